What follows belongs to an exercise in optimizing a design on an open flow for small area, a short achievable clock period and few clock cycles; a production flow would make more cautious choices. The RTL was checked by simulation tests, not by an equivalence proof against the original design. Order is by start time. A run may have started before the one above it ended, and the first run may already hold edits. The series may have gaps, and a smaller design here may also do less where the tests do not look. Power figures rest on the tool's default switching activity, not on a simulated workload.

==> flow/design.v <==
`timescale 1ns/1ps
module reg_we #(parameter W=24)(
  input clk, input we, input [W-1:0] d, output reg [W-1:0] q
);
  always @(posedge clk) if (we) q <= d;
endmodule
module data_bank
#(parameter W=24, parameter DEPTH=40, parameter ADDRW=6, parameter FORWARD=1)
(
  input clk,
  input we, input [ADDRW-1:0] waddr, input [W-1:0] wdata,
  input [ADDRW-1:0] raddr_a, input [ADDRW-1:0] raddr_b,
  output reg [W-1:0] rdata_a, output reg [W-1:0] rdata_b
);
  reg [W-1:0] mem [0:DEPTH-1];
  always @(posedge clk) if (we) mem[waddr] <= wdata;
  always @* begin
    rdata_a = mem[raddr_a];
    if (FORWARD && we && (raddr_a == waddr)) rdata_a = wdata;
  end
  always @* begin
    rdata_b = mem[raddr_b];
    if (FORWARD && we && (raddr_b == waddr)) rdata_b = wdata;
  end
endmodule
module mem_reg
#(parameter W=24, parameter DEPTH=40, parameter ADDRW=6, parameter FORWARD=1)
(
  input clk,
  input db_we, input [ADDRW-1:0] db_waddr, input [W-1:0] db_wdata,
  input [ADDRW-1:0] db_raddr_a, input [ADDRW-1:0] db_raddr_b,
  output [W-1:0] db_rdata_a, output [W-1:0] db_rdata_b,
  input rq_we, input [W-1:0] rq_d, output [W-1:0] rq_q,
  input rd_we, input [W-1:0] rd_d, output [W-1:0] rd_q
);
  data_bank #(.W(W), .DEPTH(DEPTH), .ADDRW(ADDRW), .FORWARD(FORWARD)) Data_Bank (
    .clk(clk), .we(db_we), .waddr(db_waddr), .wdata(db_wdata),
    .raddr_a(db_raddr_a), .raddr_b(db_raddr_b),
    .rdata_a(db_rdata_a), .rdata_b(db_rdata_b)
  );
  reg_we #(.W(W)) RQ (.clk(clk), .we(rq_we), .d(rq_d), .q(rq_q));
  reg_we #(.W(W)) RD (.clk(clk), .we(rd_we), .d(rd_d), .q(rd_q));
endmodule
`timescale 1ns/1ps
module router_b
#(parameter W=24)
(
  input  [W-1:0] A_data,    
  input  [W-1:0] B_data,    
  input  [W-1:0] RQ,        
  input  [W-1:0] RD,        
  input  [1:0]   sel_R,     
  input  [1:0]   sel_S,     
  input          inv_R,     
  input          inv_S,     
  input  [1:0]   sel_I,     
  output [W-1:0] R,
  output [W-1:0] S,
  output [W-1:0] I,
  output         msb_R,
  output         msb_S
);
  reg [W-1:0] R_mux;
  always @* begin
    case (sel_R)
      2'b00: R_mux = A_data;
      2'b01: R_mux = RQ;
      2'b10: R_mux = {W{1'b0}};
      default: R_mux = {W{1'b1}};  
    endcase
  end
  reg [W-1:0] S_mux;
  always @* begin
    case (sel_S)
      2'b00: S_mux = B_data;
      2'b01: S_mux = RD;
      2'b10: S_mux = {W{1'b0}};
      default: S_mux = {W{1'b1}};  
    endcase
  end
  assign R = inv_R ? ~R_mux : R_mux;
  assign S = inv_S ? ~S_mux : S_mux;
  reg [W-1:0] I_r;
  always @* begin
    case (sel_I)
      2'b00: I_r = {W{1'b0}};                
      2'b01: I_r = {{(W-1){1'b0}}, 1'b1};    
      2'b10: I_r = {W{1'b1}};                
      default: I_r = {W{1'b0}};
    endcase
  end
  assign I = I_r;
  assign msb_R = R[W-1];
  assign msb_S = S[W-1];
endmodule
`timescale 1ns/1ps
module recip_unit
#(parameter W=24, parameter FRAC=14)
(
  input              clk,
  input              rst_n,       
  input              start,       
  input  [W-2:0]     den_mag,     
  output reg [W-2:0] q_mag,       
  output reg         rdy          
);
  localparam CNTW = 8;            
  reg [CNTW-1:0]    cnt;
  reg               run;
  reg [2*FRAC+W:0]  rem;          
  wire [2*FRAC+W:0] rem_sub = rem - {{(2*FRAC+1){1'b0}}, den_mag, {(W-1){1'b0}}};  
  always @(posedge clk) begin
    if (!rst_n) begin
      run   <= 1'b0;
      rdy   <= 1'b0;
    end else if (start && !run) begin
      rem   <= {{(W-2){1'b0}}, 1'b1, {(2*FRAC+1){1'b0}}};  
      q_mag <= {(W-1){1'b0}};
      cnt   <= (W-1);   
      run   <= 1'b1;
      rdy   <= 1'b0;
    end else if (run) begin
      rem <= {rem[2*FRAC+W-1:0], 1'b0};
      if (rem_sub[2*FRAC+W]) begin
        q_mag <= {q_mag[W-3:0], 1'b0};
      end else begin
        rem   <= {rem_sub[2*FRAC+W-1:0], 1'b0};
        q_mag <= {q_mag[W-3:0], 1'b1};
      end
      if (cnt == 1) begin
        run <= 1'b0;
        rdy <= 1'b1;
      end else begin
        cnt <= cnt - 1;
        rdy <= 1'b0;
      end
    end else begin
      rdy <= 1'b0;
    end
  end
endmodule
module au
#(parameter W=24, parameter FRAC=14)
(
  input               clk,
  input               rst_n,         
  input               start,         
  input  [W-1:0]      R_in,
  input  [W-1:0]      S_in,
  input  [W-1:0]      Iimm_in,       
  input  [1:0]        op_sel,        
  input  [1:0]        mul_y_sel,     
  output reg [W-1:0]  result,        
  output reg          done,          
  output              busy           
);
  localparam [W-2:0] MAG_MAX = {(W-1){1'b1}};
  function [W:0] sm_to_tc;  
    input [W-1:0] sm;
    reg   [W-2:0] mag;
    begin
      mag     = sm[W-2:0];
      sm_to_tc = sm[W-1] ? -{{1'b0}, mag} : {{1'b0}, mag};
    end
  endfunction
  function [W-1:0] tc_to_sm_sat;
    input signed [W:0] val;
    reg         sign;
    reg [W-2:0] mag;
    reg signed [W:0] absval;
    begin
      sign  = (val < 0);
      absval = sign ? -val : val;
      if (absval[W-1:0] > MAG_MAX) mag = MAG_MAX;
      else                         mag = absval[W-1:0];
      tc_to_sm_sat = {sign, mag};
    end
  endfunction
  wire signed [W:0] R_tc = sm_to_tc(R_in);
  wire signed [W:0] S_tc = sm_to_tc(S_in);
  wire signed [W:0] add_tc = R_tc + S_tc;
  wire signed [W:0] sub_tc = R_tc - S_tc;
  wire [W-1:0]      add_sm = tc_to_sm_sat(add_tc);
  wire [W-1:0]      sub_sm = tc_to_sm_sat(sub_tc);
  reg [W-1:0] R_lat, S_lat, Iimm_lat;
  reg [1:0]   op_lat, muly_lat;
  wire signed [W:0] R_lat_tc, S_lat_tc, add_lat_tc, sub_lat_tc;
  wire [W-1:0] add_lat_sm, sub_lat_sm;
  wire [W-2:0] R_mag   = R_lat[W-2:0];
  wire [W-2:0] S_mag   = S_lat[W-2:0];
  reg  [W-1:0] Y_sel;         
  wire [W-2:0] Y_mag   = Y_sel[W-2:0];
  wire         Y_sign  = Y_sel[W-1];
  wire         sign_mul_sel = R_lat[W-1] ^ Y_sign;
  wire [2*(W-1)-1:0] prod_full = R_mag * Y_mag;
  wire [W-2:0]       prod_scaled  = prod_full[2*(W-1)-1:FRAC];
  wire [W-2:0] mul_mag_sat = (prod_scaled > MAG_MAX) ? MAG_MAX : prod_scaled;
  wire [W-1:0] mul_sm      = {sign_mul_sel, mul_mag_sat};
  wire [W-2:0] recip_q_mag;
  wire         recip_rdy;
  reg          recip_start;
  reg          recip_start_reg;   
  recip_unit #(.W(W), .FRAC(FRAC)) Mult_Inv (
    .clk   (clk),
    .rst_n (rst_n),
    .start (recip_start_reg),
    .den_mag(S_mag == { (W-1){1'b0} } ? {{(W-2){1'b1}},1'b0} : S_mag),  
    .q_mag (recip_q_mag),
    .rdy   (recip_rdy)
  );
  localparam ST_IDLE   = 2'd0;
  localparam ST_SIMPLE = 2'd1;  
  localparam ST_WAITR  = 2'd2;  
  localparam ST_MULINV = 2'd3;  
  reg [1:0] state, next_state;
  assign R_lat_tc = sm_to_tc(R_lat);
  assign S_lat_tc = sm_to_tc(S_lat);
  assign add_lat_tc = R_lat_tc + S_lat_tc;
  assign sub_lat_tc = R_lat_tc - S_lat_tc;
  assign add_lat_sm = tc_to_sm_sat(add_lat_tc);
  assign sub_lat_sm = tc_to_sm_sat(sub_lat_tc);
  assign busy = (state == ST_WAITR);
  always @* begin
    next_state   = state;
    recip_start  = 1'b0;
    case (state)
      ST_IDLE: begin
        if (start) begin
          if (op_sel == 2'b11 || (op_sel==2'b10 && mul_y_sel==2'b10)) begin
            next_state  = ST_WAITR;
            recip_start = 1'b1;
          end else begin
            next_state  = ST_SIMPLE;
          end
        end
      end
      ST_SIMPLE: begin
        next_state = ST_IDLE;
      end
      ST_WAITR: begin
        if (recip_rdy) begin
          next_state = ST_MULINV;  
        end
      end
      ST_MULINV: begin
        next_state = ST_IDLE;
      end
    endcase
  end
  always @(posedge clk) begin
    if (state == ST_IDLE && start) begin
      R_lat    <= R_in;
      S_lat    <= S_in;
      Iimm_lat <= Iimm_in;
      op_lat   <= op_sel;
      muly_lat <= mul_y_sel;
    end
  end
  always @* begin
    case (state)
      ST_SIMPLE: begin
        case (op_lat==2'b10 ? muly_lat : 2'b00)  
          2'b01: Y_sel = Iimm_lat;
          2'b10: Y_sel = {S_lat[W-1], recip_q_mag};  
          default: Y_sel = S_lat;
        endcase
      end
      ST_MULINV: begin
        Y_sel = {S_lat[W-1], recip_q_mag};  
      end
      default: begin
        Y_sel = S_in;
      end
    endcase
  end
  always @(posedge clk) begin
    case (state)
      ST_SIMPLE: begin
        case (op_lat)
          2'b00: result <= add_lat_sm;     
          2'b01: result <= sub_lat_sm;     
          2'b10: result <= mul_sm;         
          default: result <= {1'b0, {(W-1){1'b0}}};
        endcase
      end
      ST_MULINV: begin
        result <= mul_sm;              
      end
    endcase
  end
  always @(posedge clk) begin
    if (!rst_n) begin
      state           <= ST_IDLE;
      done            <= 1'b0;
      recip_start_reg <= 1'b0;
    end else begin
      state <= next_state;
      done <= (state == ST_SIMPLE || state == ST_MULINV);
      recip_start_reg <= recip_start;
    end
  end
endmodule
`timescale 1ns/1ps
module rom_256x16 (
  input      [7:0]   addr,
  output reg [15:0]  dout
);
  always @* begin
    case (addr)
      8'd0: dout = 16'b00010_00000_00_00_01;  
      8'd1: dout = 16'b00011_00000_00_00_01;  
      8'd2: dout = 16'b00100_00000_00_00_01;  
      8'd3: dout = 16'b00000_00000_00_00_01;  
      8'd4: dout = 16'b00001_00000_00_00_01;  
      8'd5: dout = 16'b00101_00000_00_00_01;  
      8'd6: dout = 16'b00010_00000_00_00_11;  
      8'd7: dout = 16'b00000_01000_00_10_10;  
      8'd8: dout = 16'b00000_00000_01_00_00;  
      8'd9: dout = 16'b01000_00000_00_00_01;  
      8'd10: dout = 16'b00001_01000_00_10_10;  
      8'd11: dout = 16'b00000_00000_01_00_00;  
      8'd12: dout = 16'b01110_00000_00_00_01;  
      8'd13: dout = 16'b00110_01000_00_10_10;  
      8'd14: dout = 16'b00000_00000_01_00_00;  
      8'd15: dout = 16'b01110_00000_00_00_01;  
      8'd16: dout = 16'b00110_00000_00_00_11;  
      8'd17: dout = 16'b00011_01000_00_00_10;  
      8'd18: dout = 16'b00000_00000_01_00_00;  
      8'd19: dout = 16'b01110_00000_00_00_01;  
      8'd20: dout = 16'b00110_00000_00_00_11;  
      8'd21: dout = 16'b00100_01000_00_00_10;  
      8'd22: dout = 16'b00000_00000_01_00_00;  
      8'd23: dout = 16'b01111_00000_00_00_01;  
      8'd24: dout = 16'b00111_01000_00_11_10;  
      8'd25: dout = 16'b00000_00000_01_00_00;  
      8'd26: dout = 16'b01001_00000_00_00_01;  
      8'd27: dout = 16'b00101_00000_00_00_11;  
      8'd28: dout = 16'b00000_01000_00_01_10;  
      8'd29: dout = 16'b00000_00000_01_00_00;  
      8'd30: dout = 16'b01111_00000_00_00_01;  
      8'd31: dout = 16'b00001_00000_00_00_11;  
      8'd32: dout = 16'b00111_01000_00_10_10;  
      8'd33: dout = 16'b00000_00000_01_00_00;  
      8'd34: dout = 16'b01111_00000_00_00_01;  
      8'd35: dout = 16'b00000_00000_00_00_11;  
      8'd36: dout = 16'b00111_01000_00_00_10;  
      8'd37: dout = 16'b00000_00000_01_00_00;  
      8'd38: dout = 16'b01000_00000_00_00_01;  
      8'd39: dout = 16'b00000_00000_10_00_00;  
      default: dout = 16'b00000_00000_10_00_00;  
    endcase
  end
endmodule
module sequencer (
  input             clk,
  input             rst_n,       
  input             start,       
  input             continue_i,  
  output     [4:0]  ctl_a,
  output     [4:0]  ctl_b,
  output     [1:0]  ctl_c,
  output     [1:0]  ctl_d,
  output     [1:0]  ctl_e,
  output reg        ready,       
  output     [7:0]  pc_dbg       
);
  reg running;
  reg [7:0] pc;
  wire [15:0] instr;
  rom_256x16 ROM (
    .addr(pc),
    .dout(instr)
  );
  assign ctl_a = instr[15:11];
  assign ctl_b = instr[10:6];
  assign ctl_c = instr[5:4];
  assign ctl_d = instr[3:2];
  assign ctl_e = instr[1:0];
  assign pc_dbg = pc;
  always @(posedge clk) begin
    if (!rst_n) begin
      ready <= 1'b1;
      pc    <= 8'd0;
    end else if (ready) begin
      if (start) begin
        ready <= 1'b0;
        pc    <= 8'd0;
      end
    end else begin
      case (ctl_c)
        2'b00: begin
          pc <= pc + 8'd1;
        end
        2'b01: begin
          if (continue_i) begin
            pc <= pc + 8'd1;
          end
        end
        2'b10: begin
          ready <= 1'b1;
        end
        2'b11: begin
          pc <= pc + 8'd1;
        end
      endcase
    end
  end
endmodule
`timescale 1ns/1ps
module kf_top
#(parameter W=24, parameter FRAC=14, parameter NR=40, parameter ADDRW=6)
(
  input              clk,
  input              rst_n,
  input              start,            
  input  [W-1:0]     data_in,          
  output             ready,            
  output [W-1:0]     result_out,       
  output reg         au_done           
);
  wire [4:0]  ctl_a;       
  wire [4:0]  ctl_b;       
  wire [1:0]  ctl_c;       
  wire [1:0]  ctl_d;       
  wire [1:0]  ctl_e;       
  wire        continue_i;  
  sequencer Sequencer (
    .clk        (clk),
    .rst_n      (rst_n),
    .start      (start),
    .continue_i (continue_i),
    .ready      (ready),
    .ctl_a      (ctl_a),
    .ctl_b      (ctl_b),
    .ctl_c      (ctl_c),
    .ctl_d      (ctl_d),
    .ctl_e      (ctl_e),
    .pc_dbg     ()              
  );
  wire [1:0]  sel_data   = ctl_a[4:3];
  wire [ADDRW-1:0] addr_a = {{(ADDRW-3){1'b0}}, ctl_a[2:0]};
  wire [1:0]  sel_R      = ctl_b[4:3];
  wire [1:0]  sel_S      = ctl_b[2:1];
  wire        addr_mode  = ctl_b[0];
  wire [ADDRW-1:0] addr_b = addr_mode ? 
                            (addr_a + 1'b1) : 
                            addr_a;
  wire        inv_R      = 1'b0;   
  wire        inv_S      = 1'b0;
  wire [1:0]  sel_I      = 2'b00;  
  wire [1:0]  op_sel     = ctl_d[1:0];
  wire [1:0]  mul_y_sel  = 2'b00;  
  wire        rq_we      = (ctl_e == 2'b11);
  wire        rd_we      = (sel_data == 2'b10) && ctl_e[0] && !rq_we;
  wire        au_start   = ctl_e[1] && !rq_we && !rd_we;
  wire        write_en   = ctl_e[0] && !rq_we && !rd_we;
  wire [W-1:0]     ra_data;
  wire             ra_we;
  wire [W-1:0]     au_result;
  assign ra_data = (sel_data == 2'b00) ? data_in :
                   (sel_data == 2'b01) ? au_result :
                   {W{1'b0}};   
  assign ra_we = write_en;
  wire [W-1:0] db_rdata_a, db_rdata_b;
  wire [W-1:0] rq_q, rd_q;
  mem_reg #(.W(W), .DEPTH(NR), .ADDRW(ADDRW), .FORWARD(1)) Memory_Registers (
    .clk        (clk),
    .db_we      (ra_we && !rq_we && !rd_we),   
    .db_waddr   (addr_a),      
    .db_wdata   (ra_data),
    .db_raddr_a (addr_a),      
    .db_raddr_b (addr_b),      
    .db_rdata_a (db_rdata_a),
    .db_rdata_b (db_rdata_b),
    .rq_we      (rq_we),
    .rq_d       (db_rdata_a),   
    .rq_q       (rq_q),
    .rd_we      (rd_we),
    .rd_d       (db_rdata_a),   
    .rd_q       (rd_q)
  );
  wire [W-1:0] R_bus, S_bus, I_bus;
  router_b #(.W(W)) Router_B (
    .A_data (db_rdata_a),
    .B_data (db_rdata_b),
    .RQ     (rq_q),
    .RD     (rd_q),
    .sel_R  (sel_R),
    .sel_S  (sel_S),
    .inv_R  (inv_R),
    .inv_S  (inv_S),
    .sel_I  (sel_I),
    .R      (R_bus),
    .S      (S_bus),
    .I      (I_bus),
    .msb_R  (),   
    .msb_S  ()
  );
  wire au_busy;
  wire au_op_done;
  au #(.W(W), .FRAC(FRAC)) AU (
    .clk       (clk),
    .rst_n     (rst_n),
    .start     (au_start),
    .R_in      (R_bus),
    .S_in      (S_bus),
    .Iimm_in   (I_bus),
    .op_sel    (op_sel),
    .mul_y_sel (mul_y_sel),
    .result    (au_result),
    .done      (au_op_done),
    .busy      (au_busy)
  );
  assign continue_i = au_op_done;
  always @(posedge clk) begin
    if (!rst_n) au_done <= 1'b0;
    else        au_done <= !ready && (ctl_c == 2'b10);
  end
  assign result_out = au_result;
endmodule
==> flow/run.sh <==
#!/bin/bash
# synth_recipe.tcl (not shown) runs the flow's synth.tcl, then flattens the netlist and writes it again
# the make line also repeats each setting of config.mk as NAME=value (left out here)
make -C /OpenROAD-flow-scripts/flow DESIGN_CONFIG=/design/flow/config.mk WORK_HOME=/design/flow/orfs CLKGATE_MAP_FILE= SYNTH_SCRIPT=/design/flow/synth_recipe.tcl finish
==> flow/config.mk <==
export PLATFORM = sky130hd
export DESIGN_NAME = kf_top
export DESIGN_NICKNAME = kf_top
export VERILOG_FILES = /design/flow/design.v
export SDC_FILE = /design/flow/constraint.sdc
export NUM_CORES = 4
export LEC_CHECK = 0
export CAP_MARGIN = 20
export CORE_MARGIN = 2
export CORE_UTILIZATION = 40
export PLACE_DENSITY = 0.6
export SLEW_MARGIN = 20
==> flow/constraint.sdc <==
create_clock -name core_clock -period 10.0 [get_ports {clk}]
set_input_delay 2.0000 -clock core_clock [delete_from_list [all_inputs] [get_ports {clk}]]
set_output_delay 2.0000 -clock core_clock [all_outputs]
set_load 0.01 [all_outputs]
==> results.tsv, run 1 <==
metric	value	unit
firstDrtPassIters	7	
critical-path-max-stage-delay	0.53	ns
fin_area	0.0431	mm²
vias_per_cell	5.48	
antennaDiodeCount	0	
tightest_slew	1.14	ns
slowest_stage	a21oi_1	
syn_inst	3920	
die_h	313	µm
syn_area	0.0381	mm²
final-hold-violation-count	0	
track_usage	0.244	
netlist_top_cells_area	edfxtp_1 28%, fa_1 21%, ha_1 6.8%, inv_1 5.4%, nand2_1 4.1%	
synthArstFlopShare	0	
final_util	0.455	
avgSynthCellArea	9.71	µm²
cellPowerDensity	289	mW/mm²
synth_compound_gate_area_share	0.114	
grt_overflow	0	
numCtsBuffers	42	
die_area	0.0977	mm²
rsz0062_at_grt	false	
grt_max_degree	54	
synth_edf_count	350	
fp-row-count	113	
dpl.hpwl	92700	µm
synth.distinct_cells	85	
cts_tree	done	
fp.dieW	313	µm
synth_area_leader_cell	edfxtp_1	
cts_buffer_depth	3	
relSlewSlack	0.242	
synth_top_area_share	0.276	
grt_antenna_before_repair	0	
drt_iter0_markers	2423	
multi_input_area	0.0244	mm²
drc_errors	0	
io_buffers	52	
n_fill_cell	9060	
synth_warnings	8	
postCtsSetupBuffers	0	
place.gp.congestion	0.945	
ys_ff_latch	377	
postRouteAntennaNets	0	
cts-root-buf	clkbuf_16	
synth_top_family_by_area	adder cells	
period_share	0.963	
drive_gt1_frac	0.116	
ir_drop	0.530	mV
worst_path_most_repeated_cell	fa_1	
worstPathArrival	9.94	ns
vias	29400	
nNetsFinal	4707	
ys_seq_area_frac	0.290	
whs	0.477	ns
core	0.0947	mm²
yosys-mux-area-fraction	0.0402	
ioPinCount	53	
grt_first_pass_wirelength	182000	µm
area_growth_syn_to_layout	13.1	%
totalWireLength	119000	µm
grt_pass1_vias	29500	
largest_register_ffs	192	
synthSimpleGateAreaFrac	0.153	
clk_pin_slew	0.06	ns
synth-adder-area-share	0.281	
regArea	0.0111	mm²
period_minus_slack	9.63	ns
holdCritPathClass	reg -> reg	
post_drt_wl_per_cell	22.2	µm
drv_slew	0	
required	10.32	ns
crit_fanout	10	
critPathKind	in -> reg	
synth_xor_area_frac	0.0462	
initial_core_util	0.402	
setup.worst_path.start_class	primary input	
leakagePower	18.3	nW
fin_tns_setup	0	ns
synthFlopType	edfxtp_1	
status	timing/DRC/antenna clean	
htreeDepth	2	
setup_viol	0	
cap_viol_max_count	0	
clock_sinks	377	
skew	0.0251	ns
clk_latency	0.59	ns
dpl_cell_area	0.0416	mm²
end_kind	flop	
fmax	104	MHz
==> cell usage after synthesis, types with 27 or more instances <==
cell type  instances
inv_1            544
nand2_1          417
fa_1             406
edfxtp_1         350
nor2_1           232
ha_1             207
and2_1           191
clkbuf_1         177
a21oi_1          152
o21ai_0          140
xnor2_1          131
mux2i_1           73
nor2b_1           72
mux2_2            63
xor2_1            56
a21o_1            47
nand2b_1          43
nand3_1           43
nor3_1            42
o211ai_1          34
a31oi_1           31
o31ai_1           28
a211oi_1          27
dfxtp_1           27
==> path summary, 6_finish.rpt <==
check / end / start / slack [ns] / depth (start not counted)
worst max-delay path: AU.result[22]$_DFFE_PN_ / data_in[13] / 0.37 / 34
worst min register to register: AU.state[0]$_SDFFE_PN0P_ / AU.Mult_Inv.rdy$_SDFF_PP0_ / 0.48 / 2
worst min-delay path: AU.state[0]$_SDFFE_PN0P_ / AU.Mult_Inv.rdy$_SDFF_PP0_ / 0.48 / 2
worst max register to register: AU.result[22]$_DFFE_PN_ / flop / 0.63 / 32
==> routing by layer <==
| metal | routed length, µm | track usage | vias up |
|---|---|---|---|
| met5 | 0 | 0 | - |
| met2 | 56800 | 0.406 | 994 |
| li1 | - | - | 13400 |
| met3 | 7580 | 0.0311 | 174 |
| met4 | 3940 | 0.0718 | 0 |
| met1 | 50900 | 0.335 | 14800 |
==> placed cells by master, fill, tap and decap left out, types with 52 or more instances in the layout <==
master | Yosys | final
nand2_1 | 417 | 416
nor2b_1 | 72 | 71
mux2_2 | 63 | 63
and2_1 | 191 | 191
xor2_1 | 56 | 56
inv_1 | 544 | 544
fa_1 | 406 | 406
o21ai_0 | 140 | 139
edfxtp_1 | 350 | 350
buf_4 | 0 | 244
a21oi_1 | 152 | 130
clkdlybuf4s50_1 | 0 | 52
xnor2_1 | 131 | 130
nor2_1 | 232 | 225
ha_1 | 207 | 207
mux2i_1 | 73 | 73
==> final cells by class <==
cell class                      count  share of cell area
Clock inverter                     20             0.00436
Sequential cell                   377               0.257
Tap cell                         1265              0.0367
Multi-Input combinational cell   2787               0.566
Clock buffer                       56              0.0268
Timing Repair Buffer              312              0.0618
Inverter                          547              0.0477
==> power breakdown <==
group	switching (mW)	total [mW]	internal, mW
Combinational	5.07	9.16	4.09
Clock	0.665	1.51	0.849
Sequential	0.0102	1.76	1.75
==> what timing repair did <==
action,CTS,global route
resized for setup,3,17
endpoints found under the setup margin,4,7
hold buffers,0,0
pin swaps,0,1
==> worst max-delay path: cells and delay by family <==
kind	cells	cell delay, ns
AND/OR/NAND/NOR	3	0.22
XOR/XNOR	1	0.15
buffers and inverters	10	1.45
adder cells (fa/ha/maj)	8	3.66
AO/OA/AOI/OAI	11	2.28
multiplexers	1	0.17
==> cell families (layout without fill, tap and decap cells) <==
group                    count (synthesis)  count (layout)
flip-flops                             377             377
XOR/XNOR                               193             193
AND/OR/NAND/NOR                       1188            1188
AO/OA/AOI/OAI                          653             653
multiplexers                           140             140
buffers and inverters                  756             935
adder cells (fa/ha/maj)                613             613
==> per-stage QoR <==
stage | total power, mW | std cells | setup slack [ns]
after floorplan | 6.18 | 3920 | 0.242
final | 12.4 | 5364 | 0.373
after CTS | 12.4 | 5364 | 0.000128
after detailed placement | 10.8 | 5288 | -0.723
after global placement | 10.8 | 5288 | -0.607
after global routing | 13.2 | 5364 | 0.0107
Testbench counts, summed over its fixed seeds: cycles 24,000.
==> inputs of run 2 (changes only) <==
==> flow/design.v (replaced) <==
`timescale 1ns/1ps
module kf_top
#(parameter W=24, parameter FRAC=14, parameter NR=40, parameter ADDRW=6)
(
  input              clk,
  input              rst_n,
  input              start,
  input  [W-1:0]     data_in,
  output reg         ready,
  output [W-1:0]     result_out,
  output reg         au_done
);
  localparam S_IDLE = 4'd0, S_LOAD = 4'd1, S_M1 = 4'd2, S_M2 = 4'd3,
             S_OP1  = 4'd4, S_OP2  = 4'd5, S_DIV = 4'd6, S_M3F = 4'd7,
             S_M4   = 4'd8, S_OP4  = 4'd9;
  reg [3:0]  st;
  reg [2:0]  lc;           
  reg [2:0]  mcnt;         
  reg        mfirst;       
  reg        px;           
  reg        xmv;          
  reg        innd;         
  reg        dvalid;       
  reg        dhi;          
  reg        dfirst;       
  reg        dsmall;        
  reg [3:0]  dcnt;         
  reg        accs;         
  reg        m3first;      
  reg [23:0] PHI, Q, R, X, Y, AR;
  reg [36:0] ACC;
  reg [23:0] REM;
  reg [3:0]  DG;
  assign result_out = X;
  function [2:0] top_digit;   
    input [22:0] v;
    begin
      if      (|v[22:20]) top_digit = 3'd5;
      else if (|v[19:16]) top_digit = 3'd4;
      else if (|v[15:12]) top_digit = 3'd3;
      else if (|v[11:8])  top_digit = 3'd2;
      else if (|v[7:4])   top_digit = 3'd1;
      else                top_digit = 3'd0;
    end
  endfunction
  wire [23:0] phi_pad = {1'b0, PHI[22:0]};
  reg  [3:0]  bdig;
  always @* begin
    case (mcnt)
      3'd0: bdig = phi_pad[3:0];
      3'd1: bdig = phi_pad[7:4];
      3'd2: bdig = phi_pad[11:8];
      3'd3: bdig = phi_pad[15:12];
      3'd4: bdig = phi_pad[19:16];
      default: bdig = phi_pad[23:20];
    endcase
  end
  wire        m3_step = dvalid;                  
  wire [3:0]  dig     = m3_step ? DG : bdig;
  wire [26:0] pp      = AR[22:0] * dig;
  wire        mz      = m3_step ? m3first : mfirst;
  wire [36:0] acc_in  = mz ? 37'd0 : ACC;
  wire [36:0] msum    = {acc_in[32:0], 4'b0} + {10'd0, pp};
  wire [22:0] mprod   = msum[36:14];
  reg  [23:0] sa_in, sb_in;
  reg         sub_op;
  always @* begin
    sub_op = 1'b0;
    case (st)
      S_OP1:   begin sa_in = {accs, ACC[36:14]}; sb_in = Q; end
      S_OP2:   begin sa_in = R;                  sb_in = Q; end
      S_OP4:   begin sa_in = {accs, ACC[36:14]}; sb_in = X; end
      default: begin sa_in = Y;                  sb_in = X; sub_op = 1'b1; end
    endcase
  end
  wire        sa  = sa_in[23];
  wire        sb  = sb_in[23] ^ sub_op;
  wire [22:0] ma  = sa_in[22:0];
  wire [22:0] mb  = sb_in[22:0];
  wire        esub = sa ^ sb;
  wire [23:0] s_add = {1'b0, ma} + {1'b0, mb};
  wire [23:0] s_ab  = {1'b0, ma} - {1'b0, mb};
  wire [22:0] s_ba  = mb - ma;
  reg  [23:0] smres;
  always @* begin
    if (!esub)
      smres = {sa & (|ma | |mb), s_add[23] ? 23'h7FFFFF : s_add[22:0]};
    else if (!s_ab[23])
      smres = {sa & (ma != mb), s_ab[22:0]};
    else
      smres = {~sa, s_ba};
  end
  wire [22:0] dmag = R[22:0];
  wire [24:0] t1  = {1'b0, REM} - {2'b0, dmag};
  wire        b1  = ~t1[24];
  wire [23:0] r1  = b1 ? {t1[22:0], 1'b0} : {REM[22:0], 1'b0};
  wire [24:0] t2  = {1'b0, r1} - {2'b0, dmag};
  wire        b2  = ~t2[24];
  wire [23:0] r2  = b2 ? {t2[22:0], 1'b0} : {r1[22:0], 1'b0};
  wire        qb1 = dsmall ? ~dfirst : b1;
  wire        qb0 = dsmall | b2;
  wire [22:0] den_m  = (smres[22:0] == 23'd0) ? 23'h7FFFFE : smres[22:0];
  wire        den_sm = (den_m[22:6] == 17'd0) && (!den_m[5] || den_m[4:0] == 5'd0);
  reg  [3:0]  dm;
  always @* begin
    if      (|den_m[22:21]) dm = 4'd10;
    else if (|den_m[20:19]) dm = 4'd9;
    else if (|den_m[18:17]) dm = 4'd8;
    else if (|den_m[16:15]) dm = 4'd7;
    else if (|den_m[14:13]) dm = 4'd6;
    else if (|den_m[12:11]) dm = 4'd5;
    else if (|den_m[10:9])  dm = 4'd4;
    else if (|den_m[8:7])   dm = 4'd3;
    else                    dm = 4'd2;
  end
  reg [23:0] rinit;
  always @* begin
    rinit = 24'd0;
    rinit[{dm, 1'b1}] = 1'b1;
  end
  wire [24:0] d2   = {1'b0, R[22:0], 1'b0};
  wire [24:0] pm4  = {Q[22:0], 2'b0};
  wire [2:0]  kest = (pm4 < {2'b0, R[22:0]}) ? 3'd2 :
                     ({2'b0, Q[22:0]} < d2)  ? 3'd3 : 3'd5;
  wire mfree1 = ~px | (mcnt == 3'd0);
  wire mfree2 = ~px | (mcnt <= 3'd1);
  wire dgo    = dhi ? mfree2 : mfree1;
  wire mstep = (st == S_M1) | (st == S_M2) | (st == S_M4) | px;
  always @(posedge clk) begin
    if (!rst_n) begin
      st <= S_IDLE; ready <= 1'b1; au_done <= 1'b0;
      px <= 1'b0; dvalid <= 1'b0; lc <= 3'd0; mfirst <= 1'b0; m3first <= 1'b0;
      xmv <= 1'b0; innd <= 1'b0;
    end else begin
      au_done <= 1'b0;
      if (mstep && !m3_step) begin
        ACC    <= msum;
        mcnt   <= mcnt - 3'd1;
        mfirst <= 1'b0;
      end
      if (m3_step) begin
        ACC     <= msum;
        m3first <= 1'b0;
        dvalid  <= 1'b0;
      end
      if (px && mcnt == 3'd0) begin
        px  <= 1'b0;
        X   <= {X[23] ^ PHI[23], mprod};
        if (st != S_OP1) AR <= Q;      
        xmv <= 1'b1;
      end
      case (st)
        S_IDLE: if (start) begin
          st <= S_LOAD; lc <= 3'd1; ready <= 1'b0;
        end
        S_LOAD: begin
          lc <= lc + 3'd1;
          case (lc)
            3'd1: PHI <= data_in;
            3'd2: Q   <= data_in;
            3'd3: R   <= data_in;
            3'd4: X   <= data_in;
            default: begin
              AR <= data_in; st <= S_M1;
              mcnt <= top_digit(PHI[22:0]); mfirst <= 1'b1;
              xmv <= 1'b0; innd <= 1'b0;
            end
          endcase
        end
        S_M1: begin
          if (mfirst) Y <= data_in;
          if (mcnt == 3'd0) begin
            AR <= {AR[23] ^ PHI[23], mprod};
            st <= S_M2; mcnt <= top_digit(PHI[22:0]); mfirst <= 1'b1;
          end
        end
        S_M2: if (mcnt == 3'd0) begin
          accs <= AR[23] ^ PHI[23];
          AR   <= X;
          st   <= S_OP1; mcnt <= top_digit(PHI[22:0]); mfirst <= 1'b1; px <= 1'b1;
        end
        S_OP1: begin
          Q  <= smres;
          st <= S_OP2;
        end
        S_OP2: begin
          if (xmv) AR <= Q;            
          R      <= {smres[23], den_m};
          REM    <= rinit;
          dcnt   <= 4'd13 - dm;
          dhi    <= ~dm[0];
          DG     <= 4'd0;
          dfirst <= 1'b1;
          dsmall  <= den_sm;
          m3first <= 1'b1;
          st     <= S_DIV;
        end
        S_DIV: begin
          if (xmv && !innd) begin
            Y    <= smres;
            innd <= 1'b1;
          end
          if (dgo) begin
            REM    <= r2;
            dfirst <= 1'b0;
            dhi    <= ~dhi;
            if (dhi) DG[3:2] <= {qb1, qb0};
            else begin DG[1:0] <= {qb1, qb0}; dvalid <= 1'b1; end
            dcnt <= dcnt - 4'd1;
            if (dcnt == 4'd0) st <= S_M3F;
          end
        end
        S_M3F: begin
          PHI  <= {AR[23] ^ R[23], mprod};
          AR   <= Y;
          mcnt <= kest; mfirst <= 1'b1;
          st   <= S_M4;
        end
        S_M4: if (mcnt == 3'd0) begin
          accs <= AR[23] ^ PHI[23];
          st   <= S_OP4;
        end
        S_OP4: begin
          X <= smres;
          ready <= 1'b1; au_done <= 1'b1;
          st <= S_IDLE;
        end
        default: st <= S_IDLE;
      endcase
    end
  end
endmodule
==> results.tsv, run 2 <==
metric	value	unit	change
status	timing/DRC/antenna clean		unchanged
syn_inst	2949		was 3920
clk_pin_slew	0.06	ns	about the same
postRouteAntennaNets	0		unchanged
drive_gt1_frac	0.0741		was 0.116
grt_pass1_vias	23600		was 29.5k
slowest_stage	o21ai_0		was a21oi_1
period_share	0.966		was 0.963
rsz0062_at_grt	false		unchanged
synthMostInstantiatedCell	nand2_1		was inv_1
cts_resized	0		was 3
cts-root-buf	clkbuf_16		unchanged
critical-path-max-stage-delay	1.24	ns	was 0.53 ns
synth_commonest_cells	327 x nand2_1, 256 x o21ai_0, 227 x inv_1		was 544 x inv_1, 417 x nand2_1, 406 x fa_1
fin_tns_setup	0	ns	unchanged
synth.distinct_cells	107		was 85
required	10.37	ns	was 10.32 ns
firstDrtPassIters	7		unchanged
end_kind	flop		unchanged
synthFlopType	edfxtp_1		unchanged
ys_ff_latch	234		was 377
fp-row-count	91		was 113
worstPathArrival	10.04	ns	was 9.94 ns
drc_errors	0		unchanged
setup.worst_path.start_class	flop		was primary input
regArea	0.00688	mm²	was 0.0111 mm²
synth_top_area_share	0.264		was 0.276
io_buffers	52		unchanged
area_growth_syn_to_layout	10.0	%	was 13.1%
htreeDepth	1		was 2
nNetsFinal	3239		was 4707
die_area	0.0643	mm²	was 0.0977 mm²
place.gp.congestion	1.05		was 0.945
skew	0.0360	ns	was 0.0251 ns
numCtsBuffers	31		was 42
cts_buffer_depth	3		unchanged
multi_input_area	0.0167	mm²	was 0.0244 mm²
grt_first_pass_wirelength	160000	µm	was 182000 µm
postCtsSetupBuffers	0		unchanged
setup_viol	0		unchanged
die_h	254	µm	was 313 µm
clock_sinks	234		was 377
post_drt_wl_per_cell	28.6	µm	was 22.2 µm
vias	24700		was 29.4k
vias_per_cell	6.49		was 5.48
synthArstFlopShare	0		unchanged
dpl.hpwl	85000	µm	was 92700 µm
relSlewSlack	0.140		was 0.242
cap_viol_max_count	0		unchanged
synth_area_leader_cell	edfxtp_1		unchanged
drt_iter0_markers	3128		was 2423
netlist_top_cells_area	edfxtp_1 26%, ha_1 10%, fa_1 5.3%, o21ai_0 5.1%, nand2_1 4.9%		was edfxtp_1 28%, fa_1 21%, ha_1 6.8%, inv_1 5.4%, nand2_1 4.1%
holdBufCountCts	0		unchanged
initial_core_util	0.404		was 0.402
period_minus_slack	9.66	ns	was 9.63 ns
fp.dieW	254	µm	was 313 µm
worst_path_most_repeated_cell	a21oi_2		was fa_1
clk_latency	0.61	ns	was 0.59 ns
critPathKind	reg -> reg		was in -> reg
cts_tree	done		unchanged
final_common_cell	nand2_1		was inv_1
ys_seq_area_frac	0.276		was 0.290
tightest_slew	1.28	ns	was 1.14 ns
ioPinCount	53		unchanged
syn_area	0.0249	mm²	was 0.0381 mm²
synth_warnings	1		was 8
final_util	0.444		was 0.455
largest_register_ffs	37		was 192
holdCritPathClass	reg -> reg		unchanged
final-hold-violation-count	0		unchanged
avgSynthCellArea	8.45	µm²	was 9.71 µm²
whs	0.490	ns	was 0.477 ns
final_cell_mix	327 x nand2_1, 251 x o21ai_0, 226 x inv_1, 219 x edfxtp_1, 209 x a21oi_1		was 544 x inv_1, 416 x nand2_1, 406 x fa_1, 350 x edfxtp_1, 244 x buf_4
fmax	104	MHz	about the same
placed_cells	3748		was 5288
path_cells	nor2b_1, nand2_1, o21ai_0, inv_1, ha_1, nand2b_1, a31o_2, o211a_1, a21oi_2, o211ai_1, o22ai_2, nand2_1, o221ai_2, nand4b_1, or3b_1, nor4_4, a21oi_2, buf_4, a21oi_2		
max_flop_register	ACC		
n_fill_cell	6129		was 9060
synth_edf_count	219		was 350
stdcell_count	3815		was 5364
track_usage	0.335		was 0.244
grt_max_degree	60		was 54
grt_overflow	0		unchanged
totalWireLength	109000	µm	was 119000 µm
crit_fanout	26		was 10
core	0.0617	mm²	was 0.0947 mm²
drv_slew	0		unchanged
grt_antenna_before_repair	13		was 0
==> run 2: cell count changes after synthesis, sizes merged, moves of 39 or more <==
cell,previous run,this run
a22oi,6,45
inv,545,229
fa,406,66
edfxtp,350,219
and2,191,110
o21ai,144,261
a21oi,152,231
xnor2,131,57
clkbuf,177,123
nand2,417,327
mux2,63,19
==> run 2: critical path: cells and delay by family, from the launching register on <==
family,cells,cell delay [ns]
buffers and inverters,2,0.44
AO/OA/AOI/OAI,9,4.20
flip-flops,1,1.10
adder cells (fa/ha/maj),1,0.52
AND/OR/NAND/NOR,7,3.07
==> run 2: path summary, 6_finish.rpt <==
check	from	to	slack, ns	cells after the start
setup / recovery	st[0]$_SDFFE_PN0P_	R[8]$_DFFE_PP_	0.34	19
hold / removal	ready$_SDFFE_PN1P_	ready$_SDFFE_PN1P_	0.49	2
setup reg to reg	st[0]$_SDFFE_PN0P_	R[8]$_DFFE_PP_	0.34	19
hold reg to reg	ready$_SDFFE_PN1P_	ready$_SDFFE_PN1P_	0.49	2
==> run 2: area by class of cell <==
type	count	area share
repair buffers	113	0.0357
well taps	837	0.0382
multi-input cells	2336	0.608
inverters	229	0.0313
clock inverters	13	0.00415
clock buffers	45	0.0306
flip-flops and latches	234	0.251
diodes	8	0.000730
==> run 2: routing by layer <==
layer,vias up,track usage,wire length (µm)
li1,10800,-,-
met1,12100,0.452,44500
met2,1517,0.513,47100
met3,320,0.0690,11700
met4,4,0.157,5840
met5,-,0,22
==> run 2: per-stage QoR <==
stage,setup slack [ns],cell area [µm²]
finish,0.339,27400
global route,0.276,27400
CTS,0.829,27400
detailed placement,0.829,26400
global placement,0.298,26400
floorplan,3.31,24900
==> run 2: cell families after synthesis <==
| family | after synthesis | synth area share |
|---|---|---|
| buf+inv | 379 | 0.0597 |
| xor+xnor | 94 | 0.0330 |
| fa+ha+maj | 267 | 0.154 |
| mux | 97 | 0.0406 |
| simple gates | 934 | 0.187 |
| compound gates | 944 | 0.250 |
| flops | 234 | 0.276 |
Testbench counts for the RTL of run 2, summed over its fixed seeds: cycles 9,492.
Power of run 2 is not shown: the default activity estimate is doubtful for this run.
==> inputs of run 3 (changes only) <==
--- a/flow/config.mk
+++ b/flow/config.mk
@@ -10,3 +10,4 @@
 export CORE_UTILIZATION = 40
 export PLACE_DENSITY = 0.6
+export SETUP_SLACK_MARGIN = 5
 export SLEW_MARGIN = 20
==> results.tsv, run 3 <==
metric	value	unit	change
synth_area_leader_cell	edfxtp_1		unchanged
vias	26600		was 24.7k
synth_compound_gate_area_share	0.250		unchanged
period_share	0.671		was 0.966
drc_errors	0		unchanged
cap_viol_max_count	0		unchanged
cts_buffer_depth	3		unchanged
clk_pin_slew	0.06	ns	about the same
grt_pass1_vias	25100		was 23.6k
grt_overflow	0		unchanged
final_cell_mix	301 x nand2_1, 267 x buf_4, 219 x edfxtp_1, 207 x inv_1, 185 x o21ai_0		was 327 x nand2_1, 251 x o21ai_0, 226 x inv_1, 219 x edfxtp_1, 209 x a21oi_1
drt_iter0_markers	3369		was 3128
track_usage	0.351		was 0.335
clock_sinks	234		unchanged
syn_area	0.0249	mm²	unchanged
crit_fanout	6		was 26
synthArstFlopShare	0		unchanged
die_h	254	µm	unchanged
avgSynthCellArea	8.45	µm²	unchanged
worstPathArrival	7.15	ns	was 10.04 ns
synth_top_family_by_area	compound AO/OA/AOI/OAI gates		unchanged
rsz0062_at_grt	true		was false
postRouteAntennaNets	0		unchanged
largest_register_ffs	37		unchanged
grt_max_degree	55		was 60
max_flop_register	ACC		unchanged
skew	0.0420	ns	was 0.0360 ns
die_area	0.0643	mm²	unchanged
clk_latency	0.63	ns	was 0.61 ns
synthSimpleGateAreaFrac	0.187		unchanged
setup_viol	0		unchanged
synthMostInstantiatedCell	nand2_1		unchanged
synth_xor_area_frac	0.0330		unchanged
numCtsBuffers	31		unchanged
fin_tns_setup	0	ns	unchanged
setup.worst_path.start_class	flop		unchanged
ys_ff_latch	234		unchanged
ioPinCount	53		unchanged
yosys-mux-area-fraction	0.0406		unchanged
drv_slew	0		unchanged
totalWireLength	116000	µm	was 109000 µm
holdCritPathClass	reg -> reg		unchanged
nNetsFinal	3543		was 3239
drive_gt1_frac	0.279		was 0.0741
grt_first_pass_wirelength	167000	µm	was 160000 µm
htreeDepth	1		unchanged
dpl.hpwl	84500	µm	was 85000 µm
ys_seq_area_frac	0.276		unchanged
core	0.0617	mm²	unchanged
final_common_cell	nand2_1		unchanged
synth-adder-area-share	0.154		unchanged
cts-root-buf	clkbuf_16		unchanged
status	timing/DRC/antenna clean		unchanged
area_growth_syn_to_layout	32.8	%	was 10.0%
tightest_slew	1.03	ns	was 1.28 ns
synth_edf_count	219		unchanged
required	10.44	ns	was 10.37 ns
final-hold-violation-count	0		unchanged
syn_inst	2949		unchanged
synth.distinct_cells	107		unchanged
fp.dieW	254	µm	unchanged
io_buffers	52		unchanged
synth_top_area_share	0.264		unchanged
synth_warnings	1		unchanged
end_kind	flop		unchanged
holdBufCountCts	0		unchanged
period_minus_slack	6.71	ns	was 9.66 ns
fp-row-count	91		unchanged
initial_core_util	0.404		unchanged
netlist_top_cells_area	edfxtp_1 26%, ha_1 10%, fa_1 5.3%, o21ai_0 5.1%, nand2_1 4.9%		unchanged
cts_tree	done		unchanged
relSlewSlack	0.308		was 0.140
critPathKind	reg -> reg		unchanged
firstDrtPassIters	7		unchanged
fmax	149	MHz	was 104 MHz
grt_antenna_before_repair	4		was 13
post_drt_wl_per_cell	28.3	µm	was 28.6 µm
synth_commonest_cells	327 x nand2_1, 256 x o21ai_0, 227 x inv_1		unchanged
place.gp.congestion	1.03		was 1.05
vias_per_cell	6.46		was 6.49
synthFlopType	edfxtp_1		unchanged
==> run 3: cell count changes in the layout (fill, tap and decap cells not counted), sizes merged <==
cell / change
clkinv: +1
diode: -7
inv: -3
clkinvlp: +5
bufbuf: +1
bufinv: +2
clkbuf: -7
buf: +302
nand2: +2
==> run 3: cell families after synthesis <==
logic type / count (synthesis)
buffers and inverters: 379
muxes: 97
DFF: 234
adders and majority gates: 267
xor gates and xnor gates: 94
and+or+nand+nor: 934
AOI/OAI and AO/OA: 944
==> run 3: layer usage <==
metal	track usage	vias up	share of wire
met5	0	-	0.00054
met4	0.167	4	0.064
met3	0.0791	439	0.12
met2	0.534	1815	0.43
met1	0.472	12900	0.39
li1	-	11400	-
==> run 3: layout make-up <==
class / count / area (µm²)
inverter: 229 / 876
tap: 837 / 1050
multi-input combinational: 2338 / 19400
sequential: 234 / 6890
fill: 5565 / 28600
timing repair buffer: 415 / 3830
antenna: 1 / 2.50
clock buffer: 39 / 806
clock inverter: 18 / 206
==> run 3: path summary, 6_finish.rpt <==
kind	from	end	slack, ns	cells after the start
setup / recovery	mcnt[0]$_DFFE_PP_	AR[14]$_DFFE_PP_	3.29	27
hold / removal	ready$_SDFFE_PN1P_	ready$_SDFFE_PN1P_	0.48	2
setup reg to reg	mcnt[0]$_DFFE_PP_	AR[14]$_DFFE_PP_	3.29	27
hold reg to reg	ready$_SDFFE_PN1P_	ready$_SDFFE_PN1P_	0.48	2
==> run 3: critical path, stage by stage, from the launching register on <==
cell	delay [ns]
edfxtp_1	0.46
buf_6	0.16
ha_4	0.18
a22oi_2	0.20
a21oi_2	0.08
a31o_2	0.25
a21oi_4	0.15
o21ai_4	0.07
buf_6	0.15
and2_4	0.15
fa_1	0.51
fa_1	0.43
fa_1	0.48
ha_1	0.30
a21o_1	0.19
a21oi_4	0.19
o21ai_4	0.08
a2111oi_4	0.37
o31ai_2	0.11
a2111o_1	0.43
a211o_4	0.38
nand4_1	0.26
buf_4	0.19
buf_4	0.11
nand3_2	0.11
xnor2_4	0.28
o21ai_1	0.10
a22oi_1	0.16
==> run 3: metrics by stage <==
stage	setup WS, ns	cells	instance area [µm²]	util	hold slack, ns
6_report	3.29	4111	33100	0.536	0.476
5_1_grt	3.10	4110	33100	0.536	0.513
4_1_cts	3.23	4027	31400	0.509	0.481
3_5_place_dp	2.43	3749	26800	0.434	0.472
3_3_place_gp	2.60	3749	26800	0.434	0.467
2_1_floorplan	3.88	2949	25400	-	0.453
==> run 3: what timing repair did <==
action | in CTS | in global routing
gates cloned | 9 | 0
pin swaps | 140 | 120
setup endpoints to repair | 200 | 174
setup buffers | 212 | 83
resized for setup | 383 | 202
Power of run 3 is left out: the tool's default activity adds up to more than one toggle a clock period on the data nets, which glitch-free logic cannot reach.
==> inputs of run 4 (changes only) <==
--- a/flow/config.mk
+++ b/flow/config.mk
@@ -6,4 +6,5 @@
 export NUM_CORES = 4
 export LEC_CHECK = 0
+export ABC_CLOCK_PERIOD_IN_PS = 4000
 export CAP_MARGIN = 20
 export CORE_MARGIN = 2
==> results.tsv, run 4 <==
metric	value	unit	change
whs	0.476	ns	unchanged
multi_input_area	0.0194	mm²	unchanged
area_growth_syn_to_layout	32.8	%	unchanged
worst_path_most_repeated_cell	fa_1		unchanged
crit_fanout	6		unchanged
die_area	0.0643	mm²	unchanged
synthArstFlopShare	0		unchanged
synth_top_area_share	0.264		unchanged
skew	0.0420	ns	unchanged
final_common_cell	nand2_1		unchanged
n_fill_cell	5565		unchanged
clk_pin_slew	0.06	ns	about the same
totalWireLength	116000	µm	unchanged
numCtsBuffers	31		unchanged
setup.worst_path.start_class	flop		unchanged
grt_antenna_before_repair	4		unchanged
io_buffers	52		unchanged
place.gp.congestion	1.03		unchanged
period_share	0.671		unchanged
synth_commonest_cells	327 x nand2_1, 256 x o21ai_0, 227 x inv_1		unchanged
rr_startpoint	mcnt[0]$_DFFE_PP_		unchanged
dpl.hpwl	84500	µm	unchanged
final-hold-violation-count	0		unchanged
drc_errors	0		unchanged
cts-root-buf	clkbuf_16		unchanged
fin_tns_setup	0	ns	unchanged
syn_inst	2949		unchanged
end_kind	flop		unchanged
netlist_top_cells_area	edfxtp_1 26%, ha_1 10%, fa_1 5.3%, o21ai_0 5.1%, nand2_1 4.9%		unchanged
critical-path-max-stage-delay	0.51	ns	about the same
drv_slew	0		unchanged
synthMostInstantiatedCell	nand2_1		unchanged
vias_per_cell	6.46		unchanged
fin_ws	3.29	ns	unchanged
fmax	149	MHz	unchanged
critPathKind	reg -> reg		unchanged
vias	26600		unchanged
nNetsFinal	3543		unchanged
initial_core_util	0.404		unchanged
grt_max_degree	55		unchanged
setup_viol	0		unchanged
tightest_slew	1.03	ns	unchanged
rsz0062_at_grt	true		unchanged
grt_pass1_vias	25100		unchanged
ioPinCount	53		unchanged
relSlewSlack	0.308		unchanged
cts_buffer_depth	3		unchanged
clk_latency	0.63	ns	about the same
cpLargestDelayFamily	compound AO/OA/AOI/OAI gates		unchanged
drive_gt1_frac	0.279		unchanged
path_buf_inv	4		unchanged
clock_sinks	234		unchanged
holdCritPathClass	reg -> reg		unchanged
required	10.44	ns	about the same
synth_warnings	1		unchanged
regArea	0.00689	mm²	unchanged
htreeDepth	1		unchanged
syn_area	0.0249	mm²	unchanged
worstHoldStart	ready$_SDFFE_PN1P_		unchanged
post_drt_wl_per_cell	28.3	µm	unchanged
period_minus_slack	6.71	ns	unchanged
postRouteAntennaNets	0		unchanged
status	timing/DRC/antenna clean		unchanged
fp-row-count	91		unchanged
max_flop_register	ACC		unchanged
largest_register_ffs	37		unchanged
ys_seq_area_frac	0.276		unchanged
track_usage	0.351		unchanged
grt_overflow	0		unchanged
fp.dieW	254	µm	unchanged
firstDrtPassIters	7		unchanged
die_h	254	µm	unchanged
grt_first_pass_wirelength	167000	µm	unchanged
final_cell_mix	301 x nand2_1, 267 x buf_4, 219 x edfxtp_1, 207 x inv_1, 185 x o21ai_0		unchanged
cap_viol_max_count	0		unchanged
slowest_stage	fa_1		unchanged
cts_tree	done		unchanged
drt_iter0_markers	3369		unchanged
worstPathArrival	7.15	ns	about the same
avgSynthCellArea	8.45	µm²	unchanged
synth_edf_count	219		unchanged
synth.distinct_cells	107		unchanged
synth_area_leader_cell	edfxtp_1		unchanged
critical_path.startpoint	mcnt[0]$_DFFE_PP_		unchanged
core	0.0617	mm²	unchanged
synthFlopType	edfxtp_1		unchanged
ys_ff_latch	234		unchanged
place_ws	2.43	ns	unchanged
==> run 4: cell counts after synthesis <==
No cell type changed its count.
==> run 4: metal layers <==
metal	vias to the layer above	GRT usage	wire length [µm]
met5	-	0	63
met3	439	0.0791	13500
met2	1815	0.534	49800
met4	4	0.167	7410
li1	11400	-	-
met1	12900	0.472	45500
==> run 4: through the flow <==
step / util / std cells / cell area [µm²]
after detailed placement: 0.434 / 3749 / 26800
after global placement: 0.434 / 3749 / 26800
after floorplan: - / 2949 / 25400
after global routing: 0.536 / 4110 / 33100
after CTS: 0.509 / 4027 / 31400
final: 0.536 / 4111 / 33100
==> run 4: worst paths after layout <==
| check | endpoint | slack [ns] | cells past startpoint |
|---|---|---|---|
| min | ready$_SDFFE_PN1P_ | 0.48 | 2 |
| min reg2reg | ready$_SDFFE_PN1P_ | 0.48 | 2 |
| max reg2reg | AR[14]$_DFFE_PP_ | 3.29 | 27 |
| max | AR[14]$_DFFE_PP_ | 3.29 | 27 |
==> run 4: tightest hold or removal path: stages, from the launching register on <==
cell and delay (ns):
dfxtp_1 0.31, nand2_1 0.05, nand3_1 0.06
==> run 4: layout make-up <==
| class | count | share of cell area |
|---|---|---|
| Antenna cell | 1 | 0.0000756 |
| Clock buffer | 39 | 0.0243 |
| Clock inverter | 18 | 0.00624 |
| Inverter | 229 | 0.0265 |
| Multi-Input combinational cell | 2338 | 0.587 |
| Sequential cell | 234 | 0.208 |
| Tap cell | 837 | 0.0316 |
| Timing Repair Buffer | 415 | 0.116 |
==> run 4: logic make-up after synthesis <==
family,after synthesis,share of synthesized area
AOI/OAI and AO/OA,944,0.250
and+or+nand+nor,934,0.187
buffers and inverters,379,0.0597
adders and majority gates,267,0.154
DFF,234,0.276
muxes,97,0.0406
xor gates and xnor gates,94,0.0330
==> run 4: what timing repair did <==
action                                  4_1_cts  5_1_grt
pin swaps                                   140      120
endpoints found under the setup margin      200      174
setup buffers                               212       83
hold buffers                                  0        0
gates cloned                                  9        0
resized for setup                           383      202
Power of run 4 is left out for the same reason.
==> inputs of run 5 (changes only) <==
==> flow/design.v (replaced) <==
`timescale 1ns/1ps
module kf_top
#(parameter W=24, parameter FRAC=14, parameter NR=40, parameter ADDRW=6)
(
  input              clk,
  input              rst_n,
  input              start,
  input  [W-1:0]     data_in,
  output reg         ready,
  output [W-1:0]     result_out,
  output reg         au_done
);
  reg sLOAD, sM1, sM2, sOP1, sOP2, sDI, sDIV, sM3F, sM4, sOP4;
  reg [2:0]  lc;           
  reg [2:0]  mcnt;         
  reg        mfirst;       
  reg        px;           
  reg        xmv;          
  reg        innd;         
  reg        dvalid;       
  reg        dhi;          
  reg        dfirst;       
  reg        dsm;          
  reg [3:0]  dcnt;         
  reg        accs;         
  reg [23:0] PHI, Q, R, X, Y, AR;
  reg [36:0] ACC;
  reg [23:0] REM;
  reg [3:0]  DG;
  reg [1:0]  DGH;
  assign result_out = X;
  function [2:0] top_digit;   
    input [22:0] v;
    begin
      if      (|v[22:20]) top_digit = 3'd5;
      else if (|v[19:16]) top_digit = 3'd4;
      else if (|v[15:12]) top_digit = 3'd3;
      else if (|v[11:8])  top_digit = 3'd2;
      else if (|v[7:4])   top_digit = 3'd1;
      else                top_digit = 3'd0;
    end
  endfunction
  function [3:0] digit;
    input [22:0] v;
    input [2:0]  i;
    begin
      case (i)
        3'd0: digit = v[3:0];
        3'd1: digit = v[7:4];
        3'd2: digit = v[11:8];
        3'd3: digit = v[15:12];
        3'd4: digit = v[19:16];
        default: digit = {1'b0, v[22:20]};
      endcase
    end
  endfunction
  wire [26:0] pp     = AR[22:0] * DG;
  wire [36:0] acc_in = mfirst ? 37'd0 : ACC;
  wire [36:0] msum   = {acc_in[32:0], 4'b0} + {10'd0, pp};
  wire [22:0] mprod  = msum[36:14];
  wire        mB     = sM1 | sM2 | sM4 | px;        
  wire        mstep  = mB | dvalid | sM3F;
  wire        mlastB = mB & (mcnt == 3'd0);
  wire [2:0]  ptop   = top_digit(PHI[22:0]);
  wire        a_prod = sOP1 | sOP4;
  wire        b_q    = sOP1 | sOP2;
  wire        sub_op = sDIV;
  wire [23:0] sa_in  = a_prod ? {accs, ACC[36:14]} : (sOP2 ? R : Y);
  wire [23:0] sb_in  = b_q ? Q : X;
  wire [23:0] smres;
  smadd SMA (.a(sa_in), .b({sb_in[23] ^ sub_op, sb_in[22:0]}), .y(smres));
  wire [22:0] smag = smres[22:0];
  wire [22:0] dmag = R[22:0];
  wire [25:0] u2  = {1'b0, REM, 1'b0};
  wire [25:0] dd  = {3'b0, dmag};
  wire [25:0] t1  = {2'b0, REM} - dd;                  
  wire [25:0] ta  = u2 - dd;                           
  wire [25:0] tb  = u2 + ~dd + ~{dd[24:0], 1'b0} + 26'd2;    
  wire        b1  = ~t1[25];
  wire        b2  = b1 ? ~tb[25] : ~ta[25];
  reg  [22:0] rv;
  always @* begin
    case ({b1, b2})
      2'b00: rv = u2[22:0];
      2'b01: rv = ta[22:0];
      2'b10: rv = {t1[21:0], 1'b0};
      default: rv = tb[22:0];
    endcase
  end
  wire [23:0] r2  = {rv, 1'b0};
  wire        qb1 = dsm ? ~dfirst : b1;
  wire        qb0 = dsm | b2;
  wire        den_z  = ~|R[22:0];
  wire [22:0] den_m  = den_z ? 23'h7FFFFE : R[22:0];
  wire        den_sm = ~den_z && (R[22:6] == 17'd0) && (!R[5] || R[4:0] == 5'd0);
  reg  [3:0]  dm;
  always @* begin
    if      (|R[22:21]) dm = 4'd10;
    else if (|R[20:19]) dm = 4'd9;
    else if (|R[18:17]) dm = 4'd8;
    else if (|R[16:15]) dm = 4'd7;
    else if (|R[14:13]) dm = 4'd6;
    else if (|R[12:11]) dm = 4'd5;
    else if (|R[10:9])  dm = 4'd4;
    else if (|R[8:7])   dm = 4'd3;
    else if (den_z)     dm = 4'd10;
    else                dm = 4'd2;
  end
  reg [23:0] rinit;
  always @* begin
    rinit = 24'd0;
    rinit[{dm, 1'b1}] = 1'b1;
  end
  wire        klow = {1'b0, Q[22:0]} < {R[22:0], 1'b0};
  wire mfree1 = ~px | (mcnt == 3'd0);
  wire mfree2 = ~px | (mcnt <= 3'd1);
  wire dgo    = sDIV & (dhi ? mfree2 : mfree1);
  always @(posedge clk) begin
    if (!rst_n) begin
      ready <= 1'b1; au_done <= 1'b0;
      sLOAD <= 1'b0; sM1 <= 1'b0; sM2 <= 1'b0; sOP1 <= 1'b0; sOP2 <= 1'b0; sDI <= 1'b0;
      sDIV <= 1'b0; sM3F <= 1'b0; sM4 <= 1'b0; sOP4 <= 1'b0;
      px <= 1'b0; dvalid <= 1'b0; lc <= 3'd0; mfirst <= 1'b0;
      xmv <= 1'b0; innd <= 1'b0; mcnt <= 3'd0;
    end else begin
      au_done <= 1'b0;
      if (mstep) begin
        ACC    <= msum;
        mfirst <= mlastB | sM3F;
      end
      if (mB && mcnt != 3'd0) begin
        mcnt <= mcnt - 3'd1;
        DG   <= digit(PHI[22:0], mcnt - 3'd1);
      end
      if (dvalid) dvalid <= 1'b0;
      if (px && mcnt == 3'd0) begin
        px  <= 1'b0;
        X   <= {X[23] ^ PHI[23], mprod};
        if (!sOP1) AR <= Q;            
        xmv <= 1'b1;
      end
      if (ready) begin
        if (start) begin
          ready <= 1'b0; sLOAD <= 1'b1; lc <= 3'd1;
        end
      end
      if (sLOAD) begin
        lc <= lc + 3'd1;
        case (lc)
          3'd1: PHI <= data_in;
          3'd2: Q   <= data_in;
          3'd3: R   <= data_in;
          3'd4: X   <= data_in;
          default: begin
            AR <= data_in;
            sLOAD <= 1'b0; sM1 <= 1'b1;
            mcnt <= ptop; DG <= digit(PHI[22:0], ptop); mfirst <= 1'b1;
            xmv <= 1'b0; innd <= 1'b0;
          end
        endcase
      end
      if (sM1) begin
        if (mfirst) Y <= data_in;
        if (mcnt == 3'd0) begin
          AR <= {AR[23] ^ PHI[23], mprod};
          sM1 <= 1'b0; sM2 <= 1'b1;
          mcnt <= ptop; DG <= digit(PHI[22:0], ptop);
        end
      end
      if (sM2 && mcnt == 3'd0) begin
        accs <= AR[23] ^ PHI[23];
        AR   <= X;
        sM2 <= 1'b0; sOP1 <= 1'b1;
        mcnt <= ptop; DG <= digit(PHI[22:0], ptop); px <= 1'b1;
      end
      if (sOP1) begin
        Q <= smres;
        sOP1 <= 1'b0; sOP2 <= 1'b1;
      end
      if (sOP2) begin
        if (xmv) AR <= Q;              
        R    <= smres;
        sOP2 <= 1'b0; sDI <= 1'b1;
      end
      if (sDI) begin
        R[22:0] <= den_m;
        REM    <= rinit;
        dcnt   <= 4'd13 - dm;
        dhi    <= ~dm[0];
        DGH    <= 2'd0;
        dfirst <= 1'b1;
        dsm    <= den_sm;
        sDI <= 1'b0; sDIV <= 1'b1;
      end
      if (sDIV) begin
        if (xmv && !innd) begin
          Y    <= smres;
          innd <= 1'b1;
        end
        if (dgo) begin
          REM    <= r2;
          dfirst <= 1'b0;
          dhi    <= ~dhi;
          if (dhi) DGH <= {qb1, qb0};
          else begin DG <= {DGH, qb1, qb0}; dvalid <= 1'b1; end
          dcnt <= dcnt - 4'd1;
          if (dcnt == 4'd0) begin sDIV <= 1'b0; sM3F <= 1'b1; end
        end
      end
      if (sM3F) begin
        PHI  <= {AR[23] ^ R[23], mprod};
        AR   <= Y;
        mcnt <= klow ? 3'd3 : 3'd5;
        DG   <= klow ? msum[29:26] : {1'b0, msum[36:34]};
        sM3F <= 1'b0; sM4 <= 1'b1;
      end
      if (sM4 && mcnt == 3'd0) begin
        accs <= AR[23] ^ PHI[23];
        sM4 <= 1'b0; sOP4 <= 1'b1;
      end
      if (sOP4) begin
        X <= smres;
        ready <= 1'b1; au_done <= 1'b1;
        sOP4 <= 1'b0;
      end
    end
  end
endmodule
module smadd(input [23:0] a, input [23:0] b, output [23:0] y);
  wire        sa   = a[23];
  wire        esub = a[23] ^ b[23];
  wire [22:0] ma   = a[22:0];
  wire [22:0] yb   = b[22:0] ^ {23{esub}};
  wire [22:0] g0   = ma & yb;
  wire [22:0] p0   = ma ^ yb;
  wire [22:0] g [0:5];
  wire [22:0] p [0:5];
  assign g[0] = g0; assign p[0] = p0;
  genvar l, i;
  generate
    for (l = 0; l < 5; l = l + 1) begin : lv
      for (i = 0; i < 23; i = i + 1) begin : bt
        if ((i >> l) & 1) begin : cmb
          localparam integer j = ((i >> l) << l) - 1;
          assign g[l+1][i] = g[l][i] | (p[l][i] & g[l][j]);
          assign p[l+1][i] = p[l][i] & p[l][j];
        end else begin : pas
          assign g[l+1][i] = g[l][i];
          assign p[l+1][i] = p[l][i];
        end
      end
    end
  endgenerate
  wire [22:0] G = g[5];
  wire [22:0] P = p[5];
  wire [22:0] c0 = {G[21:0], 1'b0};
  wire [22:0] c1 = {G[21:0] | P[21:0], 1'b1};
  wire [22:0] s0 = p0 ^ c0;
  wire [22:0] s1 = p0 ^ c1;
  wire        gt = G[22];              
  wire        eq = P[22];              
  reg  [23:0] r;
  always @* begin
    if (!esub)
      r = {sa & (|ma | |b[22:0]), gt ? 23'h7FFFFF : s0};
    else if (gt | eq)
      r = {sa & gt, s1};
    else
      r = {~sa, ~s0};
  end
  assign y = r;
endmodule
--- a/flow/config.mk
+++ b/flow/config.mk
@@ -6,5 +6,4 @@
 export NUM_CORES = 4
 export LEC_CHECK = 0
-export ABC_CLOCK_PERIOD_IN_PS = 4000
 export CAP_MARGIN = 20
 export CORE_MARGIN = 2
==> results.tsv, run 5 <==
metric	value	unit	change
status	timing/DRC/antenna clean		unchanged
fp-row-count	91		unchanged
combPwrFrac	0.675		
placed_cells	3677		was 3749
sw_frac_of_total	0.470		
die_area	0.0644	mm²	was 0.0643 mm²
clk_latency	0.62	ns	was 0.63 ns
drive_gt1_frac	0.124		was 0.279
ioPinCount	53		unchanged
ys_ff_latch	242		was 234
nNetsFinal	3238		was 3543
grt_first_pass_wirelength	142000	µm	was 167000 µm
antennaDiodeCount	0		was 1
netSwitchingPower	4.07	mW	
worstHoldStart	innd$_SDFF_PN0_		was ready$_SDFFE_PN1P_
initial_core_util	0.404		about the same
synthMostInstantiatedCell	a21oi_1		was nand2_1
final_common_cell	nand2_1		unchanged
syn_area	0.0250	mm²	was 0.0249 mm²
leakagePower	11.6	nW	
synth_warnings	2		was 1
grt_max_degree	64		was 55
grt_overflow	0		unchanged
grt_pass1_vias	22200		was 25.1k
core	0.0617	mm²	unchanged
setup.worst_path.start_class	flop		unchanged
required	10.37	ns	was 10.44 ns
min_to	innd$_SDFF_PN0_		was ready$_SDFFE_PN1P_
min_path_cells	2		unchanged
synth_area_leader_cell	edfxtp_1		unchanged
drv_slew	0		unchanged
period_minus_slack	5.15	ns	was 6.71 ns
synthArstFlopShare	0		unchanged
post_drt_wl_per_cell	25.3	µm	was 28.3 µm
synth_top_area_share	0.263		was 0.264
syn_inst	2893		was 2949
rsz0062_at_grt	true		unchanged
n_fill_cell	5881		was 5565
holdBufCountCts	0		unchanged
stdcell_count	3795		was 4111
rr_startpoint	DG[2]$_DFFE_PP_		was mcnt[0]$_DFFE_PP_
grt_antenna_before_repair	0		was 4
skew	0.0484	ns	was 0.0420 ns
regArea	0.00705	mm²	was 0.00689 mm²
htreeDepth	1		unchanged
rrSetupSlack	4.85	ns	was 3.29 ns
area_growth_syn_to_layout	16.0	%	was 32.8%
fmax	194	MHz	was 149 MHz
firstDrtPassIters	9		was 7
avgSynthCellArea	8.63	µm²	was 8.45 µm²
final_cell_mix	281 x nand2_1, 271 x a21oi_1, 233 x nor2_1, 219 x edfxtp_1, 180 x inv_1		was 301 x nand2_1, 267 x buf_4, 219 x edfxtp_1, 207 x inv_1, 185 x o21ai_0
cts-root-buf	clkbuf_16		unchanged
worst-r2r-cell-count	20		was 27
period_share	0.515		was 0.671
worst-path-stages	20		was 27
critPathKind	reg -> reg		unchanged
die_h	254	µm	about the same
fp.dieW	254	µm	about the same
final-hold-violation-count	0		unchanged
cellPowerDensity	299	mW/mm²	
multi_input_area	0.0176	mm²	was 0.0194 mm²
cap_viol_max_count	0		unchanged
vias	23400		was 26.6k
clock_sinks	242		was 234
clock_power_share	0.147		
path_cells	buf_6, buf_6, and2_4, fa_2, fa_1, fa_1, buf_6, ha_4, a211oi_4, nor4_4, nor2_1, buf_4, a21oi_4, o21ai_2, a211o_4, a21boi_4, xnor2_4, buf_12, nor4_4, a211o_1		
synth.distinct_cells	92		was 107
netlist_top_cells_area	edfxtp_1 26%, ha_1 9.3%, fa_1 7.4%, a21oi_1 5.8%, mux2i_1 4.5%		was edfxtp_1 26%, ha_1 10%, fa_1 5.3%, o21ai_0 5.1%, nand2_1 4.9%
largest_register_ffs	37		unchanged
worst_path_most_repeated_cell	buf_6		was fa_1
numCtsBuffers	31		unchanged
totalWireLength	96100	µm	was 116000 µm
vias_per_cell	6.17		was 6.46
path_buf_inv	5		was 4
track_usage	0.291		was 0.351
cts_buffer_depth	3		unchanged
ir_drop	0.317	mV	
io_buffers	52		unchanged
worstPathArrival	5.53	ns	was 7.15 ns
drt_iter0_markers	3038		was 3369
r2r_end	X[20]$_DFFE_PP_		was AR[14]$_DFFE_PP_
end_kind	flop		unchanged
dpl.hpwl	68800	µm	was 84500 µm
relSlewSlack	0.307		was 0.308
critical-path-max-stage-delay	0.53	ns	was 0.51 ns
drc_errors	0		unchanged
synthFlopType	edfxtp_1		unchanged
seq_power_share	0.179		
max_flop_register	ACC		unchanged
tightest_slew	1.04	ns	was 1.03 ns
cpLargestDelayFamily	adder cells		was compound AO/OA/AOI/OAI gates
postRouteAntennaNets	0		unchanged
synth_edf_count	219		unchanged
slowest_stage	fa_2		was fa_1
synth_commonest_cells	289 x a21oi_1, 282 x nand2_1, 239 x nor2_1		was 327 x nand2_1, 256 x o21ai_0, 227 x inv_1
intPower	4.59	mW	
clk_pin_slew	0.06	ns	about the same
setup_viol	0		unchanged
holdCritPathClass	reg -> reg		unchanged
crit_fanout	5		was 6
place.gp.congestion	0.976		was 1.03
cts_tree	done		unchanged
ys_seq_area_frac	0.282		was 0.276
fin_tns_setup	0	ns	unchanged
==> run 5: metrics by stage <==
stage	utilization	setup WS [ns]	hold slack (ns)	total power, mW	instance area (µm²)
finish	0.469	4.85	0.451	8.66	29000
global route	0.469	4.75	0.480	9.16	29000
CTS	0.457	4.97	0.452	7.69	28200
detailed placement	0.426	3.62	0.444	5.96	26300
global placement	0.426	3.73	0.441	5.90	26300
floorplan	-	5.02	0.431	4.65	25000
==> run 5: how the worst max path moves through the flow <==
| stage | endpoint | slack (ns) | startpoint |
|---|---|---|---|
| 2_1_floorplan | Q[17]$_DFFE_PP_ | 5.02 | sOP2$_SDFF_PP0_ |
| 3_3_place_gp | R[17]$_SDFFCE_PP1P_ | 3.73 | sOP2$_SDFF_PP0_ |
| 3_5_place_dp | R[17]$_SDFFCE_PP1P_ | 3.62 | sOP2$_SDFF_PP0_ |
| 4_1_cts | DG[2]$_DFFE_PP_ | 4.97 | DG[2]$_DFFE_PP_ |
| 5_1_grt | X[20]$_DFFE_PP_ | 4.75 | DG[2]$_DFFE_PP_ |
| 6_report | X[20]$_DFFE_PP_ | 4.85 | DG[2]$_DFFE_PP_ |
==> run 5: power by group through the flow <==
stage	Clock [mW]	Combinational, mW	Sequential [mW]
after global routing	1.32	6.29	1.55
after CTS	1.27	4.88	1.54
after global placement	0	4.34	1.56
after floorplan	0	3.19	1.46
final	1.27	5.84	1.55
after detailed placement	0	4.39	1.57
==> run 5: tightest hold or removal path, delay by kind of cell (launching register included) <==
family           cells  cell delay [ns]
flip-flops           1             0.30
AO/OA/AOI/OAI        1             0.05
AND/OR/NAND/NOR      1             0.05
==> run 5: routing by layer <==
metal | share of wire | track usage | up-vias
met3 | 0.11 | 0.0530 | 247
li1 | - | - | 10500
met5 | 0 | 0 | -
met4 | 0.050 | 0.119 | 0
met1 | 0.41 | 0.410 | 11200
met2 | 0.43 | 0.439 | 1424
==> run 5: what timing repair did <==
item	in CTS	in global routing
cloned	5	0
pin swaps	16	51
resized for setup	86	109
buffers inserted	20	35
setup endpoints to repair	153	107
==> run 5: cells by family after synthesis <==
logic type | count (synthesis) | synth area share
AO/OA/AOI/OAI | 828 | 0.210
XOR/XNOR | 142 | 0.0504
adder cells (fa/ha/maj) | 278 | 0.167
buffers and inverters | 331 | 0.0520
flip-flops | 242 | 0.282
multiplexers | 161 | 0.0671
AND/OR/NAND/NOR | 911 | 0.172
==> run 5: final cells by class <==
cell class	count	share of cell area
Timing Repair Buffer	149	0.0497
Multi-Input combinational cell	2321	0.607
Sequential cell	242	0.243
Clock inverter	23	0.0111
Clock buffer	35	0.0273
Tap cell	837	0.0362
Inverter	188	0.0249
Testbench counts for the RTL of run 5, summed over its fixed seeds: cycles 9,625.
==> inputs of run 6 (changes only) <==
==> flow/design.v (replaced) <==
`timescale 1ns/1ps
module kf_top
#(parameter W=24, parameter FRAC=14, parameter NR=40, parameter ADDRW=6)
(
  input              clk,
  input              rst_n,
  input              start,
  input  [W-1:0]     data_in,
  output reg         ready,
  output [W-1:0]     result_out,
  output reg         au_done
);
  reg sLOAD, sM1, sM2, sOP1, sOP2, sDI, sDIV, sM3, sM4, sOP4;
  reg [2:0]  lc;           
  reg [1:0]  mcnt;         
  reg        mfirst;       
  reg        px;           
  reg        dfirst;       
  reg        dsm;          
  reg [3:0]  dcnt;         
  reg        accs;         
  reg [23:0] PHI, Q, R, X, Y, AR;
  reg [36:0] ACC;
  reg [23:0] REM;
  reg [11:0] BSEL;         
  assign result_out = X;
  function [1:0] top_chunk;
    input [22:0] v;
    begin
      if      (|v[22:15]) top_chunk = 2'd2;
      else if (|v[14:7])  top_chunk = 2'd1;
      else                top_chunk = 2'd0;
    end
  endfunction
  function [11:0] booth;
    input [8:0] c;
    integer k;
    begin
      for (k = 0; k < 4; k = k + 1) begin
        booth[3*k]   = c[2*k+1] ^ c[2*k];                                   
        booth[3*k+1] = (c[2*k+2] & ~c[2*k+1] & ~c[2*k]) |
                       (~c[2*k+2] & c[2*k+1] & c[2*k]);                     
        booth[3*k+2] = c[2*k+2] & ~(c[2*k+1] & c[2*k]);                     
      end
    end
  endfunction
  function [8:0] chunk;
    input [22:0] v;
    input [1:0]  i;
    begin
      case (i)
        2'd0:    chunk = {v[7:0], 1'b0};
        2'd1:    chunk = v[15:7];
        default: chunk = {1'b0, v[22:15]};
      endcase
    end
  endfunction
  wire [23:0] am  = {1'b0, AR[22:0]};
  wire [23:0] am2 = {AR[22:0], 1'b0};
  wire [23:0] row [0:3];
  wire [3:0]  ng;
  genvar gk;
  generate
    for (gk = 0; gk < 4; gk = gk + 1) begin : brow
      assign ng[gk]  = BSEL[3*gk+2];
      assign row[gk] = (({24{BSEL[3*gk]}} & am) | ({24{BSEL[3*gk+1]}} & am2)) ^ {24{ng[gk]}};
    end
  endgenerate
  wire [36:0] acc_sh = mfirst ? 37'd0 : {ACC[28:0], 8'd0};
  wire [36:0] op0 = {12'd0, ~ng[0], row[0]};
  wire [36:0] op1 = {10'd0, ~ng[1], row[1], 2'd0};
  wire [36:0] op2 = {8'd0,  ~ng[2], row[2], 4'd0};
  wire [36:0] op3 = {6'd0,  ~ng[3], row[3], 6'd0};
  wire [36:0] opn = {30'd0, ng[3], 1'b0, ng[2], 1'b0, ng[1], 1'b0, ng[0]};
  localparam [36:0] SEXT = 37'h1FAB000000;    
  wire [36:0] msum  = acc_sh + op0 + op1 + op2 + op3 + opn + SEXT;
  wire [22:0] mprod = msum[36:14];
  wire        mB     = sM1 | sM2 | sM3 | sM4 | px;
  wire        mlast  = mB & (mcnt == 2'd0);
  wire [1:0]  ptop   = top_chunk(PHI[22:0]);
  wire [1:0]  qtop   = top_chunk(Q[22:0]);
  wire        klow = {1'b0, Q[22:0]} < {R[22:0], 1'b0};
  wire        bsel_q  = sDIV | (sM3 & (mcnt != 2'd0));       
  wire        mstart  = (sLOAD & (lc == 3'd5)) | ((sM1 | sM2) & (mcnt == 2'd0));
  wire [1:0]  cidx    = sDIV ? qtop : mstart ? ptop : mcnt - 2'd1;
  wire [8:0]  bchunk  = chunk(bsel_q ? Q[22:0] : PHI[22:0], cidx);
  wire [8:0]  kchunk  = klow ? mprod[15:7] : {1'b0, mprod[22:15]};
  wire [11:0] bnext   = booth(sM3 & (mcnt == 2'd0) ? kchunk : bchunk);
  wire        a_prod = sOP1 | sOP4;
  wire        b_q    = sOP1 | sOP2;
  wire        sub_op = sDIV;
  wire [23:0] sa_in  = a_prod ? {accs, ACC[36:14]} : (sOP2 ? R : Y);
  wire [23:0] sb_in  = b_q ? Q : X;
  wire [23:0] smres;
  smadd SMA (.a(sa_in), .b({sb_in[23] ^ sub_op, sb_in[22:0]}), .y(smres));
  wire [22:0] dmag = R[22:0];
  wire [25:0] u2  = {1'b0, REM, 1'b0};
  wire [25:0] dd  = {3'b0, dmag};
  wire [25:0] t1  = {2'b0, REM} - dd;                        
  wire [25:0] ta  = u2 - dd;                                 
  wire [25:0] tb  = u2 + ~dd + ~{dd[24:0], 1'b0} + 26'd2;    
  wire        b1  = ~t1[25];
  wire        b2  = b1 ? ~tb[25] : ~ta[25];
  reg  [22:0] rv;
  always @* begin
    case ({b1, b2})
      2'b00: rv = u2[22:0];
      2'b01: rv = ta[22:0];
      2'b10: rv = {t1[21:0], 1'b0};
      default: rv = tb[22:0];
    endcase
  end
  wire        qb1 = dsm ? ~dfirst : b1;
  wire        qb0 = dsm | b2;
  wire        den_z  = ~|R[22:0];
  wire [22:0] den_m  = den_z ? 23'h7FFFFE : R[22:0];
  wire        den_sm = ~den_z && (R[22:6] == 17'd0) && (!R[5] || R[4:0] == 5'd0);
  reg  [3:0]  dm;
  always @* begin
    if      (|R[22:21]) dm = 4'd10;
    else if (|R[20:19]) dm = 4'd9;
    else if (|R[18:17]) dm = 4'd8;
    else if (|R[16:15]) dm = 4'd7;
    else if (|R[14:13]) dm = 4'd6;
    else if (|R[12:11]) dm = 4'd5;
    else if (|R[10:9])  dm = 4'd4;
    else if (|R[8:7])   dm = 4'd3;
    else if (den_z)     dm = 4'd10;
    else                dm = 4'd2;
  end
  reg [23:0] rinit;
  always @* begin
    rinit = 24'd0;
    rinit[{dm, 1'b1}] = 1'b1;
  end
  always @(posedge clk) begin
    if (!rst_n) begin
      ready <= 1'b1; au_done <= 1'b0;
      sLOAD <= 1'b0; sM1 <= 1'b0; sM2 <= 1'b0; sOP1 <= 1'b0; sOP2 <= 1'b0;
      sDI <= 1'b0; sDIV <= 1'b0; sM3 <= 1'b0; sM4 <= 1'b0; sOP4 <= 1'b0;
      px <= 1'b0; lc <= 3'd0; mfirst <= 1'b0; mcnt <= 2'd0;
    end else begin
      au_done <= 1'b0;
      if (mB) begin
        ACC    <= msum;
        mfirst <= mlast;
        if (mcnt != 2'd0) begin
          mcnt <= mcnt - 2'd1;
          BSEL <= bnext;
        end
      end
      if (px && mcnt == 2'd0) begin
        px <= 1'b0;
        X  <= {X[23] ^ PHI[23], mprod};
      end
      if (ready && start) begin
        ready <= 1'b0; sLOAD <= 1'b1; lc <= 3'd1;
      end
      if (sLOAD) begin
        lc <= lc + 3'd1;
        case (lc)
          3'd1: PHI <= data_in;
          3'd2: Q   <= data_in;
          3'd3: R   <= data_in;
          3'd4: X   <= data_in;
          default: begin
            AR <= data_in;
            sLOAD <= 1'b0; sM1 <= 1'b1;
            mcnt <= ptop; BSEL <= bnext; mfirst <= 1'b1;
          end
        endcase
      end
      if (sM1) begin
        if (mfirst) Y <= data_in;
        if (mcnt == 2'd0) begin
          AR <= {AR[23] ^ PHI[23], mprod};
          sM1 <= 1'b0; sM2 <= 1'b1;
          mcnt <= ptop; BSEL <= bnext;
        end
      end
      if (sM2 && mcnt == 2'd0) begin
        accs <= AR[23] ^ PHI[23];
        AR   <= X;
        sM2 <= 1'b0; sOP1 <= 1'b1;
        mcnt <= ptop; BSEL <= bnext; px <= 1'b1;
      end
      if (sOP1) begin
        Q <= smres;
        sOP1 <= 1'b0; sOP2 <= 1'b1;
      end
      if (sOP2) begin
        R    <= smres;
        sOP2 <= 1'b0; sDI <= 1'b1;
      end
      if (sDI) begin
        R[22:0] <= den_m;
        REM    <= rinit;
        AR     <= 24'd0;
        dcnt   <= 4'd13 - dm;
        dfirst <= 1'b1;
        dsm    <= den_sm;
        sDI <= 1'b0; sDIV <= 1'b1;
      end
      if (sDIV) begin
        if (dfirst) Y <= smres;        
        REM    <= {rv, 1'b0};
        AR     <= {AR[21:0], qb1, qb0};
        dfirst <= 1'b0;
        dcnt   <= dcnt - 4'd1;
        if (dcnt == 4'd0) begin
          sDIV <= 1'b0; sM3 <= 1'b1;
          mcnt <= qtop; BSEL <= bnext; mfirst <= 1'b1;
        end
      end
      if (sM3 && mcnt == 2'd0) begin
        PHI  <= {Q[23] ^ R[23], mprod};
        AR   <= Y;
        mcnt <= klow ? 2'd1 : 2'd2;
        BSEL <= bnext;
        sM3 <= 1'b0; sM4 <= 1'b1;
      end
      if (sM4 && mcnt == 2'd0) begin
        accs <= AR[23] ^ PHI[23];
        sM4 <= 1'b0; sOP4 <= 1'b1;
      end
      if (sOP4) begin
        X <= smres;
        ready <= 1'b1; au_done <= 1'b1;
        sOP4 <= 1'b0;
      end
    end
  end
endmodule
module smadd(input [23:0] a, input [23:0] b, output [23:0] y);
  wire        sa   = a[23];
  wire        esub = a[23] ^ b[23];
  wire [22:0] ma   = a[22:0];
  wire [22:0] yb   = b[22:0] ^ {23{esub}};
  wire [22:0] g0   = ma & yb;
  wire [22:0] p0   = ma ^ yb;
  wire [22:0] g [0:5];
  wire [22:0] p [0:5];
  assign g[0] = g0; assign p[0] = p0;
  genvar l, i;
  generate
    for (l = 0; l < 5; l = l + 1) begin : lv
      for (i = 0; i < 23; i = i + 1) begin : bt
        if ((i >> l) & 1) begin : cmb
          localparam integer j = ((i >> l) << l) - 1;
          assign g[l+1][i] = g[l][i] | (p[l][i] & g[l][j]);
          assign p[l+1][i] = p[l][i] & p[l][j];
        end else begin : pas
          assign g[l+1][i] = g[l][i];
          assign p[l+1][i] = p[l][i];
        end
      end
    end
  endgenerate
  wire [22:0] G = g[5];
  wire [22:0] P = p[5];
  wire [22:0] c0 = {G[21:0], 1'b0};
  wire [22:0] c1 = {G[21:0] | P[21:0], 1'b1};
  wire [22:0] s0 = p0 ^ c0;
  wire [22:0] s1 = p0 ^ c1;
  wire        gt = G[22];              
  wire        eq = P[22];              
  reg  [23:0] r;
  always @* begin
    if (!esub)
      r = {sa & (|ma | |b[22:0]), gt ? 23'h7FFFFF : s0};
    else if (gt | eq)
      r = {sa & gt, s1};
    else
      r = {~sa, ~s0};
  end
  assign y = r;
endmodule
==> results.tsv, run 6 <==
metric	value	unit	change
status	timing/DRC/antenna clean		unchanged
core	0.0655	mm²	was 0.0617 mm²
max_flop_register	ACC		unchanged
grt_pass1_vias	25000		was 22.2k
area_growth_syn_to_layout	23.0	%	was 16.0%
io_buffers	52		unchanged
relSlewSlack	0.195		was 0.307
synth_warnings	2		unchanged
vias	25800		was 23.4k
firstDrtPassIters	7		was 9
cts-root-buf	clkbuf_16		unchanged
cts_tree	done		unchanged
grt_first_pass_wirelength	163000	µm	was 142000 µm
synthArstFlopShare	0		unchanged
fmax	180	MHz	was 194 MHz
fin_tns_setup	0	ns	unchanged
synthMostInstantiatedCell	nand2_1		was a21oi_1
die_h	261	µm	was 254 µm
drt_iter0_markers	3160		was 3038
path_cells	buf_6, buf_12, a22oi_2, xnor2_2, fa_1, fa_1, inv_1, fa_1, inv_2, ha_4, a21o_1, a31o_2, a221oi_2, buf_4, buf_6, a21oi_4, or3_4, nand2_4, inv_2, a221o_1, or4b_1, nand3_1		was buf_6, buf_6, and2_4, fa_2, fa_1, fa_1, buf_6, ha_4, a211oi_4, nor4_4, nor2_1, buf_4, a21oi_4, o21ai_2, a211o_4, a21boi_4, xnor2_4, buf_12, nor4_4, a211o_1
clk_latency	0.64	ns	was 0.62 ns
setup_viol	0		unchanged
critPathKind	reg -> reg		unchanged
grt_overflow	0		unchanged
period_share	0.554		was 0.515
initial_core_util	0.403		was 0.404
synth_area_leader_cell	edfxtp_1		unchanged
vias_per_cell	6.35		was 6.17
worst_path_most_repeated_cell	fa_1		was buf_6
place.gp.congestion	0.967		was 0.976
die_area	0.0681	mm²	was 0.0644 mm²
stdcell_count	4059		was 3795
synth_edf_count	223		was 219
nNetsFinal	3511		was 3238
cts_buffer_depth	3		unchanged
holdCritPathClass	reg -> reg		unchanged
synthFlopType	edfxtp_1		unchanged
dpl.hpwl	78200	µm	was 68800 µm
period_minus_slack	5.54	ns	was 5.15 ns
cap_viol_max_count	0		unchanged
clk_pin_slew	0.07	ns	was 0.06 ns
post_drt_wl_per_cell	27.8	µm	was 25.3 µm
numCtsBuffers	31		unchanged
htreeDepth	1		unchanged
whs	0.490	ns	was 0.451 ns
synth.distinct_cells	93		was 92
grt_antenna_before_repair	4		was 0
critical-path-max-stage-delay	0.51	ns	was 0.53 ns
crit_end	BSEL[10]$_DFFE_PP_		was X[20]$_DFFE_PP_
fin_area	0.0325	mm²	was 0.0290 mm²
syn_inst	3013		was 2893
use_met1	0.416		was 0.410
grt.busiest_layer	met2		unchanged
skew	0.0478	ns	was 0.0484 ns
worstPathArrival	6.04	ns	was 5.53 ns
critical_path.startpoint	BSEL[0]$_DFFE_PP_		was DG[2]$_DFFE_PP_
min_path_cells	1		was 2
worst-path-stages	22		was 20
end_kind	flop		unchanged
totalWireLength	113000	µm	was 96100 µm
rsz0062_at_grt	true		unchanged
r2r_end	BSEL[10]$_DFFE_PP_		was X[20]$_DFFE_PP_
netlist_top_cells_area	edfxtp_1 25%, ha_1 11%, fa_1 7.1%, xnor2_1 6.2%, nand2_1 4.7%		was edfxtp_1 26%, ha_1 9.3%, fa_1 7.4%, a21oi_1 5.8%, mux2i_1 4.5%
slowest_stage	fa_1		was fa_2
drc_errors	0		unchanged
grt_max_degree	89		was 64
crit_fanout	8		was 5
drv_slew	0		unchanged
synth_commonest_cells	329 x nand2_1, 225 x ha_1, 223 x edfxtp_1		was 289 x a21oi_1, 282 x nand2_1, 239 x nor2_1
ioPinCount	53		unchanged
rr_startpoint	BSEL[0]$_DFFE_PP_		was DG[2]$_DFFE_PP_
fp-row-count	94		was 91
final_common_cell	nand2_1		unchanged
ys_ff_latch	242		unchanged
placed_cells	3791		was 3677
setup.worst_path.start_class	flop		unchanged
avgSynthCellArea	8.76	µm²	was 8.63 µm²
synth_top_area_share	0.254		was 0.263
syn_area	0.0264	mm²	was 0.0250 mm²
path_buf_inv	7		was 5
drive_gt1_frac	0.196		was 0.124
cpLargestDelayFamily	adder cells		unchanged
final_cell_mix	314 x nand2_1, 223 x edfxtp_1, 194 x ha_1, 182 x inv_1, 182 x a21oi_1		was 281 x nand2_1, 271 x a21oi_1, 233 x nor2_1, 219 x edfxtp_1, 180 x inv_1
tightest_slew	1.21	ns	was 1.04 ns
worst-r2r-cell-count	22		was 20
grt.met3_usage	0.0794		was 0.0530
track_usage	0.322		was 0.291
rrSetupSlack	4.46	ns	was 4.85 ns
fp.dieW	261	µm	was 254 µm
dpl_cell_area	0.0278	mm²	was 0.0263 mm²
largest_register_ffs	37		unchanged
required	10.50	ns	was 10.37 ns
postRouteAntennaNets	0		unchanged
met2_usage	0.495		was 0.439
final-hold-violation-count	0		unchanged
ys_seq_area_frac	0.268		was 0.282
clock_sinks	242		unchanged
run 6: layout make-up:
| class | count | area, µm² |
|---|---|---|
| repair buffers | 294 | 2900 |
| well taps | 864 | 1080 |
| multi-input cells | 2401 | 19600 |
| diodes | 4 | 10.0 |
| fillers | 5991 | 33000 |
| clock buffers | 41 | 843 |
| inverters | 196 | 741 |
| clock inverters | 17 | 193 |
| flip-flops and latches | 242 | 7090 |
run 6: per-layer routing:
metal	wire length (µm)	up-vias
met5	74	-
met4	7030	4
met3	12700	350
met2	49600	1630
met1	43500	12600
li1	-	11200
run 6: kinds of logic after synthesis:
logic type                 Yosys count  share of synthesized area
AOI/OAI and AO/OA                  865                      0.219
xor gates and xnor gates           237                     0.0786
adders and majority gates          318                      0.177
buffers and inverters              373                     0.0538
DFF                                242                      0.268
muxes                              132                     0.0513
and+or+nand+nor                    846                      0.152
run 6: repair_timing:
| action | 4_1_cts | 5_1_grt |
|---|---|---|
| hold buffers | 0 | 0 |
| cloned | 6 | 2 |
| pin swaps | 99 | 66 |
| buffers inserted | 165 | 32 |
| endpoints found under the setup margin | 177 | 152 |
| gates resized for setup | 278 | 125 |
run 6: stage by stage:
stage	util	worst slack [ns]
after floorplan	-	4.96
after global placement	0.424	3.25
after detailed placement	0.424	3.10
after CTS	0.483	4.56
after global routing	0.496	4.33
final	0.496	4.46
run 6: worst min path at each step:
stage | startpoint | slack, ns | to
finish | sOP1$_SDFF_PP0_ | 0.49 | sOP1$_SDFF_PP0_
global route | sOP1$_SDFF_PP0_ | 0.49 | sOP1$_SDFF_PP0_
CTS | sM4$_SDFFE_PP0P_ | 0.50 | sOP4$_SDFF_PP0_
detailed placement | sM4$_SDFFE_PP0P_ | 0.49 | sOP4$_SDFF_PP0_
global placement | sM4$_SDFFE_PP0P_ | 0.49 | sOP4$_SDFF_PP0_
floorplan | px$_SDFFE_PN0P_ | 0.48 | px$_SDFFE_PN0P_
Testbench counts for the RTL of run 6, summed over its fixed seeds: cycles 8,176.
Power of run 6 is left out: the tool's default activity adds up to more than one toggle a clock period on the data nets, which glitch-free logic cannot reach.
==> inputs of run 7 (changes only) <==
==> flow/flow/run.sh (new file) <==
#!/bin/bash
set -euo pipefail
bash standard.sh SETUP_SLACK_MARGIN=6.5 finish > standard.log 2>&1
==> flow/standard.sh (new file) <==
#!/bin/bash
# synth_recipe.tcl (not shown) runs the flow's synth.tcl, then flattens the netlist and writes it again
# the make line also repeats each setting of config.mk as NAME=value (left out here)
make -C /OpenROAD-flow-scripts/flow DESIGN_CONFIG=/design/flow/config.mk WORK_HOME=/design/flow/orfs CLKGATE_MAP_FILE= SYNTH_SCRIPT=/design/flow/synth_recipe.tcl "${@:-finish}"
removed: flow/run.sh
==> results.tsv, run 7 <==
metric	value	unit	change
synth_warnings	2		unchanged
synth_area_leader_cell	edfxtp_1		unchanged
grt_pass1_vias	25800		was 25.0k
clock_sinks	242		unchanged
area_growth_syn_to_layout	36.5	%	was 23.0%
postRouteAntennaNets	0		unchanged
worstPathArrival	6.00	ns	was 6.04 ns
relSlewSlack	0.178		was 0.195
fmax	181	MHz	was 180 MHz
synthMostInstantiatedCell	nand2_1		unchanged
skew	0.0318	ns	was 0.0478 ns
cap_viol_max_count	0		unchanged
fin_ws	4.48	ns	was 4.46 ns
tightest_slew	1.23	ns	was 1.21 ns
numCtsBuffers	31		unchanged
critPathKind	reg -> reg		unchanged
synthArstFlopShare	0		unchanged
drive_gt1_frac	0.300		was 0.196
grt_first_pass_wirelength	167000	µm	was 163000 µm
dpl.hpwl	76600	µm	was 78200 µm
die_area	0.0681	mm²	unchanged
final_cell_mix	304 x nand2_1, 273 x buf_4, 223 x edfxtp_1, 177 x ha_1, 167 x inv_1		was 314 x nand2_1, 223 x edfxtp_1, 194 x ha_1, 182 x inv_1, 182 x a21oi_1
synth.distinct_cells	93		unchanged
grt_max_degree	72		was 89
crit_fanout	6		was 8
cts-root-buf	clkbuf_16		unchanged
avgSynthCellArea	8.76	µm²	unchanged
post_drt_wl_per_cell	27.5	µm	was 27.8 µm
r2r_end	BSEL[10]$_DFFE_PP_		unchanged
clk_pin_slew	0.07	ns	about the same
worst-r2r-cell-count	21		was 22
vias_per_cell	6.38		was 6.35
die_h	261	µm	unchanged
holdCritPathClass	reg -> reg		unchanged
grt_antenna_before_repair	2		was 4
largest_register_ffs	37		unchanged
netlist_top_cells_area	edfxtp_1 25%, ha_1 11%, fa_1 7.1%, xnor2_1 6.2%, nand2_1 4.7%		unchanged
drt_iter0_markers	3494		was 3160
synth_top_area_share	0.254		unchanged
ys_ff_latch	242		unchanged
fp-row-count	94		unchanged
place.gp.congestion	0.981		was 0.967
crit_end	BSEL[10]$_DFFE_PP_		unchanged
status	timing/DRC/antenna clean		unchanged
cts_tree	done		unchanged
rsz0062_at_grt	true		unchanged
grt_overflow	0		unchanged
ioPinCount	53		unchanged
antennaDiodeCount	0		was 4
max_flop_register	ACC		unchanged
nNetsFinal	3720		was 3511
drc_errors	0		unchanged
synth_edf_count	223		unchanged
fin_tns_setup	0	ns	unchanged
grt.met3_usage	0.0757		was 0.0794
clk_latency	0.63	ns	was 0.64 ns
totalWireLength	117000	µm	was 113000 µm
end_kind	flop		unchanged
initial_core_util	0.403		unchanged
core	0.0655	mm²	unchanged
syn_inst	3013		unchanged
drv_slew	0		unchanged
setup.worst_path.start_class	flop		unchanged
firstDrtPassIters	6		was 7
io_buffers	52		unchanged
place_ws	3.41	ns	was 3.10 ns
fp.dieW	261	µm	unchanged
use_met1	0.431		was 0.416
synthFlopType	edfxtp_1		unchanged
track_usage	0.330		was 0.322
period_share	0.552		was 0.554
ys_seq_area_frac	0.268		unchanged
vias	27200		was 25.8k
period_minus_slack	5.52	ns	was 5.54 ns
met2_usage	0.512		was 0.495
final-hold-violation-count	0		unchanged
critical_path.startpoint	BSEL[0]$_DFFE_PP_		unchanged
rrSetupSlack	4.48	ns	was 4.46 ns
htreeDepth	1		unchanged
setup_viol	0		unchanged
required	10.47	ns	was 10.50 ns
cts_buffer_depth	3		unchanged
grt.busiest_layer	met2		unchanged
synth_commonest_cells	329 x nand2_1, 225 x ha_1, 223 x edfxtp_1		unchanged
rr_startpoint	BSEL[0]$_DFFE_PP_		unchanged
syn_area	0.0264	mm²	unchanged
final_common_cell	nand2_1		unchanged
## run 7: cell counts after synthesis
No cell type changed its count.
## run 7: final cells by class
cell class | instances | area, µm²
multi-input cells | 2404 | 21100
clock inverters | 18 | 244
flip-flops and latches | 242 | 7090
clock buffers | 38 | 812
inverters | 196 | 783
well taps | 864 | 1080
fillers | 5541 | 29500
repair buffers | 500 | 4930
## run 7: what timing repair did
| action | 4_1_cts | 5_1_grt |
|---|---|---|
| hold buffers | 0 | 0 |
| setup buffers | 300 | 96 |
| cloned | 17 | 1 |
| gates resized for setup | 494 | 251 |
| pin swaps | 150 | 153 |
| setup endpoints to repair | 269 | 298 |
## run 7: per-layer routing
metal  part of all wire  vias to the layer above
met5                  0                        -
met4              0.067                        0
met3               0.12                      458
met2               0.44                     1867
met1               0.38                    13200
li1                   -                    11700
## run 7: logic make-up after synthesis
group / after synthesis / share of synthesized area
simple gates: 846 / 0.152
compound gates: 865 / 0.219
fa+ha+maj: 318 / 0.177
xor+xnor: 237 / 0.0786
flops: 242 / 0.268
mux: 132 / 0.0513
buf+inv: 373 / 0.0538
## run 7: worst min path at each step
stage               slack (ns)  depth (start not counted)        startpoint              end
floorplan                 0.48                          2   px$_SDFFE_PN0P_  px$_SDFFE_PN0P_
global placement          0.49                          1  sM4$_SDFFE_PP0P_  sOP4$_SDFF_PP0_
detailed placement        0.49                          1  sM4$_SDFFE_PP0P_  sOP4$_SDFF_PP0_
global route              0.51                          1  sM4$_SDFFE_PP0P_  sOP4$_SDFF_PP0_
finish                    0.50                          1  sM4$_SDFFE_PP0P_  sOP4$_SDFF_PP0_
CTS                       0.50                          1  sM4$_SDFFE_PP0P_  sOP4$_SDFF_PP0_
## run 7: critical path, cell delays in order (launching register included)
cell,delay [ns]
edfxtp_1,0.47
buf_6,0.18
buf_16,0.14
a22oi_2,0.23
xnor2_2,0.16
fa_1,0.47
fa_1,0.49
inv_1,0.05
fa_1,0.47
inv_1,0.07
ha_4,0.35
nand2_1,0.12
o21ai_4,0.24
a211oi_4,0.05
buf_6,0.14
o31ai_4,0.24
a21oi_2,0.14
o211a_1,0.29
xnor2_4,0.31
o221ai_4,0.16
or4b_1,0.51
nand3_1,0.10
## run 7: per-stage QoR
step           cells  hold WS [ns]  area (µm²)   util
2_1_floorplan   3013         0.479       27300      -
3_3_place_gp    3792         0.487       28300  0.433
3_5_place_dp    3792         0.494       28300  0.433
4_1_cts         4165         0.502       34300  0.523
5_1_grt         4262         0.515       36000  0.550
6_report        4262         0.497       36000  0.550
Power of run 7 is left out for the same reason.
==> inputs of run 8 (changes only) <==
--- a/flow/design.v
+++ b/flow/design.v
@@ -17,5 +17,4 @@
   reg        px;           
   reg        dfirst;       
-  reg        dsm;          
   reg [3:0]  dcnt;         
   reg        accs;         
@@ -80,11 +79,9 @@
   wire [1:0]  ptop   = top_chunk(PHI[22:0]);
   wire [1:0]  qtop   = top_chunk(Q[22:0]);
-  wire        klow = {1'b0, Q[22:0]} < {R[22:0], 1'b0};
   wire        bsel_q  = sDIV | (sM3 & (mcnt != 2'd0));       
-  wire        mstart  = (sLOAD & (lc == 3'd5)) | ((sM1 | sM2) & (mcnt == 2'd0));
+  wire        mstart  = (sLOAD & (lc == 3'd5)) | ((sM1 | sM2 | sM3) & (mcnt == 2'd0));
   wire [1:0]  cidx    = sDIV ? qtop : mstart ? ptop : mcnt - 2'd1;
   wire [8:0]  bchunk  = chunk(bsel_q ? Q[22:0] : PHI[22:0], cidx);
-  wire [8:0]  kchunk  = klow ? mprod[15:7] : {1'b0, mprod[22:15]};
-  wire [11:0] bnext   = booth(sM3 & (mcnt == 2'd0) ? kchunk : bchunk);
+  wire [11:0] bnext   = booth(bchunk);
   wire        a_prod = sOP1 | sOP4;
   wire        b_q    = sOP1 | sOP2;
@@ -94,5 +91,5 @@
   wire [23:0] smres;
   smadd SMA (.a(sa_in), .b({sb_in[23] ^ sub_op, sb_in[22:0]}), .y(smres));
-  wire [22:0] dmag = R[22:0];
+  wire [22:0] dmag = dz ? 23'h7FFFFE : R[22:0];
   wire [25:0] u2  = {1'b0, REM, 1'b0};
   wire [25:0] dd  = {3'b0, dmag};
@@ -111,26 +108,38 @@
     endcase
   end
+  wire        dz  = ~|R[22:0];
+  wire        dsm = ~dz && (R[22:6] == 17'd0) && (!R[5] || R[4:0] == 5'd0);
   wire        qb1 = dsm ? ~dfirst : b1;
   wire        qb0 = dsm | b2;
-  wire        den_z  = ~|R[22:0];
-  wire [22:0] den_m  = den_z ? 23'h7FFFFE : R[22:0];
-  wire        den_sm = ~den_z && (R[22:6] == 17'd0) && (!R[5] || R[4:0] == 5'd0);
-  reg  [3:0]  dm;
-  always @* begin
-    if      (|R[22:21]) dm = 4'd10;
-    else if (|R[20:19]) dm = 4'd9;
-    else if (|R[18:17]) dm = 4'd8;
-    else if (|R[16:15]) dm = 4'd7;
-    else if (|R[14:13]) dm = 4'd6;
-    else if (|R[12:11]) dm = 4'd5;
-    else if (|R[10:9])  dm = 4'd4;
-    else if (|R[8:7])   dm = 4'd3;
-    else if (den_z)     dm = 4'd10;
-    else                dm = 4'd2;
-  end
-  reg [23:0] rinit;
-  always @* begin
-    rinit = 24'd0;
-    rinit[{dm, 1'b1}] = 1'b1;
+  wire [22:0] qr     = Q[22:0] | R[22:0];
+  wire        dfast  = (Q[23] == R[23]) && (|qr[22:6]);
+  wire        pxdone = !px || mcnt == 2'd0;
+  reg  [3:0]  fm;
+  always @* begin
+    if      (|qr[22:21]) fm = 4'd10;
+    else if (|qr[20:19]) fm = 4'd9;
+    else if (|qr[18:17]) fm = 4'd8;
+    else if (|qr[16:15]) fm = 4'd7;
+    else if (|qr[14:13]) fm = 4'd6;
+    else if (|qr[12:11]) fm = 4'd5;
+    else if (|qr[10:9])  fm = 4'd4;
+    else if (|qr[8:7])   fm = 4'd3;
+    else                 fm = 4'd2;
+  end
+  reg [23:0] finit;
+  always @* begin
+    finit = 24'd0;
+    finit[{fm, 1'b1}] = 1'b1;
+  end
+  always @(posedge clk) begin
+    ACC  <= msum;
+    BSEL <= bnext;
+    if (sOP2 | sDI) begin
+      REM  <= (sOP2 & dfast) ? finit : 24'd32;
+      dcnt <= (sOP2 & dfast) ? 4'd13 - fm : 4'd11;
+    end else begin
+      REM  <= {rv, 1'b0};
+      dcnt <= dcnt - 4'd1;
+    end
   end
   always @(posedge clk) begin
@@ -143,10 +152,6 @@
       au_done <= 1'b0;
       if (mB) begin
-        ACC    <= msum;
         mfirst <= mlast;
-        if (mcnt != 2'd0) begin
-          mcnt <= mcnt - 2'd1;
-          BSEL <= bnext;
-        end
+        if (mcnt != 2'd0) mcnt <= mcnt - 2'd1;
       end
       if (px && mcnt == 2'd0) begin
@@ -167,5 +172,5 @@
             AR <= data_in;
             sLOAD <= 1'b0; sM1 <= 1'b1;
-            mcnt <= ptop; BSEL <= bnext; mfirst <= 1'b1;
+            mcnt <= ptop; mfirst <= 1'b1;
           end
         endcase
@@ -176,5 +181,5 @@
           AR <= {AR[23] ^ PHI[23], mprod};
           sM1 <= 1'b0; sM2 <= 1'b1;
-          mcnt <= ptop; BSEL <= bnext;
+          mcnt <= ptop;
         end
       end
@@ -183,5 +188,5 @@
         AR   <= X;
         sM2 <= 1'b0; sOP1 <= 1'b1;
-        mcnt <= ptop; BSEL <= bnext; px <= 1'b1;
+        mcnt <= ptop; px <= 1'b1;
       end
       if (sOP1) begin
@@ -191,31 +196,28 @@
       if (sOP2) begin
         R    <= smres;
-        sOP2 <= 1'b0; sDI <= 1'b1;
+        sOP2 <= 1'b0;
+        dfirst <= 1'b1;
+        if (pxdone) begin
+          AR   <= 24'd0;
+          sDIV <= 1'b1;
+        end else
+          sDI <= 1'b1;                 
       end
       if (sDI) begin
-        R[22:0] <= den_m;
-        REM    <= rinit;
         AR     <= 24'd0;
-        dcnt   <= 4'd13 - dm;
-        dfirst <= 1'b1;
-        dsm    <= den_sm;
         sDI <= 1'b0; sDIV <= 1'b1;
       end
       if (sDIV) begin
-        if (dfirst) Y <= smres;        
-        REM    <= {rv, 1'b0};
+        if (dfirst) PHI <= smres;      
         AR     <= {AR[21:0], qb1, qb0};
         dfirst <= 1'b0;
-        dcnt   <= dcnt - 4'd1;
         if (dcnt == 4'd0) begin
           sDIV <= 1'b0; sM3 <= 1'b1;
-          mcnt <= qtop; BSEL <= bnext; mfirst <= 1'b1;
+          mcnt <= qtop; mfirst <= 1'b1;
         end
       end
       if (sM3 && mcnt == 2'd0) begin
-        PHI  <= {Q[23] ^ R[23], mprod};
-        AR   <= Y;
-        mcnt <= klow ? 2'd1 : 2'd2;
-        BSEL <= bnext;
+        AR   <= {Q[23] ^ R[23], mprod};    
+        mcnt <= ptop;       
         sM3 <= 1'b0; sM4 <= 1'b1;
       end
==> flow/run.sh (new file) <==
#!/bin/bash
# synth_recipe.tcl (not shown) runs the flow's synth.tcl, then flattens the netlist and writes it again
# the make line also repeats each setting of config.mk as NAME=value (left out here)
make -C /OpenROAD-flow-scripts/flow DESIGN_CONFIG=/design/flow/config.mk WORK_HOME=/design/flow/orfs CLKGATE_MAP_FILE= SYNTH_SCRIPT=/design/flow/synth_recipe.tcl finish
removed: flow/flow/run.sh
removed: flow/standard.sh
==> results.tsv, run 8 <==
metric	value	unit	change
worst-r2r-cell-count	19		was 21
nNetsFinal	3194		was 3720
drt_iter0_markers	2252		was 3494
critPathKind	reg -> reg		unchanged
final-hold-violation-count	0		unchanged
synthArstFlopShare	0		unchanged
fin_area	0.0302	mm²	was 0.0360 mm²
syn_inst	2710		was 3013
tightest_slew	1.09	ns	was 1.23 ns
totalWireLength	93000	µm	was 117000 µm
vias_per_cell	6.18		was 6.38
final_util	0.511		was 0.550
synthFlopType	edfxtp_1		unchanged
grt_max_degree	49		was 72
antennaDiodeCount	0		unchanged
crit_fanout	6		unchanged
drv_slew	0		unchanged
cts_buffer_depth	3		unchanged
critical_path.startpoint	AR[18]$_DFFE_PP_		was BSEL[0]$_DFFE_PP_
synth_commonest_cells	230 x a21oi_1, 221 x nand2_1, 202 x nor2_1		was 329 x nand2_1, 225 x ha_1, 223 x edfxtp_1
rsz0062_at_grt	true		unchanged
clk_pin_slew	0.06	ns	was 0.07 ns
syn_area	0.0240	mm²	was 0.0264 mm²
synth.distinct_cells	89		was 93
grt_first_pass_wirelength	136000	µm	was 167000 µm
fin_tns_setup	0	ns	unchanged
end_kind	flop		unchanged
max_flop_register	ACC		unchanged
period_share	0.520		was 0.552
firstDrtPassIters	5		was 6
synth_top_area_share	0.183		was 0.254
synth_warnings	2		unchanged
rr_startpoint	AR[18]$_DFFE_PP_		was BSEL[0]$_DFFE_PP_
die_h	249	µm	was 261 µm
track_usage	0.283		was 0.330
synthMostInstantiatedCell	a21oi_1		was nand2_1
avgSynthCellArea	8.84	µm²	was 8.76 µm²
crit_end	X[21]$_DFFE_PP_		was BSEL[10]$_DFFE_PP_
fmax	192	MHz	was 181 MHz
htreeDepth	1		unchanged
io_buffers	52		unchanged
r2r_end	X[21]$_DFFE_PP_		was BSEL[10]$_DFFE_PP_
final_common_cell	nand2_1		unchanged
skew	0.0224	ns	was 0.0318 ns
clk_latency	0.61	ns	was 0.63 ns
dpl_cell_area	0.0252	mm²	was 0.0283 mm²
relSlewSlack	0.273		was 0.178
cap_viol_max_count	0		unchanged
post_drt_wl_per_cell	25.3	µm	was 27.5 µm
status	timing/DRC/antenna clean		unchanged
synth_area_leader_cell	edfxtp_1		unchanged
grt_antenna_before_repair	0		was 2
rrSetupSlack	4.80	ns	was 4.48 ns
grt_overflow	0		unchanged
whs	0.462	ns	was 0.497 ns
initial_core_util	0.405		was 0.403
holdCritPathClass	reg -> reg		unchanged
netlist_top_cells_area	edfxtp_1 18%, ha_1 10%, dfxtp_1 7.9%, fa_1 7.6%, xnor2_1 7.2%		was edfxtp_1 25%, ha_1 11%, fa_1 7.1%, xnor2_1 6.2%, nand2_1 4.7%
final_cell_mix	214 x nand2_1, 202 x a21oi_1, 182 x buf_4, 178 x nor2_1, 169 x xnor2_1		was 304 x nand2_1, 273 x buf_4, 223 x edfxtp_1, 177 x ha_1, 167 x inv_1
drive_gt1_frac	0.232		was 0.300
dpl.hpwl	63700	µm	was 76600 µm
die_area	0.0619	mm²	was 0.0681 mm²
fp-row-count	89		was 94
area_growth_syn_to_layout	26.1	%	was 36.5%
ys_seq_area_frac	0.262		was 0.268
largest_register_ffs	37		unchanged
ys_ff_latch	241		was 242
core	0.0591	mm²	was 0.0655 mm²
clock_sinks	241		was 242
numCtsBuffers	29		was 31
postRouteAntennaNets	0		unchanged
cts-root-buf	clkbuf_16		unchanged
fp.dieW	249	µm	was 261 µm
setup_viol	0		unchanged
drc_errors	0		unchanged
worstPathArrival	5.52	ns	was 6.00 ns
ioPinCount	53		unchanged
period_minus_slack	5.20	ns	was 5.52 ns
vias	22700		was 27.2k
setup.worst_path.start_class	flop		unchanged
required	10.33	ns	was 10.47 ns
cts_tree	done		unchanged
grt_pass1_vias	21800		was 25.8k
synth_edf_count	146		was 223
place.gp.congestion	0.977		was 0.981
[run 8: cell count changes after synthesis, sizes merged, moves of 26 or more]
cell    change
clkbuf     -26
dfxtp      +76
edfxtp     -77
ha         -30
inv        -30
mux2       +33
mux2i      +28
nand2     -108
nand3      -48
o21ai      -63
[run 8: area by class of cell]
| cell class | count | area, µm² |
|---|---|---|
| fillers | 5356 | 28900 |
| multi-input cells | 2145 | 18300 |
| flip-flops and latches | 241 | 6320 |
| repair buffers | 300 | 2990 |
| well taps | 773 | 967 |
| clock buffers | 41 | 832 |
| inverters | 164 | 623 |
| clock inverters | 13 | 139 |
[run 8: logic make-up (layout without fill, tap and decap cells)]
family	after synthesis	after routing	share of synthesized area
DFF	241	241	0.262
and+or+nand+nor	653	653	0.125
xor gates and xnor gates	244	244	0.0892
buffers and inverters	324	518	0.0524
muxes	193	193	0.0838
AOI/OAI and AO/OA	769	769	0.210
adders and majority gates	286	286	0.178
[run 8: what timing repair did]
item / in CTS / in global routing
gates resized for setup: 223 / 228
gates cloned: 6 / 5
setup buffers: 133 / 68
hold buffers: 0 / 0
pin swaps: 87 / 125
endpoints found under the setup margin: 160 / 139
[run 8: worst min-delay path by stage]
stage	start	to	cells after the start
CTS	dcnt[0]$_DFF_P_	dcnt[0]$_DFF_P_	1
finish	dcnt[0]$_DFF_P_	dcnt[0]$_DFF_P_	1
global placement	dcnt[0]$_DFF_P_	dcnt[0]$_DFF_P_	1
detailed placement	dcnt[0]$_DFF_P_	dcnt[0]$_DFF_P_	1
floorplan	dcnt[0]$_DFF_P_	dcnt[0]$_DFF_P_	1
global route	dcnt[0]$_DFF_P_	dcnt[0]$_DFF_P_	1
[run 8: per-layer routing]
layer	track usage	vias up	routed length (µm)
met3	0.0481	239	8120
met5	0	-	0
met2	0.453	1195	42500
li1	-	10200	-
met1	0.377	11100	38000
met4	0.124	0	4430
[run 8: per-stage QoR]
stage | setup WS, ns | instances
final | 4.80 | 3677
after global routing | 4.63 | 3677
after CTS | 4.79 | 3604
after detailed placement | 3.32 | 3411
after global placement | 3.39 | 3411
after floorplan | 5.02 | 2710
[run 8: critical path, stage by stage, from the launching register on]
cell	delay (ns)
edfxtp_1	0.41
buf_6	0.16
a22oi_2	0.18
xnor2_1	0.17
fa_1	0.52
fa_1	0.53
inv_1	0.05
fa_1	0.50
inv_2	0.05
ha_4	0.27
nand4_1	0.11
or3_4	0.36
o311a_4	0.39
o21bai_1	0.17
a21oi_2	0.10
o41ai_2	0.34
xor2_1	0.13
buf_4	0.18
a211oi_2	0.22
a21oi_1	0.07
Testbench counts for the RTL of run 8, summed over its fixed seeds: cycles 8,234.
Power of run 8 is left out for the same reason.
==> inputs of run 9 (changes only) <==
--- a/flow/config.mk
+++ b/flow/config.mk
@@ -6,4 +6,5 @@
 export NUM_CORES = 4
 export LEC_CHECK = 0
+export ABC_AREA = 1
 export CAP_MARGIN = 20
 export CORE_MARGIN = 2
==> results.tsv, run 9 <==
metric	value	unit	change
status	timing/DRC/antenna clean		unchanged
path_cells	clkinvlp_4, buf_4, o22ai_2, xor2_2, fa_1, fa_1, inv_1, fa_1, inv_1, ha_2, nand2_1, o21ai_0, inv_1, nand2_2, xor2_1, nand2_1, nand3_1, nand3_1, o21ai_1		was buf_6, a22oi_2, xnor2_1, fa_1, fa_1, inv_1, fa_1, inv_2, ha_4, nand4_1, or3_4, o311a_4, o21bai_1, a21oi_2, o41ai_2, xor2_1, buf_4, a211oi_2, a21oi_1
synth_compound_gate_area_share	0.147		was 0.210
post_drt_wl_per_cell	22.2	µm	was 25.3 µm
postRouteAntennaNets	0		unchanged
final_common_cell	nand2_1		unchanged
firstDrtPassIters	6		was 5
critPathKind	reg -> reg		unchanged
final-hold-violation-count	0		unchanged
final_cell_mix	945 x nand2_1, 508 x inv_1, 274 x nor2_1, 251 x nand3_1, 206 x o21ai_0		was 214 x nand2_1, 202 x a21oi_1, 182 x buf_4, 178 x nor2_1, 169 x xnor2_1
htreeDepth	1		unchanged
end_kind	flop		unchanged
synth.distinct_cells	57		was 89
vias	27100		was 22.7k
grt_pass1_vias	24700		was 21.8k
syn_area	0.0262	mm²	was 0.0240 mm²
totalWireLength	106000	µm	was 93000 µm
clk_pin_slew	0.06	ns	about the same
ys_ff_latch	241		unchanged
holdBufCountCts	0		unchanged
n_fill_cell	6644		was 5356
period_share	0.491		was 0.520
synth_top_area_share	0.167		was 0.183
holdCritPathClass	reg -> reg		unchanged
nNetsFinal	4199		was 3194
ioPinCount	53		unchanged
max_flop_register	ACC		unchanged
cts_buffer_depth	3		unchanged
synth_top_family_by_area	simple AND/OR/NAND/NOR gates		was compound AO/OA/AOI/OAI gates
synth-adder-area-share	0.163		was 0.178
yosys-mux-area-fraction	0.00339		was 0.0838
period_minus_slack	4.91	ns	was 5.20 ns
die_area	0.0675	mm²	was 0.0619 mm²
initial_core_util	0.405		about the same
fp.dieW	260	µm	was 249 µm
slowest_stage	fa_1		unchanged
grt_overflow	0		unchanged
netlist_top_cells_area	edfxtp_1 17%, nand2_1 14%, ha_1 9.3%, inv_1 7.6%, dfxtp_1 7.3%		was edfxtp_1 18%, ha_1 10%, dfxtp_1 7.9%, fa_1 7.6%, xnor2_1 7.2%
fp-row-count	93		was 89
rsz0062_at_grt	true		unchanged
clk_latency	0.61	ns	about the same
cts-root-buf	clkbuf_16		unchanged
critical-path-max-stage-delay	0.52	ns	was 0.53 ns
drt_iter0_markers	3043		was 2252
track_usage	0.303		was 0.283
worstPathArrival	5.36	ns	was 5.52 ns
drive_gt1_frac	0.0918		was 0.232
fmax	204	MHz	was 192 MHz
cts_tree	done		unchanged
synth_edf_count	146		unchanged
grt_antenna_before_repair	1		was 0
drc_errors	0		unchanged
antennaDiodeCount	0		unchanged
numCtsBuffers	30		was 29
fin_tns_setup	0	ns	unchanged
required	10.45	ns	was 10.33 ns
setup.worst_path.start_class	flop		unchanged
synthMostInstantiatedCell	nand2_1		was a21oi_1
largest_register_ffs	37		unchanged
synthSimpleGateAreaFrac	0.277		was 0.125
synth_warnings	2		unchanged
avgSynthCellArea	6.84	µm²	was 8.84 µm²
grt_max_degree	68		was 49
relSlewSlack	0.219		was 0.273
io_buffers	52		unchanged
setup_viol	0		unchanged
crit_fanout	6		unchanged
grt_first_pass_wirelength	155000	µm	was 136000 µm
dpl.hpwl	79900	µm	was 63700 µm
skew	0.0202	ns	was 0.0224 ns
clock_sinks	241		unchanged
cap_viol_max_count	0		unchanged
syn_inst	3829		was 2710
ys_seq_area_frac	0.240		was 0.262
rrSetupSlack	5.09	ns	was 4.80 ns
area_growth_syn_to_layout	13.7	%	was 26.1%
core	0.0646	mm²	was 0.0591 mm²
synth_commonest_cells	967 x nand2_1, 528 x inv_1, 306 x nor2_1		was 230 x a21oi_1, 221 x nand2_1, 202 x nor2_1
tightest_slew	1.17	ns	was 1.09 ns
vias_per_cell	5.70		was 6.18
synth_xor_area_frac	0.0692		was 0.0892
place.gp.congestion	1.04		was 0.977
synthFlopType	edfxtp_1		unchanged
drv_slew	0		unchanged
synthArstFlopShare	0		unchanged
synth_area_leader_cell	edfxtp_1		unchanged
die_h	260	µm	was 249 µm
run 9: changes by cell type after synthesis, moves of 40 or more:
cell and delta:
inv_1 +369, a21o_1 -56, xor2_1 +121, mux2i_1 -132
nor2_1 +104, o21ai_0 +111, a22oi_1 -103, nand2_1 +746
clkbuf_1 -40, o22ai_1 +65, nand4_1 +52, mux2_2 -56
xnor2_1 -158, nand3_1 +223
run 9: path summary, 6_finish.rpt:
path,to,depth (start not counted),start
max,X[1]$_DFFE_PP_,19,BSEL[3]$_DFF_P_
min reg2reg,sOP1$_SDFF_PP0_,1,sOP1$_SDFF_PP0_
min,sOP1$_SDFF_PP0_,1,sOP1$_SDFF_PP0_
max reg2reg,X[1]$_DFFE_PP_,19,BSEL[3]$_DFF_P_
run 9: area by class of cell:
class	count	area [µm²]	share of cell area
Timing Repair Buffer	143	1280	0.0430
Clock buffer	40	850	0.0285
Clock inverter	16	115	0.00386
Inverter	548	2130	0.0715
Timing Repair inverter	14	105	0.00353
Multi-Input combinational cell	2908	17900	0.602
Sequential cell	241	6310	0.212
Tap cell	855	1070	0.0359
run 9: per-stage QoR:
step                worst slack (ns)  cell area [µm²]   util  cells  hold WS (ns)
floorplan                       5.48            26200      -   3829         0.417
global placement                4.18            27500  0.425   4633         0.411
detailed placement              4.12            27500  0.425   4633         0.421
CTS                             4.99            28900  0.447   4723         0.453
global route                    4.91            29800  0.461   4765         0.486
finish                          5.09            29800  0.461   4765         0.456
run 9: kinds of logic after synthesis:
| group | after synthesis |
|---|---|
| adders and majority gates | 286 |
| buffers and inverters | 682 |
| DFF | 241 |
| xor gates and xnor gates | 207 |
| AOI/OAI and AO/OA | 688 |
| muxes | 8 |
| and+or+nand+nor | 1717 |
run 9: layer usage:
metal,wire (µm),up-vias,track usage
li1,-,12700,-
met1,43600,12600,0.412
met2,44700,1499,0.453
met3,10400,271,0.0500
met4,7060,0,0.174
met5,0,-,0
run 9: timing repair:
| action | CTS | global route |
|---|---|---|
| setup endpoints to repair | 137 | 128 |
| setup buffers | 20 | 40 |
| gates cloned | 14 | 2 |
| resized for setup | 87 | 136 |
| endpoints found under the hold margin | 0 | 0 |
| pin swaps | 3 | 11 |
run 9: critical path, delay by kind of cell (launching register included):
family	cells	cell delay [ns]
compound gates	3	0.61
fa+ha+maj	4	1.86
flops	1	0.43
xor+xnor	2	0.62
buf+inv	5	0.62
simple gates	5	0.62
Power of run 9 is left out for the same reason.
==> inputs of run 10 (changes only) <==
--- a/flow/design.v
+++ b/flow/design.v
@@ -19,4 +19,5 @@
   reg [3:0]  dcnt;         
   reg        accs;         
+  reg        qtop2;        
   reg [23:0] PHI, Q, R, X, Y, AR;
   reg [36:0] ACC;
@@ -55,32 +56,26 @@
     end
   endfunction
-  wire [23:0] am  = {1'b0, AR[22:0]};
-  wire [23:0] am2 = {AR[22:0], 1'b0};
-  wire [23:0] row [0:3];
-  wire [3:0]  ng;
-  genvar gk;
-  generate
-    for (gk = 0; gk < 4; gk = gk + 1) begin : brow
-      assign ng[gk]  = BSEL[3*gk+2];
-      assign row[gk] = (({24{BSEL[3*gk]}} & am) | ({24{BSEL[3*gk+1]}} & am2)) ^ {24{ng[gk]}};
-    end
-  endgenerate
   wire [36:0] acc_sh = mfirst ? 37'd0 : {ACC[28:0], 8'd0};
-  wire [36:0] op0 = {12'd0, ~ng[0], row[0]};
-  wire [36:0] op1 = {10'd0, ~ng[1], row[1], 2'd0};
-  wire [36:0] op2 = {8'd0,  ~ng[2], row[2], 4'd0};
-  wire [36:0] op3 = {6'd0,  ~ng[3], row[3], 6'd0};
-  wire [36:0] opn = {30'd0, ng[3], 1'b0, ng[2], 1'b0, ng[1], 1'b0, ng[0]};
-  localparam [36:0] SEXT = 37'h1FAB000000;    
-  wire [36:0] msum  = acc_sh + op0 + op1 + op2 + op3 + opn + SEXT;
+  wire [36:0] msum;
+  mulstep MUL (.acc(acc_sh), .a(AR[22:0]), .bsel(BSEL), .sum(msum));
   wire [22:0] mprod = msum[36:14];
-  wire        mB     = sM1 | sM2 | sM3 | sM4 | px;
-  wire        mlast  = mB & (mcnt == 2'd0);
+  wire        m3div  = sDIV & ((dcnt == 4'd5 & qtop2) | dcnt == 4'd1);
+  wire        mP     = sM1 | sM2 | sM4 | px;           
+  wire        mB     = mP | m3div | sM3;
+  wire        mlast  = (mP & (mcnt == 2'd0)) | sM3;
   wire [1:0]  ptop   = top_chunk(PHI[22:0]);
-  wire [1:0]  qtop   = top_chunk(Q[22:0]);
-  wire        bsel_q  = sDIV | (sM3 & (mcnt != 2'd0));       
   wire        mstart  = (sLOAD & (lc == 3'd5)) | ((sM1 | sM2 | sM3) & (mcnt == 2'd0));
-  wire [1:0]  cidx    = sDIV ? qtop : mstart ? ptop : mcnt - 2'd1;
-  wire [8:0]  bchunk  = chunk(bsel_q ? Q[22:0] : PHI[22:0], cidx);
+  wire [1:0]  cidx    = mstart ? ptop : mcnt - 2'd1;
+  reg  [8:0]  bchunk;
+  always @* begin
+    if (sDIV)
+      case (dcnt)
+        4'd6:    bchunk = {1'b0, Y[22:15]};
+        4'd2:    bchunk = Y[15:7];
+        default: bchunk = {Y[7:2], qb1, qb0, 1'b0};
+      endcase
+    else
+      bchunk = chunk(PHI[22:0], cidx);
+  end
   wire [11:0] bnext   = booth(bchunk);
   wire        a_prod = sOP1 | sOP4;
@@ -91,22 +86,9 @@
   wire [23:0] smres;
   smadd SMA (.a(sa_in), .b({sb_in[23] ^ sub_op, sb_in[22:0]}), .y(smres));
+  wire        dz   = ~|R[22:0];    
   wire [22:0] dmag = dz ? 23'h7FFFFE : R[22:0];
-  wire [25:0] u2  = {1'b0, REM, 1'b0};
-  wire [25:0] dd  = {3'b0, dmag};
-  wire [25:0] t1  = {2'b0, REM} - dd;                        
-  wire [25:0] ta  = u2 - dd;                                 
-  wire [25:0] tb  = u2 + ~dd + ~{dd[24:0], 1'b0} + 26'd2;    
-  wire        b1  = ~t1[25];
-  wire        b2  = b1 ? ~tb[25] : ~ta[25];
-  reg  [22:0] rv;
-  always @* begin
-    case ({b1, b2})
-      2'b00: rv = u2[22:0];
-      2'b01: rv = ta[22:0];
-      2'b10: rv = {t1[21:0], 1'b0};
-      default: rv = tb[22:0];
-    endcase
-  end
-  wire        dz  = ~|R[22:0];
+  wire        b1, b2;
+  wire [22:0] rv;
+  divstep DIVS (.r(REM), .d(dmag), .b1(b1), .b2(b2), .rv(rv));
   wire        dsm = ~dz && (R[22:6] == 17'd0) && (!R[5] || R[4:0] == 5'd0);
   wire        qb1 = dsm ? ~dfirst : b1;
@@ -133,5 +115,5 @@
   end
   always @(posedge clk) begin
-    ACC  <= msum;
+    if (mB) ACC <= msum;
     BSEL <= bnext;
     if (sOP2 | sDI) begin
@@ -153,5 +135,5 @@
       if (mB) begin
         mfirst <= mlast;
-        if (mcnt != 2'd0) mcnt <= mcnt - 2'd1;
+        if (mP && mcnt != 2'd0) mcnt <= mcnt - 2'd1;
       end
       if (px && mcnt == 2'd0) begin
@@ -198,6 +180,7 @@
         sOP2 <= 1'b0;
         dfirst <= 1'b1;
+        qtop2 <= ~dfast | (fm <= 4'd6);
         if (pxdone) begin
-          AR   <= 24'd0;
+          AR   <= Q;                   
           sDIV <= 1'b1;
         end else
@@ -205,19 +188,23 @@
       end
       if (sDI) begin
-        AR     <= 24'd0;
+        AR     <= Q;
+        qtop2  <= 1'b1;
         sDI <= 1'b0; sDIV <= 1'b1;
       end
       if (sDIV) begin
-        if (dfirst) PHI <= smres;      
-        AR     <= {AR[21:0], qb1, qb0};
+        if (dfirst) begin
+          PHI <= smres;                
+          Y   <= 24'd0;
+        end
+        Y[{dcnt, 1'b1}] <= qb1;
+        Y[{dcnt, 1'b0}] <= qb0;
         dfirst <= 1'b0;
         if (dcnt == 4'd0) begin
           sDIV <= 1'b0; sM3 <= 1'b1;
-          mcnt <= qtop; mfirst <= 1'b1;
-        end
-      end
-      if (sM3 && mcnt == 2'd0) begin
+        end
+      end
+      if (sM3) begin
         AR   <= {Q[23] ^ R[23], mprod};    
-        mcnt <= ptop;       
+        mcnt <= ptop;                      
         sM3 <= 1'b0; sM4 <= 1'b1;
       end
@@ -278,2 +265,30 @@
   assign y = r;
 endmodule
+module mulstep(input [36:0] acc, input [22:0] a, input [11:0] bsel, output [36:0] sum);
+  wire [23:0] am  = {1'b0, a};
+  wire [23:0] am2 = {a, 1'b0};
+  wire [23:0] row [0:3];
+  wire [3:0]  ng;
+  genvar gk;
+  generate
+    for (gk = 0; gk < 4; gk = gk + 1) begin : brow
+      assign ng[gk]  = bsel[3*gk+2];
+      assign row[gk] = (({24{bsel[3*gk]}} & am) | ({24{bsel[3*gk+1]}} & am2)) ^ {24{ng[gk]}};
+    end
+  endgenerate
+  wire [36:0] op0 = {12'd0, ~ng[0], row[0]};
+  wire [36:0] op1 = {10'd0, ~ng[1], row[1], 2'd0};
+  wire [36:0] op2 = {8'd0,  ~ng[2], row[2], 4'd0};
+  wire [36:0] op3 = {6'd0,  ~ng[3], row[3], 6'd0};
+  wire [36:0] opn = {30'd0, ng[3], 1'b0, ng[2], 1'b0, ng[1], 1'b0, ng[0]};
+  localparam [36:0] SEXT = 37'h1FAB000000;    
+  assign sum = acc + op0 + op1 + op2 + op3 + opn + SEXT;
+endmodule
+module divstep(input [23:0] r, input [22:0] d, output b1, output b2, output [22:0] rv);
+  wire [24:0] t1  = {1'b0, r} - {2'b0, d};
+  assign      b1  = ~t1[24];
+  wire [23:0] r1  = b1 ? {t1[22:0], 1'b0} : {r[22:0], 1'b0};
+  wire [24:0] t2  = {1'b0, r1} - {2'b0, d};
+  assign      b2  = ~t2[24];
+  assign      rv  = b2 ? t2[22:0] : r1[22:0];
+endmodule
--- a/flow/config.mk
+++ b/flow/config.mk
@@ -13,2 +13,3 @@
 export SETUP_SLACK_MARGIN = 5
 export SLEW_MARGIN = 20
+export SYNTH_HIERARCHICAL = 1
==> results.tsv, run 10 <==
metric	value	unit	change
status	timing/DRC/antenna clean		unchanged
ys_ff_latch	242		was 241
crit_end	X[0]$_DFFE_PP_		was X[1]$_DFFE_PP_
initial_core_util	0.405		about the same
ys_seq_area_frac	0.251		was 0.240
slowest_stage	fa_1		unchanged
skew	0.0384	ns	was 0.0202 ns
track_usage	0.307		was 0.303
tightest_slew	1.08	ns	was 1.17 ns
synthMostInstantiatedCell	nand2_1		unchanged
fin_ws	5.09	ns	about the same
syn_inst	3857		was 3829
worst-r2r-cell-count	21		was 19
place.gp.congestion	1.02		was 1.04
final_util	0.476		was 0.461
postRouteAntennaNets	0		unchanged
numCtsBuffers	30		unchanged
htreeDepth	1		unchanged
cpLargestDelayFamily	adder cells		unchanged
clk_pin_slew	0.07	ns	was 0.06 ns
synth_commonest_cells	963 x nand2_1, 650 x inv_1, 272 x o21ai_0		was 967 x nand2_1, 528 x inv_1, 306 x nor2_1
post_drt_wl_per_cell	22.7	µm	was 22.2 µm
rrSetupSlack	5.09	ns	about the same
area_growth_syn_to_layout	17.6	%	was 13.7%
die_h	262	µm	was 260 µm
path_cells	clkinvlp_4, buf_4, o22ai_2, xor2_2, fa_1, fa_1, inv_1, fa_1, inv_1, ha_4, nand2_2, nor2_1, nand2_1, nand2_2, nand2_1, nand2_2, xor2_1, inv_1, o21ai_0, a21oi_1, a21oi_1		was clkinvlp_4, buf_4, o22ai_2, xor2_2, fa_1, fa_1, inv_1, fa_1, inv_1, ha_2, nand2_1, o21ai_0, inv_1, nand2_2, xor2_1, nand2_1, nand3_1, nand3_1, o21ai_1
drt_iter0_markers	3945		was 3043
clock_sinks	242		was 241
dpl.hpwl	82200	µm	was 79900 µm
synth_warnings	9		was 2
nNetsFinal	4243		was 4199
grt_antenna_before_repair	2		was 1
ioPinCount	53		unchanged
setup.worst_path.start_class	flop		unchanged
r2r_end	X[0]$_DFFE_PP_		was X[1]$_DFFE_PP_
core	0.0659	mm²	was 0.0646 mm²
max_flop_register	ACC		unchanged
relSlewSlack	0.277		was 0.219
cts-root-buf	clkbuf_16		unchanged
holdCritPathClass	reg -> reg		unchanged
drv_slew	0		unchanged
setup_viol	0		unchanged
vias	27600		was 27.1k
synthArstFlopShare	0		unchanged
synth_edf_count	184		was 146
fin_tns_setup	0	ns	unchanged
critical_path.startpoint	BSEL[3]$_DFF_P_		unchanged
place_ws	3.32	ns	was 4.12 ns
end_kind	flop		unchanged
die_area	0.0688	mm²	was 0.0675 mm²
fmax	204	MHz	about the same
final_cell_mix	926 x nand2_1, 613 x inv_1, 259 x o21ai_0, 241 x nor2_1, 184 x edfxtp_1		was 945 x nand2_1, 508 x inv_1, 274 x nor2_1, 251 x nand3_1, 206 x o21ai_0
avgSynthCellArea	6.92	µm²	was 6.84 µm²
critical-path-max-stage-delay	0.54	ns	was 0.52 ns
cts_buffer_depth	3		unchanged
cap_viol_max_count	0		unchanged
rsz0062_at_grt	true		unchanged
synth.distinct_cells	66		was 57
whs	0.491	ns	was 0.456 ns
netlist_top_cells_area	edfxtp_1 21%, nand2_1 14%, inv_1 9.1%, ha_1 7.9%, fa_1 6.0%		was edfxtp_1 17%, nand2_1 14%, ha_1 9.3%, inv_1 7.6%, dfxtp_1 7.3%
grt_first_pass_wirelength	162000	µm	was 155000 µm
critPathKind	reg -> reg		unchanged
syn_area	0.0267	mm²	was 0.0262 mm²
required	10.48	ns	was 10.45 ns
period_share	0.491		about the same
synth_area_leader_cell	edfxtp_1		unchanged
synth_top_area_share	0.207		was 0.167
largest_register_ffs	37		unchanged
vias_per_cell	5.68		was 5.70
period_minus_slack	4.91	ns	about the same
totalWireLength	110000	µm	was 106000 µm
io_buffers	52		unchanged
grt_pass1_vias	25200		was 24.7k
fp.dieW	262	µm	was 260 µm
final_common_cell	nand2_1		unchanged
drc_errors	0		unchanged
cts_tree	done		unchanged
rr_startpoint	BSEL[3]$_DFF_P_		unchanged
grt_max_degree	63		was 68
firstDrtPassIters	7		was 6
crit_fanout	5		was 6
clk_latency	0.64	ns	was 0.61 ns
synthFlopType	edfxtp_1		unchanged
worstPathArrival	5.40	ns	was 5.36 ns
fp-row-count	94		was 93
worst-path-stages	21		was 19
path_buf_inv	5		unchanged
min_path_cells	1		unchanged
final-hold-violation-count	0		unchanged
grt_overflow	0		unchanged
drive_gt1_frac	0.157		was 0.0918
run 10: worst min path at each step:
stage                          to               start  slack, ns
6_report         sM4$_SDFFE_PP0P_    sM4$_SDFFE_PP0P_       0.49
4_1_cts          sM4$_SDFFE_PP0P_    sM4$_SDFFE_PP0P_       0.48
5_1_grt          sM4$_SDFFE_PP0P_    sM4$_SDFFE_PP0P_       0.52
3_5_place_dp   ready$_SDFFE_PP1P_  ready$_SDFFE_PP1P_       0.47
3_3_place_gp     sM4$_SDFFE_PP0P_    sM4$_SDFFE_PP0P_       0.46
2_1_floorplan    sM4$_SDFFE_PP0P_    sM4$_SDFFE_PP0P_       0.44
run 10: layer usage:
| layer | up-vias | global-route usage | share of wire |
|---|---|---|---|
| met5 | - | 0 | 0.000082 |
| met4 | 2 | 0.151 | 0.060 |
| met3 | 304 | 0.0664 | 0.12 |
| met2 | 1726 | 0.453 | 0.42 |
| met1 | 12800 | 0.425 | 0.40 |
| li1 | 12700 | - | - |
run 10: worst reg2reg max path, stage by stage (launching register included):
cell	delay (ns)
dfxtp_4	0.39
clkinvlp_4	0.16
buf_4	0.19
o22ai_2	0.21
xor2_2	0.11
fa_1	0.54
fa_1	0.50
inv_1	0.05
fa_1	0.48
inv_1	0.07
ha_4	0.31
nand2_2	0.09
nor2_1	0.12
nand2_1	0.08
nand2_2	0.15
nand2_1	0.09
nand2_2	0.10
xor2_1	0.53
inv_1	0.18
o21ai_0	0.21
a21oi_1	0.09
a21oi_1	0.15
run 10: layout make-up:
class | instances | area, µm²
clock buffer | 38 | 842
fill | 6684 | 34500
clock inverter | 18 | 171
multi-input combinational | 2813 | 18000
sequential | 242 | 6720
timing repair buffer | 187 | 1800
inverter | 681 | 2610
timing repair inverter | 13 | 96.3
antenna | 1 | 2.50
tap | 864 | 1080
run 10: what timing repair did:
| action | 4_1_cts | 5_1_grt |
|---|---|---|
| setup buffers | 44 | 59 |
| hold endpoints to repair | 0 | 0 |
| pin swaps | 13 | 54 |
| endpoints found under the setup margin | 147 | 137 |
| gates resized for setup | 118 | 203 |
| hold buffers | 0 | 0 |
| cloned | 20 | 5 |
run 10: logic make-up (layout without fill, tap and decap cells):
family	Yosys count	in the layout	synth area share
AOI/OAI and AO/OA	706	706	0.151
xor gates and xnor gates	191	191	0.0627
adders and majority gates	248	248	0.139
buffers and inverters	818	937	0.122
DFF	242	242	0.251
muxes	5	5	0.00206
other	1	11	0.000141
and+or+nand+nor	1646	1653	0.273
run 10: through the flow:
step | instances | cell area (µm²)
final | 4857 | 31400
after global routing | 4856 | 31400
after CTS | 4792 | 30000
after detailed placement | 4672 | 27900
after global placement | 4672 | 27900
after floorplan | 3866 | 26700
run 10: Yosys stat by module, one instance, submodules excluded:
module / copies in the design / flip-flops and latches / cell area [µm²]
kf_top: 1 / 242 / 13800
mulstep: 1 / 0 / 6460
divstep: 1 / 0 / 3790
smadd: 1 / 0 / 2600
Testbench counts for the RTL of run 10, summed over its fixed seeds: cycles 7,763.
Power of run 10 is left out for the same reason.
==> inputs of run 11 (changes only) <==
==> flow/flow/run.sh (new file) <==
#!/bin/bash
set -euo pipefail
bash standard.sh SETUP_SLACK_MARGIN=6.5 finish > standard.log 2>&1
==> flow/standard.sh (new file) <==
#!/bin/bash
# synth_recipe.tcl (not shown) runs the flow's synth.tcl, then flattens the netlist and writes it again
# the make line also repeats each setting of config.mk as NAME=value (left out here)
make -C /OpenROAD-flow-scripts/flow DESIGN_CONFIG=/design/flow/config.mk WORK_HOME=/design/flow/orfs CLKGATE_MAP_FILE= SYNTH_SCRIPT=/design/flow/synth_recipe.tcl "${@:-finish}"
removed: flow/run.sh
==> results.tsv, run 11 <==
metric	value	unit	change
io_buffers	52		unchanged
core	0.0659	mm²	unchanged
clock_sinks	242		unchanged
ys_ff_latch	242		unchanged
max_flop_register	ACC		unchanged
fin_tns_setup	0	ns	unchanged
end_kind	flop		unchanged
drc_errors	0		unchanged
firstDrtPassIters	9		was 7
nNetsFinal	4491		was 4243
drt_iter0_markers	3800		was 3945
syn_area	0.0267	mm²	unchanged
rrSetupSlack	5.23	ns	was 5.09 ns
grt_first_pass_wirelength	173000	µm	was 162000 µm
track_usage	0.328		was 0.307
period_share	0.477		was 0.491
synthFlopType	edfxtp_1		unchanged
clk_latency	0.58	ns	was 0.64 ns
fp.dieW	262	µm	unchanged
tightest_slew	1.30	ns	was 1.08 ns
grt_overflow	0		unchanged
period_minus_slack	4.77	ns	was 4.91 ns
postRouteAntennaNets	0		unchanged
cap_viol_max_count	0		unchanged
post_drt_wl_per_cell	23.9	µm	was 22.7 µm
cts_buffer_depth	3		unchanged
ys_seq_area_frac	0.251		unchanged
rsz0062_at_grt	true		unchanged
min_path_cells	1		unchanged
regArea	0.00672	mm²	about the same
grt_antenna_before_repair	3		was 2
n_fill_cell	5776		was 6684
netlist_top_cells_area	edfxtp_1 21%, nand2_1 14%, inv_1 9.1%, ha_1 7.9%, fa_1 6.0%		unchanged
grt_max_degree	74		was 63
synth_area_leader_cell	edfxtp_1		unchanged
fp-row-count	94		unchanged
holdBufCountCts	0		unchanged
synth_edf_count	184		unchanged
crit_fanout	6		was 5
ioPinCount	53		unchanged
avgSynthCellArea	6.92	µm²	unchanged
clk_pin_slew	0.06	ns	was 0.07 ns
totalWireLength	122000	µm	was 110000 µm
worst_path_most_repeated_cell	nand2_4		
dpl.hpwl	82800	µm	was 82200 µm
critPathKind	reg -> reg		unchanged
final_common_cell	nand2_1		unchanged
dpl_cell_area	0.0291	mm²	was 0.0279 mm²
vias_per_cell	5.82		was 5.68
syn_inst	3857		unchanged
synth_commonest_cells	963 x nand2_1, 650 x inv_1, 272 x o21ai_0		unchanged
final_cell_mix	696 x nand2_1, 491 x inv_1, 251 x buf_4, 213 x nor2_1, 191 x nand2_2		was 926 x nand2_1, 613 x inv_1, 259 x o21ai_0, 241 x nor2_1, 184 x edfxtp_1
synth.distinct_cells	66		unchanged
multi_input_area	0.0222	mm²	was 0.0180 mm²
htreeDepth	2		was 1
largest_register_ffs	37		unchanged
skew	0.0329	ns	was 0.0384 ns
final_util	0.580		was 0.476
critical-path-max-stage-delay	0.40	ns	was 0.54 ns
r2r_end	Y[4]$_DFFE_PP_		was X[0]$_DFFE_PP_
drv_slew	0		unchanged
die_area	0.0688	mm²	unchanged
fmax	210	MHz	was 204 MHz
worstHoldStart	sM4$_SDFFE_PP0P_		unchanged
synthArstFlopShare	0		unchanged
vias	29700		was 27.6k
min_to	sM4$_SDFFE_PP0P_		unchanged
initial_core_util	0.405		unchanged
slowest_stage	edfxtp_1		was fa_1
setup.worst_path.start_class	flop		unchanged
rr_startpoint	R[6]$_DFFE_PP_		was BSEL[3]$_DFF_P_
final-hold-violation-count	0		unchanged
status	timing/DRC/antenna clean		unchanged
place.gp.congestion	1.01		was 1.02
drive_gt1_frac	0.361		was 0.157
cts_tree	done		unchanged
synthMostInstantiatedCell	nand2_1		unchanged
numCtsBuffers	34		was 30
holdCritPathClass	reg -> reg		unchanged
area_growth_syn_to_layout	43.2	%	was 17.6%
relSlewSlack	0.131		was 0.277
die_h	262	µm	unchanged
cts-root-buf	clkbuf_16		unchanged
worst-r2r-cell-count	33		was 21
worstPathArrival	5.18	ns	was 5.40 ns
fin_ws	5.23	ns	was 5.09 ns
place_ws	3.89	ns	was 3.32 ns
synth_top_area_share	0.207		unchanged
required	10.41	ns	was 10.48 ns
fin_area	0.0382	mm²	was 0.0314 mm²
synth_warnings	9		unchanged
setup_viol	0		unchanged
grt_pass1_vias	27500		was 25.2k
## run 11: critical path: cells and delay by family (launching register included)
kind | cells | cell delay (ns)
AND/OR/NAND/NOR | 22 | 2.78
adder cells (fa/ha/maj) | 2 | 0.54
flip-flops | 1 | 0.40
AO/OA/AOI/OAI | 2 | 0.31
buffers and inverters | 7 | 0.56
## run 11: final cells by class
type	count	share of cell area
Multi-Input combinational cell	2814	0.580
Sequential cell	242	0.176
Timing Repair Buffer	437	0.114
Inverter	681	0.0729
Tap cell	864	0.0283
Clock buffer	43	0.0234
Clock inverter	19	0.00370
Timing Repair inverter	6	0.00160
Antenna cell	1	0.0000655
## run 11: what timing repair did
action                                  4_1_cts  5_1_grt
setup buffers                               255       97
pin swaps                                   320      296
cloned                                       20        2
resized for setup                           765      481
endpoints found under the setup margin      276      206
## run 11: stage by stage
step,instances,hold WS [ns]
floorplan,3866,0.444
global placement,4669,0.465
detailed placement,4670,0.471
CTS,5007,0.492
global route,5106,0.530
finish,5107,0.494
## run 11: metal layers
| layer | vias to the layer above | share of wire | GRT usage | wire length (µm) |
|---|---|---|---|---|
| met3 | 498 | 0.11 | 0.0691 | 13600 |
| met5 | - | 0.00022 | 0 | 27 |
| met2 | 1932 | 0.43 | 0.497 | 51900 |
| li1 | 13300 | - | - | - |
| met1 | 14000 | 0.38 | 0.435 | 46800 |
| met4 | 4 | 0.078 | 0.185 | 9560 |
## run 11: per-module statistics from Yosys (local to each module, per instance)
module / area, µm² / cells / copies in the design / flops+latches
mulstep: 6460 / 930 / 1 / 0
smadd: 2600 / 437 / 1 / 0
divstep: 3790 / 749 / 1 / 0
kf_top: 13800 / 1741 / 1 / 242
## run 11: logic make-up after synthesis
group / after synthesis / share of synthesized area
AO/OA/AOI/OAI: 706 / 0.151
adder cells (fa/ha/maj): 248 / 0.139
buffers and inverters: 818 / 0.122
AND/OR/NAND/NOR: 1646 / 0.273
XOR/XNOR: 191 / 0.0627
multiplexers: 5 / 0.00206
other: 1 / 0.000141
flip-flops: 242 / 0.251
## run 11: how the worst max path moves through the flow
stage / from / to / slack, ns
global placement: R[0]$_DFFE_PP_ / BSEL[0]$_DFF_P_ / 3.99
finish: R[6]$_DFFE_PP_ / Y[4]$_DFFE_PP_ / 5.23
floorplan: R[6]$_DFFE_PP_ / BSEL[0]$_DFF_P_ / 5.69
global route: R[6]$_DFFE_PP_ / BSEL[1]$_DFF_P_ / 5.04
CTS: R[13]$_DFFE_PP_ / BSEL[0]$_DFF_P_ / 5.43
detailed placement: R[0]$_DFFE_PP_ / BSEL[0]$_DFF_P_ / 3.89
Power of run 11 is left out for the same reason.
==> inputs of run 12 (changes only) <==
--- a/flow/design.v
+++ b/flow/design.v
@@ -56,7 +56,23 @@
     end
   endfunction
+  wire [23:0] am  = {1'b0, AR[22:0]};
+  wire [23:0] am2 = {AR[22:0], 1'b0};
+  wire [23:0] row [0:3];
+  wire [3:0]  ng;
+  genvar gk;
+  generate
+    for (gk = 0; gk < 4; gk = gk + 1) begin : brow
+      assign ng[gk]  = BSEL[3*gk+2];
+      assign row[gk] = (({24{BSEL[3*gk]}} & am) | ({24{BSEL[3*gk+1]}} & am2)) ^ {24{ng[gk]}};
+    end
+  endgenerate
   wire [36:0] acc_sh = mfirst ? 37'd0 : {ACC[28:0], 8'd0};
-  wire [36:0] msum;
-  mulstep MUL (.acc(acc_sh), .a(AR[22:0]), .bsel(BSEL), .sum(msum));
+  wire [36:0] op0 = {12'd0, ~ng[0], row[0]};
+  wire [36:0] op1 = {10'd0, ~ng[1], row[1], 2'd0};
+  wire [36:0] op2 = {8'd0,  ~ng[2], row[2], 4'd0};
+  wire [36:0] op3 = {6'd0,  ~ng[3], row[3], 6'd0};
+  wire [36:0] opn = {30'd0, ng[3], 1'b0, ng[2], 1'b0, ng[1], 1'b0, ng[0]};
+  localparam [36:0] SEXT = 37'h1FAB000000;    
+  wire [36:0] msum  = acc_sh + op0 + op1 + op2 + op3 + opn + SEXT;
   wire [22:0] mprod = msum[36:14];
   wire        m3div  = sDIV & ((dcnt == 4'd5 & qtop2) | dcnt == 4'd1);
@@ -88,7 +104,10 @@
   wire        dz   = ~|R[22:0];    
   wire [22:0] dmag = dz ? 23'h7FFFFE : R[22:0];
-  wire        b1, b2;
-  wire [22:0] rv;
-  divstep DIVS (.r(REM), .d(dmag), .b1(b1), .b2(b2), .rv(rv));
+  wire [24:0] t1  = {1'b0, REM} - {2'b0, dmag};
+  wire        b1  = ~t1[24];
+  wire [23:0] r1  = b1 ? {t1[22:0], 1'b0} : {REM[22:0], 1'b0};
+  wire [24:0] t2  = {1'b0, r1} - {2'b0, dmag};
+  wire        b2  = ~t2[24];
+  wire [22:0] rv  = b2 ? t2[22:0] : r1[22:0];
   wire        dsm = ~dz && (R[22:6] == 17'd0) && (!R[5] || R[4:0] == 5'd0);
   wire        qb1 = dsm ? ~dfirst : b1;
@@ -265,30 +284,2 @@
   assign y = r;
 endmodule
-module mulstep(input [36:0] acc, input [22:0] a, input [11:0] bsel, output [36:0] sum);
-  wire [23:0] am  = {1'b0, a};
-  wire [23:0] am2 = {a, 1'b0};
-  wire [23:0] row [0:3];
-  wire [3:0]  ng;
-  genvar gk;
-  generate
-    for (gk = 0; gk < 4; gk = gk + 1) begin : brow
-      assign ng[gk]  = bsel[3*gk+2];
-      assign row[gk] = (({24{bsel[3*gk]}} & am) | ({24{bsel[3*gk+1]}} & am2)) ^ {24{ng[gk]}};
-    end
-  endgenerate
-  wire [36:0] op0 = {12'd0, ~ng[0], row[0]};
-  wire [36:0] op1 = {10'd0, ~ng[1], row[1], 2'd0};
-  wire [36:0] op2 = {8'd0,  ~ng[2], row[2], 4'd0};
-  wire [36:0] op3 = {6'd0,  ~ng[3], row[3], 6'd0};
-  wire [36:0] opn = {30'd0, ng[3], 1'b0, ng[2], 1'b0, ng[1], 1'b0, ng[0]};
-  localparam [36:0] SEXT = 37'h1FAB000000;    
-  assign sum = acc + op0 + op1 + op2 + op3 + opn + SEXT;
-endmodule
-module divstep(input [23:0] r, input [22:0] d, output b1, output b2, output [22:0] rv);
-  wire [24:0] t1  = {1'b0, r} - {2'b0, d};
-  assign      b1  = ~t1[24];
-  wire [23:0] r1  = b1 ? {t1[22:0], 1'b0} : {r[22:0], 1'b0};
-  wire [24:0] t2  = {1'b0, r1} - {2'b0, d};
-  assign      b2  = ~t2[24];
-  assign      rv  = b2 ? t2[22:0] : r1[22:0];
-endmodule
==> flow/run.sh (new file) <==
#!/bin/bash
# synth_recipe.tcl (not shown) runs the flow's synth.tcl, then flattens the netlist and writes it again
# the make line also repeats each setting of config.mk as NAME=value (left out here)
make -C /OpenROAD-flow-scripts/flow DESIGN_CONFIG=/design/flow/config.mk WORK_HOME=/design/flow/orfs CLKGATE_MAP_FILE= SYNTH_SCRIPT=/design/flow/synth_recipe.tcl finish
--- a/flow/config.mk
+++ b/flow/config.mk
@@ -13,3 +13,2 @@
 export SETUP_SLACK_MARGIN = 5
 export SLEW_MARGIN = 20
-export SYNTH_HIERARCHICAL = 1
removed: flow/flow/run.sh
removed: flow/standard.sh
==> results.tsv, run 12 <==
metric	value	unit	change
ys_ff_latch	242		unchanged
clk_pin_slew	0.07	ns	was 0.06 ns
max_flop_register	ACC		unchanged
grt_antenna_before_repair	2		was 3
synth_commonest_cells	644 x nand2_1, 518 x inv_1, 280 x o21ai_0		was 963 x nand2_1, 650 x inv_1, 272 x o21ai_0
io_buffers	52		unchanged
n_fill_cell	5671		was 5776
synth_area_leader_cell	edfxtp_1		unchanged
slowest_stage	fa_2		was edfxtp_1
synth.distinct_cells	63		was 66
drive_gt1_frac	0.249		was 0.361
drv_slew	0		unchanged
fp.dieW	250	µm	was 262 µm
vias	26400		was 29.7k
grt_pass1_vias	24000		was 27.5k
ys_seq_area_frac	0.275		was 0.251
fin_tns_setup	0	ns	unchanged
nNetsFinal	3874		was 4491
antennaDiodeCount	0		was 1
fp-row-count	90		was 94
netlist_top_cells_area	edfxtp_1 23%, nand2_1 10%, ha_1 8.3%, inv_1 8.0%, xor2_1 5.9%		was edfxtp_1 21%, nand2_1 14%, inv_1 9.1%, ha_1 7.9%, fa_1 6.0%
postRouteAntennaNets	0		unchanged
htreeDepth	1		was 2
cts-root-buf	clkbuf_16		unchanged
clock_sinks	242		unchanged
worstPathArrival	5.73	ns	was 5.18 ns
synthFlopType	edfxtp_1		unchanged
ioPinCount	53		unchanged
area_growth_syn_to_layout	30.9	%	was 43.2%
cap_viol_max_count	0		unchanged
period_minus_slack	5.39	ns	was 4.77 ns
place.gp.congestion	1.04		was 1.01
synthArstFlopShare	0		unchanged
cts_tree	done		unchanged
initial_core_util	0.404		was 0.405
synth_top_area_share	0.228		was 0.207
skew	0.0224	ns	was 0.0329 ns
die_h	250	µm	was 262 µm
critPathKind	reg -> reg		unchanged
die_area	0.0627	mm²	was 0.0688 mm²
placed_cells	4094		was 4670
final-hold-violation-count	0		unchanged
holdCritPathClass	reg -> reg		unchanged
rsz0062_at_grt	true		unchanged
required	10.35	ns	was 10.41 ns
firstDrtPassIters	8		was 9
dpl.hpwl	75200	µm	was 82800 µm
fmax	186	MHz	was 210 MHz
end_kind	flop		unchanged
regArea	0.00671	mm²	was 0.00672 mm²
drc_errors	0		unchanged
whs	0.477	ns	was 0.494 ns
vias_per_cell	5.97		was 5.82
status	timing/DRC/antenna clean		unchanged
synth_warnings	2		was 9
largest_register_ffs	37		unchanged
grt_max_degree	62		was 74
setup_viol	0		unchanged
avgSynthCellArea	7.22	µm²	was 6.92 µm²
crit_fanout	11		was 6
stdcell_count	4422		was 5107
core	0.0601	mm²	was 0.0659 mm²
relSlewSlack	0.160		was 0.131
grt_first_pass_wirelength	154000	µm	was 173000 µm
path_buf_inv	7		unchanged
cts_buffer_depth	3		unchanged
grt_overflow	0		unchanged
drt_iter0_markers	3370		was 3800
syn_inst	3360		was 3857
period_share	0.539		was 0.477
final_cell_mix	544 x nand2_1, 452 x inv_1, 234 x nor2_1, 230 x buf_4, 184 x edfxtp_1		was 696 x nand2_1, 491 x inv_1, 251 x buf_4, 213 x nor2_1, 191 x nand2_2
track_usage	0.324		was 0.328
syn_area	0.0243	mm²	was 0.0267 mm²
tightest_slew	1.25	ns	was 1.30 ns
final_common_cell	nand2_1		unchanged
synth_edf_count	184		unchanged
setup.worst_path.start_class	flop		unchanged
multi_input_area	0.0178	mm²	was 0.0222 mm²
cpLargestDelayFamily	adder cells		was simple AND/OR/NAND/NOR gates
numCtsBuffers	31		was 34
critical-path-max-stage-delay	0.56	ns	was 0.40 ns
synthMostInstantiatedCell	nand2_1		unchanged
totalWireLength	109000	µm	was 122000 µm
post_drt_wl_per_cell	24.6	µm	was 23.9 µm
clk_latency	0.62	ns	was 0.58 ns
-- run 12: final cells by class --
class / count / share of cell area
timing repair inverter: 13 / 0.00311
inverter: 533 / 0.0664
sequential: 242 / 0.211
tap: 782 / 0.0308
multi-input combinational: 2462 / 0.561
timing repair buffer: 333 / 0.0946
clock inverter: 18 / 0.00697
clock buffer: 39 / 0.0254
-- run 12: what timing repair did --
action	CTS	global route
endpoints found under the setup margin	180	164
pin swaps	78	178
hold buffers	0	0
setup buffers	127	116
resized for setup	298	483
cloned	21	7
-- run 12: per-stage QoR --
stage               utilization  setup WS (ns)  cell area [µm²]
finish                    0.528           4.61            31800
global placement          0.425           2.74            25500
detailed placement        0.425           2.74            25500
floorplan                     -           5.01            24300
global route              0.528           4.39            31800
CTS                       0.479           4.66            28800
-- run 12: worst paths after layout --
kind	start	end	slack, ns	cells after the start
max	BSEL[1]$_DFF_P_	X[20]$_DFFE_PP_	4.61	29
min	ready$_SDFFE_PP1P_	ready$_SDFFE_PP1P_	0.48	2
max reg2reg	BSEL[1]$_DFF_P_	X[20]$_DFFE_PP_	4.61	29
min reg2reg	ready$_SDFFE_PP1P_	ready$_SDFFE_PP1P_	0.48	2
-- run 12: cells by family after synthesis --
group / Yosys count / synth area share
AO/OA/AOI/OAI: 824 / 0.196
XOR/XNOR: 200 / 0.0722
adder cells (fa/ha/maj): 231 / 0.141
buffers and inverters: 666 / 0.105
flip-flops: 242 / 0.275
multiplexers: 5 / 0.00211
AND/OR/NAND/NOR: 1192 / 0.208
-- run 12: routing by layer --
layer  part of all wire  global-route usage  wire [µm]
met3               0.10              0.0453      11300
met5           0.000074                   0          8
met1               0.38               0.429      41200
met4              0.081               0.189       8780
met2               0.44               0.506      47400
-- run 12: tightest hold or removal path, cell delays in order, from the launching register on --
cell and delay (ns):
dfxtp_1 0.32, nand2_1 0.06, nand3_1 0.05
Testbench counts for the RTL of run 12, summed over its fixed seeds: cycles 7,763.
Power of run 12 is left out for the same reason.
==> inputs of run 13 (changes only) <==
==> flow/design.v: back to that of run 10 <==
--- a/flow/config.mk
+++ b/flow/config.mk
@@ -9,6 +9,7 @@
 export CAP_MARGIN = 20
 export CORE_MARGIN = 2
-export CORE_UTILIZATION = 40
-export PLACE_DENSITY = 0.6
+export CORE_UTILIZATION = 60
+export PLACE_DENSITY = 0.75
 export SETUP_SLACK_MARGIN = 5
 export SLEW_MARGIN = 20
+export SYNTH_HIERARCHICAL = 1
==> results.tsv, run 13 <==
metric	value	unit	change
ys_ff_latch	242		unchanged
setup.worst_path.start_class	flop		unchanged
synthArstFlopShare	0		unchanged
worstPathArrival	5.33	ns	was 5.73 ns
whs	0.487	ns	was 0.477 ns
avgSynthCellArea	6.92	µm²	was 7.22 µm²
cts-root-buf	clkbuf_16		unchanged
clock_sinks	242		unchanged
synthMostInstantiatedCell	nand2_1		unchanged
cts_tree	done		unchanged
syn_area	0.0267	mm²	was 0.0243 mm²
nNetsFinal	4237		was 3874
grt_antenna_before_repair	5		was 2
firstDrtPassIters	8		unchanged
tightest_slew	0.920	ns	was 1.25 ns
top_layer	met5		unchanged
drt_iter0_markers	4452		was 3370
rr_startpoint	BSEL[0]$_DFF_P_		was BSEL[1]$_DFF_P_
synth_commonest_cells	963 x nand2_1, 650 x inv_1, 272 x o21ai_0		was 644 x nand2_1, 518 x inv_1, 280 x o21ai_0
max_flop_register	ACC		unchanged
initial_core_util	0.606		was 0.404
rrSetupSlack	5.02	ns	was 4.61 ns
setup_viol	0		unchanged
die_area	0.0462	mm²	was 0.0627 mm²
critPathKind	reg -> reg		unchanged
relSlewSlack	0.380		was 0.160
largest_register_ffs	37		unchanged
fp.dieW	215	µm	was 250 µm
totalWireLength	110000	µm	was 109000 µm
post_drt_wl_per_cell	23.9	µm	was 24.6 µm
synth_top_area_share	0.207		was 0.228
drv_slew	0		unchanged
final_common_cell	nand2_1		unchanged
numCtsBuffers	30		was 31
cts_buffer_depth	3		unchanged
r2r_end	AR[17]$_DFFE_PP_		was X[20]$_DFFE_PP_
grt_pass1_vias	25200		was 24.0k
synth_area_leader_cell	edfxtp_1		unchanged
worst-r2r-cell-count	25		was 29
crit_fanout	8		was 11
clk_pin_slew	0.06	ns	was 0.07 ns
netlist_top_cells_area	edfxtp_1 21%, nand2_1 14%, inv_1 9.1%, ha_1 7.9%, fa_1 6.0%		was edfxtp_1 23%, nand2_1 10%, ha_1 8.3%, inv_1 8.0%, xor2_1 5.9%
grt_first_pass_wirelength	156000	µm	was 154000 µm
required	10.35	ns	about the same
rsz0062_at_grt	true		unchanged
io_buffers	52		unchanged
drt-met1-wl	41100	µm	was 41200 µm
end_kind	flop		unchanged
drc_errors	0		unchanged
synth.distinct_cells	66		was 63
syn_inst	3857		was 3360
track_usage	0.448		was 0.324
wl_met2	43700	µm	was 47400 µm
die_h	215	µm	was 250 µm
holdCritPathClass	reg -> reg		unchanged
synth_warnings	9		was 2
grt_max_degree	79		was 62
htreeDepth	1		unchanged
area_growth_syn_to_layout	16.8	%	was 30.9%
cap_viol_max_count	0		unchanged
core	0.0440	mm²	was 0.0601 mm²
wl_met3	17500	µm	was 11300 µm
ioPinCount	53		unchanged
postRouteAntennaNets	0		unchanged
fin_area	0.0312	mm²	was 0.0318 mm²
place.gp.congestion	1.08		was 1.04
synth_edf_count	184		unchanged
skew	0.0419	ns	was 0.0224 ns
dpl.hpwl	80100	µm	was 75200 µm
dpl_cell_area	0.0275	mm²	was 0.0255 mm²
ys_seq_area_frac	0.251		was 0.275
grt_overflow	0		unchanged
vias_per_cell	6.19		was 5.97
period_minus_slack	4.98	ns	was 5.39 ns
status	timing/DRC/antenna clean		unchanged
worstHoldStart	ready$_SDFFE_PP1P_		unchanged
final_cell_mix	917 x nand2_1, 619 x inv_1, 256 x o21ai_0, 242 x nor2_1, 185 x nand3_1		was 544 x nand2_1, 452 x inv_1, 234 x nor2_1, 230 x buf_4, 184 x edfxtp_1
drive_gt1_frac	0.157		was 0.249
clk_latency	0.63	ns	was 0.62 ns
fp-row-count	77		was 90
synthFlopType	edfxtp_1		unchanged
vias	28400		was 26.4k
fmax	201	MHz	was 186 MHz
min_path_cells	2		unchanged
period_share	0.498		was 0.539
min_to	ready$_SDFFE_PP1P_		unchanged
fin_tns_setup	0	ns	unchanged
final-hold-violation-count	0		unchanged
## run 13: timing repair
action | CTS | global route
hold buffers | 0 | 0
pin swaps | 18 | 50
buffers inserted | 37 | 64
endpoints found under the setup margin | 147 | 151
cloned | 17 | 6
resized for setup | 99 | 257
## run 13: cells by family after synthesis
| kind of cell | count (synthesis) | synth area share |
|---|---|---|
| buffers and inverters | 818 | 0.122 |
| adders and majority gates | 248 | 0.139 |
| and+or+nand+nor | 1646 | 0.273 |
| DFF | 242 | 0.251 |
| xor gates and xnor gates | 191 | 0.0627 |
| AOI/OAI and AO/OA | 706 | 0.151 |
| muxes | 5 | 0.00206 |
| other | 1 | 0.000141 |
## run 13: area by class of cell
class	count	area [µm²]
repair inverters	13	101
diodes	4	10.0
clock buffers	45	858
clock inverters	10	100
flip-flops and latches	242	6710
fillers	3817	12900
multi-input cells	2813	18300
repair buffers	181	1720
inverters	681	2620
well taps	592	741
## run 13: routing by layer
| metal | global-route usage | vias up |
|---|---|---|
| li1 | - | 12700 |
| met1 | 0.618 | 13000 |
| met2 | 0.632 | 2168 |
| met3 | 0.135 | 477 |
| met4 | 0.226 | 4 |
| met5 | 0 | - |
## run 13: worst max-delay path by stage
| stage | start | endpoint | slack, ns | depth (start not counted) |
|---|---|---|---|---|
| 6_report | BSEL[0]$_DFF_P_ | AR[17]$_DFFE_PP_ | 5.02 | 25 |
| 5_1_grt | BSEL[9]$_DFF_P_ | AR[22]$_DFFE_PP_ | 4.84 | 25 |
| 4_1_cts | BSEL[1]$_DFF_P_ | X[5]$_DFFE_PP_ | 4.96 | 19 |
| 3_5_place_dp | R[8]$_DFFE_PP_ | BSEL[0]$_DFF_P_ | 3.39 | 32 |
| 3_3_place_gp | R[8]$_DFFE_PP_ | BSEL[0]$_DFF_P_ | 3.50 | 34 |
| 2_1_floorplan | rst_n | R[0]$_DFFE_PP_ | 5.36 | 3 |
## run 13: stage by stage
step,util,setup slack (ns),instances
after CTS,0.667,4.96,4507
final,0.708,5.02,4581
after global placement,0.625,3.50,4398
after floorplan,-,5.36,3866
after detailed placement,0.625,3.39,4398
after global routing,0.708,4.84,4578
## run 13: worst max-delay path, cell delays in order, from the launching register on
cell and delay [ns]:
dfxtp_4 0.42, clkinvlp_4 0.11, buf_4 0.18, buf_4 0.16, o22ai_1 0.16, xor2_1 0.22
fa_1 0.47, fa_1 0.51, inv_1 0.05, fa_1 0.47, inv_1 0.04, ha_2 0.30
a21oi_2 0.20, nor2_1 0.07, nor2_2 0.18, nand2_2 0.12, nand2_1 0.12, nand2_4 0.09
nand2_4 0.09, nand2_1 0.05, nand2_1 0.11, nand2_4 0.11, o221ai_2 0.17, nand2_1 0.12
nand3_1 0.09, o21ai_1 0.10
## run 13: modules after synthesis (local to each module, per instance)
module	cell area (µm²)	cells inside	copies in the design	flops+latches
mulstep	6460	930	1	0
divstep	3790	749	1	0
kf_top	13800	1741	1	242
smadd	2600	437	1	0
Testbench counts for the RTL of run 13, summed over its fixed seeds: cycles 7,763.
Power of run 13 is left out for the same reason.
==> inputs of run 14 (changes only) <==
--- a/flow/design.v
+++ b/flow/design.v
@@ -24,5 +24,5 @@
   reg [23:0] REM;
   reg [11:0] BSEL;         
-  assign result_out = X;
+  assign result_out = Q;           
   function [1:0] top_chunk;
     input [22:0] v;
@@ -214,5 +214,5 @@
       end
       if (sOP4) begin
-        X <= smres;
+        Q <= smres;
         ready <= 1'b1; au_done <= 1'b1;
         sOP4 <= 1'b0;
--- a/flow/config.mk
+++ b/flow/config.mk
@@ -9,6 +9,6 @@
 export CAP_MARGIN = 20
 export CORE_MARGIN = 2
-export CORE_UTILIZATION = 60
-export PLACE_DENSITY = 0.75
+export CORE_UTILIZATION = 40
+export PLACE_DENSITY = 0.6
 export SETUP_SLACK_MARGIN = 5
 export SLEW_MARGIN = 20
==> results.tsv, run 14 <==
metric	value	unit	change
status	timing/DRC/antenna clean		unchanged
grt_overflow	0		unchanged
relSlewSlack	0.158		was 0.380
numCtsBuffers	29		was 30
use_met1	0.409		was 0.618
critical-path-max-stage-delay	0.51	ns	about the same
cts_buffer_depth	3		unchanged
initial_core_util	0.403		was 0.606
synth-adder-area-share	0.140		was 0.139
clock_sinks	242		unchanged
cts_tree	done		unchanged
clk_latency	0.61	ns	was 0.63 ns
synthFlopType	edfxtp_1		unchanged
synth_commonest_cells	924 x nand2_1, 655 x inv_1, 327 x nor2_1		was 963 x nand2_1, 650 x inv_1, 272 x o21ai_0
min_to	sM4$_SDFFE_PP0P_		was ready$_SDFFE_PP1P_
setup_viol	0		unchanged
grt.busiest_layer	met2		unchanged
area_growth_syn_to_layout	15.6	%	was 16.8%
grt_pass1_vias	24600		was 25.2k
yosys-mux-area-fraction	0.000853		was 0.00206
critPathKind	reg -> reg		unchanged
syn_inst	3844		was 3857
clk_pin_slew	0.06	ns	about the same
firstDrtPassIters	9		was 8
totalWireLength	104000	µm	was 110000 µm
rsz0062_at_grt	true		unchanged
setup.worst_path.start_class	flop		unchanged
core	0.0655	mm²	was 0.0440 mm²
largest_register_ffs	37		unchanged
die_h	261	µm	was 215 µm
path_cells	clkinvlp_4, buf_4, o22ai_2, xor2_1, fa_1, fa_1, inv_1, fa_1, inv_1, ha_1, nand2_2, inv_2, a21oi_2, nand3_2, nand2_1, nand2_2, nand2_1, nand2_1, nand2_1, nand2_4, o211ai_1, nand2_1, o211ai_1, nand2_1		
crit_fanout	11		was 8
synth_area_leader_cell	edfxtp_1		unchanged
critical_path.startpoint	BSEL[1]$_DFF_P_		was BSEL[0]$_DFF_P_
track_usage	0.298		was 0.448
place.gp.congestion	0.994		was 1.08
io_buffers	52		unchanged
grt_max_degree	74		was 79
min_path_cells	1		was 2
met2_usage	0.463		was 0.632
fp-row-count	94		was 77
cts-root-buf	clkbuf_16		unchanged
synth_top_family_by_area	simple AND/OR/NAND/NOR gates		unchanged
tightest_slew	1.25	ns	was 0.920 ns
drc_errors	0		unchanged
rr_startpoint	BSEL[1]$_DFF_P_		was BSEL[0]$_DFF_P_
synthMostInstantiatedCell	nand2_1		unchanged
final-hold-violation-count	0		unchanged
r2r_end	AR[22]$_DFFE_PP_		was AR[17]$_DFFE_PP_
die_area	0.0681	mm²	was 0.0462 mm²
synth_edf_count	184		unchanged
syn_area	0.0264	mm²	was 0.0267 mm²
synth_xor_area_frac	0.0640		was 0.0627
worstHoldStart	sM4$_SDFFE_PP0P_		was ready$_SDFFE_PP1P_
fp.dieW	261	µm	was 215 µm
synth_warnings	9		unchanged
synthArstFlopShare	0		unchanged
drv_slew	0		unchanged
vias	26700		was 28.4k
grt_first_pass_wirelength	154000	µm	was 156000 µm
grt_antenna_before_repair	3		was 5
required	10.35	ns	about the same
path_buf_inv	5		unchanged
ys_ff_latch	242		unchanged
n_fill_cell	6618		was 3817
period_share	0.481		was 0.498
synthSimpleGateAreaFrac	0.269		was 0.273
skew	0.0187	ns	was 0.0419 ns
ys_seq_area_frac	0.253		was 0.251
end_kind	flop		unchanged
worstPathArrival	5.15	ns	was 5.33 ns
slowest_stage	fa_1		unchanged
worst-path-stages	24		was 25
holdBufCountCts	0		unchanged
cap_viol_max_count	0		unchanged
ioPinCount	53		unchanged
postRouteAntennaNets	0		unchanged
worst-r2r-cell-count	24		was 25
netlist_top_cells_area	edfxtp_1 21%, nand2_1 13%, inv_1 9.3%, ha_1 8.0%, fa_1 6.1%		was edfxtp_1 21%, nand2_1 14%, inv_1 9.1%, ha_1 7.9%, fa_1 6.0%
dpl.hpwl	78300	µm	was 80100 µm
synth_compound_gate_area_share	0.151		about the same
cpLargestDelayFamily	adder cells		unchanged
worst_path_most_repeated_cell	nand2_1		unchanged
post_drt_wl_per_cell	21.6	µm	was 23.9 µm
period_minus_slack	4.81	ns	was 4.98 ns
max_flop_register	ACC		unchanged
nNetsFinal	4192		was 4237
rrSetupSlack	5.19	ns	was 5.02 ns
drt_iter0_markers	2989		was 4452
vias_per_cell	5.56		was 6.19
grt.met3_usage	0.0394		was 0.135
synth_top_area_share	0.209		was 0.207
avgSynthCellArea	6.87	µm²	was 6.92 µm²
holdCritPathClass	reg -> reg		unchanged
fmax	208	MHz	was 201 MHz
fin_tns_setup	0	ns	unchanged
final_cell_mix	893 x nand2_1, 634 x inv_1, 307 x nor2_1, 282 x o21ai_0, 184 x edfxtp_1		was 917 x nand2_1, 619 x inv_1, 256 x o21ai_0, 242 x nor2_1, 185 x nand3_1
synth.distinct_cells	67		was 66
drive_gt1_frac	0.122		was 0.157
htreeDepth	1		unchanged
final_common_cell	nand2_1		unchanged
-- run 14: area by class of cell --
| cell class | instances | area, µm² | area share |
|---|---|---|---|
| inverter | 679 | 2610 | 0.0853 |
| timing repair inverter | 11 | 85.1 | 0.00279 |
| sequential | 242 | 6710 | 0.220 |
| clock buffer | 43 | 862 | 0.0282 |
| clock inverter | 11 | 123 | 0.00402 |
| tap | 864 | 1080 | 0.0354 |
| timing repair buffer | 151 | 1490 | 0.0487 |
| multi-input combinational | 2803 | 17600 | 0.576 |
| antenna | 1 | 2.50 | 0.0000820 |
-- run 14: per-module statistics from Yosys (local to each module, per instance) --
module / cell area [µm²] / cells inside / copies in the design / flip-flops and latches
divstep: 3790 / 749 / 1 / 0
kf_top: 13600 / 1728 / 1 / 242
mulstep: 6460 / 930 / 1 / 0
smadd: 2600 / 437 / 1 / 0
-- run 14: kinds of logic (layout without fill, tap and decap cells) --
group	Yosys count	in the layout
simple gates	1636	1643
buf+inv	815	895
compound gates	707	707
fa+ha+maj	248	248
flops	242	242
xor+xnor	193	193
mux	2	2
other cells	1	11
-- run 14: worst max-delay path by stage --
stage | endpoint | slack, ns
after global placement | BSEL[0]$_DFF_P_ | 3.80
after global routing | BSEL[0]$_DFF_P_ | 4.95
after CTS | Y[2]$_DFFE_PP_ | 5.00
after floorplan | BSEL[0]$_DFF_P_ | 5.43
after detailed placement | BSEL[0]$_DFF_P_ | 3.63
final | AR[22]$_DFFE_PP_ | 5.19
-- run 14: layer usage --
| metal | up-vias | wire length (µm) |
|---|---|---|
| met4 | 2 | 5870 |
| met1 | 12600 | 43000 |
| li1 | 12600 | - |
| met2 | 1287 | 45600 |
| met5 | - | 13 |
| met3 | 257 | 9110 |
-- run 14: per-stage QoR --
stage               std cells  setup WS (ns)  utilization  instance area (µm²)  hold WS (ns)
finish                   4805           5.19        0.466                30500         0.483
global placement         4660           3.80        0.422                27600         0.465
detailed placement       4661           3.63        0.422                27600         0.478
CTS                      4765           5.00        0.452                29600         0.486
global route             4804           4.95        0.466                30500         0.503
floorplan                3853           5.43            -                26400         0.434
-- run 14: timing repair --
action	4_1_cts	5_1_grt
pin swaps	11	38
setup buffers	34	37
gates cloned	16	2
gates resized for setup	85	142
setup endpoints to repair	129	126
Testbench counts for the RTL of run 14, summed over its fixed seeds: cycles 7,763.
Power of run 14 is left out for the same reason.
==> inputs of run 15 (changes only) <==
==> flow/flow/run.sh (new file) <==
#!/bin/bash
set -euo pipefail
bash standard.sh SETUP_SLACK_MARGIN=5.6 finish > standard.log 2>&1
==> flow/standard.sh (new file) <==
#!/bin/bash
# synth_recipe.tcl (not shown) runs the flow's synth.tcl, then flattens the netlist and writes it again
# the make line also repeats each setting of config.mk as NAME=value (left out here)
make -C /OpenROAD-flow-scripts/flow DESIGN_CONFIG=/design/flow/config.mk WORK_HOME=/design/flow/orfs CLKGATE_MAP_FILE= SYNTH_SCRIPT=/design/flow/synth_recipe.tcl "${@:-finish}"
removed: flow/run.sh
==> results.tsv, run 15 <==
metric	value	unit	change
status	timing/DRC/antenna clean		unchanged
die_h	261	µm	unchanged
vias	28000		was 26.7k
syn_inst	3844		unchanged
fmax	211	MHz	was 208 MHz
numCtsBuffers	29		unchanged
synth_top_area_share	0.209		unchanged
final-hold-violation-count	0		unchanged
cap_viol_max_count	0		unchanged
synth.distinct_cells	67		unchanged
fin_tns_setup	0	ns	unchanged
end_kind	flop		unchanged
syn_area	0.0264	mm²	unchanged
required	10.45	ns	was 10.35 ns
path_cells	clkinvlp_4, o22ai_2, xor2_1, fa_1, fa_1, inv_2, fa_1, inv_2, ha_4, nand2_4, nor2_4, nand3_2, nand3_4, nand2_4, nand2_8, buf_6, nand2_4, nand2_2, nand2_2, nand2_4, inv_2, o211ai_1, a21oi_1, a21oi_1		was clkinvlp_4, buf_4, o22ai_2, xor2_1, fa_1, fa_1, inv_1, fa_1, inv_1, ha_1, nand2_2, inv_2, a21oi_2, nand3_2, nand2_1, nand2_2, nand2_1, nand2_1, nand2_1, nand2_4, o211ai_1, nand2_1, o211ai_1, nand2_1
dpl.hpwl	79400	µm	was 78300 µm
critical-path-max-stage-delay	0.57	ns	was 0.51 ns
period_minus_slack	4.75	ns	was 4.81 ns
crit_fanout	5		was 11
ys_seq_area_frac	0.253		unchanged
synth_warnings	9		unchanged
critPathKind	reg -> reg		unchanged
max_flop_register	ACC		unchanged
clk_pin_slew	0.06	ns	about the same
vias_per_cell	5.63		was 5.56
drive_gt1_frac	0.256		was 0.122
die_area	0.0681	mm²	unchanged
final_util	0.526		was 0.466
synthMostInstantiatedCell	nand2_1		unchanged
ys_ff_latch	242		unchanged
final_cell_mix	763 x nand2_1, 581 x inv_1, 262 x nor2_1, 252 x o21ai_0, 214 x buf_4		was 893 x nand2_1, 634 x inv_1, 307 x nor2_1, 282 x o21ai_0, 184 x edfxtp_1
core	0.0655	mm²	unchanged
synth_commonest_cells	924 x nand2_1, 655 x inv_1, 327 x nor2_1		unchanged
n_fill_cell	6198		was 6618
synthArstFlopShare	0		unchanged
drc_errors	0		unchanged
slowest_stage	fa_1		unchanged
holdCritPathClass	reg -> reg		unchanged
nNetsFinal	4366		was 4192
initial_core_util	0.403		unchanged
drt_iter0_markers	2949		was 2989
fp.dieW	261	µm	unchanged
grt_first_pass_wirelength	161000	µm	was 154000 µm
area_growth_syn_to_layout	30.4	%	was 15.6%
clk_latency	0.62	ns	was 0.61 ns
grt_overflow	0		unchanged
relSlewSlack	0.218		was 0.158
rsz0062_at_grt	true		unchanged
cts-root-buf	clkbuf_16		unchanged
synth_area_leader_cell	edfxtp_1		unchanged
cts_tree	done		unchanged
synth_edf_count	184		unchanged
cts_buffer_depth	3		unchanged
track_usage	0.313		was 0.298
postRouteAntennaNets	0		unchanged
largest_register_ffs	37		unchanged
htreeDepth	1		unchanged
skew	0.0403	ns	was 0.0187 ns
drv_slew	0		unchanged
place_ws	4.10	ns	was 3.63 ns
grt_pass1_vias	25900		was 24.6k
place.gp.congestion	1.02		was 0.994
worst_path_most_repeated_cell	nand2_4		was nand2_1
setup.worst_path.start_class	flop		unchanged
fin_ws	5.25	ns	was 5.19 ns
grt_antenna_before_repair	2		was 3
period_share	0.475		was 0.481
tightest_slew	1.16	ns	was 1.25 ns
worstPathArrival	5.19	ns	was 5.15 ns
fp-row-count	94		unchanged
post_drt_wl_per_cell	22.4	µm	was 21.6 µm
ioPinCount	53		unchanged
io_buffers	52		unchanged
setup_viol	0		unchanged
clock_sinks	242		unchanged
avgSynthCellArea	6.87	µm²	unchanged
final_common_cell	nand2_1		unchanged
netlist_top_cells_area	edfxtp_1 21%, nand2_1 13%, inv_1 9.3%, ha_1 8.0%, fa_1 6.1%		unchanged
firstDrtPassIters	6		was 9
grt_max_degree	52		was 74
synthFlopType	edfxtp_1		unchanged
totalWireLength	112000	µm	was 104000 µm
holdBufCountCts	0		unchanged
[run 15: layout make-up]
cell class,instances,area [µm²],share of cell area
multi-input cells,2803,19800,0.575
flip-flops and latches,242,6720,0.195
repair buffers,325,3080,0.0895
inverters,679,2650,0.0770
well taps,864,1080,0.0314
clock buffers,44,873,0.0254
clock inverters,10,111,0.00323
repair inverters,11,104,0.00301
diodes,2,5.00,0.000145
[run 15: what timing repair did]
action                                  4_1_cts  5_1_grt
setup buffers                               139       99
endpoints found under the setup margin      179      170
gates cloned                                 21        3
resized for setup                           400      428
pin swaps                                   139      258
[run 15: worst paths after layout]
kind / from / endpoint / slack (ns) / cells after the start
setup reg to reg: AR[6]$_DFFE_PP_ / AR[14]$_DFFE_PP_ / 5.25 / 24
hold / removal: sOP2$_SDFF_PP0_ / sOP2$_SDFF_PP0_ / 0.47 / 1
setup / recovery: AR[6]$_DFFE_PP_ / AR[14]$_DFFE_PP_ / 5.25 / 24
hold reg to reg: sOP2$_SDFF_PP0_ / sOP2$_SDFF_PP0_ / 0.47 / 1
[run 15: per-module statistics from Yosys (local to each module, per instance)]
module | cells | times used | cell area, µm²
kf_top | 1728 | 1 | 13600
mulstep | 930 | 1 | 6460
divstep | 749 | 1 | 3790
smadd | 437 | 1 | 2600
[run 15: critical path: cells and delay by family, from the launching register on]
| family | cells | cell delay, ns |
|---|---|---|
| adders and majority gates | 4 | 1.91 |
| buffers and inverters | 5 | 0.48 |
| and+or+nand+nor | 10 | 0.96 |
| AOI/OAI and AO/OA | 4 | 0.58 |
| xor gates and xnor gates | 1 | 0.19 |
| DFF | 1 | 0.47 |
[run 15: kinds of logic (layout without fill, tap and decap cells)]
family | after synthesis | after routing | synth area share
flip-flops | 242 | 242 | 0.253
XOR/XNOR | 193 | 193 | 0.0640
adder cells (fa/ha/maj) | 248 | 248 | 0.140
multiplexers | 2 | 2 | 0.000853
buffers and inverters | 815 | 1069 | 0.121
AND/OR/NAND/NOR | 1636 | 1643 | 0.269
AO/OA/AOI/OAI | 707 | 707 | 0.151
other | 1 | 12 | 0.000142
[run 15: layer usage]
metal  share of wire  GRT usage
met5         0.00019          0
met4           0.068      0.171
met3           0.089     0.0479
met2            0.44      0.487
met1            0.40      0.418
[run 15: stage by stage]
stage	std cells	hold slack, ns	area, µm²
finish	4980	0.470	34400
global route	4978	0.478	34400
CTS	4876	0.467	32000
detailed placement	4662	0.424	28000
global placement	4662	0.424	28000
floorplan	3853	0.434	26800
Power of run 15 is left out for the same reason.
==> inputs of run 16 (changes only) <==
==> flow/flow/run.sh (replaced) <==
#!/bin/bash
# The standard layout (standard.sh), with Yosys's full-adder cell mapping
# turned off so that ABC maps the adder trees; clock and constraints unchanged.
set -euo pipefail
bash standard.sh ADDER_MAP_FILE= finish > standard.log 2>&1
==> results.tsv, run 16 <==
metric	value	unit	change
drc_errors	0		unchanged
final_util	0.445		was 0.526
required	10.35	ns	was 10.45 ns
cap_viol_max_count	0		unchanged
rrSetupSlack	5.08	ns	was 5.25 ns
synthArstFlopShare	0		unchanged
tightest_slew	1.09	ns	was 1.16 ns
max_flop_register	ACC		unchanged
min_path_cells	2		was 1
postRouteAntennaNets	0		unchanged
skew	0.0196	ns	was 0.0403 ns
crit_fanout	55		was 5
cts_buffer_depth	3		unchanged
fin_area	0.0326	mm²	was 0.0344 mm²
numCtsBuffers	31		was 29
ioPinCount	53		unchanged
cts_tree	done		unchanged
synth_top_area_share	0.258		was 0.209
fmax	203	MHz	was 211 MHz
firstDrtPassIters	8		was 6
netlist_top_cells_area	nand2_1 26%, edfxtp_1 19%, inv_1 8.3%, nand3_1 7.8%, nor2_1 5.0%		was edfxtp_1 21%, nand2_1 13%, inv_1 9.3%, ha_1 8.0%, fa_1 6.1%
fp.dieW	276	µm	was 261 µm
ys_ff_latch	242		unchanged
die_h	276	µm	was 261 µm
rsz0062_at_grt	true		unchanged
worstPathArrival	5.27	ns	was 5.19 ns
period_minus_slack	4.92	ns	was 4.75 ns
holdCritPathClass	reg -> reg		unchanged
status	timing/DRC/antenna clean		unchanged
setup.worst_path.start_class	flop		unchanged
ys_seq_area_frac	0.225		was 0.253
syn_area	0.0297	mm²	was 0.0264 mm²
min_to	sM1$_SDFF_PN0_		was sOP2$_SDFF_PP0_
io_buffers	52		unchanged
whs	0.509	ns	was 0.470 ns
vias	33800		was 28.0k
clk_latency	0.62	ns	about the same
nNetsFinal	5248		was 4366
grt_overflow	0		unchanged
drive_gt1_frac	0.0940		was 0.256
vias_per_cell	5.45		was 5.63
track_usage	0.301		was 0.313
grt_first_pass_wirelength	179000	µm	was 161000 µm
cts-root-buf	clkbuf_16		unchanged
synth.distinct_cells	69		was 67
die_area	0.0764	mm²	was 0.0681 mm²
synthMostInstantiatedCell	nand2_1		unchanged
worstHoldStart	sM1$_SDFF_PN0_		was sOP2$_SDFF_PP0_
final_common_cell	nand2_1		unchanged
drt_iter0_markers	3584		was 2949
largest_register_ffs	37		unchanged
drv_slew	0		unchanged
dpl.hpwl	91900	µm	was 79400 µm
grt_pass1_vias	30300		was 25.9k
relSlewSlack	0.266		was 0.218
synthFlopType	edfxtp_1		unchanged
synth_edf_count	184		unchanged
dpl_cell_area	0.0307	mm²	was 0.0280 mm²
initial_core_util	0.405		was 0.403
holdBufCountCts	0		unchanged
post_drt_wl_per_cell	19.3	µm	was 22.4 µm
setup_viol	0		unchanged
fin_tns_setup	0	ns	unchanged
syn_inst	5223		was 3844
grt_antenna_before_repair	2		unchanged
worst-r2r-cell-count	20		was 24
critPathKind	reg -> reg		unchanged
rr_startpoint	sOP4$_SDFF_PP0_		was AR[6]$_DFFE_PP_
fp-row-count	99		was 94
end_kind	flop		unchanged
synth_commonest_cells	2041 x nand2_1, 655 x inv_1, 462 x nand3_1		was 924 x nand2_1, 655 x inv_1, 327 x nor2_1
avgSynthCellArea	5.68	µm²	was 6.87 µm²
clk_pin_slew	0.06	ns	about the same
grt_max_degree	69		was 52
r2r_end	R[7]$_DFFE_PP_		was AR[14]$_DFFE_PP_
synth_area_leader_cell	nand2_1		was edfxtp_1
synth_warnings	9		unchanged
htreeDepth	1		unchanged
period_share	0.492		was 0.475
clock_sinks	242		unchanged
final_cell_mix	2025 x nand2_1, 653 x inv_1, 459 x nand3_1, 385 x nor2_1, 273 x o21ai_0		was 763 x nand2_1, 581 x inv_1, 262 x nor2_1, 252 x o21ai_0, 214 x buf_4
final-hold-violation-count	0		unchanged
area_growth_syn_to_layout	9.67	%	was 30.4%
place.gp.congestion	1.01		was 1.02
totalWireLength	120000	µm	was 112000 µm
core	0.0732	mm²	was 0.0655 mm²
-- run 16: repair_timing --
item / CTS / global route
setup buffers: 10 / 17
endpoints found under the hold margin: 0 / 0
cloned: 12 / 3
resized for setup: 29 / 56
endpoints found under the setup margin: 110 / 132
pin swaps: 10 / 13
-- run 16: worst max-delay path, cell delays in order (launching register included) --
cell and delay, ns:
dfxtp_1 0.53, nor2_4 0.28, buf_6 0.40, o21ai_0 0.16, o22ai_1 0.62, nor2_1 0.15, inv_1 0.08, nand2_1 0.13
nor2_2 0.19, nand2_2 0.14, nor2_4 0.31, inv_2 0.06, nor2_1 0.15, nand2_1 0.19, nand3_4 0.26, inv_1 0.13
o21ai_0 0.17, nand2_1 0.06, nand2_1 0.29, nand2_1 0.12, o21ai_0 0.22
-- run 16: kinds of logic (layout without fill, tap and decap cells) --
logic type / after synthesis / in the layout / share of synthesized area
buffers and inverters: 913 / 905 / 0.127
other: 1 / 20 / 0.000126
DFF: 242 / 242 / 0.225
muxes: 10 / 10 / 0.00337
and+or+nand+nor: 3256 / 3269 / 0.475
xor gates and xnor gates: 124 / 124 / 0.0371
AOI/OAI and AO/OA: 677 / 677 / 0.132
-- run 16: worst max-delay path by stage --
stage               startpoint               to  slack (ns)
2_1_floorplan            rst_n   Q[0]$_DFFE_PP_        5.80
3_3_place_gp    R[0]$_DFFE_PP_   Y[2]$_DFFE_PP_        3.46
3_5_place_dp    R[0]$_DFFE_PP_  Y[20]$_DFFE_PP_        3.47
4_1_cts         R[6]$_DFFE_PP_  Y[20]$_DFFE_PP_        5.01
5_1_grt        sOP2$_SDFF_PP0_   R[7]$_DFFE_PP_        4.94
6_report       sOP4$_SDFF_PP0_   R[7]$_DFFE_PP_        5.08
-- run 16: cell type report --
cell class              instances  area (µm²)
clock buffers                  39         847
inverters                     737        2790
repair inverters                1        5.00
fillers                      7957       40700
multi-input cells            4099       19700
diodes                          1        2.50
flip-flops and latches        242        6700
clock inverters                19         249
repair buffers                109        1070
well taps                     959        1200
-- run 16: stage by stage --
stage,instances,setup WS [ns]
after detailed placement,6105,3.47
after global routing,6205,4.94
after global placement,6104,3.46
final,6206,5.08
after floorplan,5241,5.80
after CTS,6185,5.01
-- run 16: routing by layer --
layer  vias up  track usage  wire (µm)
met5         -            0          0
met4         0        0.130       6000
met3       276       0.0483      11200
met2      1525        0.461      50400
met1     15400        0.419      52500
li1      16700            -          -
-- run 16: Yosys stat by module, one instance, submodules excluded --
| module | cells | copies in the design |
|---|---|---|
| smadd | 564 | 1 |
| divstep | 927 | 1 |
| kf_top | 1679 | 1 |
| mulstep | 2053 | 1 |
Power of run 16 is left out for the same reason.
==> inputs of run 17 (changes only) <==
==> flow/run.sh (new file) <==
#!/bin/bash
# synth_recipe.tcl (not shown) runs the flow's synth.tcl, then flattens the netlist and writes it again
# the make line also repeats each setting of config.mk as NAME=value (left out here)
make -C /OpenROAD-flow-scripts/flow DESIGN_CONFIG=/design/flow/config.mk WORK_HOME=/design/flow/orfs CLKGATE_MAP_FILE= SYNTH_SCRIPT=/design/flow/synth_recipe.tcl finish
--- a/flow/config.mk
+++ b/flow/config.mk
@@ -14,2 +14,3 @@
 export SLEW_MARGIN = 20
 export SYNTH_HIERARCHICAL = 1
+export TNS_END_PERCENT = 20
removed: flow/flow/run.sh
removed: flow/standard.sh
==> results.tsv, run 17 <==
metric	value	unit	change
ioPinCount	53		unchanged
period_minus_slack	4.85	ns	was 4.92 ns
cts-root-buf	clkbuf_16		unchanged
netlist_top_cells_area	edfxtp_1 21%, nand2_1 13%, inv_1 9.3%, ha_1 8.0%, fa_1 6.1%		was nand2_1 26%, edfxtp_1 19%, inv_1 8.3%, nand3_1 7.8%, nor2_1 5.0%
relSlewSlack	0.157		was 0.266
top_layer	met5		was met4
area_growth_syn_to_layout	15.2	%	was 9.67%
synth_area_leader_cell	edfxtp_1		was nand2_1
synthSimpleGateAreaFrac	0.269		was 0.475
worstHoldStart	sM4$_SDFFE_PP0P_		was sM1$_SDFF_PN0_
end_kind	flop		unchanged
io_buffers	52		unchanged
vias	26500		was 33.8k
synth_commonest_cells	924 x nand2_1, 655 x inv_1, 327 x nor2_1		was 2041 x nand2_1, 655 x inv_1, 462 x nand3_1
worst-r2r-cell-count	21		was 20
period_share	0.485		was 0.492
largest_register_ffs	37		unchanged
fp-row-count	94		was 99
clk_pin_slew	0.06	ns	about the same
htreeDepth	1		unchanged
setup.worst_path.start_class	flop		unchanged
fp.dieW	261	µm	was 276 µm
ys_ff_latch	242		unchanged
fin_tns_setup	0	ns	unchanged
wl_met3	9080	µm	was 11200 µm
vias_per_cell	5.53		was 5.45
yosys-mux-area-fraction	0.000853		was 0.00337
ys_seq_area_frac	0.253		was 0.225
die_h	261	µm	was 276 µm
critPathKind	reg -> reg		unchanged
synthFlopType	edfxtp_1		unchanged
wl_met2	45700	µm	was 50400 µm
dpl.hpwl	78300	µm	was 91900 µm
post_drt_wl_per_cell	21.5	µm	was 19.3 µm
syn_inst	3844		was 5223
drc_errors	0		unchanged
synth_top_area_share	0.209		was 0.258
rsz0062_at_grt	true		unchanged
cts_tree	done		unchanged
nNetsFinal	4190		was 5248
holdCritPathClass	reg -> reg		unchanged
clk_latency	0.61	ns	was 0.62 ns
multi_input_area	0.0175	mm²	was 0.0197 mm²
syn_area	0.0264	mm²	was 0.0297 mm²
drt-met1-wl	42900	µm	was 52500 µm
final_common_cell	nand2_1		unchanged
worstPathArrival	5.30	ns	was 5.27 ns
postRouteAntennaNets	0		unchanged
grt_overflow	0		unchanged
grt_pass1_vias	24600		was 30.3k
critical_path.startpoint	BSEL[1]$_DFF_P_		was sOP4$_SDFF_PP0_
initial_core_util	0.403		was 0.405
grt_antenna_before_repair	3		was 2
drt_iter0_markers	2999		was 3584
status	timing/DRC/antenna clean		unchanged
max_flop_register	ACC		unchanged
regArea	0.00671	mm²	was 0.00670 mm²
cts_buffer_depth	3		unchanged
numCtsBuffers	29		was 31
r2r_end	AR[1]$_DFFE_PP_		was R[7]$_DFFE_PP_
fin_ws	5.15	ns	was 5.08 ns
grt_first_pass_wirelength	154000	µm	was 179000 µm
drv_slew	0		unchanged
final_cell_mix	895 x nand2_1, 635 x inv_1, 307 x nor2_1, 283 x o21ai_0, 184 x edfxtp_1		was 2025 x nand2_1, 653 x inv_1, 459 x nand3_1, 385 x nor2_1, 273 x o21ai_0
clock_sinks	242		unchanged
setup_viol	0		unchanged
die_area	0.0681	mm²	was 0.0764 mm²
tightest_slew	1.25	ns	was 1.09 ns
synth.distinct_cells	67		was 69
synth_top_family_by_area	simple AND/OR/NAND/NOR gates		unchanged
drive_gt1_frac	0.119		was 0.0940
firstDrtPassIters	5		was 8
synth_warnings	9		unchanged
whs	0.484	ns	was 0.509 ns
crit_fanout	11		was 55
final-hold-violation-count	0		unchanged
synth_xor_area_frac	0.0640		was 0.0371
totalWireLength	103000	µm	was 120000 µm
min_path_cells	1		was 2
track_usage	0.298		was 0.301
rrSetupSlack	5.15	ns	was 5.08 ns
n_fill_cell	6630		was 7957
required	10.45	ns	was 10.35 ns
synthArstFlopShare	0		unchanged
place.gp.congestion	0.994		was 1.01
skew	0.0116	ns	was 0.0196 ns
avgSynthCellArea	6.87	µm²	was 5.68 µm²
antennaDiodeCount	0		was 1
place_ws	3.63	ns	was 3.47 ns
fmax	206	MHz	was 203 MHz
grt_max_degree	74		was 69
holdBufCountCts	0		unchanged
synth_edf_count	184		unchanged
synth-adder-area-share	0.140		was 0
cap_viol_max_count	0		unchanged
rr_startpoint	BSEL[1]$_DFF_P_		was sOP4$_SDFF_PP0_
min_to	sM4$_SDFFE_PP0P_		was sM1$_SDFF_PN0_
core	0.0655	mm²	was 0.0732 mm²
synth_compound_gate_area_share	0.151		was 0.132
synthMostInstantiatedCell	nand2_1		unchanged
run 17: worst max-delay path by stage:
| stage | end | cells after the start |
|---|---|---|
| 2_1_floorplan | BSEL[0]$_DFF_P_ | 36 |
| 3_3_place_gp | BSEL[0]$_DFF_P_ | 32 |
| 3_5_place_dp | BSEL[0]$_DFF_P_ | 32 |
| 4_1_cts | Q[1]$_DFFE_PP_ | 24 |
| 5_1_grt | AR[0]$_DFFE_PP_ | 21 |
| 6_report | AR[1]$_DFFE_PP_ | 21 |
run 17: per-layer routing:
| layer | GRT usage | vias up |
|---|---|---|
| li1 | - | 12600 |
| met1 | 0.408 | 12500 |
| met2 | 0.462 | 1244 |
| met3 | 0.0391 | 237 |
| met4 | 0.145 | 2 |
| met5 | 0 | - |
run 17: cell type report:
class                           instances  share of cell area
Clock buffer                           43              0.0283
Inverter                              679              0.0857
Tap cell                              864              0.0355
Sequential cell                       242               0.220
Timing Repair inverter                 11             0.00280
Timing Repair Buffer                  149              0.0479
Clock inverter                         11             0.00403
Multi-Input combinational cell       2803               0.575
run 17: cells by family (layout without fill, tap and decap cells):
| group | after synthesis | count (layout) |
|---|---|---|
| simple gates | 1636 | 1643 |
| buf+inv | 815 | 893 |
| compound gates | 707 | 707 |
| fa+ha+maj | 248 | 248 |
| flops | 242 | 242 |
| xor+xnor | 193 | 193 |
| mux | 2 | 2 |
| other cells | 1 | 10 |
run 17: per-stage QoR:
stage	cells	cell area (µm²)	util
finish	4802	30400	0.464
global route	4802	30400	0.464
CTS	4764	29600	0.451
detailed placement	4661	27600	0.422
global placement	4660	27600	0.422
floorplan	3853	26400	-
run 17: modules after synthesis (local to each module, per instance):
module   copies in the design  flops+latches  cell area [µm²]
smadd                       1              0             2600
mulstep                     1              0             6460
divstep                     1              0             3790
kf_top                      1            242            13600
run 17: critical path, cell delays in order (launching register included):
cell	delay [ns]
dfxtp_4	0.43
clkinvlp_4	0.10
buf_4	0.18
o22ai_1	0.20
xor2_1	0.20
fa_1	0.47
fa_1	0.50
inv_1	0.05
fa_1	0.52
inv_1	0.05
ha_1	0.34
a21oi_2	0.22
nor2_1	0.07
nor2_2	0.15
nand2_2	0.10
nand2_1	0.08
nand2_2	0.09
xor2_2	0.44
nand2_1	0.10
nand3_1	0.10
o211ai_1	0.11
a21oi_1	0.16
run 17: timing repair:
item                       in CTS  in global routing
gates cloned                   15                  3
resized for setup              85                127
pin swaps                      11                 35
setup endpoints to repair     129                136
setup buffers                  34                 35
Power of run 17 is left out for the same reason.
==> inputs of run 18 (changes only) <==
--- a/flow/config.mk
+++ b/flow/config.mk
@@ -14,3 +14,3 @@
 export SLEW_MARGIN = 20
 export SYNTH_HIERARCHICAL = 1
-export TNS_END_PERCENT = 20
+export TNS_END_PERCENT = 0
==> results.tsv, run 18 <==
metric	value	unit	change
place.gp.congestion	0.994		unchanged
initial_core_util	0.403		unchanged
holdCritPathClass	reg -> reg		unchanged
fmax	203	MHz	was 206 MHz
grt_max_degree	74		unchanged
nNetsFinal	4163		was 4190
core	0.0655	mm²	unchanged
fin_ws	5.07	ns	was 5.15 ns
drt_iter0_markers	2874		was 2999
post_drt_wl_per_cell	21.6	µm	was 21.5 µm
ys_ff_latch	242		unchanged
max_flop_register	ACC		unchanged
period_share	0.493		was 0.485
numCtsBuffers	29		unchanged
rr_startpoint	BSEL[1]$_DFF_P_		unchanged
period_minus_slack	4.93	ns	was 4.85 ns
place_ws	3.63	ns	unchanged
setup_viol	0		unchanged
drc_errors	0		unchanged
cts-root-buf	clkbuf_16		unchanged
avgSynthCellArea	6.87	µm²	unchanged
worstHoldStart	sM4$_SDFFE_PP0P_		unchanged
syn_area	0.0264	mm²	unchanged
relSlewSlack	0.193		was 0.157
synth-adder-area-share	0.140		unchanged
postRouteAntennaNets	0		unchanged
tightest_slew	1.20	ns	was 1.25 ns
grt_pass1_vias	24600		about the same
netlist_top_cells_area	edfxtp_1 21%, nand2_1 13%, inv_1 9.3%, ha_1 8.0%, fa_1 6.1%		unchanged
yosys-mux-area-fraction	0.000853		unchanged
skew	0.0133	ns	was 0.0116 ns
worstPathArrival	5.38	ns	was 5.30 ns
cap_viol_max_count	0		unchanged
status	timing/DRC/antenna clean		unchanged
vias_per_cell	5.55		was 5.53
grt_overflow	0		unchanged
drv_slew	0		unchanged
ioPinCount	53		unchanged
holdBufCountCts	0		unchanged
io_buffers	52		unchanged
firstDrtPassIters	6		was 5
grt_antenna_before_repair	3		unchanged
rrSetupSlack	5.07	ns	was 5.15 ns
final_util	0.458		was 0.464
clock_sinks	242		unchanged
totalWireLength	103000	µm	about the same
crit_fanout	11		unchanged
critPathKind	reg -> reg		unchanged
clk_latency	0.61	ns	about the same
drive_gt1_frac	0.106		was 0.119
fin_tns_setup	0	ns	unchanged
syn_inst	3844		unchanged
required	10.46	ns	was 10.45 ns
synthFlopType	edfxtp_1		unchanged
area_growth_syn_to_layout	13.6	%	was 15.2%
synth_commonest_cells	924 x nand2_1, 655 x inv_1, 327 x nor2_1		unchanged
fp-row-count	94		unchanged
synth_top_area_share	0.209		unchanged
vias	26500		about the same
htreeDepth	1		unchanged
final-hold-violation-count	0		unchanged
synth_warnings	9		unchanged
cts_tree	done		unchanged
end_kind	flop		unchanged
dpl.hpwl	78300	µm	unchanged
grt_first_pass_wirelength	154000	µm	about the same
setup.worst_path.start_class	flop		unchanged
largest_register_ffs	37		unchanged
synth_compound_gate_area_share	0.151		unchanged
die_h	261	µm	unchanged
synth.distinct_cells	67		unchanged
clk_pin_slew	0.06	ns	about the same
cts_buffer_depth	3		unchanged
track_usage	0.297		was 0.298
worst-r2r-cell-count	19		was 21
rsz0062_at_grt	true		unchanged
final_cell_mix	899 x nand2_1, 641 x inv_1, 308 x nor2_1, 286 x o21ai_0, 184 x edfxtp_1		was 895 x nand2_1, 635 x inv_1, 307 x nor2_1, 283 x o21ai_0, 184 x edfxtp_1
synth_top_family_by_area	simple AND/OR/NAND/NOR gates		unchanged
fp.dieW	261	µm	unchanged
r2r_end	AR[4]$_DFFE_PP_		was AR[1]$_DFFE_PP_
synth_area_leader_cell	edfxtp_1		unchanged
synth_xor_area_frac	0.0640		unchanged
die_area	0.0681	mm²	unchanged
ys_seq_area_frac	0.253		unchanged
final_common_cell	nand2_1		unchanged
min_path_cells	1		unchanged
min_to	sM4$_SDFFE_PP0P_		unchanged
synthMostInstantiatedCell	nand2_1		unchanged
synthSimpleGateAreaFrac	0.269		unchanged
synth_edf_count	184		unchanged
synthArstFlopShare	0		unchanged
## run 18: changes by cell type in the layout (fill, tap and decap cells not counted), moves of 5 or more
cell     before  now
inv_1       635  641
a21oi_1     137  145
a21oi_2      28   20
ha_1        130  137
ha_4         33   28
inv_2        28   23
buf_4        77   58
## run 18: critical path: stages, from the launching register on
cell and delay, ns:
dfxtp_2 0.44, clkinvlp_4 0.11, buf_4 0.19, o22ai_1 0.21
xor2_1 0.21, fa_1 0.46, fa_1 0.49, inv_1 0.05
fa_1 0.47, inv_1 0.04, ha_1 0.45, nand2_2 0.13
o21ai_0 0.39, a21oi_1 0.10, nand2_2 0.17, xor2_2 0.40
nand2_1 0.10, nand3_1 0.09, o211ai_1 0.12, a21oi_1 0.16
## run 18: final cells by class
cell class,count,area [µm²]
multi-input cells,2803,17400
fillers,6689,35500
repair buffers,123,1210
well taps,864,1080
inverters,679,2600
clock inverters,11,123
diodes,1,2.50
clock buffers,43,862
flip-flops and latches,242,6700
repair inverters,10,75.1
## run 18: worst max path at each step
stage	to	startpoint	cells after the start	slack, ns
2_1_floorplan	BSEL[0]$_DFF_P_	R[7]$_DFFE_PP_	36	5.43
3_3_place_gp	BSEL[0]$_DFF_P_	R[7]$_DFFE_PP_	32	3.80
3_5_place_dp	BSEL[0]$_DFF_P_	R[7]$_DFFE_PP_	32	3.63
4_1_cts	Y[2]$_DFFE_PP_	R[7]$_DFFE_PP_	35	4.99
5_1_grt	BSEL[0]$_DFF_P_	R[6]$_DFFE_PP_	37	4.86
6_report	AR[4]$_DFFE_PP_	BSEL[1]$_DFF_P_	19	5.07
## run 18: logic make-up after synthesis
family | after synthesis
buffers and inverters | 815
AOI/OAI and AO/OA | 707
and+or+nand+nor | 1636
adders and majority gates | 248
xor gates and xnor gates | 193
DFF | 242
muxes | 2
other | 1
## run 18: timing repair
item | CTS | global route
endpoints found under the hold margin | 0 | 0
pin swaps | 10 | 22
endpoints found under the setup margin | 129 | 136
gates cloned | 15 | 2
resized for setup | 81 | 85
buffers inserted | 31 | 12
## run 18: stage by stage
step	hold slack (ns)	area (µm²)	std cells
6_report	0.484	30000	4776
5_1_grt	0.503	30000	4775
4_1_cts	0.486	29500	4761
3_5_place_dp	0.478	27600	4661
3_3_place_gp	0.465	27600	4660
2_1_floorplan	0.434	26400	3853
## run 18: routing by layer
layer  share of wire  wire length (µm)  GRT usage
met5         0.00013                13          0
met3           0.087              8930     0.0391
met1            0.42             42900      0.408
met2            0.44             45100      0.461
met4           0.058              6010      0.147
## run 18: modules after synthesis, one instance, submodules excluded
module	cells	copies in the design
kf_top	1728	1
mulstep	930	1
divstep	749	1
smadd	437	1
Power of run 18 is left out for the same reason.
==> inputs of run 19 (changes only) <==
==> flow/flow/run.sh (new file) <==
#!/bin/bash
# The standard layout (standard.sh, unchanged synthesis); the timing repair
# may also resize cells to other footprints. Clock and constraints unchanged.
set -euo pipefail
bash standard.sh MATCH_CELL_FOOTPRINT=0 finish > standard.log 2>&1
==> flow/standard.sh (new file) <==
#!/bin/bash
# synth_recipe.tcl (not shown) runs the flow's synth.tcl, then flattens the netlist and writes it again
# the make line also repeats each setting of config.mk as NAME=value (left out here)
make -C /OpenROAD-flow-scripts/flow DESIGN_CONFIG=/design/flow/config.mk WORK_HOME=/design/flow/orfs CLKGATE_MAP_FILE= SYNTH_SCRIPT=/design/flow/synth_recipe.tcl "${@:-finish}"
--- a/flow/config.mk
+++ b/flow/config.mk
@@ -14,3 +14,2 @@
 export SLEW_MARGIN = 20
 export SYNTH_HIERARCHICAL = 1
-export TNS_END_PERCENT = 0
removed: flow/run.sh
==> results.tsv, run 19 <==
metric	value	unit	change
netlist_top_cells_area	edfxtp_1 21%, nand2_1 13%, inv_1 9.3%, ha_1 8.0%, fa_1 6.1%		unchanged
syn_inst	3844		unchanged
clock_sinks	242		unchanged
fmax	207	MHz	was 203 MHz
rsz0062_at_grt	true		unchanged
nNetsFinal	4182		was 4163
grt_overflow	0		unchanged
track_usage	0.298		was 0.297
cts-root-buf	clkbuf_16		unchanged
relSlewSlack	0.172		was 0.193
firstDrtPassIters	6		unchanged
syn_area	0.0264	mm²	unchanged
io_buffers	52		unchanged
end_kind	flop		unchanged
synth_warnings	9		unchanged
period_share	0.484		was 0.493
die_area	0.0681	mm²	unchanged
area_growth_syn_to_layout	15.5	%	was 13.6%
cts_tree	done		unchanged
max_flop_register	ACC		unchanged
synth-adder-area-share	0.140		unchanged
place.gp.congestion	0.994		unchanged
grt_antenna_before_repair	2		was 3
synth_top_family_by_area	simple AND/OR/NAND/NOR gates		unchanged
synth_xor_area_frac	0.0640		unchanged
status	timing/DRC/antenna clean		unchanged
drt_iter0_markers	2742		was 2874
numCtsBuffers	29		unchanged
final_cell_mix	896 x nand2_1, 626 x inv_1, 307 x nor2_1, 282 x o21ai_0, 184 x edfxtp_1		was 899 x nand2_1, 641 x inv_1, 308 x nor2_1, 286 x o21ai_0, 184 x edfxtp_1
postRouteAntennaNets	0		unchanged
synth_top_area_share	0.209		unchanged
skew	0.0148	ns	was 0.0133 ns
synth_commonest_cells	924 x nand2_1, 655 x inv_1, 327 x nor2_1		unchanged
holdCritPathClass	reg -> reg		unchanged
avgSynthCellArea	6.87	µm²	unchanged
tightest_slew	1.23	ns	was 1.20 ns
yosys-mux-area-fraction	0.000853		unchanged
synthFlopType	edfxtp_1		unchanged
clk_pin_slew	0.06	ns	about the same
drv_slew	0		unchanged
dpl.hpwl	78300	µm	unchanged
grt_first_pass_wirelength	154000	µm	about the same
grt_max_degree	74		unchanged
period_minus_slack	4.84	ns	was 4.93 ns
drive_gt1_frac	0.124		was 0.106
fp.dieW	261	µm	unchanged
n_fill_cell	6615		was 6689
antennaDiodeCount	0		was 1
vias_per_cell	5.53		was 5.55
critPathKind	reg -> reg		unchanged
required	10.35	ns	was 10.46 ns
vias	26500		about the same
final_common_cell	nand2_1		unchanged
fp-row-count	94		unchanged
cts_buffer_depth	3		unchanged
core	0.0655	mm²	unchanged
initial_core_util	0.403		unchanged
synth_area_leader_cell	edfxtp_1		unchanged
fin_tns_setup	0	ns	unchanged
synth.distinct_cells	67		unchanged
drc_errors	0		unchanged
grt_pass1_vias	24700		was 24.6k
post_drt_wl_per_cell	21.6	µm	about the same
synthMostInstantiatedCell	nand2_1		unchanged
synth_edf_count	184		unchanged
synth_compound_gate_area_share	0.151		unchanged
largest_register_ffs	37		unchanged
die_h	261	µm	unchanged
crit_fanout	8		was 11
synthArstFlopShare	0		unchanged
clk_latency	0.61	ns	about the same
totalWireLength	103000	µm	about the same
ys_ff_latch	242		unchanged
cap_viol_max_count	0		unchanged
worstPathArrival	5.19	ns	was 5.38 ns
ioPinCount	53		unchanged
final-hold-violation-count	0		unchanged
ys_seq_area_frac	0.253		unchanged
setup.worst_path.start_class	flop		unchanged
htreeDepth	1		unchanged
setup_viol	0		unchanged
synthSimpleGateAreaFrac	0.269		unchanged
## run 19: layout make-up
class	count	area, µm²	area share
multi-input combinational	2803	17700	0.579
sequential	242	6710	0.220
inverter	679	2610	0.0855
timing repair buffer	141	1360	0.0446
tap	864	1080	0.0355
clock buffer	43	862	0.0283
clock inverter	11	123	0.00402
timing repair inverter	11	85.1	0.00279
## run 19: path summary, 6_finish.rpt
path / startpoint / to / slack [ns] / cells past startpoint
worst max-delay path: AR[7]$_DFFE_PP_ / AR[22]$_DFFE_PP_ / 5.16 / 23
worst min-delay path: sM4$_SDFFE_PP0P_ / sM4$_SDFFE_PP0P_ / 0.49 / 1
worst max register to register: AR[7]$_DFFE_PP_ / AR[22]$_DFFE_PP_ / 5.16 / 23
worst min register to register: sM4$_SDFFE_PP0P_ / sM4$_SDFFE_PP0P_ / 0.49 / 1
## run 19: cell families (layout without fill, tap and decap cells)
kind of cell | Yosys count | count (layout)
DFF | 242 | 242
AOI/OAI and AO/OA | 707 | 707
xor gates and xnor gates | 193 | 193
other | 1 | 10
muxes | 2 | 2
buffers and inverters | 815 | 885
and+or+nand+nor | 1636 | 1643
adders and majority gates | 248 | 248
## run 19: timing repair
action	CTS	global route
gates resized for setup	92	148
buffers inserted	32	29
hold endpoints to repair	0	0
pin swaps	12	36
endpoints found under the setup margin	129	125
cloned	16	2
hold buffers	0	0
## run 19: per-layer routing
| metal | routed length (µm) | vias up | global-route usage |
|---|---|---|---|
| li1 | - | 12500 | - |
| met1 | 43000 | 12500 | 0.409 |
| met2 | 45200 | 1225 | 0.461 |
| met3 | 9000 | 262 | 0.0385 |
| met4 | 6240 | 0 | 0.152 |
| met5 | 0 | - | 0 |
## run 19: per-stage QoR
| step | cells | cell area [µm²] | util | hold slack (ns) | worst slack [ns] |
|---|---|---|---|---|---|
| after global routing | 4794 | 30500 | 0.465 | 0.503 | 4.96 |
| after detailed placement | 4661 | 27600 | 0.422 | 0.478 | 3.63 |
| after CTS | 4763 | 29600 | 0.452 | 0.486 | 5.00 |
| final | 4794 | 30500 | 0.465 | 0.491 | 5.16 |
| after global placement | 4660 | 27600 | 0.422 | 0.465 | 3.80 |
| after floorplan | 3853 | 26400 | - | 0.434 | 5.43 |
## run 19: worst max-delay path, stage by stage, from the launching register on
cell and delay, ns:
edfxtp_1 0.47, inv_1 0.31, o22ai_1 0.13, xor2_1 0.18
fa_1 0.49, fa_1 0.49, inv_1 0.06, fa_1 0.51
inv_1 0.06, ha_1 0.34, nand2_2 0.12, inv_2 0.05
a21oi_2 0.18, nand3_2 0.15, nand2_1 0.10, nand2_2 0.10
nand2_1 0.11, nand2_1 0.06, nand2_1 0.07, nand2_2 0.14
o211ai_1 0.21, nand2_1 0.08, o211ai_1 0.10, nand2_1 0.07
## run 19: modules after synthesis, one instance, submodules excluded
module	copies in the design	area [µm²]	flip-flops and latches
kf_top	1	13600	242
smadd	1	2600	0
divstep	1	3790	0
mulstep	1	6460	0
Power of run 19 is left out for the same reason.
==> inputs of run 20 (changes only) <==
==> flow/flow/run.sh (replaced) <==
#!/bin/bash
# The standard layout (standard.sh, unchanged synthesis); the timing repair
# may also resize cells to other footprints. Clock and constraints unchanged.
set -euo pipefail
bash standard.sh MATCH_CELL_FOOTPRINT=0 SETUP_SLACK_MARGIN=5.5 finish > standard.log 2>&1
==> results.tsv, run 20 <==
metric	value	unit	change
holdBufCountCts	0		unchanged
synthArstFlopShare	0		unchanged
period_minus_slack	4.86	ns	was 4.84 ns
drv_slew	0		unchanged
drive_gt1_frac	0.271		was 0.124
post_drt_wl_per_cell	22.3	µm	was 21.6 µm
grt_pass1_vias	25900		was 24.7k
holdCritPathClass	reg -> reg		unchanged
vias_per_cell	5.61		was 5.53
totalWireLength	112000	µm	was 103000 µm
synth_edf_count	184		unchanged
fmax	206	MHz	was 207 MHz
final_util	0.535		was 0.465
track_usage	0.313		was 0.298
worst_path_most_repeated_cell	nand2_1		unchanged
ys_seq_area_frac	0.253		unchanged
synth_commonest_cells	924 x nand2_1, 655 x inv_1, 327 x nor2_1		unchanged
slowest_stage	edfxtp_1		was fa_1
cts_tree	done		unchanged
cts_buffer_depth	3		unchanged
grt_antenna_before_repair	2		unchanged
final_common_cell	nand2_1		unchanged
crit_fanout	7		was 8
required	10.46	ns	was 10.35 ns
tightest_slew	1.12	ns	was 1.23 ns
fp-row-count	94		unchanged
synth.distinct_cells	67		unchanged
cts-root-buf	clkbuf_16		unchanged
clock_sinks	242		unchanged
core	0.0655	mm²	unchanged
clk_pin_slew	0.06	ns	about the same
status	timing/DRC/antenna clean		unchanged
io_buffers	52		unchanged
skew	0.0272	ns	was 0.0148 ns
worstPathArrival	5.32	ns	was 5.19 ns
final_cell_mix	739 x nand2_1, 578 x inv_1, 259 x o21ai_0, 251 x nor2_1, 217 x buf_4		was 896 x nand2_1, 626 x inv_1, 307 x nor2_1, 282 x o21ai_0, 184 x edfxtp_1
relSlewSlack	0.247		was 0.172
drt_iter0_markers	3267		was 2742
grt_max_degree	54		was 74
ys_ff_latch	242		unchanged
clk_latency	0.57	ns	was 0.61 ns
synthMostInstantiatedCell	nand2_1		unchanged
numCtsBuffers	34		was 29
multi_input_area	0.0202	mm²	was 0.0177 mm²
setup_viol	0		unchanged
critical-path-max-stage-delay	0.45	ns	was 0.51 ns
synth_top_area_share	0.209		unchanged
initial_core_util	0.403		unchanged
vias	28100		was 26.5k
regArea	0.00671	mm²	about the same
fin_tns_setup	0	ns	unchanged
final-hold-violation-count	0		unchanged
place.gp.congestion	1.01		was 0.994
avgSynthCellArea	6.87	µm²	unchanged
period_share	0.486		was 0.484
rsz0062_at_grt	true		unchanged
dpl.hpwl	79100	µm	was 78300 µm
grt_overflow	0		unchanged
area_growth_syn_to_layout	32.6	%	was 15.5%
nNetsFinal	4387		was 4182
htreeDepth	2		was 1
ioPinCount	53		unchanged
syn_inst	3844		unchanged
end_kind	flop		unchanged
syn_area	0.0264	mm²	unchanged
synth_area_leader_cell	edfxtp_1		unchanged
netlist_top_cells_area	edfxtp_1 21%, nand2_1 13%, inv_1 9.3%, ha_1 8.0%, fa_1 6.1%		unchanged
fp.dieW	261	µm	unchanged
die_h	261	µm	unchanged
n_fill_cell	6123		was 6615
setup.worst_path.start_class	flop		unchanged
drc_errors	0		unchanged
firstDrtPassIters	6		unchanged
synth_warnings	9		unchanged
die_area	0.0681	mm²	unchanged
max_flop_register	ACC		unchanged
synthFlopType	edfxtp_1		unchanged
largest_register_ffs	37		unchanged
critPathKind	reg -> reg		unchanged
grt_first_pass_wirelength	161000	µm	was 154000 µm
cap_viol_max_count	0		unchanged
postRouteAntennaNets	0		unchanged
==> run 20: changes by cell type in the layout (fill, tap and decap cells not counted), moves of 38 or more <==
cell / previous run / this run
nand2_1: 896 / 739
buf_4: 74 / 217
nand2_2: 71 / 151
nand2_4: 17 / 91
nor2_1: 307 / 251
inv_1: 626 / 578
nand3_1: 175 / 134
inv_2: 36 / 74
==> run 20: cell type report <==
type                    instances  share of cell area
multi-input cells            2804               0.576
flip-flops and latches        242               0.192
repair buffers                336              0.0910
inverters                     679              0.0755
well taps                     864              0.0309
clock buffers                  48              0.0267
repair inverters               15             0.00421
clock inverters                13             0.00354
diodes                          2            0.000143
==> run 20: per-module statistics from Yosys (local to each module, per instance) <==
module	cells inside	area [µm²]
divstep	749	3790
kf_top	1728	13600
mulstep	930	6460
smadd	437	2600
==> run 20: through the flow <==
step                instances  setup slack (ns)  hold slack (ns)  cell area (µm²)
CTS                      4893              5.41            0.422            32100
detailed placement       4661              3.88            0.414            27600
finish                   5003              5.14            0.426            35000
global route             5001              5.01            0.436            35000
global placement         4661              3.98            0.411            27600
floorplan                3853              5.50            0.434            26500
==> run 20: cells by family after synthesis <==
family	share of synthesized area
flops	0.253
buf+inv	0.121
other cells	0.000142
compound gates	0.151
xor+xnor	0.0640
simple gates	0.269
mux	0.000853
fa+ha+maj	0.140
==> run 20: per-layer routing <==
layer	track usage	vias up	wire, µm
li1	-	13000	-
met1	0.411	13300	44100
met2	0.486	1466	49800
met3	0.0584	343	10300
met4	0.173	4	7540
met5	0	-	34
==> run 20: path summary, 6_finish.rpt <==
kind	from	slack [ns]	cells past startpoint	endpoint
setup / recovery	R[9]$_DFFE_PP_	5.14	36	REM[16]$_SDFF_PN0_
hold / removal	sM3$_SDFF_PP0_	0.43	1	sM3$_SDFF_PP0_
setup reg to reg	R[9]$_DFFE_PP_	5.14	36	REM[16]$_SDFF_PN0_
hold reg to reg	sM3$_SDFF_PP0_	0.43	1	sM3$_SDFF_PP0_
==> run 20: critical path: cells and delay by family, from the launching register on <==
kind                     cells  cell delay, ns
flip-flops                   1            0.45
buffers and inverters        9            0.80
AO/OA/AOI/OAI                2            0.30
adder cells (fa/ha/maj)      2            0.58
AND/OR/NAND/NOR             23            2.60
==> run 20: timing repair <==
| item | 4_1_cts | 5_1_grt |
|---|---|---|
| setup endpoints to repair | 179 | 160 |
| gates cloned | 21 | 7 |
| resized for setup | 442 | 500 |
| hold endpoints to repair | 0 | 0 |
| pin swaps | 123 | 239 |
| setup buffers | 150 | 101 |
Power of run 20 is left out for the same reason.
==> inputs of run 21 (changes only) <==
--- a/flow/design.v
+++ b/flow/design.v
@@ -56,7 +56,23 @@
     end
   endfunction
+  wire [23:0] am  = {1'b0, AR[22:0]};
+  wire [23:0] am2 = {AR[22:0], 1'b0};
+  wire [23:0] row [0:3];
+  wire [3:0]  ng;
+  genvar gk;
+  generate
+    for (gk = 0; gk < 4; gk = gk + 1) begin : brow
+      assign ng[gk]  = BSEL[3*gk+2];
+      assign row[gk] = (({24{BSEL[3*gk]}} & am) | ({24{BSEL[3*gk+1]}} & am2)) ^ {24{ng[gk]}};
+    end
+  endgenerate
   wire [36:0] acc_sh = mfirst ? 37'd0 : {ACC[28:0], 8'd0};
-  wire [36:0] msum;
-  mulstep MUL (.acc(acc_sh), .a(AR[22:0]), .bsel(BSEL), .sum(msum));
+  wire [36:0] op0 = {12'd0, ~ng[0], row[0]};
+  wire [36:0] op1 = {10'd0, ~ng[1], row[1], 2'd0};
+  wire [36:0] op2 = {8'd0,  ~ng[2], row[2], 4'd0};
+  wire [36:0] op3 = {6'd0,  ~ng[3], row[3], 6'd0};
+  wire [36:0] opn = {30'd0, ng[3], 1'b0, ng[2], 1'b0, ng[1], 1'b0, ng[0]};
+  localparam [36:0] SEXT = 37'h1FAB000000;    
+  wire [36:0] msum  = acc_sh + op0 + op1 + op2 + op3 + opn + SEXT;
   wire [22:0] mprod = msum[36:14];
   wire        m3div  = sDIV & ((dcnt == 4'd5 & qtop2) | dcnt == 4'd1);
@@ -88,7 +104,10 @@
   wire        dz   = ~|R[22:0];    
   wire [22:0] dmag = dz ? 23'h7FFFFE : R[22:0];
-  wire        b1, b2;
-  wire [22:0] rv;
-  divstep DIVS (.r(REM), .d(dmag), .b1(b1), .b2(b2), .rv(rv));
+  wire [24:0] t1  = {1'b0, REM} - {2'b0, dmag};
+  wire        b1  = ~t1[24];
+  wire [23:0] r1  = b1 ? {t1[22:0], 1'b0} : {REM[22:0], 1'b0};
+  wire [24:0] t2  = {1'b0, r1} - {2'b0, dmag};
+  wire        b2  = ~t2[24];
+  wire [22:0] rv  = b2 ? t2[22:0] : r1[22:0];
   wire        dsm = ~dz && (R[22:6] == 17'd0) && (!R[5] || R[4:0] == 5'd0);
   wire        qb1 = dsm ? ~dfirst : b1;
@@ -265,30 +284,2 @@
   assign y = r;
 endmodule
-module mulstep(input [36:0] acc, input [22:0] a, input [11:0] bsel, output [36:0] sum);
-  wire [23:0] am  = {1'b0, a};
-  wire [23:0] am2 = {a, 1'b0};
-  wire [23:0] row [0:3];
-  wire [3:0]  ng;
-  genvar gk;
-  generate
-    for (gk = 0; gk < 4; gk = gk + 1) begin : brow
-      assign ng[gk]  = bsel[3*gk+2];
-      assign row[gk] = (({24{bsel[3*gk]}} & am) | ({24{bsel[3*gk+1]}} & am2)) ^ {24{ng[gk]}};
-    end
-  endgenerate
-  wire [36:0] op0 = {12'd0, ~ng[0], row[0]};
-  wire [36:0] op1 = {10'd0, ~ng[1], row[1], 2'd0};
-  wire [36:0] op2 = {8'd0,  ~ng[2], row[2], 4'd0};
-  wire [36:0] op3 = {6'd0,  ~ng[3], row[3], 6'd0};
-  wire [36:0] opn = {30'd0, ng[3], 1'b0, ng[2], 1'b0, ng[1], 1'b0, ng[0]};
-  localparam [36:0] SEXT = 37'h1FAB000000;    
-  assign sum = acc + op0 + op1 + op2 + op3 + opn + SEXT;
-endmodule
-module divstep(input [23:0] r, input [22:0] d, output b1, output b2, output [22:0] rv);
-  wire [24:0] t1  = {1'b0, r} - {2'b0, d};
-  assign      b1  = ~t1[24];
-  wire [23:0] r1  = b1 ? {t1[22:0], 1'b0} : {r[22:0], 1'b0};
-  wire [24:0] t2  = {1'b0, r1} - {2'b0, d};
-  assign      b2  = ~t2[24];
-  assign      rv  = b2 ? t2[22:0] : r1[22:0];
-endmodule
==> flow/run.sh (new file) <==
#!/bin/bash
# synth_recipe.tcl (not shown) runs the flow's synth.tcl, then flattens the netlist and writes it again
# the make line also repeats each setting of config.mk as NAME=value (left out here)
make -C /OpenROAD-flow-scripts/flow DESIGN_CONFIG=/design/flow/config.mk WORK_HOME=/design/flow/orfs CLKGATE_MAP_FILE= SYNTH_SCRIPT=/design/flow/synth_recipe.tcl finish
removed: flow/flow/run.sh
removed: flow/standard.sh
==> results.tsv, run 21 <==
metric	value	unit	change
holdCritPathClass	reg -> reg		unchanged
syn_area	0.0244	mm²	was 0.0264 mm²
end_kind	flop		unchanged
track_usage	0.301		was 0.313
post_drt_wl_per_cell	23.3	µm	was 22.3 µm
vias_per_cell	5.81		was 5.61
crit_fanout	7		unchanged
synth_area_leader_cell	edfxtp_1		unchanged
place.gp.congestion	1.01		about the same
relSlewSlack	0.315		was 0.247
slowest_stage	fa_1		was edfxtp_1
cts_tree	done		unchanged
firstDrtPassIters	8		was 6
grt_pass1_vias	22700		was 25.9k
io_buffers	52		unchanged
worst_path_most_repeated_cell	buf_4		was nand2_1
worstPathArrival	5.49	ns	was 5.32 ns
final-hold-violation-count	0		unchanged
dpl.hpwl	72300	µm	was 79100 µm
core	0.0604	mm²	was 0.0655 mm²
initial_core_util	0.405		was 0.403
synthArstFlopShare	0		unchanged
totalWireLength	100000	µm	was 112000 µm
critical-path-max-stage-delay	0.56	ns	was 0.45 ns
max_flop_register	ACC		unchanged
clk_latency	0.59	ns	was 0.57 ns
grt_max_degree	63		was 54
netlist_top_cells_area	edfxtp_1 23%, nand2_1 9.8%, ha_1 8.2%, inv_1 7.6%, xor2_1 6.4%		was edfxtp_1 21%, nand2_1 13%, inv_1 9.3%, ha_1 8.0%, fa_1 6.1%
period_minus_slack	5.16	ns	was 4.86 ns
syn_inst	3341		was 3844
htreeDepth	1		was 2
ys_ff_latch	242		unchanged
tightest_slew	1.02	ns	was 1.12 ns
fp.dieW	251	µm	was 261 µm
clock_sinks	242		unchanged
cap_viol_max_count	0		unchanged
fmax	194	MHz	was 206 MHz
synth.distinct_cells	70		was 67
critPathKind	reg -> reg		unchanged
ioPinCount	53		unchanged
area_growth_syn_to_layout	21.6	%	was 32.6%
rsz0062_at_grt	true		unchanged
final_cell_mix	604 x nand2_1, 460 x inv_1, 279 x nor2_1, 241 x o21ai_0, 184 x edfxtp_1		was 739 x nand2_1, 578 x inv_1, 259 x o21ai_0, 251 x nor2_1, 217 x buf_4
synth_edf_count	184		unchanged
avgSynthCellArea	7.32	µm²	was 6.87 µm²
grt_overflow	0		unchanged
antennaDiodeCount	0		was 2
ys_seq_area_frac	0.274		was 0.253
cts_buffer_depth	3		unchanged
postRouteAntennaNets	0		unchanged
numCtsBuffers	30		was 34
synth_commonest_cells	640 x nand2_1, 497 x inv_1, 296 x nor2_1		was 924 x nand2_1, 655 x inv_1, 327 x nor2_1
vias	24900		was 28.1k
grt_antenna_before_repair	0		was 2
holdBufCountCts	0		unchanged
clk_pin_slew	0.06	ns	about the same
fp-row-count	90		was 94
required	10.34	ns	was 10.46 ns
drive_gt1_frac	0.177		was 0.271
largest_register_ffs	37		unchanged
final_common_cell	nand2_1		unchanged
cts-root-buf	clkbuf_16		unchanged
drv_slew	0		unchanged
setup.worst_path.start_class	flop		unchanged
period_share	0.516		was 0.486
drc_errors	0		unchanged
grt_first_pass_wirelength	145000	µm	was 161000 µm
synth_top_area_share	0.226		was 0.209
drt_iter0_markers	3179		was 3267
die_h	251	µm	was 261 µm
synth_warnings	8		was 9
die_area	0.0631	mm²	was 0.0681 mm²
nNetsFinal	3742		was 4387
synthFlopType	edfxtp_1		unchanged
skew	0.0136	ns	was 0.0272 ns
status	timing/DRC/antenna clean		unchanged
fin_tns_setup	0	ns	unchanged
synthMostInstantiatedCell	nand2_1		unchanged
setup_viol	0		unchanged
## run 21: cell count changes after synthesis, sizes merged, moves of 21 or more
| cell | change |
|---|---|
| inv | -171 |
| nand2 | -303 |
| o21ai | -36 |
| nor3 | +21 |
| nor2 | -53 |
| a31oi | +35 |
| nand3 | -65 |
## run 21: modules after synthesis, one instance, submodules excluded
module	flip-flops and latches	cell area (µm²)	times used	cells
kf_top	242	21900	1	2891
smadd	0	2560	1	450
## run 21: worst max-delay path: cells and delay by family (launching register included)
family                   cells  cell delay, ns
AND/OR/NAND/NOR              5            0.31
XOR/XNOR                     2            0.28
adder cells (fa/ha/maj)      4            1.84
AO/OA/AOI/OAI                5            0.59
buffers and inverters       13            1.52
flip-flops                   1            0.37
## run 21: timing repair
action / in CTS / in global routing
resized for setup: 148 / 230
endpoints found under the setup margin: 167 / 160
cloned: 14 / 7
setup buffers: 74 / 61
pin swaps: 40 / 79
## run 21: routing by layer
metal | track usage | up-vias | share of wire
met4 | 0.174 | 0 | 0.068
met1 | 0.416 | 11700 | 0.41
li1 | - | 11500 | -
met2 | 0.447 | 1450 | 0.42
met3 | 0.0479 | 272 | 0.10
met5 | 0 | - | 0
## run 21: cell type report
| cell class | count | area, µm² |
|---|---|---|
| Fill cell | 5916 | 30600 |
| Multi-Input combinational cell | 2453 | 16800 |
| Sequential cell | 242 | 6710 |
| Inverter | 522 | 2060 |
| Timing Repair Buffer | 225 | 2040 |
| Tap cell | 782 | 978 |
| Clock buffer | 38 | 842 |
| Clock inverter | 18 | 229 |
| Timing Repair inverter | 10 | 71.3 |
## run 21: worst paths after layout
path / start / endpoint / slack, ns / cells past startpoint
min: sM4$_SDFFE_PP0P_ / sM4$_SDFFE_PP0P_ / 0.48 / 2
min reg2reg: sM4$_SDFFE_PP0P_ / sM4$_SDFFE_PP0P_ / 0.48 / 2
max: BSEL[1]$_DFF_P_ / AR[1]$_DFFE_PP_ / 4.84 / 29
max reg2reg: BSEL[1]$_DFF_P_ / AR[1]$_DFFE_PP_ / 4.84 / 29
## run 21: cells by family after synthesis
kind of cell / synth area share
mux: 0.00732
xor+xnor: 0.0749
buf+inv: 0.103
compound gates: 0.177
fa+ha+maj: 0.140
flops: 0.274
simple gates: 0.224
## run 21: through the flow
step	std cells	utilization	hold WS [ns]	setup WS, ns	cell area [µm²]
2_1_floorplan	3341	-	0.434	5.00	24400
3_3_place_gp	4078	0.425	0.461	3.61	25700
3_5_place_dp	4078	0.425	0.464	3.55	25700
4_1_cts	4222	0.464	0.474	4.86	28000
5_1_grt	4290	0.492	0.523	4.52	29700
6_report	4290	0.492	0.477	4.84	29700
Testbench counts for the RTL of run 21, summed over its fixed seeds: cycles 7,763.
Power of run 21 is left out for the same reason.
==> inputs of run 22 (changes only) <==
--- a/flow/design.v
+++ b/flow/design.v
@@ -56,23 +56,7 @@
     end
   endfunction
-  wire [23:0] am  = {1'b0, AR[22:0]};
-  wire [23:0] am2 = {AR[22:0], 1'b0};
-  wire [23:0] row [0:3];
-  wire [3:0]  ng;
-  genvar gk;
-  generate
-    for (gk = 0; gk < 4; gk = gk + 1) begin : brow
-      assign ng[gk]  = BSEL[3*gk+2];
-      assign row[gk] = (({24{BSEL[3*gk]}} & am) | ({24{BSEL[3*gk+1]}} & am2)) ^ {24{ng[gk]}};
-    end
-  endgenerate
   wire [36:0] acc_sh = mfirst ? 37'd0 : {ACC[28:0], 8'd0};
-  wire [36:0] op0 = {12'd0, ~ng[0], row[0]};
-  wire [36:0] op1 = {10'd0, ~ng[1], row[1], 2'd0};
-  wire [36:0] op2 = {8'd0,  ~ng[2], row[2], 4'd0};
-  wire [36:0] op3 = {6'd0,  ~ng[3], row[3], 6'd0};
-  wire [36:0] opn = {30'd0, ng[3], 1'b0, ng[2], 1'b0, ng[1], 1'b0, ng[0]};
-  localparam [36:0] SEXT = 37'h1FAB000000;    
-  wire [36:0] msum  = acc_sh + op0 + op1 + op2 + op3 + opn + SEXT;
+  wire [36:0] msum;
+  mulstep MUL (.acc(acc_sh), .a(AR[22:0]), .bsel(BSEL), .sum(msum));
   wire [22:0] mprod = msum[36:14];
   wire        m3div  = sDIV & ((dcnt == 4'd5 & qtop2) | dcnt == 4'd1);
@@ -102,13 +86,9 @@
   wire [23:0] smres;
   smadd SMA (.a(sa_in), .b({sb_in[23] ^ sub_op, sb_in[22:0]}), .y(smres));
-  wire        dz   = ~|R[22:0];    
+  reg         dz, dsm;
   wire [22:0] dmag = dz ? 23'h7FFFFE : R[22:0];
-  wire [24:0] t1  = {1'b0, REM} - {2'b0, dmag};
-  wire        b1  = ~t1[24];
-  wire [23:0] r1  = b1 ? {t1[22:0], 1'b0} : {REM[22:0], 1'b0};
-  wire [24:0] t2  = {1'b0, r1} - {2'b0, dmag};
-  wire        b2  = ~t2[24];
-  wire [22:0] rv  = b2 ? t2[22:0] : r1[22:0];
-  wire        dsm = ~dz && (R[22:6] == 17'd0) && (!R[5] || R[4:0] == 5'd0);
+  wire        b1, b2;
+  wire [22:0] rv;
+  divstep DIVS (.r(REM), .d(dmag), .b1(b1), .b2(b2), .rv(rv));
   wire        qb1 = dsm ? ~dfirst : b1;
   wire        qb0 = dsm | b2;
@@ -158,5 +138,5 @@
       if (px && mcnt == 2'd0) begin
         px <= 1'b0;
-        X  <= {X[23] ^ PHI[23], mprod};
+        X[23] <= X[23] ^ PHI[23];
       end
       if (ready && start) begin
@@ -180,5 +160,5 @@
         if (mfirst) Y <= data_in;
         if (mcnt == 2'd0) begin
-          AR <= {AR[23] ^ PHI[23], mprod};
+          AR[23] <= AR[23] ^ PHI[23];
           sM1 <= 1'b0; sM2 <= 1'b1;
           mcnt <= ptop;
@@ -192,5 +172,4 @@
       end
       if (sOP1) begin
-        Q <= smres;
         sOP1 <= 1'b0; sOP2 <= 1'b1;
       end
@@ -200,5 +179,7 @@
         dfirst <= 1'b1;
         qtop2 <= ~dfast | (fm <= 4'd6);
-        if (pxdone) begin
+        dz   <= 1'b0;
+        dsm  <= 1'b0;
+        if (dfast && pxdone) begin
           AR   <= Q;                   
           sDIV <= 1'b1;
@@ -209,4 +190,6 @@
         AR     <= Q;
         qtop2  <= 1'b1;
+        dz     <= ~|R[22:0];
+        dsm    <= |R[22:0] && (R[22:6] == 17'd0) && (!R[5] || R[4:0] == 5'd0);
         sDI <= 1'b0; sDIV <= 1'b1;
       end
@@ -224,5 +207,5 @@
       end
       if (sM3) begin
-        AR   <= {Q[23] ^ R[23], mprod};    
+        AR[23] <= Q[23] ^ R[23];           
         mcnt <= ptop;                      
         sM3 <= 1'b0; sM4 <= 1'b1;
@@ -233,8 +216,10 @@
       end
       if (sOP4) begin
-        Q <= smres;
         ready <= 1'b1; au_done <= 1'b1;
         sOP4 <= 1'b0;
       end
+      if ((sM1 && mcnt == 2'd0) || sM3) AR[22:0] <= mprod;    
+      if (px && mcnt == 2'd0)           X[22:0]  <= mprod;    
+      if (sOP1 | sOP4)                  Q        <= smres;    
     end
   end
@@ -284,2 +269,30 @@
   assign y = r;
 endmodule
+module mulstep(input [36:0] acc, input [22:0] a, input [11:0] bsel, output [36:0] sum);
+  wire [23:0] am  = {1'b0, a};
+  wire [23:0] am2 = {a, 1'b0};
+  wire [23:0] row [0:3];
+  wire [3:0]  ng;
+  genvar gk;
+  generate
+    for (gk = 0; gk < 4; gk = gk + 1) begin : brow
+      assign ng[gk]  = bsel[3*gk+2];
+      assign row[gk] = (({24{bsel[3*gk]}} & am) | ({24{bsel[3*gk+1]}} & am2)) ^ {24{ng[gk]}};
+    end
+  endgenerate
+  wire [36:0] op0 = {12'd0, ~ng[0], row[0]};
+  wire [36:0] op1 = {10'd0, ~ng[1], row[1], 2'd0};
+  wire [36:0] op2 = {8'd0,  ~ng[2], row[2], 4'd0};
+  wire [36:0] op3 = {6'd0,  ~ng[3], row[3], 6'd0};
+  wire [36:0] opn = {30'd0, ng[3], 1'b0, ng[2], 1'b0, ng[1], 1'b0, ng[0]};
+  localparam [36:0] SEXT = 37'h1FAB000000;    
+  assign sum = acc + op0 + op1 + op2 + op3 + opn + SEXT;
+endmodule
+module divstep(input [23:0] r, input [22:0] d, output b1, output b2, output [22:0] rv);
+  wire [24:0] t1  = {1'b0, r} - {2'b0, d};
+  assign      b1  = ~t1[24];
+  wire [23:0] r1  = b1 ? {t1[22:0], 1'b0} : {r[22:0], 1'b0};
+  wire [24:0] t2  = {1'b0, r1} - {2'b0, d};
+  assign      b2  = ~t2[24];
+  assign      rv  = b2 ? t2[22:0] : r1[22:0];
+endmodule
==> results.tsv, run 22 <==
metric	value	unit	change
clock_sinks	244		was 242
drc_errors	0		unchanged
track_usage	0.286		was 0.301
final_common_cell	nand2_1		unchanged
period_minus_slack	4.90	ns	was 5.16 ns
relSlewSlack	0.278		was 0.315
tightest_slew	1.07	ns	was 1.02 ns
die_h	260	µm	was 251 µm
htreeDepth	1		unchanged
io_buffers	52		unchanged
initial_core_util	0.406		was 0.405
numCtsBuffers	30		unchanged
max_flop_register	ACC		unchanged
ys_seq_area_frac	0.257		was 0.274
drv_slew	0		unchanged
setup.worst_path.start_class	flop		unchanged
netlist_top_cells_area	edfxtp_1 21%, nand2_1 14%, inv_1 9.1%, ha_1 8.0%, fa_1 6.1%		was edfxtp_1 23%, nand2_1 9.8%, ha_1 8.2%, inv_1 7.6%, xor2_1 6.4%
synth_edf_count	186		was 184
final_util	0.455		was 0.492
setup_viol	0		unchanged
synth_commonest_cells	1010 x nand2_1, 638 x inv_1, 263 x nor2_1		was 640 x nand2_1, 497 x inv_1, 296 x nor2_1
area_growth_syn_to_layout	12.0	%	was 21.6%
worst-r2r-cell-count	16		was 29
grt_max_degree	66		was 63
drive_gt1_frac	0.0898		was 0.177
totalWireLength	101000	µm	was 100000 µm
synth_top_family_by_area	simple AND/OR/NAND/NOR gates		unchanged
synthArstFlopShare	0		unchanged
dpl.hpwl	77100	µm	was 72300 µm
cts_tree	done		unchanged
place.gp.congestion	1.03		was 1.01
placed_cells	4605		was 4078
synthFlopType	edfxtp_1		unchanged
grt_overflow	0		unchanged
yosys-mux-area-fraction	0.00310		was 0.00732
fp-row-count	93		was 90
largest_register_ffs	37		unchanged
ioPinCount	53		unchanged
synth_area_leader_cell	edfxtp_1		unchanged
ys_ff_latch	244		was 242
crit_fanout	11		was 7
nNetsFinal	4116		was 3742
synth_warnings	9		was 8
synth_xor_area_frac	0.0641		was 0.0749
synthSimpleGateAreaFrac	0.285		was 0.224
fp.dieW	260	µm	was 251 µm
synth_compound_gate_area_share	0.129		was 0.177
clk_pin_slew	0.06	ns	about the same
vias	26000		was 24.9k
cts_buffer_depth	3		unchanged
n_fill_cell	6667		was 5916
syn_area	0.0262	mm²	was 0.0244 mm²
fin_tns_setup	0	ns	unchanged
cap_viol_max_count	0		unchanged
syn_inst	3792		was 3341
synth_top_area_share	0.213		was 0.226
avgSynthCellArea	6.91	µm²	was 7.32 µm²
holdBufCountCts	0		unchanged
synth-adder-area-share	0.141		was 0.140
synthMostInstantiatedCell	nand2_1		unchanged
holdCritPathClass	reg -> reg		unchanged
final_cell_mix	1004 x nand2_1, 625 x inv_1, 256 x nor2_1, 251 x o21ai_0, 213 x nand3_1		was 604 x nand2_1, 460 x inv_1, 279 x nor2_1, 241 x o21ai_0, 184 x edfxtp_1
clk_latency	0.60	ns	was 0.59 ns
drt_iter0_markers	2999		was 3179
final-hold-violation-count	0		unchanged
min_path_cells	2		unchanged
synth.distinct_cells	66		was 70
vias_per_cell	5.51		was 5.81
rsz0062_at_grt	true		unchanged
worstPathArrival	5.35	ns	was 5.49 ns
cts-root-buf	clkbuf_16		unchanged
skew	0.0193	ns	was 0.0136 ns
fmax	204	MHz	was 194 MHz
firstDrtPassIters	6		was 8
period_share	0.490		was 0.516
stdcell_count	4721		was 4290
core	0.0646	mm²	was 0.0604 mm²
die_area	0.0676	mm²	was 0.0631 mm²
post_drt_wl_per_cell	21.4	µm	was 23.3 µm
grt_antenna_before_repair	1		was 0
required	10.44	ns	was 10.34 ns
postRouteAntennaNets	0		unchanged
critPathKind	reg -> reg		unchanged
grt_pass1_vias	24100		was 22.7k
status	timing/DRC/antenna clean		unchanged
end_kind	flop		unchanged
grt_first_pass_wirelength	147000	µm	was 145000 µm
run 22: cell count changes in the layout (fill, tap and decap cells not counted), moves of 34 or more:
cell	before	now
ha_1	120	159
buf_4	148	50
nand2_1	604	1004
a31oi_1	46	12
inv_1	460	625
nand3_1	110	213
run 22: layout make-up:
type | instances | area (µm²) | area share
Antenna cell | 1 | 2.50 | 0.0000852
Timing Repair inverter | 13 | 98.8 | 0.00337
Inverter | 663 | 2530 | 0.0862
Timing Repair Buffer | 117 | 1190 | 0.0407
Sequential cell | 244 | 6760 | 0.230
Clock inverter | 12 | 85.1 | 0.00290
Multi-Input combinational cell | 2772 | 16700 | 0.570
Tap cell | 855 | 1070 | 0.0364
Clock buffer | 44 | 876 | 0.0298
run 22: modules after synthesis (local to each module, per instance):
module	area, µm²	cells inside	flip-flops and latches
divstep	3790	749	0
kf_top	13300	1652	244
mulstep	6480	954	0
smadd	2600	437	0
run 22: worst paths after layout:
kind,slack (ns),from,to
worst max-delay path,5.10,BSEL[0]$_DFF_P_,AR[4]$_DFFE_PP_
worst min-delay path,0.49,mcnt[1]$_SDFF_PN0_,mcnt[1]$_SDFF_PN0_
worst max register to register,5.10,BSEL[0]$_DFF_P_,AR[4]$_DFFE_PP_
worst min register to register,0.49,mcnt[1]$_SDFF_PN0_,mcnt[1]$_SDFF_PN0_
run 22: worst max-delay path, cell delays in order, from the launching register on:
cell	delay, ns
dfxtp_2	0.44
clkinvlp_4	0.32
o22ai_1	0.29
xor2_1	0.23
fa_1	0.46
fa_1	0.49
inv_1	0.05
fa_1	0.48
inv_1	0.05
ha_1	0.34
nand2_1	0.13
o21ai_0	0.45
a21oi_1	0.10
nand2_2	0.15
xor2_1	0.48
nand2_1	0.16
nand2_1	0.12
run 22: kinds of logic after synthesis:
kind of cell,count (synthesis)
multiplexers,8
other,1
buffers and inverters,790
AO/OA/AOI/OAI,607
AND/OR/NAND/NOR,1702
flip-flops,244
adder cells (fa/ha/maj),248
XOR/XNOR,192
run 22: per-stage QoR:
| step | hold WS, ns | setup slack, ns | cell area (µm²) |
|---|---|---|---|
| after global routing | 0.503 | 4.98 | 29400 |
| after CTS | 0.486 | 5.01 | 28600 |
| after global placement | 0.477 | 4.04 | 27400 |
| after floorplan | 0.434 | 5.57 | 26300 |
| final | 0.487 | 5.10 | 29400 |
| after detailed placement | 0.477 | 3.99 | 27400 |
run 22: what timing repair did:
action,in CTS,in global routing
setup buffers,10,28
pin swaps,2,14
gates resized for setup,25,93
setup endpoints to repair,109,136
gates cloned,3,18
run 22: per-layer routing:
metal	GRT usage	up-vias	part of all wire
met5	0	-	0.00013
met4	0.146	2	0.059
met3	0.0368	239	0.095
met2	0.435	1384	0.42
met1	0.398	12000	0.42
li1	-	12300	-
Testbench counts for the RTL of run 22, summed over its fixed seeds: cycles 7,763.
Power of run 22 is left out for the same reason.
==> inputs of run 23 (changes only) <==
--- a/flow/design.v
+++ b/flow/design.v
@@ -70,13 +70,10 @@
   always @* begin
     if (sDIV)
-      case (dcnt)
-        4'd6:    bchunk = {1'b0, Y[22:15]};
-        4'd2:    bchunk = Y[15:7];
-        default: bchunk = {Y[7:2], qb1, qb0, 1'b0};
-      endcase
+      bchunk = dcnt[2] ? {1'b0, Y[22:15]} : Y[15:7];    
     else
       bchunk = chunk(PHI[22:0], cidx);
   end
-  wire [11:0] bnext   = booth(bchunk);
+  wire [11:0] bq0     = booth({Y[7:2], qb1, qb0, 1'b0});
+  wire [11:0] bnext   = (sDIV && dcnt == 4'd0) ? bq0 : booth(bchunk);
   wire        a_prod = sOP1 | sOP4;
   wire        b_q    = sOP1 | sOP2;
==> results.tsv, run 23 <==
metric	value	unit	change
cts_tree	done		unchanged
fp.dieW	261	µm	was 260 µm
rrSetupSlack	5.20	ns	was 5.10 ns
clk_pin_slew	0.06	ns	about the same
grt_first_pass_wirelength	147000	µm	about the same
setup.worst_path.start_class	flop		unchanged
drv_slew	0		unchanged
critical_path.startpoint	dz$_SDFFCE_PN0P_		was BSEL[0]$_DFF_P_
syn_area	0.0265	mm²	was 0.0262 mm²
cts_buffer_depth	3		unchanged
fp-row-count	94		was 93
totalWireLength	101000	µm	about the same
initial_core_util	0.403		was 0.406
period_minus_slack	4.80	ns	was 4.90 ns
skew	0.0295	ns	was 0.0193 ns
synth_compound_gate_area_share	0.124		was 0.129
crit_end	Y[4]$_DFFE_PP_		was AR[4]$_DFFE_PP_
io_buffers	52		unchanged
end_kind	flop		unchanged
drc_errors	0		unchanged
worst-r2r-cell-count	31		was 16
max_flop_register	ACC		unchanged
htreeDepth	1		unchanged
grt_overflow	0		unchanged
synth-adder-area-share	0.139		was 0.141
avgSynthCellArea	6.95	µm²	was 6.91 µm²
die_area	0.0682	mm²	was 0.0676 mm²
worst_path_most_repeated_cell	nand2_1		
synth_edf_count	186		unchanged
synth.distinct_cells	66		unchanged
synth_top_family_by_area	simple AND/OR/NAND/NOR gates		unchanged
setup_viol	0		unchanged
period_share	0.480		was 0.490
ys_seq_area_frac	0.255		was 0.257
area_growth_syn_to_layout	12.3	%	was 12.0%
postRouteAntennaNets	0		unchanged
tightest_slew	1.07	ns	about the same
cap_viol_max_count	0		unchanged
clock_sinks	244		unchanged
yosys-mux-area-fraction	0.00870		was 0.00310
n_fill_cell	6766		was 6667
clk_latency	0.62	ns	was 0.60 ns
track_usage	0.284		was 0.286
synth_commonest_cells	994 x nand2_1, 640 x inv_1, 277 x nor2_1		was 1010 x nand2_1, 638 x inv_1, 263 x nor2_1
final_cell_mix	984 x nand2_1, 627 x inv_1, 269 x nor2_1, 237 x o21ai_0, 211 x nand3_1		was 1004 x nand2_1, 625 x inv_1, 256 x nor2_1, 251 x o21ai_0, 213 x nand3_1
synthSimpleGateAreaFrac	0.290		was 0.285
synth_xor_area_frac	0.0642		was 0.0641
slowest_stage	edfxtp_1		was fa_1
critical-path-max-stage-delay	0.46	ns	was 0.49 ns
fmax	208	MHz	was 204 MHz
dpl.hpwl	76900	µm	was 77100 µm
vias	26000		about the same
die_h	261	µm	was 260 µm
synth_area_leader_cell	edfxtp_1		unchanged
numCtsBuffers	30		unchanged
drt_iter0_markers	3120		was 2999
firstDrtPassIters	6		unchanged
fin_tns_setup	0	ns	unchanged
status	timing/DRC/antenna clean		unchanged
synth_top_area_share	0.211		was 0.213
rr_startpoint	dz$_SDFFCE_PN0P_		was BSEL[0]$_DFF_P_
relSlewSlack	0.285		was 0.278
r2r_end	Y[4]$_DFFE_PP_		was AR[4]$_DFFE_PP_
cts-root-buf	clkbuf_16		unchanged
syn_inst	3807		was 3792
largest_register_ffs	37		unchanged
core	0.0656	mm²	was 0.0646 mm²
required	10.35	ns	was 10.44 ns
final_common_cell	nand2_1		unchanged
grt_antenna_before_repair	1		unchanged
worstPathArrival	5.15	ns	was 5.35 ns
synthArstFlopShare	0		unchanged
grt_max_degree	72		was 66
critPathKind	reg -> reg		unchanged
holdCritPathClass	reg -> reg		unchanged
grt_pass1_vias	23700		was 24.1k
rsz0062_at_grt	true		unchanged
netlist_top_cells_area	edfxtp_1 21%, nand2_1 14%, inv_1 9.1%, ha_1 7.9%, fa_1 6.1%		was edfxtp_1 21%, nand2_1 14%, inv_1 9.1%, ha_1 8.0%, fa_1 6.1%
synth_warnings	9		unchanged
crit_fanout	16		was 11
post_drt_wl_per_cell	21.3	µm	was 21.4 µm
vias_per_cell	5.49		was 5.51
synthFlopType	edfxtp_1		unchanged
synthMostInstantiatedCell	nand2_1		unchanged
nNetsFinal	4126		was 4116
ioPinCount	53		unchanged
final-hold-violation-count	0		unchanged
drive_gt1_frac	0.0960		was 0.0898
place.gp.congestion	0.997		was 1.03
ys_ff_latch	244		unchanged
run 23: cell count changes in the layout (fill, tap and decap cells not counted), sizes merged, moves of 3 or more:
cell | before | now
nand4 | 29 | 41
a211oi | 0 | 15
inv | 656 | 646
a22oi | 1 | 4
nor2 | 290 | 309
o21ai | 304 | 260
mux2i | 7 | 23
clkinv | 12 | 17
a32o | 4 | 1
a21oi | 134 | 143
nand3 | 239 | 231
run 23: timing repair:
item / CTS / global route
setup endpoints to repair: 136 / 149
buffers inserted: 8 / 31
resized for setup: 22 / 91
hold buffers: 0 / 0
cloned: 6 / 10
pin swaps: 5 / 16
run 23: final cells by class:
class                           count  area, µm²  area share
Multi-Input combinational cell   2789      17100       0.576
Tap cell                          864       1080      0.0364
Inverter                          660       2530      0.0850
Timing Repair Buffer              119       1150      0.0387
Sequential cell                   244       6760       0.228
Timing Repair inverter              8       63.8     0.00215
Clock inverter                     14        139     0.00467
Clock buffer                       42        867      0.0292
Antenna cell                        1       2.50   0.0000842
run 23: cell families (layout without fill, tap and decap cells):
logic type / Yosys count / after routing
fa+ha+maj: 247 / 247
xor+xnor: 194 / 194
compound gates: 583 / 583
other cells: 1 / 11
simple gates: 1727 / 1732
mux: 23 / 23
flops: 244 / 244
buf+inv: 788 / 843
run 23: per-module statistics from Yosys (local to each module, per instance):
| module | times used | flops+latches |
|---|---|---|
| smadd | 1 | 0 |
| kf_top | 1 | 244 |
| divstep | 1 | 0 |
| mulstep | 1 | 0 |
run 23: stage by stage:
step	instance area (µm²)	util	hold slack [ns]	worst slack [ns]	instances
final	29700	0.453	0.497	5.20	4741
after floorplan	26500	-	0.434	5.37	3816
after CTS	28900	0.440	0.500	5.01	4699
after global placement	27700	0.422	0.487	3.85	4629
after detailed placement	27700	0.422	0.479	3.70	4629
after global routing	29700	0.453	0.522	4.96	4740
run 23: per-layer routing:
| metal | GRT usage | up-vias | share of wire |
|---|---|---|---|
| li1 | - | 12400 | - |
| met1 | 0.400 | 12300 | 0.43 |
| met2 | 0.439 | 1177 | 0.44 |
| met3 | 0.0337 | 222 | 0.083 |
| met4 | 0.124 | 2 | 0.050 |
| met5 | 0 | - | 0.00013 |
run 23: critical path, delay by kind of cell, from the launching register on:
kind	cells	cell delay (ns)
and+or+nand+nor	21	2.50
AOI/OAI and AO/OA	2	0.27
adders and majority gates	2	0.64
DFF	1	0.46
buffers and inverters	6	0.64
run 23: worst min path at each step:
| stage | startpoint | endpoint | cells after the start |
|---|---|---|---|
| after global placement | ready$_SDFFE_PP1P_ | ready$_SDFFE_PP1P_ | 1 |
| after global routing | sOP4$_SDFF_PP0_ | au_done$_SDFF_PN0_ | 2 |
| after floorplan | sOP4$_SDFF_PP0_ | au_done$_SDFF_PN0_ | 2 |
| after CTS | sOP4$_SDFF_PP0_ | au_done$_SDFF_PN0_ | 2 |
| after detailed placement | ready$_SDFFE_PP1P_ | ready$_SDFFE_PP1P_ | 1 |
| final | ready$_SDFFE_PP1P_ | ready$_SDFFE_PP1P_ | 1 |
Testbench counts for the RTL of run 23, summed over its fixed seeds: cycles 7,763.
Power of run 23 is left out for the same reason.
==> inputs of run 24 (changes only) <==
--- a/flow/design.v
+++ b/flow/design.v
@@ -65,5 +65,5 @@
   wire        mlast  = (mP & (mcnt == 2'd0)) | sM3;
   wire [1:0]  ptop   = top_chunk(PHI[22:0]);
-  wire        mstart  = (sLOAD & (lc == 3'd5)) | ((sM1 | sM2 | sM3) & (mcnt == 2'd0));
+  wire        mstart  = (sLOAD & (lc == 3'd5)) | ((sM1 | sM2) & (mcnt == 2'd0));
   wire [1:0]  cidx    = mstart ? ptop : mcnt - 2'd1;
   reg  [8:0]  bchunk;
@@ -75,5 +75,10 @@
   end
   wire [11:0] bq0     = booth({Y[7:2], qb1, qb0, 1'b0});
-  wire [11:0] bnext   = (sDIV && dcnt == 4'd0) ? bq0 : booth(bchunk);
+  reg         dz, dsm;
+  wire [22:0] dmag = dz ? 23'h7FFFFE : R[22:0];
+  wire        klow    = {1'b0, Q[22:0]} < {dmag, 1'b0};
+  wire [8:0]  kchunk  = klow ? mprod[15:7] : {1'b0, mprod[22:15]};
+  wire [11:0] bnext   = sM3 ? booth(kchunk) :
+                        (sDIV && dcnt == 4'd0) ? bq0 : booth(bchunk);
   wire        a_prod = sOP1 | sOP4;
   wire        b_q    = sOP1 | sOP2;
@@ -83,6 +88,4 @@
   wire [23:0] smres;
   smadd SMA (.a(sa_in), .b({sb_in[23] ^ sub_op, sb_in[22:0]}), .y(smres));
-  reg         dz, dsm;
-  wire [22:0] dmag = dz ? 23'h7FFFFE : R[22:0];
   wire        b1, b2;
   wire [22:0] rv;
@@ -204,6 +207,7 @@
       end
       if (sM3) begin
-        AR[23] <= Q[23] ^ R[23];           
-        mcnt <= ptop;                      
+        AR   <= PHI;                       
+        PHI[23] <= Q[23] ^ R[23];          
+        mcnt <= klow ? 2'd1 : 2'd2;
         sM3 <= 1'b0; sM4 <= 1'b1;
       end
@@ -216,5 +220,6 @@
         sOP4 <= 1'b0;
       end
-      if ((sM1 && mcnt == 2'd0) || sM3) AR[22:0] <= mprod;    
+      if (sM1 && mcnt == 2'd0)          AR[22:0] <= mprod;    
+      if (sM3)                          PHI[22:0] <= mprod;   
       if (px && mcnt == 2'd0)           X[22:0]  <= mprod;    
       if (sOP1 | sOP4)                  Q        <= smres;    
==> results.tsv, run 24 <==
metric	value	unit	change
status	timing/DRC/antenna clean		unchanged
synth_top_area_share	0.202		was 0.211
htreeDepth	2		was 1
final_cell_mix	1021 x nand2_1, 629 x inv_1, 303 x nor2_1, 297 x o21ai_0, 186 x edfxtp_1		was 984 x nand2_1, 627 x inv_1, 269 x nor2_1, 237 x o21ai_0, 211 x nand3_1
fin_tns_setup	0	ns	unchanged
die_area	0.0713	mm²	was 0.0682 mm²
setup.worst_path.start_class	flop		unchanged
post_drt_wl_per_cell	21.7	µm	was 21.3 µm
rsz0062_at_grt	true		unchanged
slowest_stage	fa_1		was edfxtp_1
path_cells	clkinvlp_4, buf_4, o22ai_1, xor2_1, fa_1, fa_1, inv_1, fa_1, inv_1, ha_1, nand2_1, nor2_1, inv_2, nor2_4, nand4_1, nand3_1, nand2_1, nand2_2, inv_1, o21ai_2, ha_1, nor2_1, a21oi_1		
final_common_cell	nand2_1		unchanged
dpl.hpwl	83400	µm	was 76900 µm
numCtsBuffers	34		was 30
synth.distinct_cells	71		was 66
firstDrtPassIters	5		was 6
period_share	0.489		was 0.480
top_layer	met4		was met5
totalWireLength	110000	µm	was 101000 µm
drt_iter0_markers	3093		was 3120
netlist_top_cells_area	edfxtp_1 20%, nand2_1 14%, inv_1 8.9%, ha_1 8.6%, fa_1 5.8%		was edfxtp_1 21%, nand2_1 14%, inv_1 9.1%, ha_1 7.9%, fa_1 6.1%
place.gp.congestion	0.989		was 0.997
track_usage	0.302		was 0.284
ys_seq_area_frac	0.244		was 0.255
nNetsFinal	4433		was 4126
setup_viol	0		unchanged
tightest_slew	1.08	ns	was 1.07 ns
avgSynthCellArea	6.82	µm²	was 6.95 µm²
synthFlopType	edfxtp_1		unchanged
synth_warnings	9		unchanged
fmax	204	MHz	was 208 MHz
critical-path-max-stage-delay	0.49	ns	was 0.46 ns
drt-met1-wl	45600	µm	was 43500 µm
wl_met3	9970	µm	was 8370 µm
largest_register_ffs	37		unchanged
core	0.0686	mm²	was 0.0656 mm²
cts_tree	done		unchanged
final-hold-violation-count	0		unchanged
max_flop_register	ACC		unchanged
initial_core_util	0.404		was 0.403
grt_first_pass_wirelength	162000	µm	was 147000 µm
wl_met2	48700	µm	was 44200 µm
fp.dieW	267	µm	was 261 µm
period_minus_slack	4.89	ns	was 4.80 ns
synth_area_leader_cell	edfxtp_1		unchanged
crit_fanout	11		was 16
drc_errors	0		unchanged
ioPinCount	53		unchanged
clk_latency	0.56	ns	was 0.62 ns
relSlewSlack	0.277		was 0.285
grt_antenna_before_repair	1		unchanged
vias	28200		was 26.0k
cts_buffer_depth	3		unchanged
worstPathArrival	5.33	ns	was 5.15 ns
syn_inst	4056		was 3807
cts-root-buf	clkbuf_16		unchanged
drive_gt1_frac	0.129		was 0.0960
end_kind	flop		unchanged
clock_sinks	244		unchanged
holdCritPathClass	reg -> reg		unchanged
synthMostInstantiatedCell	nand2_1		unchanged
area_growth_syn_to_layout	15.6	%	was 12.3%
syn_area	0.0277	mm²	was 0.0265 mm²
io_buffers	52		unchanged
clk_pin_slew	0.06	ns	about the same
n_fill_cell	7090		was 6766
synth_edf_count	186		unchanged
drv_slew	0		unchanged
synth_commonest_cells	1051 x nand2_1, 659 x inv_1, 332 x nor2_1		was 994 x nand2_1, 640 x inv_1, 277 x nor2_1
postRouteAntennaNets	0		unchanged
ys_ff_latch	244		unchanged
grt_max_degree	76		was 72
critPathKind	reg -> reg		unchanged
fp-row-count	96		was 94
vias_per_cell	5.54		was 5.49
required	10.44	ns	was 10.35 ns
die_h	267	µm	was 261 µm
skew	0.0218	ns	was 0.0295 ns
synthArstFlopShare	0		unchanged
grt_pass1_vias	26100		was 23.7k
grt_overflow	0		unchanged
cap_viol_max_count	0		unchanged
[run 24: cell types whose count changed in the layout (fill, tap and decap cells not counted), sizes merged, moves of 37 or more]
cell / before / now
buf: 65 / 110
nand3: 231 / 194
nand2: 1066 / 1123
o21ai: 260 / 336
a21oi: 143 / 194
nor2: 309 / 357
[run 24: cell type report]
type / instances / area [µm²] / share of cell area
multi-input cells: 3004 / 18600 / 0.583
clock buffers: 44 / 962 / 0.0301
clock inverters: 18 / 199 / 0.00622
diodes: 1 / 2.50 / 0.0000782
flip-flops and latches: 244 / 6770 / 0.212
inverters: 677 / 2600 / 0.0812
repair buffers: 165 / 1570 / 0.0490
repair inverters: 10 / 76.3 / 0.00239
well taps: 931 / 1160 / 0.0364
[run 24: path summary, 6_finish.rpt]
path / from / endpoint / slack, ns / cells after the start
setup / recovery: BSEL[0]$_DFF_P_ / BSEL[0]$_DFF_P_ / 5.11 / 23
hold / removal: sM4$_SDFFE_PP0P_ / sM4$_SDFFE_PP0P_ / 0.49 / 1
setup reg to reg: BSEL[0]$_DFF_P_ / BSEL[0]$_DFF_P_ / 5.11 / 23
hold reg to reg: sM4$_SDFFE_PP0P_ / sM4$_SDFFE_PP0P_ / 0.49 / 1
[run 24: kinds of logic after synthesis]
logic type                 after synthesis  synth area share
and+or+nand+nor                       1802             0.284
buffers and inverters                  820             0.118
AOI/OAI and AO/OA                      711             0.143
adders and majority gates              270             0.144
DFF                                    244             0.244
xor gates and xnor gates               192            0.0607
muxes                                   16           0.00646
other                                    1          0.000135
[run 24: critical path, delay by kind of cell, from the launching register on]
kind            cells  cell delay, ns
compound gates      3            0.45
flops               1            0.40
buf+inv             6            0.58
simple gates        8            1.08
xor+xnor            1            0.22
fa+ha+maj           5            2.02
[run 24: timing repair]
action | CTS | global route
resized for setup | 62 | 191
hold buffers | 0 | 0
endpoints found under the setup margin | 124 | 79
buffers inserted | 36 | 46
gates cloned | 14 | 3
pin swaps | 8 | 44
[run 24: routing by layer]
| layer | global-route usage | up-vias |
|---|---|---|
| met4 | 0.150 | 0 |
| li1 | - | 13300 |
| met1 | 0.405 | 13300 |
| met2 | 0.468 | 1376 |
| met3 | 0.0540 | 287 |
| met5 | 0 | - |
[run 24: Yosys stat by module, one instance, submodules excluded]
| module | copies in the design | area [µm²] |
|---|---|---|
| divstep | 1 | 3790 |
| kf_top | 1 | 14700 |
| mulstep | 1 | 6620 |
| smadd | 1 | 2600 |
[run 24: per-stage QoR]
step	worst slack [ns]	cell area, µm²	util	cells	hold WS (ns)
after floorplan	5.44	27700	-	4065	0.434
after global placement	3.91	28900	0.422	4932	0.465
after detailed placement	3.72	28900	0.422	4932	0.466
after CTS	5.01	30700	0.448	5044	0.482
after global routing	4.93	32000	0.466	5093	0.519
final	5.11	32000	0.466	5094	0.488
Testbench counts for the RTL of run 24, summed over its fixed seeds: cycles 7,453.
Power of run 24 is left out for the same reason.

-- afterwards: timing with drivers on the ports --
Ports are ideal in the flow. The routed layouts listed here were re-timed in OpenROAD. Step 1, drivers: a clkbuf_16 drives clk and a buf_2 each remaining input, both assumed. Step 2 moves the port delays by t, midway between the first and last clock arrival at a register: inputs arrive t later, outputs are due t later. That takes back most of the time a late clock gives input paths. Three values: no drivers, after step 1, after step 2; two values: the first two.
run | t (ns) | setup WS [ns] | hold slack, ns
run 1 | 0.629 | 0.373 / 0.396 / -0.233 | 0.477 / 0.477 / 0.477
run 2 | 0.652 | 0.339 / 0.339 / 0.339 | 0.490 / 0.490 / 0.490
run 3 | 0.672 | 3.290 / 3.290 / 3.290 | 0.476 / 0.476 / 0.476
run 4 | 0.672 | 3.290 / 3.290 / 3.290 | 0.476 / 0.476 / 0.476
run 5 | 0.662 | 4.848 / 4.848 / 4.848 | 0.451 / 0.451 / 0.451
run 6 | 0.683 | 4.457 / 4.457 / 4.457 | 0.490 / 0.490 / 0.490
run 7 | 0.672 | 4.476 / 4.476 / 4.476 | 0.497 / 0.497 / 0.497
run 8 | 0.655 | 4.804 / 4.804 / 4.804 | 0.462 / 0.462 / 0.462
run 9 | 0.655 | 5.087 / 5.087 / 5.087 | 0.456 / 0.456 / 0.456
run 10 | 0.684 | 5.087 / 5.087 / 5.087 | 0.491 / 0.491 / 0.491
run 11 | 0.625 | 5.229 / 5.229 / 5.229 | 0.494 / 0.494 / 0.494
run 12 | 0.663 | 4.614 / 4.614 / 4.614 | 0.477 / 0.477 / 0.477
run 13 | 0.676 | 5.021 / 5.021 / 5.021 | 0.487 / 0.487 / 0.487
run 14 | 0.671 | 5.193 / 5.193 / 5.193 | 0.483 / 0.483 / 0.483
run 15 | 0.665 | 5.254 / 5.254 / 5.254 | 0.470 / 0.470 / 0.470
run 16 | 0.676 | 5.080 / 5.080 / 5.080 | 0.509 / 0.509 / 0.509
run 17 | 0.664 | 5.149 / 5.149 / 5.149 | 0.484 / 0.484 / 0.484
run 18 | 0.667 | 5.073 / 5.073 / 5.073 | 0.484 / 0.484 / 0.484
run 19 | 0.666 | 5.160 / 5.160 / 5.160 | 0.491 / 0.491 / 0.491
run 20 | 0.619 | 5.141 / 5.141 / 5.141 | 0.426 / 0.426 / 0.426
run 21 | 0.649 | 4.843 / 4.843 / 4.843 | 0.477 / 0.477 / 0.477
run 22 | 0.647 | 5.099 / 5.099 / 5.099 | 0.487 / 0.487 / 0.487
run 23 | 0.661 | 5.197 / 5.197 / 5.197 | 0.497 / 0.497 / 0.497
run 24 | 0.608 | 5.108 / 5.108 / 5.108 | 0.488 / 0.488 / 0.488
Met with ideal ports but missed after step 2: setup timing in run 1. The setup slack of run 1, which loses most, moves by +0.023 ns with the drivers and by -0.606 ns with both steps.
